From an optimization exercise on the open Yosys and OpenROAD flow, aimed at a short achievable clock period and few clock cycles; shortcuts taken in it are not production practice.
Function was checked by simulation only, so behaviour that the tests miss may differ from the original.
The runs stand in the order in which they began. Some may have run side by side, so a run need not build on the results above it, and the first need not be the original design.
The series may have gaps, and a smaller design here may also do less where the tests do not look.
Power is estimated from default activity; no workload was simulated.

File: run.sh
#!/bin/bash
# synth_recipe.tcl (not shown) runs the flow's synth.tcl, then flattens the netlist and writes it again
# the make line also repeats each setting of config.mk as NAME=value (left out here)
make -C /OpenROAD-flow-scripts/flow DESIGN_CONFIG=/design/flow/config.mk WORK_HOME=/design/flow/orfs CLKGATE_MAP_FILE= SYNTH_SCRIPT=/design/flow/synth_recipe.tcl finish
File: constraint.sdc
create_clock -name core_clock -period 7.0 [get_ports {clk}]
set_input_delay 1.4000 -clock core_clock [delete_from_list [all_inputs] [get_ports {clk}]]
set_output_delay 1.4000 -clock core_clock [all_outputs]
set_load 0.01 [all_outputs]
File: design.v
`timescale 1ns / 1ns
`timescale 1ns / 1ns
module alu #(
    parameter DATA_WIDTH = 16
) (
    input [DATA_WIDTH-1:0] data_in1,
    data_in2,
    input [1:0] op,
    output reg [DATA_WIDTH-1:0] data_out,
    output [2:0] flag
);
  reg carry;
  wire zero, neg;
  wire [16:0] data_in1_add, data_in2_add;
  assign data_in1_add = data_in1;
  assign data_in2_add = data_in2;
  always @(*) begin
    case (op)
      2'b00: {carry, data_out} = {1'b0, ~(data_in1 | data_in2)};
      2'b01: {carry, data_out} = data_in1_add + data_in2_add;
      2'b10: {carry, data_out} = {1'b0, data_in1};
      2'b11: {carry, data_out} = {1'b0, (data_in2 >> 1)};
    endcase
  end
  assign zero = ~(|data_out);
  assign neg  = data_out[DATA_WIDTH-1];
  assign flag = {zero, neg, carry};
endmodule
`timescale 1ns / 1ns
module register #(
    parameter N = 16
) (
    input clk,
    rst,
    en,
    input [N-1:0] data_in,
    output reg [N-1:0] data_out
);
  always @(posedge clk, negedge rst) begin
    if (!rst) begin
      data_out <= 0;
    end else begin
      if (en) begin
        data_out <= data_in;
      end
    end
  end
endmodule
`timescale 1ns / 1ns
module registerfile #(
    parameter N = 16,
    M = 5
) (
    input clk,
    en,
    input [N-1:0] wr_data,
    input [M-1:0] addr,
    output [N-1:0] rd_data
);
  reg [N-1:0] mem[(2**M)-1:0];
  assign rd_data = (addr == 29) ? 0 : ( (addr == 30) ? 16'h1 : ( (addr == 31) ? 16'hffff : mem[addr]));
  always @(posedge clk) begin
    if (en) begin
      mem[addr] <= wr_data;
    end
  end
endmodule
`timescale 1ns / 1ns
 `timescale 1ns / 1ns
module state (
    input            clk,
    rst,
    input      [2:0] op,
    output reg [3:0] state,
    input      [2:0] flag
);
  reg [3:0] nextstate;
  reg       br;
  always @(*) begin
    case (state)
      4'b0000: begin
        if (op == 3'b000) begin
          nextstate = 4'b0001;
        end else if (op == 3'b001) begin
          nextstate = 4'b0010;
        end else if (op == 3'b010) begin
          nextstate = 4'b0011;
        end else if (op == 3'b011) begin
          nextstate = 4'b1010;
        end else if (op == 3'b100) begin
          nextstate = 4'b0100;
        end else if (op == 3'b101) begin
          nextstate = 4'b0101;
        end else if (op == 3'b110) begin
          nextstate = 4'b1000;
        end else nextstate = 4'b0111;
      end
      4'b0001: begin
        nextstate = 4'b1010;
      end
      4'b0010: nextstate = 4'b1010;
      4'b0011: nextstate = 4'b1010;
      4'b0100: nextstate = 4'b1010;
      4'b0101: nextstate = 4'b0110;
      4'b0110: nextstate = 4'b1010;
      4'b0111: nextstate = 4'b1010;
      4'b1000:
      if (br) nextstate = 4'b1001;
      else nextstate = 4'b1010;
      4'b1001: nextstate = 4'b0000;
      4'b1010: nextstate = 4'b0000;
      default: nextstate = 4'b0000;
    endcase   
  end
  always @(posedge clk, negedge rst) begin
    if (!rst) begin
      state <= 4'b0000;
    end else begin
      state <= nextstate;
    end
  end
  always @(*) begin
    case (op)
      3'h0: br = 0;
      3'h1: br = flag[0];
      3'h2: br = flag[1];
      3'h3: br = flag[1] | flag[0];
      3'h4: br = flag[2];
      3'h5: br = flag[2] | flag[0];
      3'h6: br = flag[2] | flag[1];
      3'h7: br = 1;
      default: br = 0;
    endcase   
  end   
endmodule   
`timescale 1ns / 1ns
 `timescale 1ns / 1ns
module decode (
    input [2:0] op,
    input [3:0] state,
    output reg [13:0] dec
);
  always @(*) begin
    case (state)
      4'b0000: begin
        if (op == 3'b110) begin
          dec = 14'b1_1_x_x_xx_xx_1_0_0_1_0_0;
        end else if (op == 3'b101) begin
          dec = 14'b1_1_x_x_xx_xx_1_0_0_0_0_0;
        end else if (op == 3'b011) begin
          dec = 14'bx_1_0_x_1x_xx_0_0_1_0_0_0;
        end else begin
          dec = 14'bx_1_x_x_xx_xx_0_0_0_1_0_0;
        end
      end
      4'b0001: dec = 14'bx_1_x_1_xx_00_0_1_0_0_1_0;
      4'b0010: dec = 14'bx_1_x_1_xx_01_0_1_0_0_1_0;
      4'b0011: dec = 14'bx_0_x_0_1x_xx_0_1_0_0_0_0;
      4'b0100: dec = 14'bx_0_x_x_xx_xx_0_0_0_0_0_1;
      4'b0101: dec = 14'b1_1_x_0_00_xx_1_1_0_0_0_0;
      4'b0110: dec = 14'b1_1_x_0_01_xx_0_1_0_0_0_0;
      4'b1000: dec = 14'bx_1_1_x_xx_xx_0_0_1_0_0_0;
      4'b1001: dec = 14'b0_1_x_x_xx_xx_1_0_0_0_0_0;
      4'b0111: dec = 14'bx_1_x_1_xx_11_0_1_0_0_1_0;
      4'b1011: dec = 14'bx_1_0_x_xx_xx_0_0_0_0_0_1;
      4'b1010: dec = 14'b1_1_x_x_xx_xx_1_0_0_0_0_0;
      default: dec = 14'b0;
    endcase
  end
endmodule
`timescale 1ns / 1ns
module Temple #(
    parameter ADDR_WIDTH = 16,
    parameter DATA_WIDTH = 16
) (
    input                   clk,
    rst,
    output [ADDR_WIDTH-1:0] addr,
    input  [          15:0] rd_data,
    output [          15:0] wr_data,
    output                  en
);
  wire [15:0] pc_sel_data, acc_sel_data, reg_sel_data, imm_sel_data;
  wire [15:0] pc_out, add_out, acc_out;
  wire [15:0] regfile_out, rf_out, alu_out;
  wire [2:0] flag_out, alu_flag;
  wire pc_sel, acc_sel, reg_sel, addr_sel;
  wire pc_en, acc_en, regfile_en, flag_en, rf_en;
  wire [1:0] imm_sel, alu_op;
  wire [ 2:0] op;
  wire [ 3:0] state;
  wire [13:0] dec;
  wire [ 4:0] regfile_addr;
  wire [ 7:0] half_imm_data;
  assign {pc_sel,addr_sel,reg_sel,acc_sel,imm_sel[1:0],alu_op[1:0],pc_en,acc_en,regfile_en,rf_en,flag_en,en} = dec;
  state statemachine (
      .clk(clk),
      .rst(rst),
      .op(op),
      .state(state),
      .flag(flag_out)
  );
  decode decode (
      .op(op),
      .state(state),
      .dec(dec)
  );
  register PC (
      .clk(clk),
      .rst(rst),
      .en(pc_en),
      .data_in(pc_sel_data),
      .data_out(pc_out)
  );
  register Acc (
      .clk(clk),
      .rst(rst),
      .en(acc_en),
      .data_in(acc_sel_data),
      .data_out(acc_out)
  );
  register #(
      .N(3)
  ) flag (
      .clk(clk),
      .rst(rst),
      .en(flag_en),
      .data_in(alu_flag),
      .data_out(flag_out)
  );
  register regi (
      .clk(clk),
      .rst(rst),
      .en(rf_en),
      .data_in(regfile_out),
      .data_out(rf_out)
  );
  alu alu (
      .data_in1(rf_out),
      .data_in2(acc_out),
      .op(alu_op),
      .data_out(alu_out),
      .flag(alu_flag)
  );
  registerfile regfile (
      .clk(clk),
      .en(regfile_en),
      .wr_data(reg_sel_data),
      .rd_data(regfile_out),
      .addr(regfile_addr)
  );
  assign pc_sel_data = (pc_sel) ? add_out : rf_out;
  assign add_out = pc_out + 16'h1;
  assign acc_sel_data = (acc_sel) ? alu_out : imm_sel_data;
  assign reg_sel_data = (reg_sel) ? add_out : acc_out;
  assign addr = addr_sel ? {pc_out[15:1], 1'b0} : {rf_out[15:1], 1'b0};
  assign wr_data = acc_out;
  assign op = (pc_out[0]) ? rd_data[15:13] : rd_data[7:5];
  assign regfile_addr = (pc_out[0]) ? rd_data[12:8] : rd_data[4:0];
  assign half_imm_data = (pc_out[0]) ? rd_data[15:8] : rd_data[7:0];
  assign imm_sel_data = (imm_sel[1]) ? rd_data[15:0] : ( (imm_sel[0]) ? {half_imm_data, acc_out[7:0]} : {acc_out[15:8], half_imm_data});
endmodule   
File: config.mk
export PLATFORM = sky130hd
export DESIGN_NAME = Temple
export DESIGN_NICKNAME = Temple
export VERILOG_FILES = /design/flow/design.v
export SDC_FILE = /design/flow/constraint.sdc
export NUM_CORES = 4
export LEC_CHECK = 0
export CAP_MARGIN = 20
export CORE_MARGIN = 2
export CORE_UTILIZATION = 40
export PLACE_DENSITY = 0.6
export SLEW_MARGIN = 20
==> flow_metrics.py, run 1 <==
metrics = {
    "power": {
        "clkPwrFrac_pct": 25.4,
        "seqPwrFrac_pct": 40.1,
        "pwr-share-comb_pct": 34.6,
        "powerDensity_nw_per_um2": 447,
        "vdd.ir_drop.worst_mv": 0.273,
        "p_leak_nw": 9.09,
        "internal_power_mw": 7.82,
        "p_switching_mw": 4.37,
        "switching_share_pct": 35.8,
    },
    "synthesis": {
        "synth.area.top_cells": "edfxtp_1 63%, mux4_2 11%, dfrtp_1 5.8%",
        "synth-async-reset-ratio_pct": 10.0,
        "syn_nets": 1544,
        "yosysWarnings": 6,
        "synth_common_cells": "495 x edfxtp_1, 125 x nand2_1, 112 x mux4_2",
        "synth_cell_types": 66,
        "syn-cell-area_um2": 23500,
        "synth_edf_count": 495,
        "yosysSeqAreaShare_pct": 69.0,
        "ys.flop_type": "edfxtp_1",
        "synthDominantCellAreaShare_pct": 63.1,
        "netlist_instances": 1492,
        "synth_top_cell_by_area": "edfxtp_1",
        "synth_seq_cells": 550,
        "synth_most_common_cell": "edfxtp_1",
        "synth_area_per_cell_um2": 15.8,
    },
    "clock_tree": {
        "post-cts-setup-buffers": 0,
        "cts.sinks": 550,
        "cts_resized": 0,
        "cts_tree": "yes",
        "ctsHoldBuffers": 0,
        "clkLatencyLatePin_ns": 0.64,
        "root_buffer": "clkbuf_16",
        "ctsLongestPathBuffers": 3,
        "numCtsBuffers": 56,
        "clkTransAtPathRegs_ns": 0.06,
        "cts_htree_levels": 2,
    },
    "global_routing": {
        "track_usage_pct": 21.4,
        "grt-ovfl-total": 0,
        "grt_pass1_vias": 13600,
        "grt_max_degree": 76,
        "antenna_found_initial": 3,
        "grt_pass1_wl_mm": 93.9,
    },
    "layout": {
        "nFillCells": 4944,
        "fin_cells": 2392,
        "area_growth_pct": 15.7,
        "final_nets": 1636,
        "drive_above_1_share_pct": 18.9,
        "antenna_cells": 0,
    },
    "sta": {
        "setup_tns_ns": 0,
        "maxSlewHeadroom_pct": 27.1,
        "layout_setup_ws_ns": 2.38,
        "max_freq_mhz": 216,
        "slew_viol_final": 0,
        "fin_worst_skew_ns": 0.0386,
        "setup_viol": 0,
        "whs_ns": 0.495,
        "period_minus_slack_ns": 4.62,
        "period_share_pct": 66.0,
        "hold_viol_final": 0,
        "rsz0062_at_grt": "no",
        "worstMarginPinSlew_ns": 1.09,
    },
    "min_path": {
        "hp-class": "reg2reg",
    },
    "setup_path": {
        "cpPeakStageDelay_ns": 0.78,
        "worstPathCellList": "nor2_1, o21ai_0, o31a_2, nand2_1, o21ai_0, clkdlybuf4s50_1",
        "cp-start-kind": "flop",
        "cp_num_buf_inv": 1,
        "crit_path_frequent_cell": "o21ai_0",
        "critical-path-top-delay-family": "compound AO/OA/AOI/OAI gates",
        "crit_path_end_kind": "output port",
        "crit_fanout": 30,
        "crit_arrival_ns": 3.22,
        "crit_type": "reg2out",
        "critPathSlowestCell": "dfrtp_1",
        "cp.required_ns": 5.60,
    },
    "floorplanning": {
        "dieArea_um2": 60800,
        "fp.coreArea_um2": 57900,
        "pin_count": 51,
        "initial_core_util_pct": 40.6,
        "fp-row-count": 88,
        "die_y_um": 247,
        "chipWidth_um": 247,
    },
    "job": {
        "max-cap-violations": 0,
    },
    "routing": {
        "drt-pass1-iter-count": 6,
        "drtIter0Drc": 1755,
        "totalWireLength_mm": 64.3,
        "drt-vias-per-instance": 5.85,
        "route.detailed.drc": 0,
        "vias": 14000,
        "wl_per_cell_um": 26.9,
        "ant_nets": 0,
    },
    "placed_design": {
        "portBuffers": 49,
        "placed_cells": 2290,
        "place.gp.congestion": 0.887,
        "post-place-ws_ns": 2.00,
        "hpwl_mm": 40.7,
    },
    "run_status": {
        "status": "finished clean",
    },
}
area by class of cell:
cell class / instances / area, um2 / area share, %
clock buffer: 73 / 1520 / 5.56
multi-input combinational: 821 / 7020 / 25.8
clock inverter: 28 / 393 / 1.44
inverter: 45 / 169 / 0.620
sequential: 550 / 16200 / 59.6
tap: 765 / 957 / 3.51
timing repair buffer: 110 / 943 / 3.46
kinds of logic (layout without fill, tap and decap cells):
logic type | Yosys count | in the layout | share of synthesized area (%)
flops | 550 | 550 | 69.0
compound gates | 322 | 322 | 8.60
simple gates | 311 | 311 | 6.10
mux | 131 | 131 | 11.6
buf+inv | 121 | 256 | 2.07
fa+ha+maj | 34 | 34 | 1.84
xor+xnor | 22 | 22 | 0.819
other cells | 1 | 1 | 0.0159
worst reg2reg max path: cells and delay by family, from the launching register on:
kind                   cells  cell delay, ns
AO/OA/AOI/OAI              2            0.58
buffers and inverters      2            1.04
flip-flops                 1            0.55
multiplexers               2            1.27
AND/OR/NAND/NOR            1            0.28
path summary, 6_finish.rpt:
path	depth (start not counted)	slack (ns)	start	end
max in group asynchronous	2	5.45	rst	PC.data_out[10]$_DFFE_PN0P_
hold reg to reg	2	0.50	flag.data_out[0]$_DFFE_PN0P_	flag.data_out[0]$_DFFE_PN0P_
setup / recovery	6	2.38	statemachine.state[0]$_DFF_PN0_	addr[4]
min in group asynchronous	2	0.95	rst	Acc.data_out[0]$_DFFE_PN0P_
hold / removal	2	0.50	flag.data_out[0]$_DFFE_PN0P_	flag.data_out[0]$_DFFE_PN0P_
setup reg to reg	7	3.13	PC.data_out[0]$_DFFE_PN0P_	regi.data_out[12]$_DFFE_PN0P_
through the flow:
step | power (mW) | area (um2) | util (%)
floorplan | 7.37 | 23500 | -
global placement | 9.05 | 25300 | 43.6
detailed placement | 9.16 | 25300 | 43.7
CTS | 12.2 | 27200 | 47.0
global route | 12.8 | 27200 | 47.0
finish | 12.2 | 27200 | 47.0
routing by layer:
metal	track usage (%)	share of wire, %
met3	5.35	8.6
met4	6.41	3.0
met1	29.4	42
met2	33.7	47
met5	0	0.020
registers in the layout (all words and copies together) (netlist names):
signal              cells
statemachine.state      4
Acc.data_out           16
regfile.mem           495
PC.data_out            16
regi.data_out          16
flag.data_out           3
layout by cell type (no fill, tap or decap), types with 9 or more instances in the layout:
cell type	count
nand3_1	11
o21ai_0	92
nor3_1	11
xor2_1	11
xnor2_1	11
and4_1	17
mux2i_1	9
edfxtp_1	495
a22oi_1	57
a21oi_1	59
mux4_2	112
o21ai_2	12
nand2_1	125
dfrtp_1	55
a31oi_1	21
nor2_1	90
inv_1	45
clkbuf_1	12
clkdlybuf4s50_1	48
ha_1	33
buf_4	61
nand2b_1	9
clkbuf_16	56
power groups by stage:
stage	combinational [mW]	clock [mW]	sequential (mW)
2_1_floorplan	2.53	0	4.84
3_5_place_dp	4.21	0	4.95
6_report	4.21	3.09	4.88
3_3_place_gp	4.11	0	4.94
4_1_cts	4.22	3.15	4.88
5_1_grt	4.59	3.29	4.92
Testbench counts, summed over its fixed seeds: cycles 396,368.
==> inputs of run 2 (changes only) <==
==> design.v (replaced) <==
`timescale 1ns / 1ns
module ksadd (
    input  [15:0] a,
    input  [15:0] b,
    input  [ 1:0] k,
    output [16:0] sum
);
  wire [15:0] kk = {14'd0, k};
  wire [15:0] s = a ^ b ^ kk;
  wire [16:0] c = {(a & b) | (a & kk) | (b & kk), 1'b0};
  wire [15:0] g0 = s & c[15:0];
  wire [15:0] p0 = s ^ c[15:0];
  wire [15:0] g1, p1, g2, p2, g3, p3, g4, p4;
  genvar i;
  generate
    for (i = 0; i < 16; i = i + 1) begin : l1
      if (i >= 1) begin : a
        assign g1[i] = g0[i] | (p0[i] & g0[i-1]);
        assign p1[i] = p0[i] & p0[i-1];
      end else begin : b
        assign g1[i] = g0[i];
        assign p1[i] = p0[i];
      end
    end
    for (i = 0; i < 16; i = i + 1) begin : l2
      if (i >= 2) begin : a
        assign g2[i] = g1[i] | (p1[i] & g1[i-2]);
        assign p2[i] = p1[i] & p1[i-2];
      end else begin : b
        assign g2[i] = g1[i];
        assign p2[i] = p1[i];
      end
    end
    for (i = 0; i < 16; i = i + 1) begin : l3
      if (i >= 4) begin : a
        assign g3[i] = g2[i] | (p2[i] & g2[i-4]);
        assign p3[i] = p2[i] & p2[i-4];
      end else begin : b
        assign g3[i] = g2[i];
        assign p3[i] = p2[i];
      end
    end
    for (i = 0; i < 16; i = i + 1) begin : l4
      if (i >= 8) begin : a
        assign g4[i] = g3[i] | (p3[i] & g3[i-8]);
        assign p4[i] = p3[i] & p3[i-8];
      end else begin : b
        assign g4[i] = g3[i];
        assign p4[i] = p3[i];
      end
    end
  endgenerate
  assign sum[15:0] = p0 ^ {g4[14:0], 1'b0};
  assign sum[16] = c[16] ^ g4[15];
endmodule
`timescale 1ns / 1ns
module Temple #(
    parameter ADDR_WIDTH = 16,
    parameter DATA_WIDTH = 16
) (
    input                   clk,
    rst,
    output [ADDR_WIDTH-1:0] addr,
    input  [          15:0] rd_data,
    output [          15:0] wr_data,
    output                  en
);
  localparam QN = 12;   
  localparam CB = 5;   
  localparam NC = 1 << CB;
  localparam OP_NOR = 3'b000, OP_ADD = 3'b001, OP_LD = 3'b010, OP_MOVE = 3'b011;
  localparam OP_SD = 3'b100, OP_SETI = 3'b101, OP_JL = 3'b110, OP_SRL = 3'b111;
  reg  [     7:0] q        [0:QN-1];
  reg  [  QN+3:1] vt;   
  reg  [    15:0] pcq;   
  reg  [    15:0] fa;   
  reg  [    14:0] cw1, cw2, cw3;   
  reg             cah, cbh;   
  reg  [    15:0] caw, cbw;
  reg  [  NC-1:0] c_v;
  reg  [14-CB:0] c_tag    [0:NC-1];
  reg  [    15:0] c_dat    [0:NC-1];
  reg             ev;   
  reg             e_mv;   
  reg  [     4:0] e_mvr;
  reg  [     7:0] e_op;   
  reg             e_za;   
  reg  [     1:0] e_k;   
  reg             e_sm;   
  reg  [     4:0] e_smr;
  reg  [     4:0] e_l;   
  reg  [    15:0] e_imm;   
  reg  [     2:0] e_cond;   
  reg  [    15:0] opr;   
  reg             msel;   
  reg             en_r;   
  reg             o_sel;   
  reg  [    14:0] o_opr;   
  reg  [    14:0] o_fa;   
  reg  [    15:0] o_wd;   
  reg  [    15:0] acc;
  reg             cf, nf, zf;
  reg  [29*16-1:0] rfv;   
  wire [    15:0] rv       [0:31];
  genvar gi;
  generate
    for (gi = 0; gi < 29; gi = gi + 1) begin : g_rv
      assign rv[gi] = rfv[16*gi+:16];
    end
  endgenerate
  assign rv[29] = 16'h0000;
  assign rv[30] = 16'h0001;
  assign rv[31] = 16'hffff;
  function [1:0] oplen(input [2:0] op);
    oplen = (op == OP_SETI) ? 2'd3 : ((op == OP_JL) ? 2'd2 : 2'd1);
  endfunction
  function opreads(input [2:0] op);
    opreads = (op == OP_NOR) | (op == OP_ADD) | (op == OP_LD) | (op == OP_SD) | (op == OP_JL);
  endfunction
  function brcond(input [2:0] c, input cc, input nn, input zz);
    case (c)
      3'd0: brcond = 1'b0;
      3'd1: brcond = cc;
      3'd2: brcond = nn;
      3'd3: brcond = nn | cc;
      3'd4: brcond = zz;
      3'd5: brcond = zz | cc;
      3'd6: brcond = zz | nn;
      default: brcond = 1'b1;
    endcase
  endfunction
  wire e_nor = e_op[OP_NOR], e_add = e_op[OP_ADD], e_ld = e_op[OP_LD], e_move = e_op[OP_MOVE];
  wire e_sd = e_op[OP_SD], e_seti = e_op[OP_SETI], e_jl = e_op[OP_JL], e_srl = e_op[OP_SRL];
  wire [15:0] aa = e_za ? 16'h0000 : acc;
  wire [16:0] sum;
  ksadd adder (
      .a  (opr),
      .b  (aa),
      .k  (e_k),
      .sum(sum)
  );
  wire [15:0] orv = opr | acc;
  wire [15:0] ax = opr ^ aa;
  wire [15:0] ao = opr | aa;
  wire [15:0] an = opr & aa;
  wire [15:0] k1c = 16'hffff, k2c = 16'hfffe;
  wire z0 = ~|(ax ^ {ao[14:0], 1'b0});
  wire z1 = ~|(ax ^ k1c ^ {an[14:0], 1'b0});
  wire [15:0] cc2 = an | (ao & ~k2c);
  wire z2 = ~|(ax ^ k2c ^ {cc2[14:0], 1'b0});
  wire zk = (e_k == 2'd0) ? z0 : ((e_k == 2'd1) ? z1 : z2);
  reg c_n, n_n, z_n;   
  always @(*) begin
    c_n = cf;
    n_n = nf;
    z_n = zf;
    if (ev & e_nor) begin
      c_n = 1'b0;
      n_n = ~orv[15];
      z_n = &orv;
    end
    if (ev & e_add) begin
      c_n = (e_k != 2'd0) ? zk : sum[16];
      n_n = sum[15];
      z_n = zk;
    end
    if (ev & e_srl) begin
      c_n = 1'b0;
      n_n = 1'b0;
      z_n = ~|acc[15:1];
    end
  end
  reg [15:0] acc_o;   
  always @(*) begin
    acc_o = acc;
    if (ev) begin
      if (e_nor) acc_o = ~orv;
      if (e_srl) acc_o = {1'b0, acc[15:1]};
      if (e_ld) acc_o = rd_data;
      if (e_seti) acc_o = e_imm;
    end
  end
  wire e_addv = ev & e_add;
  wire [15:0] acc_n = e_addv ? sum[15:0] : acc_o;
  wire e_setf = ev & (e_nor | e_add | e_srl);
  wire taken = ev & e_jl & brcond(e_cond, cf, nf, zf);
  wire sdflush = ev & e_sd & ((opr[15:4] == pcq[15:4]) | (opr[15:4] == fa[15:4]));
  wire kill = taken | sdflush;
  wire wa = ev & e_mv;
  wire wb = ev & e_jl;
  wire wc = ev & e_sm;
  assign addr = o_sel ? {o_opr, 1'b0} : {o_fa, 1'b0};
  assign wr_data = o_wd;
  assign en = en_r;
  wire [14:0] faw = fa[15:1];
  wire [14:0] tw = opr[15:1];
  wire sdcw = ev & e_sd;   
  wire [CB-1:0] sdi = tw[CB-1:0];
  wire hita = cah, hitb = cbh;
  wire [15:0] cda = caw, cdb = cbw;
  wire lh0 = c_v[faw[CB-1:0]] & (c_tag[faw[CB-1:0]] == faw[14:CB]);
  wire lh1 = c_v[cw1[CB-1:0]] & (c_tag[cw1[CB-1:0]] == cw1[14:CB]);
  wire lh2 = c_v[cw2[CB-1:0]] & (c_tag[cw2[CB-1:0]] == cw2[14:CB]);
  wire lh3 = c_v[cw3[CB-1:0]] & (c_tag[cw3[CB-1:0]] == cw3[14:CB]);
  wire [15:0] ld0 = c_dat[faw[CB-1:0]];
  wire [15:0] ld1 = c_dat[cw1[CB-1:0]];
  wire [15:0] ld2 = c_dat[cw2[CB-1:0]];
  wire [15:0] ld3 = c_dat[cw3[CB-1:0]];
  wire [14:0] tw1 = tw + 15'd1, tw2 = tw + 15'd2;
  wire lht1 = c_v[tw1[CB-1:0]] & (c_tag[tw1[CB-1:0]] == tw1[14:CB]);
  wire lht2 = c_v[tw2[CB-1:0]] & (c_tag[tw2[CB-1:0]] == tw2[14:CB]);
  wire [15:0] ldt1 = c_dat[tw1[CB-1:0]];
  wire [15:0] ldt2 = c_dat[tw2[CB-1:0]];
  wire room = ~vt[QN-3];
  wire pfetch = ~msel & room;
  wire cfetch = msel & ~taken & hita & room;
  wire useb = pfetch & hitb;
  wire [2:0] op0 = q[0][7:5], op1 = q[1][7:5], op2 = q[2][7:5], op3 = q[3][7:5];
  wire [4:0] r0 = q[0][4:0], r1 = q[1][4:0], r2 = q[2][4:0], r3 = q[3][4:0];
  wire [2:0] op[0:6];
  wire [4:0] rr[0:6];
  genvar gp;
  generate
    for (gp = 0; gp < 7; gp = gp + 1) begin : g_dec
      assign op[gp] = q[gp][7:5];
      assign rr[gp] = q[gp][4:0];
    end
  endgenerate
  wire [6:0] inc;   
  generate
    for (gp = 0; gp < 7; gp = gp + 1) begin : g_inc
      assign inc[gp] = (op[gp] == OP_ADD) & (rr[gp] == 5'd30) & vt[gp+1];
    end
  endgenerate
  wire g0_c = (op0 == OP_NOR) & (r0 == 5'd31) & (op1 == OP_ADD) & vt[2];
  wire g0_a = (op0 == OP_ADD);
  wire g0_k1 = g0_c ? inc[2] : (g0_a & inc[1]);
  wire g0_k2 = g0_c ? (inc[2] & inc[3]) : (g0_a & inc[1] & inc[2]);
  wire [4:1] g0_l;
  assign g0_l[4] = g0_c & g0_k2;
  assign g0_l[3] = (g0_c & g0_k1 & ~g0_k2) | (g0_a & g0_k2) | (~g0_c & ~g0_a & (op0 == OP_SETI));
  assign g0_l[2] = (g0_c & ~g0_k1) | (g0_a & g0_k1 & ~g0_k2) | (~g0_c & ~g0_a & (op0 == OP_JL));
  assign g0_l[1] = ~g0_l[4] & ~g0_l[3] & ~g0_l[2];
  wire g0_ok = (g0_l[1] & vt[1]) | (g0_l[2] & vt[2]) | (g0_l[3] & vt[3]) | (g0_l[4] & vt[4]);
  wire g0_w = (op0 != OP_MOVE) & (op0 != OP_SD) & (op0 != OP_JL);
  wire g0_s = g0_w & ((g0_l[1] & (op1 == OP_MOVE) & vt[2]) | (g0_l[2] & (op2 == OP_MOVE) & vt[3]) |
                      (g0_l[3] & (op3 == OP_MOVE) & vt[4]) | (g0_l[4] & (op[4] == OP_MOVE) & vt[5]));
  wire [4:0] g0_sr = g0_l[1] ? r1 : (g0_l[2] ? r2 : (g0_l[3] ? r3 : rr[4]));
  wire g1_c = (op1 == OP_NOR) & (r1 == 5'd31) & (op2 == OP_ADD) & vt[3];
  wire g1_a = (op1 == OP_ADD);
  wire g1_k1 = g1_c ? inc[3] : (g1_a & inc[2]);
  wire g1_k2 = g1_c ? (inc[3] & inc[4]) : (g1_a & inc[2] & inc[3]);
  wire [4:1] g1_l;
  assign g1_l[4] = g1_c & g1_k2;
  assign g1_l[3] = (g1_c & g1_k1 & ~g1_k2) | (g1_a & g1_k2) | (~g1_c & ~g1_a & (op1 == OP_SETI));
  assign g1_l[2] = (g1_c & ~g1_k1) | (g1_a & g1_k1 & ~g1_k2) | (~g1_c & ~g1_a & (op1 == OP_JL));
  assign g1_l[1] = ~g1_l[4] & ~g1_l[3] & ~g1_l[2];
  wire g1_ok = (g1_l[1] & vt[2]) | (g1_l[2] & vt[3]) | (g1_l[3] & vt[4]) | (g1_l[4] & vt[5]);
  wire g1_w = (op1 != OP_MOVE) & (op1 != OP_SD) & (op1 != OP_JL);
  wire g1_s = g1_w & ((g1_l[1] & (op2 == OP_MOVE) & vt[3]) | (g1_l[2] & (op3 == OP_MOVE) & vt[4]) |
                      (g1_l[3] & (op[4] == OP_MOVE) & vt[5]) | (g1_l[4] & (op[5] == OP_MOVE) & vt[6]));
  wire [4:0] g1_sr = g1_l[1] ? r2 : (g1_l[2] ? r3 : (g1_l[3] ? rr[4] : rr[5]));
  wire g1_conf = g1_c ? (r2 == r0) : (opreads(op1) & (r1 == r0));
  wire fuse = (op0 == OP_MOVE) & g1_ok & (op1 != OP_MOVE) & ~g1_conf;
  wire dv = g0_ok & ~kill;
  wire sfx = fuse ? g1_s : g0_s;
  wire [6:0] sh;
  assign sh[0] = ~dv;
  assign sh[1] = dv & (fuse ? 1'b0 : (g0_l[1] & ~g0_s));
  assign sh[2] = dv & (fuse ? (g1_l[1] & ~g1_s) : ((g0_l[2] & ~g0_s) | (g0_l[1] & g0_s)));
  assign sh[3] = dv & (fuse ? ((g1_l[2] & ~g1_s) | (g1_l[1] & g1_s)) : ((g0_l[3] & ~g0_s) | (g0_l[2] & g0_s)));
  assign sh[4] = dv & (fuse ? ((g1_l[3] & ~g1_s) | (g1_l[2] & g1_s)) : ((g0_l[4] & ~g0_s) | (g0_l[3] & g0_s)));
  assign sh[5] = dv & (fuse ? ((g1_l[4] & ~g1_s) | (g1_l[3] & g1_s)) : (g0_l[4] & g0_s));
  assign sh[6] = dv & fuse & g1_l[4] & g1_s;
  wire g0_g = g0_c | g0_a, g1_g = g1_c | g1_a;
  wire [2:0] mop = fuse ? (g1_g ? OP_ADD : op1) : (g0_g ? OP_ADD : op0);
  wire mza = fuse ? g1_c : g0_c;
  wire [1:0] mk = fuse ? {g1_k2, g1_k1 & ~g1_k2} : {g0_k2, g0_k1 & ~g0_k2};
  wire [7:0] bl = fuse ? q[2] : q[1];   
  wire [7:0] bh = fuse ? q[3] : q[2];   
  wire msm = sfx | (~fuse & (op0 == OP_MOVE));
  wire [4:0] msr = (~fuse & (op0 == OP_MOVE)) ? r0 : (fuse ? g1_sr : g0_sr);
  function [15:0] fwd(input [4:0] r, input [15:0] p);
    if (r[4:2] == 3'b111 && r[1:0] != 2'b00) fwd = p;
    else if (wb && e_l == r) fwd = pcq;
    else if (wa && e_mvr == r) fwd = acc;
    else fwd = p;
  endfunction
  function fwdc(input [4:0] r);
    fwdc = ~(r[4:2] == 3'b111 && r[1:0] != 2'b00) & wc & (e_smr == r);
  endfunction
  wire [15:0] opd0 = fwd(r0, rv[r0]);
  wire [15:0] opd1 = fwd(r1, rv[r1]);
  wire [15:0] opd2 = fwd(r2, rv[r2]);
  wire os0 = ~fuse & ~g0_c;
  wire os1 = fuse ? ~g1_c : g0_c;
  wire os2 = fuse & g1_c;
  wire [15:0] opd0c = fwdc(r0) ? acc_n : opd0;
  wire [15:0] opd1c = fwdc(r1) ? acc_n : opd1;
  wire [15:0] opd2c = fwdc(r2) ? acc_n : opd2;
  wire [15:0] opd = ({16{os0}} & opd0c) | ({16{os1}} & opd1c) | ({16{os2}} & opd2c);
  wire d_tk = e_setf | brcond(bl[7:5], cf, nf, zf);
  wire d_ld = mop == OP_LD, d_sd = mop == OP_SD, d_jl = mop == OP_JL;
  wire ins_odd = taken ? opr[0] : fa[0];
  wire [15:0] wa_d = (msel & ~taken) ? cda : rd_data;   
  reg  [7:0] insb[0:3];
  always @(*) begin
    if (ins_odd) begin
      insb[0] = wa_d[15:8];
      insb[1] = cdb[7:0];
      insb[2] = cdb[15:8];
      insb[3] = cdb[15:8];
    end else begin
      insb[0] = wa_d[7:0];
      insb[1] = wa_d[15:8];
      insb[2] = cdb[7:0];
      insb[3] = cdb[15:8];
    end
  end
  wire ins_en = (taken | pfetch | cfetch) & ~sdflush;
  wire [4:0] nh;
  assign nh[0] = ~ins_en;
  assign nh[1] = ins_en & ins_odd & ~useb;
  assign nh[2] = ins_en & ~ins_odd & ~useb;
  assign nh[3] = ins_en & ins_odd & useb;
  assign nh[4] = ins_en & ~ins_odd & useb;
  wire [QN:0] ceq;
  genvar gk;
  generate
    for (gk = 0; gk <= QN; gk = gk + 1) begin : g_ceq
      if (gk == 0) assign ceq[gk] = ~vt[1];
      else assign ceq[gk] = vt[gk] & ~vt[gk+1];
    end
  endgenerate
  reg [7:0] strm[0:QN+5];
  integer i, j;
  always @(*) begin
    for (i = 0; i < QN + 6; i = i + 1) begin
      strm[i] = (i < QN) ? q[i] : 8'h00;
      if (i >= QN || !vt[i+1])
        for (j = 0; j < 4; j = j + 1) if (i >= j && i - j <= QN && ceq[i-j]) strm[i] = insb[j];
    end
    if (taken) begin
      for (i = 0; i < QN + 6; i = i + 1) strm[i] = (i < 4) ? insb[i] : 8'h00;
    end
  end
  reg [7:0] qn[0:QN-1];
  always @(*) begin
    for (i = 0; i < QN; i = i + 1) begin
      qn[i] = ({8{sh[0]}} & strm[i]) | ({8{sh[1]}} & strm[i+1]) | ({8{sh[2]}} & strm[i+2]) |
              ({8{sh[3]}} & strm[i+3]) | ({8{sh[4]}} & strm[i+4]) | ({8{sh[5]}} & strm[i+5]) |
              ({8{sh[6]}} & strm[i+6]);
    end
  end
  wire [QN+3:1] vb = (taken | sdflush) ? {(QN + 3) {1'b0}} : vt;
  reg [10:0] kd;
  integer a, b;
  always @(*) begin
    kd = 11'd0;
    for (a = 0; a < 7; a = a + 1)
      for (b = 0; b < 5; b = b + 1) kd[b-a+6] = kd[b-a+6] | (sh[a] & nh[b]);
  end
  wire [QN+12:0] vx = {6'b000000, vb, 4'b1111};
  reg [QN+3:1] vn;
  integer d;
  always @(*) begin
    for (i = 1; i <= QN + 3; i = i + 1) begin
      vn[i] = 1'b0;
      for (d = 0; d < 11; d = d + 1)
        if (i - d + 6 >= -3) vn[i] = vn[i] | (kd[d] & vx[i-d+6+3]);
    end
  end
  wire [15:0] pcq_n = ({16{sh[0]}} & pcq) | ({16{sh[1]}} & (pcq + 16'd1)) | ({16{sh[2]}} & (pcq + 16'd2)) |
                      ({16{sh[3]}} & (pcq + 16'd3)) | ({16{sh[4]}} & (pcq + 16'd4)) |
                      ({16{sh[5]}} & (pcq + 16'd5)) | ({16{sh[6]}} & (pcq + 16'd6));
  always @(posedge clk, negedge rst) begin
    if (!rst) begin
      vt   <= {(QN + 3) {1'b0}};
      pcq  <= 16'd0;
      fa   <= 16'd0;
      cw1  <= 15'd1;
      cw2  <= 15'd2;
      cw3  <= 15'd3;
      cah   <= 1'b0;
      cbh   <= 1'b0;
      ev   <= 1'b0;
      msel <= 1'b0;
      o_sel <= 1'b0;
      o_fa <= 15'd0;
      o_wd <= 16'd0;
      en_r <= 1'b0;
      acc  <= 16'd0;
      cf   <= 1'b0;
      nf   <= 1'b0;
      zf   <= 1'b0;
      c_v  <= {NC{1'b0}};
    end else begin
      vt   <= vn;
      ev   <= dv;
      msel <= dv & (d_ld | d_sd | (d_jl & d_tk));
      o_sel <= dv & (d_ld | d_sd | (d_jl & d_tk));
      if (ev) o_wd <= acc_n;
      en_r <= dv & d_sd;
      cf   <= c_n;
      nf   <= n_n;
      zf   <= z_n;
      if (taken) begin
        pcq <= opr;
        fa  <= {tw + 15'd1, 1'b0};
        o_fa <= tw + 15'd1;
        cw1 <= tw + 15'd2;
        cw2 <= tw + 15'd3;
        cw3 <= tw + 15'd4;
        cah  <= lht1;
        cbh  <= lht2;
        caw  <= ldt1;
        cbw  <= ldt2;
      end else if (sdflush) begin
        fa  <= pcq;
        o_fa <= pcq[15:1];
        cw1 <= pcq[15:1] + 15'd1;
        cw2 <= pcq[15:1] + 15'd2;
        cw3 <= pcq[15:1] + 15'd3;
        cah  <= 1'b0;
        cbh  <= 1'b0;
      end else begin
        pcq <= pcq_n;
        if (pfetch | cfetch) begin
          fa  <= {useb ? cw2 : cw1, 1'b0};
          o_fa <= useb ? cw2 : cw1;
          cw1 <= useb ? cw3 : cw2;
          cw2 <= useb ? cw3 + 15'd1 : cw3;
          cw3 <= useb ? cw3 + 15'd2 : cw3 + 15'd1;
          cah  <= (useb ? lh2 : lh1) & ~(sdcw & (sdi == (useb ? cw2[CB-1:0] : cw1[CB-1:0])));
          cbh  <= (useb ? lh3 : lh2) & ~(sdcw & (sdi == (useb ? cw3[CB-1:0] : cw2[CB-1:0])));
          caw  <= useb ? ld2 : ld1;
          cbw  <= useb ? ld3 : ld2;
        end else begin
          cah  <= lh0 & ~(sdcw & (sdi == faw[CB-1:0]));
          cbh  <= lh1 & ~(sdcw & (sdi == cw1[CB-1:0]));
          caw  <= ld0;
          cbw  <= ld1;
        end
      end
      acc  <= acc_n;
      if (pfetch) c_v[faw[CB-1:0]] <= 1'b1;
      else if (taken) c_v[tw[CB-1:0]] <= 1'b1;
      else if (ev & e_sd) c_v[tw[CB-1:0]] <= 1'b1;
    end
  end
  always @(posedge clk) begin
    if (pfetch) begin
      c_tag[faw[CB-1:0]] <= faw[14:CB];
      c_dat[faw[CB-1:0]] <= rd_data;
    end else if (taken) begin
      c_tag[tw[CB-1:0]] <= tw[14:CB];
      c_dat[tw[CB-1:0]] <= rd_data;
    end else if (ev & e_sd) begin
      c_tag[tw[CB-1:0]] <= tw[14:CB];
      c_dat[tw[CB-1:0]] <= acc;
    end
  end
  always @(posedge clk) begin
    for (i = 0; i < QN; i = i + 1) q[i] <= qn[i];
    e_mv  <= fuse;
    e_mvr <= r0;
    e_op  <= 8'd1 << mop;
    e_za  <= mza;
    e_k   <= mk;
    e_sm  <= msm;
    e_smr <= msr;
    e_l   <= bl[4:0];
    e_imm <= {bh, bl};
    e_cond <= bl[7:5];
    opr   <= opd;
    if (dv) o_opr <= opd[15:1];
  end
  generate
    for (gi = 0; gi < 29; gi = gi + 1) begin : g_rf
      always @(posedge clk) begin
        if (wc && e_smr == gi) rfv[16*gi+:16] <= acc_n;
        else if (wb && e_l == gi) rfv[16*gi+:16] <= pcq;
        else if (wa && e_mvr == gi) rfv[16*gi+:16] <= acc;
      end
    end
  endgenerate
endmodule
--- a/config.mk
+++ b/config.mk
@@ -5,8 +5,10 @@
 export SDC_FILE = /design/flow/constraint.sdc
 export NUM_CORES = 4
 export LEC_CHECK = 0
+export ABC_CLOCK_PERIOD_IN_PS = 2500
 export CAP_MARGIN = 20
 export CORE_MARGIN = 2
-export CORE_UTILIZATION = 40
-export PLACE_DENSITY = 0.6
+export CORE_UTILIZATION = 20
+export PLACE_DENSITY = 0.4
+export SETUP_SLACK_MARGIN = 3.5
 export SLEW_MARGIN = 20
==> run 2 against run 1 <==
Compared with the run above: routed wire length rose to 13 times the previous value; worst setup slack improved by 0.52 ns; combinational power rose to 18 times the previous value; global-route usage rose by 1.8 points; flip-flop and latch count rose by 1107; register-to-register slack got worse by 0.23 ns; design area rose to 6.2 times the previous value; count of clock-buffer cells in the layout rose by 198; clock skew rose by 0.091 ns; critical path type is now reg2reg; largest power group is now combinational logic.
==> flow_metrics.py, run 2 <==
metrics = {
    "run_status": {
        "status": "finished clean",
    },
    "layout": {
        "drive_above_1_share_pct": 37.9,
        "layout_commonest_cell": "mux4_2",
        "area_growth_pct": 29.3,
        "fin_cells": 20900,
        "final_area_um2": 170000,
        "largest_reg_flops": 512,
        "layout_common_cells": "1581 x mux4_2, 1343 x edfxtp_1, 1066 x nand2_1, 745 x nor2_1, 741 x buf_4",
        "fin_util_pct": 25.9,
        "final_nets": 12100,
        "nFillCells": 68000,
    },
    "setup_path": {
        "critPathSlowestCell": "a221o_2",
        "cp_num_buf_inv": 5,
        "r2r_end": "rfv[317]$_DFFE_PP_",
        "cpPeakStageDelay_ns": 0.47,
        "crit_arrival_ns": 4.80,
        "critical-path-top-delay-family": "compound AO/OA/AOI/OAI gates",
        "cp.required_ns": 7.70,
        "crit_fanout": 7,
        "reg2regPathDepth": 19,
        "cp-start-kind": "flop",
        "crit_path_end_kind": "flop",
        "crit_type": "reg2reg",
        "reg2reg_setup_slack_ns": 2.90,
        "r2r_start": "acc[1]$_DFF_PN0_",
        "worstPathCellList": "nand2b_4, inv_4, fa_2, ha_4, fa_2, a21o_1, a21oi_2, o21bai_1, nand2_1, a211oi_2, o31a_1, buf_4, buf_6, o31a_1, xor2_2, a221o_2, buf_12, clkinv_8, a21oi_2",
    },
    "synthesis": {
        "synthAdderAreaFrac_pct": 0.711,
        "netlist_instances": 11700,
        "synth_seq_cells": 1657,
        "synth_cell_types": 102,
        "synth_compound_area_share_pct": 15.8,
        "synth_top_family_by_area": "multiplexers",
        "ys.flop_type": "edfxtp_1",
        "synth.area.top_cells": "edfxtp_1 31%, mux4_2 27%, mux2i_1 3.9%",
        "synth-async-reset-ratio_pct": 9.90,
        "synth_xor_area_share_pct": 2.02,
        "synth_edf_count": 1343,
        "synthDominantCellAreaShare_pct": 30.6,
        "yosysSeqAreaShare_pct": 36.0,
        "syn-cell-area_um2": 132000,
        "synth_common_cells": "1581 x mux4_2, 1343 x edfxtp_1, 1136 x nand2_1",
        "synth_most_common_cell": "mux4_2",
        "synth_top_cell_by_area": "edfxtp_1",
        "synth_area_per_cell_um2": 11.3,
        "synthMuxAreaShare_pct": 31.6,
        "yosysWarnings": 28,
        "syn_nets": 11800,
        "yosys.area_share.simple_pct": 9.70,
    },
    "global_routing": {
        "grt_pass1_vias": 117000,
        "grt-ovfl-total": 0,
        "grt_pass1_wl_mm": 1080,
        "grt_max_degree": 112,
        "track_usage_pct": 23.2,
        "antenna_found_initial": 72,
    },
    "sta": {
        "setup_viol": 0,
        "slew_viol_final": 0,
        "hold_viol_final": 0,
        "period_share_pct": 58.6,
        "whs_ns": 0.341,
        "rsz0062_at_grt": "yes",
        "period_minus_slack_ns": 4.10,
        "max_freq_mhz": 244,
        "maxSlewHeadroom_pct": 17.3,
        "setup_tns_ns": 0,
        "layout_setup_ws_ns": 2.90,
        "worstMarginPinSlew_ns": 1.24,
        "fin_worst_skew_ns": 0.129,
    },
    "routing": {
        "drt-pass1-iter-count": 16,
        "vias": 128000,
        "drtIter0Drc": 22800,
        "ant_nets": 0,
        "wl_per_cell_um": 39.5,
        "route.detailed.drc": 0,
        "drt-vias-per-instance": 6.09,
        "totalWireLength_mm": 827,
    },
    "clock_tree": {
        "cts_htree_levels": 4,
        "ctsLongestPathBuffers": 4,
        "cts_tree": "yes",
        "ctsHoldBuffers": 0,
        "numCtsBuffers": 214,
        "root_buffer": "clkbuf_16",
        "cts.sinks": 1657,
        "clkTransAtPathRegs_ns": 0.07,
        "clkLatencyLatePin_ns": 1.02,
    },
    "floorplanning": {
        "dieArea_um2": 665000,
        "fp.coreArea_um2": 657000,
        "fp-row-count": 298,
        "initial_core_util_pct": 20.0,
        "chipWidth_um": 815,
        "die_y_um": 815,
        "pin_count": 51,
    },
    "job": {
        "max-cap-violations": 0,
    },
    "power": {
        "vdd.ir_drop.worst_mv": 0.451,
        "power_mw": 103,
        "internal_power_mw": 51.1,
        "p_switching_mw": 52.2,
        "clkPwrFrac_pct": 11.6,
        "switching_share_pct": 50.5,
        "seqPwrFrac_pct": 16.3,
        "powerDensity_nw_per_um2": 607,
        "p_leak_nw": 55.6,
        "pwr-share-comb_pct": 72.1,
    },
    "placed_design": {
        "dpl_cell_area_um2": 144000,
        "portBuffers": 49,
        "hpwl_mm": 475,
        "placed_cells": 19700,
        "post-place-ws_ns": 1.56,
        "place.gp.congestion": 0.966,
    },
    "min_path": {
        "hp-class": "in2async",
    },
}
run 2: changes by cell type after synthesis, moves of 167 or more:
cell / change
a21oi_1: +610
a22oi_1: +499
clkbuf_1: +917
nand3_1: +192
xnor2_1: +196
buf_1: +239
nand2_1: +1011
nor2_1: +852
o21ai_0: +593
edfxtp_1: +848
a221oi_1: +167
mux2i_1: +507
mux4_2: +1469
run 2: final cells by class:
| type | instances | area (um2) | area share (%) |
|---|---|---|---|
| repair buffers | 1403 | 17400 | 10.2 |
| well taps | 8700 | 10900 | 6.39 |
| clock inverters | 116 | 1430 | 0.840 |
| repair inverters | 5 | 63.8 | 0.0375 |
| diodes | 45 | 113 | 0.0661 |
| clock buffers | 271 | 5750 | 3.38 |
| inverters | 115 | 576 | 0.338 |
| multi-input cells | 8621 | 86400 | 50.7 |
| flip-flops and latches | 1657 | 47700 | 28.0 |
run 2: how the worst max path moves through the flow:
stage	startpoint	endpoint	slack (ns)	cells after the start
after global placement	vt[3]$_DFF_PN0_	pcq[6]$_DFFE_PN0N_	1.33	13
after floorplan	opr[2]$_DFF_P_	rfv[29]$_DFFE_PP_	3.13	19
after global routing	acc[1]$_DFF_PN0_	rfv[317]$_DFFE_PP_	2.79	19
after CTS	acc[1]$_DFF_PN0_	rfv[127]$_DFFE_PP_	2.92	19
final	acc[1]$_DFF_PN0_	rfv[317]$_DFFE_PP_	2.90	19
after detailed placement	q[0][4]$_DFF_P_	vt[1]$_DFF_PN0_	1.56	11
run 2: power by group through the flow:
stage / Combinational, mW / Clock [mW] / Sequential, mW
2_1_floorplan: 36.4 / 0 / 14.7
3_3_place_gp: 55.5 / 0 / 17.5
3_5_place_dp: 55.3 / 0 / 17.4
4_1_cts: 65.9 / 12.1 / 16.7
5_1_grt: 75.9 / 12.4 / 16.9
6_report: 74.5 / 12.0 / 16.8
run 2: what timing repair did:
action | in CTS | in global routing
pin swaps | 229 | 326
endpoints found under the setup margin | 2174 | 637
resized for setup | 1321 | 871
gates cloned | 75 | 45
buffers inserted | 476 | 244
run 2: routing by layer:
layer / global-route usage [%] / vias up / wire [um]
li1: - / 47900 / -
met1: 29.0 / 65000 / 302000
met2: 34.0 / 11400 / 346000
met3: 8.85 / 3202 / 112000
met4: 13.8 / 62 / 66000
met5: 0.598 / - / 1040
run 2: kinds of logic (layout without fill, tap and decap cells):
kind of cell / Yosys count / count (layout)
adder cells (fa/ha/maj): 73 / 73
buffers and inverters: 1403 / 1910
other: 1 / 46
multiplexers: 2176 / 2181
AO/OA/AOI/OAI: 3133 / 3136
AND/OR/NAND/NOR: 2918 / 2927
XOR/XNOR: 303 / 303
flip-flops: 1657 / 1657
run 2: worst register-to-register path, stage by stage, from the launching register on:
cell and delay (ns):
dfrtp_2 0.44, nand2b_4 0.10, inv_4 0.04, fa_2 0.44, ha_4 0.19, fa_2 0.34
a21o_1 0.18, a21oi_2 0.16, o21bai_1 0.10, nand2_1 0.11, a211oi_2 0.08, o31a_1 0.26
buf_4 0.14, buf_6 0.10, o31a_1 0.26, xor2_2 0.16, a221o_2 0.47, buf_12 0.19
clkinv_8 0.10, a21oi_2 0.06
Testbench counts for the RTL of run 2, summed over its fixed seeds: cycles 101,086.
==> inputs of run 3 (changes only) <==
--- a/design.v
+++ b/design.v
@@ -70,9 +70,10 @@
   localparam NC = 1 << CB;
   localparam OP_NOR = 3'b000, OP_ADD = 3'b001, OP_LD = 3'b010, OP_MOVE = 3'b011;
   localparam OP_SD = 3'b100, OP_SETI = 3'b101, OP_JL = 3'b110, OP_SRL = 3'b111;
-  reg  [     7:0] q        [0:QN-1];
+  reg  [    15:0] q        [0:QN-1];   
   reg  [  QN+3:1] vt;   
-  reg  [    15:0] pcq;   
+  reg  [    15:0] pcb;   
+  reg  [     2:0] padv;
   reg  [    15:0] fa;   
   reg  [    14:0] cw1, cw2, cw3;   
   reg             cah, cbh;   
@@ -87,14 +88,17 @@
   reg             e_za;   
   reg  [     1:0] e_k;   
   reg             e_sm;   
+  reg             e_sx;   
   reg  [     4:0] e_smr;
+  reg             pw_v;
+  reg  [     4:0] pw_r;
   reg  [     4:0] e_l;   
   reg  [    15:0] e_imm;   
   reg  [     2:0] e_cond;   
   reg  [    15:0] opr;   
   reg             msel;   
   reg             en_r;   
-  reg             o_sel;   
+  reg             o_fsel;   
   reg  [    14:0] o_opr;   
   reg  [    14:0] o_fa;   
   reg  [    15:0] o_wd;   
@@ -111,6 +115,16 @@
   assign rv[29] = 16'h0000;
   assign rv[30] = 16'h0001;
   assign rv[31] = 16'hffff;
+  function [7:0] pdec(input [7:0] b);
+    pdec[0] = b[7:5] == OP_MOVE;
+    pdec[1] = b == {OP_NOR, 5'd31};
+    pdec[2] = b[7:5] == OP_ADD;
+    pdec[3] = b == {OP_ADD, 5'd30};
+    pdec[4] = b[7:5] == OP_SETI;
+    pdec[5] = b[7:5] == OP_JL;
+    pdec[6] = (b[7:5] == OP_NOR) | (b[7:5] == OP_ADD) | (b[7:5] == OP_LD) | (b[7:5] == OP_SD) | (b[7:5] == OP_JL);
+    pdec[7] = (b[7:5] != OP_MOVE) & (b[7:5] != OP_SD) & (b[7:5] != OP_JL);
+  endfunction
   function [1:0] oplen(input [2:0] op);
     oplen = (op == OP_SETI) ? 2'd3 : ((op == OP_JL) ? 2'd2 : 2'd1);
   endfunction
@@ -184,12 +198,15 @@
   wire [15:0] acc_n = e_addv ? sum[15:0] : acc_o;
   wire e_setf = ev & (e_nor | e_add | e_srl);
   wire taken = ev & e_jl & brcond(e_cond, cf, nf, zf);
-  wire sdflush = ev & e_sd & ((opr[15:4] == pcq[15:4]) | (opr[15:4] == fa[15:4]));
+  wire [15:0] pcq = pcb + {13'd0, padv};
+  wire [11:0] pcb1 = pcb[15:4] + 12'd1;
+  wire sdflush = ev & e_sd & ((opr[15:4] == pcb[15:4]) | (opr[15:4] == pcb1) | (opr[15:4] == fa[15:4]));
   wire kill = taken | sdflush;
   wire wa = ev & e_mv;
   wire wb = ev & e_jl;
-  wire wc = ev & e_sm;
-  assign addr = o_sel ? {o_opr, 1'b0} : {o_fa, 1'b0};
+  wire wc = ev & e_sm;   
+  wire wd = pw_v;   
+  assign addr = o_fsel ? {o_fa, 1'b0} : {o_opr, 1'b0};
   assign wr_data = o_wd;
   assign en = en_r;
   wire [14:0] faw = fa[15:1];
@@ -206,11 +223,6 @@
   wire [15:0] ld1 = c_dat[cw1[CB-1:0]];
   wire [15:0] ld2 = c_dat[cw2[CB-1:0]];
   wire [15:0] ld3 = c_dat[cw3[CB-1:0]];
-  wire [14:0] tw1 = tw + 15'd1, tw2 = tw + 15'd2;
-  wire lht1 = c_v[tw1[CB-1:0]] & (c_tag[tw1[CB-1:0]] == tw1[14:CB]);
-  wire lht2 = c_v[tw2[CB-1:0]] & (c_tag[tw2[CB-1:0]] == tw2[14:CB]);
-  wire [15:0] ldt1 = c_dat[tw1[CB-1:0]];
-  wire [15:0] ldt2 = c_dat[tw2[CB-1:0]];
   wire room = ~vt[QN-3];
   wire pfetch = ~msel & room;
   wire cfetch = msel & ~taken & hita & room;
@@ -219,50 +231,55 @@
   wire [4:0] r0 = q[0][4:0], r1 = q[1][4:0], r2 = q[2][4:0], r3 = q[3][4:0];
   wire [2:0] op[0:6];
   wire [4:0] rr[0:6];
+  wire [6:0] pm, pn, pa, pi, ps, pj, pr, pw;   
   genvar gp;
   generate
     for (gp = 0; gp < 7; gp = gp + 1) begin : g_dec
       assign op[gp] = q[gp][7:5];
       assign rr[gp] = q[gp][4:0];
+      assign pm[gp] = q[gp][8];
+      assign pn[gp] = q[gp][9];
+      assign pa[gp] = q[gp][10];
+      assign pi[gp] = q[gp][11];
+      assign ps[gp] = q[gp][12];
+      assign pj[gp] = q[gp][13];
+      assign pr[gp] = q[gp][14];
+      assign pw[gp] = q[gp][15];
     end
   endgenerate
-  wire [6:0] inc;   
-  generate
-    for (gp = 0; gp < 7; gp = gp + 1) begin : g_inc
-      assign inc[gp] = (op[gp] == OP_ADD) & (rr[gp] == 5'd30) & vt[gp+1];
-    end
-  endgenerate
-  wire g0_c = (op0 == OP_NOR) & (r0 == 5'd31) & (op1 == OP_ADD) & vt[2];
-  wire g0_a = (op0 == OP_ADD);
+  wire [6:0] inc = pi & vt[7:1];   
+  wire g0_c = pn[0] & pa[1] & vt[2];
+  wire g0_a = pa[0];
   wire g0_k1 = g0_c ? inc[2] : (g0_a & inc[1]);
   wire g0_k2 = g0_c ? (inc[2] & inc[3]) : (g0_a & inc[1] & inc[2]);
   wire [4:1] g0_l;
   assign g0_l[4] = g0_c & g0_k2;
-  assign g0_l[3] = (g0_c & g0_k1 & ~g0_k2) | (g0_a & g0_k2) | (~g0_c & ~g0_a & (op0 == OP_SETI));
-  assign g0_l[2] = (g0_c & ~g0_k1) | (g0_a & g0_k1 & ~g0_k2) | (~g0_c & ~g0_a & (op0 == OP_JL));
+  assign g0_l[3] = (g0_c & g0_k1 & ~g0_k2) | (g0_a & g0_k2) | (~g0_c & ps[0]);
+  assign g0_l[2] = (g0_c & ~g0_k1) | (g0_a & g0_k1 & ~g0_k2) | (~g0_c & pj[0]);
   assign g0_l[1] = ~g0_l[4] & ~g0_l[3] & ~g0_l[2];
   wire g0_ok = (g0_l[1] & vt[1]) | (g0_l[2] & vt[2]) | (g0_l[3] & vt[3]) | (g0_l[4] & vt[4]);
-  wire g0_w = (op0 != OP_MOVE) & (op0 != OP_SD) & (op0 != OP_JL);
-  wire g0_s = g0_w & ((g0_l[1] & (op1 == OP_MOVE) & vt[2]) | (g0_l[2] & (op2 == OP_MOVE) & vt[3]) |
-                      (g0_l[3] & (op3 == OP_MOVE) & vt[4]) | (g0_l[4] & (op[4] == OP_MOVE) & vt[5]));
+  wire g0_s = pw[0] & ((g0_l[1] & pm[1] & vt[2]) | (g0_l[2] & pm[2] & vt[3]) |
+                       (g0_l[3] & pm[3] & vt[4]) | (g0_l[4] & pm[4] & vt[5]));
   wire [4:0] g0_sr = g0_l[1] ? r1 : (g0_l[2] ? r2 : (g0_l[3] ? r3 : rr[4]));
-  wire g1_c = (op1 == OP_NOR) & (r1 == 5'd31) & (op2 == OP_ADD) & vt[3];
-  wire g1_a = (op1 == OP_ADD);
+  wire g1_c = pn[1] & pa[2] & vt[3];
+  wire g1_a = pa[1];
   wire g1_k1 = g1_c ? inc[3] : (g1_a & inc[2]);
   wire g1_k2 = g1_c ? (inc[3] & inc[4]) : (g1_a & inc[2] & inc[3]);
   wire [4:1] g1_l;
   assign g1_l[4] = g1_c & g1_k2;
-  assign g1_l[3] = (g1_c & g1_k1 & ~g1_k2) | (g1_a & g1_k2) | (~g1_c & ~g1_a & (op1 == OP_SETI));
-  assign g1_l[2] = (g1_c & ~g1_k1) | (g1_a & g1_k1 & ~g1_k2) | (~g1_c & ~g1_a & (op1 == OP_JL));
+  assign g1_l[3] = (g1_c & g1_k1 & ~g1_k2) | (g1_a & g1_k2) | (~g1_c & ps[1]);
+  assign g1_l[2] = (g1_c & ~g1_k1) | (g1_a & g1_k1 & ~g1_k2) | (~g1_c & pj[1]);
   assign g1_l[1] = ~g1_l[4] & ~g1_l[3] & ~g1_l[2];
   wire g1_ok = (g1_l[1] & vt[2]) | (g1_l[2] & vt[3]) | (g1_l[3] & vt[4]) | (g1_l[4] & vt[5]);
-  wire g1_w = (op1 != OP_MOVE) & (op1 != OP_SD) & (op1 != OP_JL);
-  wire g1_s = g1_w & ((g1_l[1] & (op2 == OP_MOVE) & vt[3]) | (g1_l[2] & (op3 == OP_MOVE) & vt[4]) |
-                      (g1_l[3] & (op[4] == OP_MOVE) & vt[5]) | (g1_l[4] & (op[5] == OP_MOVE) & vt[6]));
+  wire g1_s = pw[1] & ((g1_l[1] & pm[2] & vt[3]) | (g1_l[2] & pm[3] & vt[4]) |
+                       (g1_l[3] & pm[4] & vt[5]) | (g1_l[4] & pm[5] & vt[6]));
   wire [4:0] g1_sr = g1_l[1] ? r2 : (g1_l[2] ? r3 : (g1_l[3] ? rr[4] : rr[5]));
-  wire g1_conf = g1_c ? (r2 == r0) : (opreads(op1) & (r1 == r0));
-  wire fuse = (op0 == OP_MOVE) & g1_ok & (op1 != OP_MOVE) & ~g1_conf;
-  wire dv = g0_ok & ~kill;
+  wire g1_conf = g1_c ? (r2 == r0) : (pr[1] & (r1 == r0));
+  wire fuse = pm[0] & g1_ok & ~pm[1] & ~g1_conf;
+  wire hx = ev & e_sx & (((pr[0] & ~pm[0] & ~pn[0]) & (r0 == e_smr)) |
+                         (((pm[0] & pr[1] & ~pn[1]) | (pn[0] & pa[1])) & (r1 == e_smr)) |
+                         ((pm[0] & pn[1] & pa[2]) & (r2 == e_smr)));
+  wire dv = g0_ok & ~kill & ~hx;
   wire sfx = fuse ? g1_s : g0_s;
   wire [6:0] sh;
   assign sh[0] = ~dv;
@@ -276,34 +293,33 @@
   wire [2:0] mop = fuse ? (g1_g ? OP_ADD : op1) : (g0_g ? OP_ADD : op0);
   wire mza = fuse ? g1_c : g0_c;
   wire [1:0] mk = fuse ? {g1_k2, g1_k1 & ~g1_k2} : {g0_k2, g0_k1 & ~g0_k2};
-  wire [7:0] bl = fuse ? q[2] : q[1];   
-  wire [7:0] bh = fuse ? q[3] : q[2];   
-  wire msm = sfx | (~fuse & (op0 == OP_MOVE));
-  wire [4:0] msr = (~fuse & (op0 == OP_MOVE)) ? r0 : (fuse ? g1_sr : g0_sr);
+  wire [7:0] bl = fuse ? q[2][7:0] : q[1][7:0];   
+  wire [7:0] bh = fuse ? q[3][7:0] : q[2][7:0];   
+  wire msm = ~fuse & pm[0];
+  wire [4:0] msr = (~fuse & pm[0]) ? r0 : (fuse ? g1_sr : g0_sr);
   function [15:0] fwd(input [4:0] r, input [15:0] p);
     if (r[4:2] == 3'b111 && r[1:0] != 2'b00) fwd = p;
     else if (wb && e_l == r) fwd = pcq;
-    else if (wa && e_mvr == r) fwd = acc;
+    else if ((wa && e_mvr == r) || (wc && e_smr == r) || (wd && pw_r == r)) fwd = acc;
     else fwd = p;
   endfunction
-  function fwdc(input [4:0] r);
-    fwdc = ~(r[4:2] == 3'b111 && r[1:0] != 2'b00) & wc & (e_smr == r);
-  endfunction
   wire [15:0] opd0 = fwd(r0, rv[r0]);
   wire [15:0] opd1 = fwd(r1, rv[r1]);
   wire [15:0] opd2 = fwd(r2, rv[r2]);
   wire os0 = ~fuse & ~g0_c;
   wire os1 = fuse ? ~g1_c : g0_c;
   wire os2 = fuse & g1_c;
-  wire [15:0] opd0c = fwdc(r0) ? acc_n : opd0;
-  wire [15:0] opd1c = fwdc(r1) ? acc_n : opd1;
-  wire [15:0] opd2c = fwdc(r2) ? acc_n : opd2;
-  wire [15:0] opd = ({16{os0}} & opd0c) | ({16{os1}} & opd1c) | ({16{os2}} & opd2c);
+  wire [15:0] opd = ({16{os0}} & opd0) | ({16{os1}} & opd1) | ({16{os2}} & opd2);
   wire d_tk = e_setf | brcond(bl[7:5], cf, nf, zf);
   wire d_ld = mop == OP_LD, d_sd = mop == OP_SD, d_jl = mop == OP_JL;
   wire ins_odd = taken ? opr[0] : fa[0];
   wire [15:0] wa_d = (msel & ~taken) ? cda : rd_data;   
   reg  [7:0] insb[0:3];
+  wire [15:0] insp[0:3];
+  assign insp[0] = {pdec(insb[0]), insb[0]};
+  assign insp[1] = {pdec(insb[1]), insb[1]};
+  assign insp[2] = {pdec(insb[2]), insb[2]};
+  assign insp[3] = {pdec(insb[3]), insb[3]};
   always @(*) begin
     if (ins_odd) begin
       insb[0] = wa_d[15:8];
@@ -332,24 +348,24 @@
       else assign ceq[gk] = vt[gk] & ~vt[gk+1];
     end
   endgenerate
-  reg [7:0] strm[0:QN+5];
+  reg [15:0] strm[0:QN+5];
   integer i, j;
   always @(*) begin
     for (i = 0; i < QN + 6; i = i + 1) begin
-      strm[i] = (i < QN) ? q[i] : 8'h00;
+      strm[i] = (i < QN) ? q[i] : 16'h0000;
       if (i >= QN || !vt[i+1])
-        for (j = 0; j < 4; j = j + 1) if (i >= j && i - j <= QN && ceq[i-j]) strm[i] = insb[j];
+        for (j = 0; j < 4; j = j + 1) if (i >= j && i - j <= QN && ceq[i-j]) strm[i] = insp[j];
     end
     if (taken) begin
-      for (i = 0; i < QN + 6; i = i + 1) strm[i] = (i < 4) ? insb[i] : 8'h00;
+      for (i = 0; i < QN + 6; i = i + 1) strm[i] = (i < 4) ? insp[i] : 16'h0000;
     end
   end
-  reg [7:0] qn[0:QN-1];
+  reg [15:0] qn[0:QN-1];
   always @(*) begin
     for (i = 0; i < QN; i = i + 1) begin
-      qn[i] = ({8{sh[0]}} & strm[i]) | ({8{sh[1]}} & strm[i+1]) | ({8{sh[2]}} & strm[i+2]) |
-              ({8{sh[3]}} & strm[i+3]) | ({8{sh[4]}} & strm[i+4]) | ({8{sh[5]}} & strm[i+5]) |
-              ({8{sh[6]}} & strm[i+6]);
+      qn[i] = ({16{sh[0]}} & strm[i]) | ({16{sh[1]}} & strm[i+1]) | ({16{sh[2]}} & strm[i+2]) |
+              ({16{sh[3]}} & strm[i+3]) | ({16{sh[4]}} & strm[i+4]) | ({16{sh[5]}} & strm[i+5]) |
+              ({16{sh[6]}} & strm[i+6]);
     end
   end
   wire [QN+3:1] vb = (taken | sdflush) ? {(QN + 3) {1'b0}} : vt;
@@ -370,13 +386,12 @@
         if (i - d + 6 >= -3) vn[i] = vn[i] | (kd[d] & vx[i-d+6+3]);
     end
   end
-  wire [15:0] pcq_n = ({16{sh[0]}} & pcq) | ({16{sh[1]}} & (pcq + 16'd1)) | ({16{sh[2]}} & (pcq + 16'd2)) |
-                      ({16{sh[3]}} & (pcq + 16'd3)) | ({16{sh[4]}} & (pcq + 16'd4)) |
-                      ({16{sh[5]}} & (pcq + 16'd5)) | ({16{sh[6]}} & (pcq + 16'd6));
+  wire [2:0] s_n = {sh[4] | sh[5] | sh[6], sh[2] | sh[3] | sh[6], sh[1] | sh[3] | sh[5]};
   always @(posedge clk, negedge rst) begin
     if (!rst) begin
       vt   <= {(QN + 3) {1'b0}};
-      pcq  <= 16'd0;
+      pcb  <= 16'd0;
+      padv <= 3'd0;
       fa   <= 16'd0;
       cw1  <= 15'd1;
       cw2  <= 15'd2;
@@ -385,7 +400,8 @@
       cbh   <= 1'b0;
       ev   <= 1'b0;
       msel <= 1'b0;
-      o_sel <= 1'b0;
+      o_fsel <= 1'b1;
+      pw_v <= 1'b0;
       o_fa <= 15'd0;
       o_wd <= 16'd0;
       en_r <= 1'b0;
@@ -398,24 +414,26 @@
       vt   <= vn;
       ev   <= dv;
       msel <= dv & (d_ld | d_sd | (d_jl & d_tk));
-      o_sel <= dv & (d_ld | d_sd | (d_jl & d_tk));
+      o_fsel <= ~(dv & (d_ld | d_sd | (d_jl & d_tk)));
+      pw_v <= ev & e_sx;
       if (ev) o_wd <= acc_n;
       en_r <= dv & d_sd;
       cf   <= c_n;
       nf   <= n_n;
       zf   <= z_n;
       if (taken) begin
-        pcq <= opr;
+        pcb <= opr;
+        padv <= 3'd0;
         fa  <= {tw + 15'd1, 1'b0};
         o_fa <= tw + 15'd1;
         cw1 <= tw + 15'd2;
         cw2 <= tw + 15'd3;
         cw3 <= tw + 15'd4;
-        cah  <= lht1;
-        cbh  <= lht2;
-        caw  <= ldt1;
-        cbw  <= ldt2;
+        cah  <= 1'b0;
+        cbh  <= 1'b0;
       end else if (sdflush) begin
+        pcb <= pcq;
+        padv <= 3'd0;
         fa  <= pcq;
         o_fa <= pcq[15:1];
         cw1 <= pcq[15:1] + 15'd1;
@@ -424,10 +442,11 @@
         cah  <= 1'b0;
         cbh  <= 1'b0;
       end else begin
-        pcq <= pcq_n;
+        pcb <= pcq;
+        padv <= s_n;
         if (pfetch | cfetch) begin
           fa  <= {useb ? cw2 : cw1, 1'b0};
-          o_fa <= useb ? cw2 : cw1;
+          o_fa <= useb ? o_fa + 15'd2 : o_fa + 15'd1;
           cw1 <= useb ? cw3 : cw2;
           cw2 <= useb ? cw3 + 15'd1 : cw3;
           cw3 <= useb ? cw3 + 15'd2 : cw3 + 15'd1;
@@ -468,6 +487,8 @@
     e_za  <= mza;
     e_k   <= mk;
     e_sm  <= msm;
+    e_sx  <= sfx;
+    pw_r  <= e_smr;
     e_smr <= msr;
     e_l   <= bl[4:0];
     e_imm <= {bh, bl};
@@ -478,9 +499,8 @@
   generate
     for (gi = 0; gi < 29; gi = gi + 1) begin : g_rf
       always @(posedge clk) begin
-        if (wc && e_smr == gi) rfv[16*gi+:16] <= acc_n;
-        else if (wb && e_l == gi) rfv[16*gi+:16] <= pcq;
-        else if (wa && e_mvr == gi) rfv[16*gi+:16] <= acc;
+        if (wb && e_l == gi) rfv[16*gi+:16] <= pcq;
+        else if ((wa && e_mvr == gi) || (wc && e_smr == gi) || (wd && pw_r == gi)) rfv[16*gi+:16] <= acc;
       end
     end
   endgenerate
==> run 3 against run 2 <==
Compared with the run above: the layout now fails its checks (antenna violations); critical path depth down 6; routed wire length down 2.8%; worst hold slack worse by 0.022 ns; total power down 5.0%; sequential share of layout area up 2.8 points; worst setup slack better by 0.12 ns; critical path type unchanged; largest cell class unchanged.
==> flow_metrics.py, run 3 <==
metrics = {
    "synthesis": {
        "yosysSeqAreaShare_pct": 40.3,
        "syn-cell-area_um2": 124000,
        "syn_nets": 11600,
        "synth-async-reset-ratio_pct": 10.3,
        "synth.area.top_cells": "edfxtp_1 33%, mux4_2 19%, dfxtp_1 4.1%",
        "netlist_instances": 11500,
        "synth_cell_types": 113,
        "synth_area_per_cell_um2": 10.8,
        "synthDominantCellAreaShare_pct": 32.6,
        "yosysWarnings": 28,
        "synth_edf_count": 1343,
        "synth_seq_cells": 1778,
        "ys.flop_type": "edfxtp_1",
        "synth_common_cells": "1343 x edfxtp_1, 1074 x nor2_1, 1034 x mux4_2",
        "synth_top_cell_by_area": "edfxtp_1",
        "synth_most_common_cell": "edfxtp_1",
    },
    "sta": {
        "worstMarginPinSlew_ns": 1.21,
        "hold_viol_final": 0,
        "period_share_pct": 56.9,
        "slew_viol_final": 0,
        "max_freq_mhz": 251,
        "rsz0062_at_grt": "yes",
        "period_minus_slack_ns": 3.98,
        "setup_tns_ns": 0,
        "fin_worst_skew_ns": 0.0986,
        "maxSlewHeadroom_pct": 18.9,
        "setup_viol": 0,
    },
    "setup_path": {
        "reg2reg_setup_slack_ns": 3.02,
        "crit_arrival_ns": 4.78,
        "r2r_end": "q[2][10]$_DFF_P_",
        "r2r_start": "vt[2]$_DFF_PN0_",
        "crit_fanout": 25,
        "crit_path_end_kind": "flop",
        "cp.required_ns": 7.79,
        "crit_type": "reg2reg",
        "cp-start-kind": "flop",
        "reg2regPathDepth": 13,
    },
    "placed_design": {
        "hpwl_mm": 466,
        "place.gp.congestion": 0.986,
        "portBuffers": 49,
        "dpl_cell_area_um2": 136000,
    },
    "routing": {
        "drt-pass1-iter-count": 15,
        "vias": 126000,
        "ant_nets": 1,
        "wl_per_cell_um": 39.3,
        "drt-vias-per-instance": 6.18,
        "route.detailed.drc": 0,
        "drtIter0Drc": 23300,
        "totalWireLength_mm": 804,
    },
    "min_path": {
        "hp-class": "in2async",
    },
    "clock_tree": {
        "cts_htree_levels": 4,
        "cts_tree": "yes",
        "ctsLongestPathBuffers": 4,
        "cts.sinks": 1778,
        "root_buffer": "clkbuf_16",
        "clkLatencyLatePin_ns": 0.99,
        "clkTransAtPathRegs_ns": 0.06,
        "numCtsBuffers": 220,
    },
    "floorplanning": {
        "pin_count": 51,
        "dieArea_um2": 626000,
        "fp-row-count": 289,
        "die_y_um": 791,
        "initial_core_util_pct": 20.0,
        "fp.coreArea_um2": 618000,
        "chipWidth_um": 791,
    },
    "job": {
        "max-cap-violations": 0,
    },
    "global_routing": {
        "grt_pass1_wl_mm": 1050,
        "globalRouteMet3Util_pct": 9.92,
        "grt-ovfl-total": 0,
        "met2_usage_pct": 34.5,
        "grt_max_degree": 70,
        "track_usage_pct": 24.0,
        "grt.busiest_layer": "met2",
        "grt_pass1_vias": 115000,
        "antenna_found_initial": 78,
        "grtUsageMet1_pct": 30.4,
    },
    "layout": {
        "final_area_um2": 163000,
        "area_growth_pct": 31.3,
        "layout_common_cells": "1343 x edfxtp_1, 1034 x mux4_2, 953 x buf_4, 849 x nor2_1, 849 x nand2_1",
        "layout_commonest_cell": "edfxtp_1",
        "drive_above_1_share_pct": 35.3,
        "final_nets": 12100,
        "largest_reg_flops": 512,
    },
    "power": {
        "powerDensity_nw_per_um2": 603,
        "power_mw": 98.2,
        "p_leak_nw": 53.7,
        "vdd.ir_drop.worst_mv": 0.442,
    },
    "run_status": {
        "status": "failed layout checks",
        "so_faults": "antenna violations",
    },
}
[run 3: cell count changes after synthesis, moves of 159 or more]
cell,before,now
o22ai_1,166,325
nand2_1,1136,921
mux2i_1,518,196
a221oi_1,173,354
a22oi_1,556,304
mux4_2,1581,1034
[run 3: metrics by stage]
step / std cells / util [%] / hold slack, ns / setup WS, ns
2_1_floorplan: 11500 / - / 0.326 / 3.17
3_3_place_gp: 19000 / 22.0 / 0.451 / 1.51
3_5_place_dp: 19000 / 22.0 / 0.465 / 1.51
4_1_cts: 20100 / 25.2 / 0.226 / 3.16
5_1_grt: 20400 / 26.3 / 0.295 / 3.00
6_report: 20400 / 26.3 / 0.319 / 3.02
[run 3: worst max path at each step]
| stage | startpoint | end | slack [ns] | cells past startpoint |
|---|---|---|---|---|
| 2_1_floorplan | ev$_DFF_PN0_ | c_dat[0][0]$_DFFE_PP_ | 3.17 | 11 |
| 3_3_place_gp | rd_data[14] | q[4][11]$_DFF_P_ | 1.51 | 10 |
| 3_5_place_dp | rd_data[5] | q[4][11]$_DFF_P_ | 1.51 | 10 |
| 4_1_cts | cf$_DFFE_PN0P_ | q[6][15]$_DFF_P_ | 3.16 | 16 |
| 5_1_grt | cf$_DFFE_PN0P_ | q[5][15]$_DFF_P_ | 3.00 | 17 |
| 6_report | vt[2]$_DFF_PN0_ | q[2][10]$_DFF_P_ | 3.02 | 13 |
[run 3: worst max-delay path, stage by stage, from the launching register on]
cell	delay, ns
dfrtp_2	0.52
buf_12	0.22
clkinv_1	0.09
buf_6	0.37
nor2_2	0.10
buf_4	0.33
nor2_4	0.38
nor2_1	0.15
o221ai_1	0.20
a221oi_1	0.09
nor2_2	0.42
o22ai_1	0.19
a2111oi_2	0.41
o21ai_2	0.24
[run 3: metal layers]
| metal | part of all wire (%) | vias up |
|---|---|---|
| met5 | 0.14 | - |
| met4 | 7.6 | 54 |
| met3 | 14 | 3461 |
| met2 | 41 | 11300 |
| met1 | 38 | 64000 |
| li1 | - | 47400 |
[run 3: layout make-up]
class / count / area [um2]
Timing Repair inverter: 3 / 47.5
Sequential cell: 1778 / 50100
Tap cell: 8148 / 10200
Timing Repair Buffer: 1564 / 17400
Clock inverter: 136 / 1520
Multi-Input combinational cell: 8361 / 76800
Inverter: 110 / 498
Fill cell: 64600 / 456000
Antenna cell: 68 / 170
Clock buffer: 272 / 5900
[run 3: kinds of logic after synthesis]
logic type	count (synthesis)	synth area share [%]
AO/OA/AOI/OAI	3672	20.2
AND/OR/NAND/NOR	2900	10.4
flip-flops	1778	40.3
multiplexers	1366	21.6
buffers and inverters	1337	4.28
XOR/XNOR	328	2.32
adder cells (fa/ha/maj)	76	0.792
other	1	0.00303
[run 3: timing repair]
item / CTS / global route
pin swaps: 306 / 344
hold buffers: 0 / 0
buffers inserted: 566 / 278
gates cloned: 73 / 32
endpoints found under the setup margin: 1434 / 716
gates resized for setup: 1297 / 762
[run 3: power breakdown]
part | switching (mW) | internal, mW | leakage (nW)
Sequential | 3.53 | 14.6 | 16.3
Combinational | 41.7 | 25.9 | 33.8
Clock | 5.38 | 7.02 | 3.59
Total | 50.6 | 47.5 | 53.7
Testbench counts for the RTL of run 3, summed over its fixed seeds: cycles 103,500.
==> inputs of run 4 (changes only) <==
--- a/design.v
+++ b/design.v
@@ -97,6 +97,8 @@
   reg  [     2:0] e_cond;   
   reg  [    15:0] opr;   
   reg             msel;   
+  reg             sdf_r;
+  reg  [    15:0] sdf_pc;
   reg             en_r;   
   reg             o_fsel;   
   reg  [    14:0] o_opr;   
@@ -143,6 +145,7 @@
       default: brcond = 1'b1;
     endcase
   endfunction
+  wire evx = ev & ~sdf_r;
   wire e_nor = e_op[OP_NOR], e_add = e_op[OP_ADD], e_ld = e_op[OP_LD], e_move = e_op[OP_MOVE];
   wire e_sd = e_op[OP_SD], e_seti = e_op[OP_SETI], e_jl = e_op[OP_JL], e_srl = e_op[OP_SRL];
   wire [15:0] aa = e_za ? 16'h0000 : acc;
@@ -168,17 +171,17 @@
     c_n = cf;
     n_n = nf;
     z_n = zf;
-    if (ev & e_nor) begin
+    if (evx & e_nor) begin
       c_n = 1'b0;
       n_n = ~orv[15];
       z_n = &orv;
     end
-    if (ev & e_add) begin
+    if (evx & e_add) begin
       c_n = (e_k != 2'd0) ? zk : sum[16];
       n_n = sum[15];
       z_n = zk;
     end
-    if (ev & e_srl) begin
+    if (evx & e_srl) begin
       c_n = 1'b0;
       n_n = 1'b0;
       z_n = ~|acc[15:1];
@@ -187,31 +190,31 @@
   reg [15:0] acc_o;   
   always @(*) begin
     acc_o = acc;
-    if (ev) begin
+    if (evx) begin
       if (e_nor) acc_o = ~orv;
       if (e_srl) acc_o = {1'b0, acc[15:1]};
       if (e_ld) acc_o = rd_data;
       if (e_seti) acc_o = e_imm;
     end
   end
-  wire e_addv = ev & e_add;
+  wire e_addv = evx & e_add;
   wire [15:0] acc_n = e_addv ? sum[15:0] : acc_o;
-  wire e_setf = ev & (e_nor | e_add | e_srl);
-  wire taken = ev & e_jl & brcond(e_cond, cf, nf, zf);
+  wire e_setf = evx & (e_nor | e_add | e_srl);
+  wire taken = evx & e_jl & brcond(e_cond, cf, nf, zf);
   wire [15:0] pcq = pcb + {13'd0, padv};
   wire [11:0] pcb1 = pcb[15:4] + 12'd1;
-  wire sdflush = ev & e_sd & ((opr[15:4] == pcb[15:4]) | (opr[15:4] == pcb1) | (opr[15:4] == fa[15:4]));
-  wire kill = taken | sdflush;
-  wire wa = ev & e_mv;
-  wire wb = ev & e_jl;
-  wire wc = ev & e_sm;   
+  wire sdhit = evx & e_sd & ((opr[15:4] == pcb[15:4]) | (opr[15:4] == pcb1) | (opr[15:4] == fa[15:4]));
+  wire kill = taken | sdf_r;
+  wire wa = evx & e_mv;
+  wire wb = evx & e_jl;
+  wire wc = evx & e_sm;   
   wire wd = pw_v;   
   assign addr = o_fsel ? {o_fa, 1'b0} : {o_opr, 1'b0};
   assign wr_data = o_wd;
   assign en = en_r;
   wire [14:0] faw = fa[15:1];
   wire [14:0] tw = opr[15:1];
-  wire sdcw = ev & e_sd;   
+  wire sdcw = evx & e_sd;   
   wire [CB-1:0] sdi = tw[CB-1:0];
   wire hita = cah, hitb = cbh;
   wire [15:0] cda = caw, cdb = cbw;
@@ -225,7 +228,7 @@
   wire [15:0] ld3 = c_dat[cw3[CB-1:0]];
   wire room = ~vt[QN-3];
   wire pfetch = ~msel & room;
-  wire cfetch = msel & ~taken & hita & room;
+  wire cfetch = msel & ~e_jl & hita & room;
   wire useb = pfetch & hitb;
   wire [2:0] op0 = q[0][7:5], op1 = q[1][7:5], op2 = q[2][7:5], op3 = q[3][7:5];
   wire [4:0] r0 = q[0][4:0], r1 = q[1][4:0], r2 = q[2][4:0], r3 = q[3][4:0];
@@ -312,8 +315,8 @@
   wire [15:0] opd = ({16{os0}} & opd0) | ({16{os1}} & opd1) | ({16{os2}} & opd2);
   wire d_tk = e_setf | brcond(bl[7:5], cf, nf, zf);
   wire d_ld = mop == OP_LD, d_sd = mop == OP_SD, d_jl = mop == OP_JL;
-  wire ins_odd = taken ? opr[0] : fa[0];
-  wire [15:0] wa_d = (msel & ~taken) ? cda : rd_data;   
+  wire ins_odd = (msel & e_jl) ? opr[0] : fa[0];
+  wire [15:0] wa_d = (msel & ~e_jl) ? cda : rd_data;   
   reg  [7:0] insb[0:3];
   wire [15:0] insp[0:3];
   assign insp[0] = {pdec(insb[0]), insb[0]};
@@ -333,7 +336,7 @@
       insb[3] = cdb[15:8];
     end
   end
-  wire ins_en = (taken | pfetch | cfetch) & ~sdflush;
+  wire ins_en = (taken | pfetch | cfetch) & ~sdf_r;
   wire [4:0] nh;
   assign nh[0] = ~ins_en;
   assign nh[1] = ins_en & ins_odd & ~useb;
@@ -356,9 +359,6 @@
       if (i >= QN || !vt[i+1])
         for (j = 0; j < 4; j = j + 1) if (i >= j && i - j <= QN && ceq[i-j]) strm[i] = insp[j];
     end
-    if (taken) begin
-      for (i = 0; i < QN + 6; i = i + 1) strm[i] = (i < 4) ? insp[i] : 16'h0000;
-    end
   end
   reg [15:0] qn[0:QN-1];
   always @(*) begin
@@ -366,9 +366,10 @@
       qn[i] = ({16{sh[0]}} & strm[i]) | ({16{sh[1]}} & strm[i+1]) | ({16{sh[2]}} & strm[i+2]) |
               ({16{sh[3]}} & strm[i+3]) | ({16{sh[4]}} & strm[i+4]) | ({16{sh[5]}} & strm[i+5]) |
               ({16{sh[6]}} & strm[i+6]);
+      if (taken) qn[i] = (i < 4) ? insp[i] : 16'h0000;
     end
   end
-  wire [QN+3:1] vb = (taken | sdflush) ? {(QN + 3) {1'b0}} : vt;
+  wire [QN+3:1] vb = (taken | sdf_r) ? {(QN + 3) {1'b0}} : vt;
   reg [10:0] kd;
   integer a, b;
   always @(*) begin
@@ -402,6 +403,7 @@
       msel <= 1'b0;
       o_fsel <= 1'b1;
       pw_v <= 1'b0;
+      sdf_r <= 1'b0;
       o_fa <= 15'd0;
       o_wd <= 16'd0;
       en_r <= 1'b0;
@@ -415,9 +417,10 @@
       ev   <= dv;
       msel <= dv & (d_ld | d_sd | (d_jl & d_tk));
       o_fsel <= ~(dv & (d_ld | d_sd | (d_jl & d_tk)));
-      pw_v <= ev & e_sx;
-      if (ev) o_wd <= acc_n;
-      en_r <= dv & d_sd;
+      pw_v <= evx & e_sx;
+      if (evx) o_wd <= acc_n;
+      sdf_r <= sdhit;
+      en_r <= dv & d_sd & ~sdhit;
       cf   <= c_n;
       nf   <= n_n;
       zf   <= z_n;
@@ -431,14 +434,14 @@
         cw3 <= tw + 15'd4;
         cah  <= 1'b0;
         cbh  <= 1'b0;
-      end else if (sdflush) begin
-        pcb <= pcq;
+      end else if (sdf_r) begin
+        pcb <= sdf_pc;
         padv <= 3'd0;
-        fa  <= pcq;
-        o_fa <= pcq[15:1];
-        cw1 <= pcq[15:1] + 15'd1;
-        cw2 <= pcq[15:1] + 15'd2;
-        cw3 <= pcq[15:1] + 15'd3;
+        fa  <= sdf_pc;
+        o_fa <= sdf_pc[15:1];
+        cw1 <= sdf_pc[15:1] + 15'd1;
+        cw2 <= sdf_pc[15:1] + 15'd2;
+        cw3 <= sdf_pc[15:1] + 15'd3;
         cah  <= 1'b0;
         cbh  <= 1'b0;
       end else begin
@@ -464,7 +467,7 @@
       acc  <= acc_n;
       if (pfetch) c_v[faw[CB-1:0]] <= 1'b1;
       else if (taken) c_v[tw[CB-1:0]] <= 1'b1;
-      else if (ev & e_sd) c_v[tw[CB-1:0]] <= 1'b1;
+      else if (evx & e_sd) c_v[tw[CB-1:0]] <= 1'b1;
     end
   end
   always @(posedge clk) begin
@@ -474,7 +477,7 @@
     end else if (taken) begin
       c_tag[tw[CB-1:0]] <= tw[14:CB];
       c_dat[tw[CB-1:0]] <= rd_data;
-    end else if (ev & e_sd) begin
+    end else if (evx & e_sd) begin
       c_tag[tw[CB-1:0]] <= tw[14:CB];
       c_dat[tw[CB-1:0]] <= acc;
     end
@@ -489,6 +492,7 @@
     e_sm  <= msm;
     e_sx  <= sfx;
     pw_r  <= e_smr;
+    sdf_pc <= pcq;
     e_smr <= msr;
     e_l   <= bl[4:0];
     e_imm <= {bh, bl};
==> run 4 against run 3 <==
Compared with the run above: the run now finishes clean; non-clock buffer count decreased by 205; synthesized cell count decreased by 0.14%; via count decreased by 3.0%; first-iteration DRC count decreased by 6.3%; synthesized area decreased by 0.37%; critical path type unchanged; clock power about the same; design area decreased by 2.3%; combinational power decreased by 2%.
==> flow_metrics.py, run 4 <==
metrics = {
    "power": {
        "powerDensity_nw_per_um2": 610,
        "p_leak_nw": 52.2,
        "vdd.ir_drop.worst_mv": 0.380,
    },
    "sta": {
        "hold_viol_final": 0,
        "worstMarginPinSlew_ns": 1.39,
        "layout_setup_ws_ns": 3.01,
        "setup_tns_ns": 0,
        "whs_ns": 0.320,
        "period_minus_slack_ns": 3.99,
        "slew_viol_final": 0,
        "max_freq_mhz": 250,
        "maxSlewHeadroom_pct": 7.12,
        "period_share_pct": 57.0,
        "fin_worst_skew_ns": 0.135,
        "rsz0062_at_grt": "yes",
        "setup_viol": 0,
    },
    "synthesis": {
        "synth_seq_cells": 1795,
        "yosysWarnings": 28,
        "synth_xor_area_share_pct": 2.29,
        "synth_area_per_cell_um2": 10.8,
        "synth.area.top_cells": "edfxtp_1 33%, mux4_2 18%, dfxtp_1 4.3%",
        "synthMuxAreaShare_pct": 21.3,
        "synth_top_family_by_area": "multiplexers",
        "synth_cell_types": 104,
        "synth_common_cells": "1343 x edfxtp_1, 1104 x nand2_1, 994 x mux4_2",
        "syn_nets": 11500,
        "yosysSeqAreaShare_pct": 40.8,
        "synth_top_cell_by_area": "edfxtp_1",
        "synth_most_common_cell": "edfxtp_1",
        "netlist_instances": 11400,
        "yosys.area_share.simple_pct": 9.92,
        "synthDominantCellAreaShare_pct": 32.7,
        "synth_edf_count": 1343,
        "ys.flop_type": "edfxtp_1",
        "synth_compound_area_share_pct": 20.6,
        "synthAdderAreaFrac_pct": 0.795,
        "syn-cell-area_um2": 123000,
        "synth-async-reset-ratio_pct": 10.3,
    },
    "global_routing": {
        "antenna_found_initial": 80,
        "grt_pass1_wl_mm": 994,
        "grt-ovfl-total": 0,
        "grt_max_degree": 141,
        "track_usage_pct": 22.6,
        "grt_pass1_vias": 111000,
    },
    "routing": {
        "vias": 122000,
        "totalWireLength_mm": 765,
        "ant_nets": 0,
        "drt-pass1-iter-count": 13,
        "drt-vias-per-instance": 6.06,
        "wl_met1_mm": 291,
        "highest_layer": "met5",
        "wl_met2_mm": 315,
        "wl_per_cell_um": 37.9,
        "wl_met3_mm": 101,
        "drtIter0Drc": 21800,
        "route.detailed.drc": 0,
    },
    "floorplanning": {
        "fp-row-count": 288,
        "fp.coreArea_um2": 615000,
        "initial_core_util_pct": 20.1,
        "dieArea_um2": 623000,
        "chipWidth_um": 790,
        "pin_count": 51,
        "die_y_um": 790,
    },
    "setup_path": {
        "crit_type": "reg2reg",
        "reg2reg_setup_slack_ns": 3.01,
        "r2r_end": "q[1][9]$_DFF_P_",
        "crit_path_end_kind": "flop",
        "crit_arrival_ns": 4.69,
        "crit_path_start": "q[0][14]$_DFF_P_",
        "cp.required_ns": 7.70,
        "reg2regPathDepth": 11,
        "cp-start-kind": "flop",
        "crit_fanout": 21,
        "r2r_start": "q[0][14]$_DFF_P_",
        "crit_end": "q[1][9]$_DFF_P_",
    },
    "layout": {
        "largest_reg_flops": 512,
        "final_nets": 11900,
        "fin_util_pct": 25.8,
        "drive_above_1_share_pct": 32.6,
        "layout_common_cells": "1343 x edfxtp_1, 1034 x nand2_1, 995 x mux4_2, 833 x buf_4, 785 x nor2_1",
        "nFillCells": 64000,
        "final_area_um2": 159000,
        "layout_commonest_cell": "edfxtp_1",
        "area_growth_pct": 28.8,
    },
    "clock_tree": {
        "ctsHoldBuffers": 0,
        "root_buffer": "clkbuf_16",
        "ctsLongestPathBuffers": 4,
        "cts.sinks": 1795,
        "clkLatencyLatePin_ns": 1.02,
        "cts_tree": "yes",
        "clkTransAtPathRegs_ns": 0.07,
        "cts_htree_levels": 4,
        "numCtsBuffers": 224,
    },
    "placed_design": {
        "place.gp.congestion": 0.947,
        "dpl_cell_area_um2": 135000,
        "portBuffers": 49,
        "post-place-ws_ns": 1.23,
        "hpwl_mm": 439,
    },
    "run_status": {
        "status": "finished clean",
    },
    "min_path": {
        "hp-class": "in2async",
    },
    "job": {
        "max-cap-violations": 0,
    },
}
[run 4: cell count changes after synthesis, sizes merged, moves of 21 or more]
| cell | change |
|---|---|
| a31oi | +34 |
| a222oi | +35 |
| nor2 | -111 |
| mux2i | +64 |
| o221ai | +41 |
| nand3 | -54 |
| nand4 | -22 |
| nand2 | +183 |
| o211ai | -80 |
| a22oi | +71 |
| clkbuf | +40 |
| a21oi | -45 |
| mux4 | -40 |
| buf | -21 |
[run 4: critical path, cell delays in order, from the launching register on]
cell      delay (ns)
dfxtp_1         0.76
nand2_1         0.41
nor3_1          0.36
o311ai_2        0.19
nand3_4         0.27
buf_6           0.17
buf_12          0.17
nor2_4          0.07
buf_12          0.15
buf_12          0.17
a222oi_1        0.57
a31oi_4         0.33
[run 4: how the worst min path moves through the flow]
stage                   startpoint  cells after the start  slack, ns             endpoint
6_report                       rst                      1       0.32  o_fa[8]$_DFFE_PN0P_
5_1_grt                        rst                      1       0.34  o_fa[8]$_DFFE_PN0P_
4_1_cts                        rst                      1       0.31  o_fa[8]$_DFFE_PN0P_
3_5_place_dp   o_wd[3]$_DFFE_PN0P_                      1       0.48  o_wd[3]$_DFFE_PN0P_
3_3_place_gp   o_wd[3]$_DFFE_PN0P_                      1       0.48  o_wd[3]$_DFFE_PN0P_
2_1_floorplan      q[0][2]$_DFF_P_                      0       0.33     e_mvr[2]$_DFF_P_
[run 4: cell type report]
cell class,count,area [um2],area share (%)
Antenna cell,71,178,0.112
Clock buffer,281,6010,3.78
Clock inverter,140,1570,0.986
Inverter,106,473,0.298
Multi-Input combinational cell,8318,74900,47.1
Sequential cell,1795,50500,31.8
Tap cell,8120,10200,6.39
Timing Repair Buffer,1359,15100,9.53
Timing Repair inverter,1,8.76,0.00551
[run 4: stage by stage]
stage               total power, mW  std cells
floorplan                      47.7      11400
global placement               69.0      18900
detailed placement             68.8      18900
CTS                            87.3      19800
global route                   98.8      20100
finish                         96.9      20200
[run 4: cell families (layout without fill, tap and decap cells)]
logic type / after synthesis / count (layout)
AND/OR/NAND/NOR: 2820 / 2835
flip-flops: 1795 / 1795
XOR/XNOR: 322 / 322
AO/OA/AOI/OAI: 3705 / 3710
multiplexers: 1371 / 1374
buffers and inverters: 1352 / 1887
adder cells (fa/ha/maj): 76 / 76
other: 1 / 72
[run 4: repair_timing]
item	4_1_cts	5_1_grt
pin swaps	147	383
gates cloned	41	57
setup endpoints to repair	2453	1038
buffers inserted	379	308
resized for setup	904	922
[run 4: power breakdown]
| group | total (mW) | switching (mW) | internal [mW] |
|---|---|---|---|
| clock network | 12.6 | 5.38 | 7.18 |
| registers | 18.2 | 3.48 | 14.7 |
| logic | 66.1 | 41.0 | 25.1 |
| total | 96.9 | 49.9 | 47.0 |
[run 4: routing by layer]
metal  GRT usage (%)  up-vias
met4            12.4       68
met2            32.9    10300
met5           0.267        -
met3            7.47     2969
li1                -    47000
met1            29.3    62100
Testbench counts for the RTL of run 4, summed over its fixed seeds: cycles 103,580.
==> inputs of run 5 (changes only) <==
==> flow/run.sh (new file) <==
#!/bin/bash
# The standard layout (standard.sh), with two changes: the port buffers are
# buf_4 cells instead of the smallest buffer, and the resizer may change a
# cell to one with another footprint (a stronger flip-flop of the same type,
# a faster buffer). make's output goes to flow_make.log here; each ORFS step
# keeps its own log under orfs/logs.
set -o pipefail
bash standard.sh MATCH_CELL_FOOTPRINT=0 "BUFFER_PORTS_ARGS=-buffer_cell sky130_fd_sc_hd__buf_4" finish > flow_make.log 2>&1
==> standard.sh (new file) <==
#!/bin/bash
# synth_recipe.tcl (not shown) runs the flow's synth.tcl, then flattens the netlist and writes it again
# the make line also repeats each setting of config.mk as NAME=value (left out here)
make -C /OpenROAD-flow-scripts/flow DESIGN_CONFIG=/design/flow/config.mk WORK_HOME=/design/flow/orfs CLKGATE_MAP_FILE= SYNTH_SCRIPT=/design/flow/synth_recipe.tcl "${@:-finish}"
removed: run.sh
==> run 5 against run 4 <==
Compared with the run above: sequential share of layout area is 0.59 points higher; worst setup slack better by 0.27 ns; clock power is 3% lower; total power is 2.5% lower; first-iteration DRC count is 0.83% lower; sequential power hardly changed; clock skew is 0.021 ns lower; critical path depth is 2 higher; largest cell class unchanged; highest routed layer unchanged.
==> flow_metrics.py, run 5 <==
metrics = {
    "floorplanning": {
        "fp-row-count": 288,
        "initial_core_util_pct": 20.1,
        "die_y_um": 790,
        "fp.coreArea_um2": 615000,
        "dieArea_um2": 623000,
        "pin_count": 51,
        "chipWidth_um": 790,
    },
    "setup_path": {
        "reg2regPathDepth": 13,
        "crit_arrival_ns": 4.49,
        "cpPeakStageDelay_ns": 0.57,
        "critical-path-top-delay-family": "compound AO/OA/AOI/OAI gates",
        "r2r_end": "vt[8]$_DFF_PN0_",
        "crit_path_frequent_cell": "buf_12",
        "crit_fanout": 8,
        "crit_path_end_kind": "flop",
        "crit_path_start": "q[2][10]$_DFF_P_",
        "crit_type": "reg2reg",
        "path_depth": 13,
        "r2r_start": "q[2][10]$_DFF_P_",
        "worstPathCellList": "and3_4, mux2i_4, a31oi_4, a311o_2, buf_12, nand2_8, buf_12, o31ai_4, buf_4, nand3_2, or4b_4, a222oi_1, a31oi_1",
        "crit_end": "vt[8]$_DFF_PN0_",
        "cp.required_ns": 7.76,
        "cp_num_buf_inv": 3,
        "reg2reg_setup_slack_ns": 3.28,
        "critPathSlowestCell": "or4b_4",
        "cp-start-kind": "flop",
    },
    "min_path": {
        "hp-class": "in2async",
    },
    "sta": {
        "setup_tns_ns": 0,
        "rsz0062_at_grt": "yes",
        "period_minus_slack_ns": 3.72,
        "worstMarginPinSlew_ns": 1.25,
        "maxSlewHeadroom_pct": 16.1,
        "hold_viol_final": 0,
        "setup_viol": 0,
        "max_freq_mhz": 269,
        "fin_worst_skew_ns": 0.114,
        "period_share_pct": 53.2,
        "slew_viol_final": 0,
        "layout_setup_ws_ns": 3.28,
    },
    "synthesis": {
        "synth_cell_types": 104,
        "synth_top_cell_by_area": "edfxtp_1",
        "synth_area_per_cell_um2": 10.8,
        "synth-async-reset-ratio_pct": 10.3,
        "ys.flop_type": "edfxtp_1",
        "yosysSeqAreaShare_pct": 40.8,
        "netlist_instances": 11400,
        "synthDominantCellAreaShare_pct": 32.7,
        "synth_common_cells": "1343 x edfxtp_1, 1104 x nand2_1, 994 x mux4_2",
        "syn-cell-area_um2": 123000,
        "synth_edf_count": 1343,
        "synth_most_common_cell": "edfxtp_1",
        "yosysWarnings": 28,
        "synth_seq_cells": 1795,
        "syn_nets": 11500,
        "synth.area.top_cells": "edfxtp_1 33%, mux4_2 18%, dfxtp_1 4.3%",
    },
    "layout": {
        "seq_area_um2": 50500,
        "area_growth_pct": 26.4,
        "layout_commonest_cell": "edfxtp_1",
        "largest_reg_flops": 512,
        "layout_common_cells": "1343 x edfxtp_1, 1035 x nand2_1, 995 x mux4_2, 910 x buf_4, 792 x nor2_1",
        "final_area_um2": 156000,
        "drive_above_1_share_pct": 31.1,
        "final_nets": 11900,
        "nFillCells": 64300,
        "multiInputGateArea_um2": 73600,
    },
    "routing": {
        "totalWireLength_mm": 764,
        "drt-pass1-iter-count": 17,
        "vias": 122000,
        "ant_nets": 0,
        "wl_per_cell_um": 38.0,
        "drt-vias-per-instance": 6.07,
        "route.detailed.drc": 0,
        "drtIter0Drc": 21600,
    },
    "clock_tree": {
        "ctsHoldBuffers": 0,
        "ctsLongestPathBuffers": 4,
        "numCtsBuffers": 222,
        "clkTransAtPathRegs_ns": 0.07,
        "cts_htree_levels": 4,
        "cts.sinks": 1795,
        "clkLatencyLatePin_ns": 1.01,
        "cts_tree": "yes",
        "root_buffer": "clkbuf_16",
    },
    "power": {
        "switching_share_pct": 51.7,
        "p_switching_mw": 48.9,
        "p_leak_nw": 51.0,
        "powerDensity_nw_per_um2": 605,
        "seqPwrFrac_pct": 19.3,
        "clkPwrFrac_pct": 12.9,
        "internal_power_mw": 45.6,
        "vdd.ir_drop.worst_mv": 0.421,
        "pwr-share-comb_pct": 67.8,
    },
    "job": {
        "max-cap-violations": 0,
    },
    "placed_design": {
        "portBuffers": 49,
        "post-place-ws_ns": 1.25,
        "hpwl_mm": 439,
        "place.gp.congestion": 0.944,
        "dpl_cell_area_um2": 135000,
    },
    "global_routing": {
        "grt_max_degree": 135,
        "track_usage_pct": 22.8,
        "grt_pass1_vias": 111000,
        "grt-ovfl-total": 0,
        "grt_pass1_wl_mm": 1000,
        "antenna_found_initial": 72,
    },
    "run_status": {
        "status": "finished clean",
    },
}
## run 5: cell counts after synthesis
No cell type changed its count.
## run 5: cell type report
type                    instances  area share [%]
well taps                    8120            6.51
flip-flops and latches       1795            32.4
repair inverters                1         0.00722
clock inverters               115           0.780
repair buffers               1317            8.92
multi-input cells            8318            47.1
clock buffers                 295            3.87
inverters                     106           0.326
diodes                         46          0.0738
## run 5: logic make-up (layout without fill, tap and decap cells)
logic type	after synthesis	count (layout)	synth area share [%]
flops	1795	1795	40.8
mux	1371	1373	21.3
simple gates	2820	2834	9.92
fa+ha+maj	76	76	0.795
xor+xnor	322	322	2.29
compound gates	3705	3712	20.6
other cells	1	47	0.00304
buf+inv	1352	1834	4.28
## run 5: how the worst min path moves through the flow
stage	startpoint	end	slack, ns	depth (start not counted)
finish	rst	o_fa[14]$_DFFE_PN0P_	0.27	1
global route	rst	o_fa[13]$_DFFE_PN0P_	0.28	1
CTS	rst	o_fa[13]$_DFFE_PN0P_	0.23	1
floorplan	q[0][2]$_DFF_P_	e_mvr[2]$_DFF_P_	0.33	0
detailed placement	o_wd[4]$_DFFE_PN0P_	o_wd[4]$_DFFE_PN0P_	0.49	2
global placement	o_wd[3]$_DFFE_PN0P_	o_wd[3]$_DFFE_PN0P_	0.48	1
## run 5: per-stage QoR
step / instances / hold slack [ns] / power [mW] / util, %
final: 20100 / 0.275 / 94.5 / 25.4
after global routing: 20100 / 0.275 / 96.3 / 25.4
after CTS: 19700 / 0.235 / 86.6 / 24.3
after detailed placement: 18900 / 0.486 / 68.4 / 21.9
after global placement: 18900 / 0.481 / 68.6 / 21.9
after floorplan: 11400 / 0.329 / 47.7 / -
## run 5: timing repair
item                                     CTS  global route
buffers inserted                         338           319
gates resized for setup                  861           594
gates cloned                              52            37
pin swaps                                129           261
endpoints found under the setup margin  1651           486
## run 5: worst register-to-register path: cells and delay by family, from the launching register on
| kind | cells | cell delay (ns) |
|---|---|---|
| and+or+nand+nor | 4 | 1.14 |
| AOI/OAI and AO/OA | 5 | 1.16 |
| muxes | 1 | 0.32 |
| buffers and inverters | 3 | 0.47 |
| DFF | 1 | 0.44 |
## run 5: per-layer routing
| layer | track usage [%] | vias to the layer above | share of wire [%] |
|---|---|---|---|
| li1 | - | 46800 | - |
| met1 | 29.1 | 61900 | 38 |
| met2 | 33.0 | 10300 | 41 |
| met3 | 8.90 | 3160 | 14 |
| met4 | 12.3 | 64 | 7.5 |
| met5 | 0.107 | - | 0.088 |
## run 5: power by group through the flow
stage	Combinational (mW)	Clock [mW]	Sequential, mW
after CTS	56.3	12.3	18.0
after floorplan	31.9	0	15.8
after detailed placement	49.9	0	18.5
after global routing	65.4	12.6	18.3
final	64.0	12.2	18.2
after global placement	50.0	0	18.5
==> inputs of run 6 (changes only) <==
--- a/design.v
+++ b/design.v
@@ -100,7 +100,6 @@
   reg             sdf_r;
   reg  [    15:0] sdf_pc;
   reg             en_r;   
-  reg             o_fsel;   
   reg  [    14:0] o_opr;   
   reg  [    14:0] o_fa;   
   reg  [    15:0] o_wd;   
@@ -209,7 +208,7 @@
   wire wb = evx & e_jl;
   wire wc = evx & e_sm;   
   wire wd = pw_v;   
-  assign addr = o_fsel ? {o_fa, 1'b0} : {o_opr, 1'b0};
+  assign addr = msel ? {o_opr, 1'b0} : {o_fa, 1'b0};
   assign wr_data = o_wd;
   assign en = en_r;
   wire [14:0] faw = fa[15:1];
@@ -370,21 +369,17 @@
     end
   end
   wire [QN+3:1] vb = (taken | sdf_r) ? {(QN + 3) {1'b0}} : vt;
-  reg [10:0] kd;
-  integer a, b;
-  always @(*) begin
-    kd = 11'd0;
-    for (a = 0; a < 7; a = a + 1)
-      for (b = 0; b < 5; b = b + 1) kd[b-a+6] = kd[b-a+6] | (sh[a] & nh[b]);
-  end
-  wire [QN+12:0] vx = {6'b000000, vb, 4'b1111};
+  reg [QN+9:1] va;
   reg [QN+3:1] vn;
-  integer d;
   always @(*) begin
+    for (i = 1; i <= QN + 9; i = i + 1) begin
+      va[i] = nh[0] & ((i <= QN + 3) ? vb[i] : 1'b0);
+      for (j = 1; j < 5; j = j + 1)
+        va[i] = va[i] | (nh[j] & ((i <= j) ? 1'b1 : ((i - j <= QN + 3) ? vb[i-j] : 1'b0)));
+    end
     for (i = 1; i <= QN + 3; i = i + 1) begin
       vn[i] = 1'b0;
-      for (d = 0; d < 11; d = d + 1)
-        if (i - d + 6 >= -3) vn[i] = vn[i] | (kd[d] & vx[i-d+6+3]);
+      for (j = 0; j < 7; j = j + 1) vn[i] = vn[i] | (sh[j] & va[i+j]);
     end
   end
   wire [2:0] s_n = {sh[4] | sh[5] | sh[6], sh[2] | sh[3] | sh[6], sh[1] | sh[3] | sh[5]};
@@ -401,7 +396,6 @@
       cbh   <= 1'b0;
       ev   <= 1'b0;
       msel <= 1'b0;
-      o_fsel <= 1'b1;
       pw_v <= 1'b0;
       sdf_r <= 1'b0;
       o_fa <= 15'd0;
@@ -416,7 +410,6 @@
       vt   <= vn;
       ev   <= dv;
       msel <= dv & (d_ld | d_sd | (d_jl & d_tk));
-      o_fsel <= ~(dv & (d_ld | d_sd | (d_jl & d_tk)));
       pw_v <= evx & e_sx;
       if (evx) o_wd <= acc_n;
       sdf_r <= sdhit;
==> run.sh (new file) <==
#!/bin/bash
# synth_recipe.tcl (not shown) runs the flow's synth.tcl, then flattens the netlist and writes it again
# the make line also repeats each setting of config.mk as NAME=value (left out here)
make -C /OpenROAD-flow-scripts/flow DESIGN_CONFIG=/design/flow/config.mk WORK_HOME=/design/flow/orfs CLKGATE_MAP_FILE= SYNTH_SCRIPT=/design/flow/synth_recipe.tcl finish
--- a/config.mk
+++ b/config.mk
@@ -8,7 +8,8 @@
 export ABC_CLOCK_PERIOD_IN_PS = 2500
 export CAP_MARGIN = 20
 export CORE_MARGIN = 2
-export CORE_UTILIZATION = 20
-export PLACE_DENSITY = 0.4
+export CORE_UTILIZATION = 25
+export CTS_CLUSTER_SIZE = 30
+export PLACE_DENSITY = 0.45
 export SETUP_SLACK_MARGIN = 3.5
 export SLEW_MARGIN = 20
removed: flow/run.sh
removed: standard.sh
==> run 6 against run 5 <==
Compared with the run above: total power shrank 5.1%; maximum frequency is 0.47% lower; global-route usage grew 5.1 points; worst hold slack improved by 0.022 ns; die area decreased by 19%; design area fell by 1.3%; clock power about the same; count of clock-buffer cells in the layout fell by 19; largest power group unchanged; highest routed layer unchanged.
==> flow_metrics.py, run 6 <==
metrics = {
    "global_routing": {
        "grt_pass1_vias": 113000,
        "antenna_found_initial": 49,
        "grt-ovfl-total": 0,
        "grt_pass1_wl_mm": 988,
        "track_usage_pct": 28.0,
        "grt_max_degree": 103,
    },
    "routing": {
        "wl_per_cell_um": 40.4,
        "wl_met2_mm": 309,
        "wl_met1_mm": 273,
        "drt-pass1-iter-count": 22,
        "vias": 124000,
        "route.detailed.drc": 0,
        "highest_layer": "met5",
        "ant_nets": 0,
        "wl_met3_mm": 104,
        "totalWireLength_mm": 751,
        "drt-vias-per-instance": 6.68,
        "drtIter0Drc": 24200,
    },
    "clock_tree": {
        "numCtsBuffers": 221,
        "ctsHoldBuffers": 0,
        "ctsLongestPathBuffers": 4,
        "cts.sinks": 1794,
        "cts_htree_levels": 4,
        "clkTransAtPathRegs_ns": 0.06,
        "root_buffer": "clkbuf_16",
        "clkLatencyLatePin_ns": 1.05,
        "cts_tree": "yes",
    },
    "synthesis": {
        "yosysWarnings": 28,
        "synth_common_cells": "1343 x edfxtp_1, 990 x nand2_1, 989 x nor2_1",
        "netlist_instances": 11600,
        "ys.flop_type": "edfxtp_1",
        "synthMuxAreaShare_pct": 20.1,
        "synth_seq_cells": 1794,
        "synth.area.top_cells": "edfxtp_1 32%, mux4_2 17%, dfxtp_1 4.3%",
        "syn-cell-area_um2": 124000,
        "synth-async-reset-ratio_pct": 10.3,
        "synthDominantCellAreaShare_pct": 32.5,
        "synth_area_per_cell_um2": 10.7,
        "synth_cell_types": 107,
        "synth_compound_area_share_pct": 22.0,
        "synth_xor_area_share_pct": 2.20,
        "syn_nets": 11700,
        "yosys.area_share.simple_pct": 9.99,
        "synth_most_common_cell": "edfxtp_1",
        "synth_top_cell_by_area": "edfxtp_1",
        "yosysSeqAreaShare_pct": 40.5,
        "synth_top_family_by_area": "compound AO/OA/AOI/OAI gates",
        "synthAdderAreaFrac_pct": 0.790,
        "synth_edf_count": 1343,
    },
    "sta": {
        "fin_worst_skew_ns": 0.0983,
        "slew_viol_final": 0,
        "period_minus_slack_ns": 3.74,
        "rsz0062_at_grt": "yes",
        "worstMarginPinSlew_ns": 1.27,
        "period_share_pct": 53.5,
        "hold_viol_final": 0,
        "setup_tns_ns": 0,
        "max_freq_mhz": 267,
        "layout_setup_ws_ns": 3.26,
        "whs_ns": 0.296,
        "setup_viol": 0,
        "maxSlewHeadroom_pct": 14.9,
    },
    "setup_path": {
        "cp-start-kind": "flop",
        "reg2regPathDepth": 13,
        "worstPathCellList": "buf_12, buf_8, buf_12, buf_8, nor2b_4, nand2_1, a2111o_1, a211o_4, a221o_1, a2111oi_4, a21oi_4, o22ai_2, o32a_1",
        "crit_path_end_kind": "flop",
        "reg2reg_setup_slack_ns": 3.26,
        "crit_type": "reg2reg",
        "cpPeakStageDelay_ns": 0.56,
        "r2r_end": "q[3][9]$_DFF_P_",
        "critPathSlowestCell": "a2111o_1",
        "r2r_start": "msel$_DFF_PN0_",
        "cp.required_ns": 7.91,
        "crit_arrival_ns": 4.65,
        "crit_fanout": 7,
    },
    "layout": {
        "layout_common_cells": "1343 x edfxtp_1, 941 x nand2_1, 919 x mux4_2, 818 x nor2_1, 784 x buf_4",
        "fin_util_pct": 31.2,
        "layout_commonest_cell": "edfxtp_1",
        "drive_above_1_share_pct": 28.9,
        "largest_reg_flops": 512,
        "final_nets": 12000,
        "area_growth_pct": 24.1,
    },
    "floorplanning": {
        "initial_core_util_pct": 25.1,
        "dieArea_um2": 502000,
        "chipWidth_um": 709,
        "fp.coreArea_um2": 494000,
        "fp-row-count": 258,
        "die_y_um": 709,
        "pin_count": 51,
    },
    "placed_design": {
        "place.gp.congestion": 0.990,
        "post-place-ws_ns": 1.48,
        "hpwl_mm": 439,
        "portBuffers": 49,
    },
    "power": {
        "powerDensity_nw_per_um2": 582,
        "p_leak_nw": 50.8,
        "vdd.ir_drop.worst_mv": 0.342,
    },
    "run_status": {
        "status": "finished clean",
    },
    "job": {
        "max-cap-violations": 0,
    },
    "min_path": {
        "hp-class": "in2async",
    },
}
-- run 6: changes by cell type after synthesis, sizes merged, moves of 41 or more --
cell   previous run  this run
a22oi           375       545
mux4            994       919
xor2            108       149
xnor2           214       162
nand2          1107       991
o22ai           318       264
-- run 6: how the worst max path moves through the flow --
stage              startpoint  cells past startpoint                      to
3_3_place_gp       rd_data[5]                     12      q[8][8]$_SDFF_PP0_
4_1_cts        msel$_DFF_PN0_                      5                 addr[6]
5_1_grt        msel$_DFF_PN0_                     14         q[2][9]$_DFF_P_
6_report       msel$_DFF_PN0_                     13         q[3][9]$_DFF_P_
3_5_place_dp       rd_data[5]                     12      q[8][8]$_SDFF_PP0_
2_1_floorplan  msel$_DFF_PN0_                     13  c_dat[19][0]$_DFFE_PP_
-- run 6: kinds of logic (layout without fill, tap and decap cells) --
logic type	after synthesis	in the layout
AO/OA/AOI/OAI	3940	3949
AND/OR/NAND/NOR	2802	2825
flip-flops	1794	1794
buffers and inverters	1383	1775
multiplexers	1324	1324
XOR/XNOR	311	311
adder cells (fa/ha/maj)	76	76
other	1	42
-- run 6: layer usage --
metal | up-vias | global-route usage [%]
met5 | - | 0
met4 | 20 | 17.9
met3 | 3286 | 9.85
met2 | 11200 | 40.4
met1 | 62300 | 35.3
li1 | 47400 | -
-- run 6: power by group --
group / total [mW] / switching (mW) / internal [mW]
clock: 12.3 / 5.36 / 6.94
combinational: 59.4 / 37.3 / 22.1
sequential: 18.0 / 3.32 / 14.7
-- run 6: area by class of cell --
cell class	count	area (um2)
Clock inverter	132	1600
Multi-Input combinational cell	8486	73600
Sequential cell	1794	50400
Timing Repair inverter	3	26.3
Inverter	128	577
Clock buffer	276	5840
Tap cell	6500	8130
Timing Repair Buffer	1236	13600
Antenna cell	41	103
Fill cell	49900	340000
-- run 6: worst max-delay path: cells and delay by family (launching register included) --
family / cells / cell delay, ns
simple gates: 2 / 0.43
buf+inv: 4 / 0.49
flops: 1 / 0.41
compound gates: 7 / 2.32
-- run 6: stage by stage --
stage / total power, mW / cells / cell area (um2)
floorplan: 46.9 / 11600 / 124000
global placement: 66.4 / 17400 / 134000
detailed placement: 66.2 / 17400 / 134000
CTS: 83.1 / 18200 / 148000
global route: 91.4 / 18600 / 154000
finish: 89.7 / 18600 / 154000
-- run 6: timing repair --
item / 4_1_cts / 5_1_grt
buffers inserted: 345 / 269
setup endpoints to repair: 2327 / 1277
gates resized for setup: 768 / 594
gates cloned: 48 / 37
pin swaps: 130 / 192
Testbench counts for the RTL of run 6, summed over its fixed seeds: cycles 103,580.
==> inputs of run 7 (changes only) <==
--- a/design.v
+++ b/design.v
@@ -97,6 +97,8 @@
   reg  [     2:0] e_cond;   
   reg  [    15:0] opr;   
   reg             msel;   
+  reg             mls;   
+  reg             mjl;   
   reg             sdf_r;
   reg  [    15:0] sdf_pc;
   reg             en_r;   
@@ -227,7 +229,7 @@
   wire [15:0] ld3 = c_dat[cw3[CB-1:0]];
   wire room = ~vt[QN-3];
   wire pfetch = ~msel & room;
-  wire cfetch = msel & ~e_jl & hita & room;
+  wire cfetch = mls & hita & room;
   wire useb = pfetch & hitb;
   wire [2:0] op0 = q[0][7:5], op1 = q[1][7:5], op2 = q[2][7:5], op3 = q[3][7:5];
   wire [4:0] r0 = q[0][4:0], r1 = q[1][4:0], r2 = q[2][4:0], r3 = q[3][4:0];
@@ -314,8 +316,8 @@
   wire [15:0] opd = ({16{os0}} & opd0) | ({16{os1}} & opd1) | ({16{os2}} & opd2);
   wire d_tk = e_setf | brcond(bl[7:5], cf, nf, zf);
   wire d_ld = mop == OP_LD, d_sd = mop == OP_SD, d_jl = mop == OP_JL;
-  wire ins_odd = (msel & e_jl) ? opr[0] : fa[0];
-  wire [15:0] wa_d = (msel & ~e_jl) ? cda : rd_data;   
+  wire ins_odd = mjl ? opr[0] : fa[0];
+  wire [15:0] wa_d = mls ? cda : rd_data;   
   reg  [7:0] insb[0:3];
   wire [15:0] insp[0:3];
   assign insp[0] = {pdec(insb[0]), insb[0]};
@@ -396,6 +398,8 @@
       cbh   <= 1'b0;
       ev   <= 1'b0;
       msel <= 1'b0;
+      mls  <= 1'b0;
+      mjl  <= 1'b0;
       pw_v <= 1'b0;
       sdf_r <= 1'b0;
       o_fa <= 15'd0;
@@ -410,6 +414,8 @@
       vt   <= vn;
       ev   <= dv;
       msel <= dv & (d_ld | d_sd | (d_jl & d_tk));
+      mls  <= dv & (d_ld | d_sd);
+      mjl  <= dv & d_jl & d_tk;
       pw_v <= evx & e_sx;
       if (evx) o_wd <= acc_n;
       sdf_r <= sdhit;
==> flow/run.sh (new file) <==
#!/bin/bash
# The standard layout (standard.sh), with two changes: the port buffers are
# buf_4 cells instead of the smallest buffer, and the resizer may change a
# cell to one with another footprint (a stronger flip-flop of the same type,
# a faster buffer). make's output goes to flow_make.log here; each ORFS step
# keeps its own log under orfs/logs.
set -o pipefail
bash standard.sh MATCH_CELL_FOOTPRINT=0 "BUFFER_PORTS_ARGS=-buffer_cell sky130_fd_sc_hd__buf_4" finish > flow_make.log 2>&1
==> standard.sh (new file) <==
#!/bin/bash
# synth_recipe.tcl (not shown) runs the flow's synth.tcl, then flattens the netlist and writes it again
# the make line also repeats each setting of config.mk as NAME=value (left out here)
make -C /OpenROAD-flow-scripts/flow DESIGN_CONFIG=/design/flow/config.mk WORK_HOME=/design/flow/orfs CLKGATE_MAP_FILE= SYNTH_SCRIPT=/design/flow/synth_recipe.tcl "${@:-finish}"
--- a/config.mk
+++ b/config.mk
@@ -9,7 +9,6 @@
 export CAP_MARGIN = 20
 export CORE_MARGIN = 2
 export CORE_UTILIZATION = 25
-export CTS_CLUSTER_SIZE = 30
 export PLACE_DENSITY = 0.45
 export SETUP_SLACK_MARGIN = 3.5
 export SLEW_MARGIN = 20
removed: run.sh
==> run 7 against run 6 <==
Compared with the run above: still clean on timing, DRC and antenna; non-clock buffer count down 154; synthesized area hardly changed; flip-flop and latch count rose by 2; critical endpoint is now cbh$_DFF_PN0_.
==> flow_metrics.py, run 7 <==
metrics = {
    "synthesis": {
        "syn-cell-area_um2": 124000,
        "synthDominantCellAreaShare_pct": 32.5,
        "yosysWarnings": 28,
        "yosysSeqAreaShare_pct": 40.6,
        "synth.area.top_cells": "edfxtp_1 33%, mux4_2 17%, dfxtp_1 4.3%",
        "synth_area_per_cell_um2": 10.6,
        "netlist_instances": 11800,
        "ys.flop_type": "edfxtp_1",
        "syn_nets": 11800,
        "synth-async-reset-ratio_pct": 10.4,
        "synth_edf_count": 1343,
        "synth_common_cells": "1343 x edfxtp_1, 1111 x nor2_1, 966 x nand2_1",
        "synth_most_common_cell": "edfxtp_1",
        "synth_cell_types": 101,
        "synth_seq_cells": 1796,
        "synth_top_cell_by_area": "edfxtp_1",
    },
    "routing": {
        "drt-pass1-iter-count": 15,
        "ant_nets": 0,
        "drt-vias-per-instance": 6.63,
        "vias": 123000,
        "totalWireLength_mm": 742,
        "route.detailed.drc": 0,
        "drtIter0Drc": 23400,
        "wl_per_cell_um": 40.1,
    },
    "global_routing": {
        "grt-ovfl-total": 0,
        "track_usage_pct": 27.8,
        "grt_pass1_wl_mm": 983,
        "grt_max_degree": 133,
        "antenna_found_initial": 72,
        "grt_pass1_vias": 113000,
    },
    "clock_tree": {
        "cts_htree_levels": 4,
        "clkLatencyLatePin_ns": 1.00,
        "cts_tree": "yes",
        "cts.sinks": 1796,
        "root_buffer": "clkbuf_16",
        "ctsHoldBuffers": 0,
        "numCtsBuffers": 219,
        "ctsLongestPathBuffers": 4,
        "clkTransAtPathRegs_ns": 0.06,
    },
    "placed_design": {
        "portBuffers": 49,
        "hpwl_mm": 431,
        "place.gp.congestion": 0.983,
    },
    "setup_path": {
        "reg2reg_setup_slack_ns": 3.26,
        "cp.required_ns": 7.88,
        "r2r_start": "cw1[0]$_DFFE_PN1P_",
        "reg2regPathDepth": 11,
        "crit_arrival_ns": 4.62,
        "crit_type": "reg2reg",
        "crit_fanout": 8,
        "cp-start-kind": "flop",
        "r2r_end": "cbh$_DFF_PN0_",
        "crit_path_end_kind": "flop",
    },
    "sta": {
        "period_share_pct": 53.4,
        "fin_worst_skew_ns": 0.116,
        "worstMarginPinSlew_ns": 1.30,
        "maxSlewHeadroom_pct": 13.5,
        "rsz0062_at_grt": "yes",
        "setup_tns_ns": 0,
        "setup_viol": 0,
        "hold_viol_final": 0,
        "period_minus_slack_ns": 3.74,
        "max_freq_mhz": 267,
        "slew_viol_final": 0,
    },
    "power": {
        "powerDensity_nw_per_um2": 566,
        "seqPwrFrac_pct": 20.6,
        "pwr-share-comb_pct": 64.7,
        "vdd.ir_drop.worst_mv": 0.405,
        "clkPwrFrac_pct": 14.6,
        "power_mw": 85.3,
        "internal_power_mw": 41.8,
        "p_leak_nw": 49.5,
        "p_switching_mw": 43.4,
        "switching_share_pct": 51.0,
    },
    "layout": {
        "area_growth_pct": 21.3,
        "layout_commonest_cell": "edfxtp_1",
        "final_nets": 11900,
        "largest_reg_flops": 512,
        "nFillCells": 50400,
        "seq_area_um2": 50500,
        "layout_common_cells": "1343 x edfxtp_1, 945 x nor2_1, 925 x nand2_1, 917 x mux4_2, 871 x a21oi_1",
        "drive_above_1_share_pct": 26.4,
        "multiInputGateArea_um2": 72000,
    },
    "floorplanning": {
        "die_y_um": 708,
        "fp-row-count": 258,
        "chipWidth_um": 708,
        "fp.coreArea_um2": 494000,
        "initial_core_util_pct": 25.1,
        "pin_count": 51,
        "dieArea_um2": 502000,
    },
    "job": {
        "max-cap-violations": 0,
    },
    "run_status": {
        "status": "finished clean",
    },
    "min_path": {
        "hp-class": "in2async",
    },
}
## run 7: cell types whose count changed in the layout (fill, tap and decap cells not counted), moves of 28 or more
cell,delta
nor2_1,+127
a22oi_1,-57
o21ai_0,+38
buf_4,-62
o31a_1,-28
a221oi_1,-42
mux2i_1,+62
o22ai_1,+40
a21oi_1,+179
nor3_1,+35
## run 7: area by class of cell
type / instances / area share, %
Antenna cell: 29 / 0.0482
Clock buffer: 278 / 3.97
Clock inverter: 127 / 1.01
Inverter: 118 / 0.355
Multi-Input combinational cell: 8583 / 47.8
Sequential cell: 1796 / 33.5
Tap cell: 6500 / 5.40
Timing Repair Buffer: 1082 / 7.80
Timing Repair inverter: 4 / 0.0283
## run 7: timing repair
action / in CTS / in global routing
setup endpoints to repair: 1659 / 985
pin swaps: 105 / 71
buffers inserted: 350 / 121
cloned: 48 / 31
resized for setup: 492 / 349
## run 7: cell families (layout without fill, tap and decap cells)
family          count (synthesis)  count (layout)  share of synthesized area (%)
buf+inv                      1394            1609                           4.46
simple gates                 2892            2911                           10.2
compound gates               3887            3890                           21.2
other cells                     1              30                        0.00302
xor+xnor                      320             320                           2.26
mux                          1384            1384                           20.6
fa+ha+maj                      77              77                          0.801
flops                        1796            1796                           40.6
## run 7: power by group through the flow
stage | registers (mW) | clock network, mW | logic, mW
2_1_floorplan | 15.7 | 0 | 29.7
3_3_place_gp | 18.0 | 0 | 46.0
4_1_cts | 17.3 | 12.5 | 50.4
3_5_place_dp | 17.9 | 0 | 45.9
6_report | 17.6 | 12.5 | 55.2
5_1_grt | 17.6 | 12.9 | 56.5
## run 7: per-layer routing
layer  share of wire, %  GRT usage (%)  vias to the layer above
li1                   -              -                    47100
met1                 37           35.0                    61300
met2                 41           40.1                    11000
met3                 15           10.8                     3263
met4                8.0           16.1                       50
met5              0.087          0.500                        -
## run 7: metrics by stage
stage / hold slack [ns] / area, um2 / worst slack [ns] / cells / util [%]
after global routing: 0.258 / 150000 / 3.26 / 18500 / 30.5
after global placement: 0.446 / 133000 / 1.90 / 17500 / 27.0
after CTS: 0.217 / 147000 / 3.30 / 18300 / 29.8
final: 0.256 / 151000 / 3.26 / 18500 / 30.5
after detailed placement: 0.455 / 133000 / 1.88 / 17500 / 27.0
after floorplan: 0.326 / 124000 / 3.25 / 11800 / -
## run 7: worst max-delay path by stage
stage	endpoint	slack [ns]	start	cells past startpoint
final	cbh$_DFF_PN0_	3.26	cw1[0]$_DFFE_PN1P_	11
after global placement	q[4][9]$_SDFF_PP0_	1.90	vt[4]$_DFF_PN0_	12
after floorplan	c_dat[19][0]$_DFFE_PP_	3.25	fa[2]$_DFFE_PN0P_	8
after detailed placement	q[8][11]$_SDFF_PP0_	1.88	vt[4]$_DFF_PN0_	11
after global routing	cbh$_DFF_PN0_	3.26	cw3[0]$_DFFE_PN1P_	9
after CTS	addr[4]	3.30	msel$_DFF_PN0_	3
## run 7: worst max-delay path: stages (launching register included)
cell and delay [ns]:
dfstp_4 0.67, buf_12 0.16, clkbuf_16 0.19, buf_4 0.22, mux4_2 0.54, mux2i_1 0.26
o22a_1 0.17, o21ai_1 0.17, xnor2_1 0.42, nand4_1 0.15, or3_4 0.43, o221ai_4 0.24
Testbench counts for the RTL of run 7, summed over its fixed seeds: cycles 103,580.
==> inputs of run 8 (changes only) <==
--- a/config.mk
+++ b/config.mk
@@ -8,7 +8,7 @@
 export ABC_CLOCK_PERIOD_IN_PS = 2500
 export CAP_MARGIN = 20
 export CORE_MARGIN = 2
-export CORE_UTILIZATION = 25
-export PLACE_DENSITY = 0.45
+export CORE_UTILIZATION = 32
+export PLACE_DENSITY = 0.55
 export SETUP_SLACK_MARGIN = 3.5
 export SLEW_MARGIN = 20
==> run 8 against run 7 <==
Compared with the run above: still clean on timing, DRC and antenna; synthesized area stayed put; count of clock-buffer cells in the layout is 2 lower; worst hold slack better by 0.052 ns; critical path type unchanged; largest cell class unchanged.
==> flow_metrics.py, run 8 <==
metrics = {
    "sta": {
        "period_share_pct": 53.2,
        "setup_tns_ns": 0,
        "rsz0062_at_grt": "yes",
        "whs_ns": 0.307,
        "max_freq_mhz": 269,
        "layout_setup_ws_ns": 3.28,
        "maxSlewHeadroom_pct": 16.0,
        "worstMarginPinSlew_ns": 1.26,
        "period_minus_slack_ns": 3.72,
        "hold_viol_final": 0,
        "setup_viol": 0,
        "slew_viol_final": 0,
        "fin_worst_skew_ns": 0.133,
    },
    "clock_tree": {
        "clkTransAtPathRegs_ns": 0.06,
        "root_buffer": "clkbuf_16",
        "numCtsBuffers": 219,
        "cts_htree_levels": 4,
        "cts.sinks": 1796,
        "ctsHoldBuffers": 0,
        "clkLatencyLatePin_ns": 1.04,
        "ctsLongestPathBuffers": 4,
        "cts_tree": "yes",
    },
    "synthesis": {
        "synth-async-reset-ratio_pct": 10.4,
        "synth.area.top_cells": "edfxtp_1 33%, mux4_2 17%, dfxtp_1 4.3%",
        "yosysWarnings": 28,
        "synth_seq_cells": 1796,
        "syn_nets": 11800,
        "syn-cell-area_um2": 124000,
        "synth_most_common_cell": "edfxtp_1",
        "synth_cell_types": 101,
        "synthDominantCellAreaShare_pct": 32.5,
        "synth_common_cells": "1343 x edfxtp_1, 1111 x nor2_1, 966 x nand2_1",
        "synth_top_cell_by_area": "edfxtp_1",
        "netlist_instances": 11800,
        "synth_area_per_cell_um2": 10.6,
        "ys.flop_type": "edfxtp_1",
        "synth_edf_count": 1343,
        "yosysSeqAreaShare_pct": 40.6,
    },
    "floorplanning": {
        "chipWidth_um": 627,
        "fp.coreArea_um2": 386000,
        "initial_core_util_pct": 32.2,
        "fp-row-count": 228,
        "pin_count": 51,
        "die_y_um": 627,
        "dieArea_um2": 393000,
    },
    "layout": {
        "final_nets": 11700,
        "area_growth_pct": 17.2,
        "fin_cells": 17000,
        "drive_above_1_share_pct": 24.3,
        "nFillCells": 37700,
        "seq_area_um2": 50500,
        "largest_reg_flops": 512,
        "layout_commonest_cell": "edfxtp_1",
        "fin_util_pct": 37.7,
        "multiInputGateArea_um2": 71300,
        "final_area_um2": 145000,
        "layout_common_cells": "1343 x edfxtp_1, 990 x nor2_1, 924 x nand2_1, 917 x mux4_2, 874 x a21oi_1",
    },
    "setup_path": {
        "reg2reg_setup_slack_ns": 3.28,
        "crit_arrival_ns": 4.55,
        "cp-start-kind": "flop",
        "crit_path_end_kind": "flop",
        "crit_type": "reg2reg",
        "cp.required_ns": 7.82,
        "crit_fanout": 14,
        "reg2regPathDepth": 9,
    },
    "routing": {
        "route.detailed.drc": 0,
        "vias": 122000,
        "wl_per_cell_um": 40.1,
        "wl_met1_mm": 236,
        "wl_met2_mm": 279,
        "drtIter0Drc": 23900,
        "drt-pass1-iter-count": 17,
        "ant_nets": 0,
        "drt-vias-per-instance": 7.18,
        "highest_layer": "met5",
        "wl_met3_mm": 105,
        "totalWireLength_mm": 682,
    },
    "power": {
        "powerDensity_nw_per_um2": 559,
        "vdd.ir_drop.worst_mv": 0.312,
        "p_leak_nw": 48.0,
        "power_mw": 81.3,
    },
    "global_routing": {
        "grt_pass1_wl_mm": 926,
        "antenna_found_initial": 41,
        "grt_max_degree": 87,
        "grt_pass1_vias": 112000,
        "track_usage_pct": 33.3,
        "grt-ovfl-total": 0,
    },
    "placed_design": {
        "placed_cells": 16200,
        "hpwl_mm": 404,
        "portBuffers": 49,
        "dpl_cell_area_um2": 131000,
        "post-place-ws_ns": 1.50,
        "place.gp.congestion": 1.02,
    },
    "min_path": {
        "hp-class": "in2async",
    },
    "run_status": {
        "status": "finished clean",
    },
    "job": {
        "max-cap-violations": 0,
    },
}
-- run 8: cell counts after synthesis --
No cell type changed its count.
-- run 8: what timing repair did --
action | 4_1_cts | 5_1_grt
setup buffers | 208 | 89
pin swaps | 74 | 55
gates cloned | 41 | 15
gates resized for setup | 485 | 287
setup endpoints to repair | 1602 | 1375
-- run 8: worst paths after layout --
kind                                     start                  end
setup / recovery            cw2[4]$_DFFE_PN0P_        cah$_DFF_PN0_
hold reg to reg            o_wd[7]$_DFFE_PN0P_  o_wd[7]$_DFFE_PN0P_
setup reg to reg            cw2[4]$_DFFE_PN0P_        cah$_DFF_PN0_
min in group core_clock    o_wd[7]$_DFFE_PN0P_  o_wd[7]$_DFFE_PN0P_
max in group asynchronous                  rst   cw1[3]$_DFFE_PN0P_
hold / removal                             rst  o_wd[8]$_DFFE_PN0P_
-- run 8: per-layer routing --
layer  global-route usage, %  up-vias
met5                   0.815        -
met4                    22.6       26
met3                    13.4     3526
met2                    47.7    11900
met1                    40.7    60000
li1                        -    46700
-- run 8: area by class of cell --
cell class | instances | area share (%)
antenna | 41 | 0.0706
clock buffer | 276 | 4.05
clock inverter | 128 | 0.886
inverter | 118 | 0.368
multi-input combinational | 8582 | 49.0
sequential | 1796 | 34.7
tap | 5175 | 4.45
timing repair buffer | 899 | 6.37
timing repair inverter | 3 | 0.0215
-- run 8: worst max-delay path: stages (launching register included) --
cell and delay (ns):
dfrtp_2 0.82, nand2_1 0.63, nor2_2 0.63, a22oi_1 0.18, o221ai_1 0.34, xor2_1 0.26, nor3_1 0.08, and4b_1 0.19
and2_1 0.15, o32a_1 0.32
-- run 8: cells by family (layout without fill, tap and decap cells) --
family	Yosys count	after routing	synth area share [%]
fa+ha+maj	77	77	0.801
mux	1384	1385	20.6
flops	1796	1796	40.6
other cells	1	42	0.00302
compound gates	3887	3889	21.2
buf+inv	1394	1424	4.46
simple gates	2892	2910	10.2
xor+xnor	320	320	2.26
-- run 8: power breakdown --
part	switching, mW	total, mW	leakage [nW]	internal (mW)
clock network	5.19	11.9	3.49	6.72
logic	32.6	51.7	27.9	19.1
registers	3.10	17.7	16.6	14.6
==> inputs of run 9 (changes only) <==
--- a/design.v
+++ b/design.v
@@ -102,8 +102,7 @@
   reg             sdf_r;
   reg  [    15:0] sdf_pc;
   reg             en_r;   
-  reg  [    14:0] o_opr;   
-  reg  [    14:0] o_fa;   
+  reg  [    14:0] a_r;   
   reg  [    15:0] o_wd;   
   reg  [    15:0] acc;
   reg             cf, nf, zf;
@@ -210,7 +209,7 @@
   wire wb = evx & e_jl;
   wire wc = evx & e_sm;   
   wire wd = pw_v;   
-  assign addr = msel ? {o_opr, 1'b0} : {o_fa, 1'b0};
+  assign addr = {a_r, 1'b0};
   assign wr_data = o_wd;
   assign en = en_r;
   wire [14:0] faw = fa[15:1];
@@ -385,6 +384,9 @@
     end
   end
   wire [2:0] s_n = {sh[4] | sh[5] | sh[6], sh[2] | sh[3] | sh[6], sh[1] | sh[3] | sh[5]};
+  wire ms_n = dv & (d_ld | d_sd | (d_jl & d_tk));
+  wire [14:0] fw_n = taken ? tw + 15'd1 : (sdf_r ? sdf_pc[15:1] :
+                     ((pfetch | cfetch) ? (useb ? cw2 : cw1) : fa[15:1]));
   always @(posedge clk, negedge rst) begin
     if (!rst) begin
       vt   <= {(QN + 3) {1'b0}};
@@ -402,7 +404,7 @@
       mjl  <= 1'b0;
       pw_v <= 1'b0;
       sdf_r <= 1'b0;
-      o_fa <= 15'd0;
+      a_r  <= 15'd0;
       o_wd <= 16'd0;
       en_r <= 1'b0;
       acc  <= 16'd0;
@@ -413,7 +415,8 @@
     end else begin
       vt   <= vn;
       ev   <= dv;
-      msel <= dv & (d_ld | d_sd | (d_jl & d_tk));
+      msel <= ms_n;
+      a_r  <= ms_n ? opd[15:1] : fw_n;
       mls  <= dv & (d_ld | d_sd);
       mjl  <= dv & d_jl & d_tk;
       pw_v <= evx & e_sx;
@@ -427,7 +430,6 @@
         pcb <= opr;
         padv <= 3'd0;
         fa  <= {tw + 15'd1, 1'b0};
-        o_fa <= tw + 15'd1;
         cw1 <= tw + 15'd2;
         cw2 <= tw + 15'd3;
         cw3 <= tw + 15'd4;
@@ -437,7 +439,6 @@
         pcb <= sdf_pc;
         padv <= 3'd0;
         fa  <= sdf_pc;
-        o_fa <= sdf_pc[15:1];
         cw1 <= sdf_pc[15:1] + 15'd1;
         cw2 <= sdf_pc[15:1] + 15'd2;
         cw3 <= sdf_pc[15:1] + 15'd3;
@@ -448,7 +449,6 @@
         padv <= s_n;
         if (pfetch | cfetch) begin
           fa  <= {useb ? cw2 : cw1, 1'b0};
-          o_fa <= useb ? o_fa + 15'd2 : o_fa + 15'd1;
           cw1 <= useb ? cw3 : cw2;
           cw2 <= useb ? cw3 + 15'd1 : cw3;
           cw3 <= useb ? cw3 + 15'd2 : cw3 + 15'd1;
@@ -497,7 +497,6 @@
     e_imm <= {bh, bl};
     e_cond <= bl[7:5];
     opr   <= opd;
-    if (dv) o_opr <= opd[15:1];
   end
   generate
     for (gi = 0; gi < 29; gi = gi + 1) begin : g_rf
--- a/config.mk
+++ b/config.mk
@@ -8,7 +8,7 @@
 export ABC_CLOCK_PERIOD_IN_PS = 2500
 export CAP_MARGIN = 20
 export CORE_MARGIN = 2
-export CORE_UTILIZATION = 32
-export PLACE_DENSITY = 0.55
+export CORE_UTILIZATION = 25
+export PLACE_DENSITY = 0.45
 export SETUP_SLACK_MARGIN = 3.5
 export SLEW_MARGIN = 20
==> run 9 against run 8 <==
Compared with the run above: routed wire length up 11%; combinational power grew 14%; final cell count is 10% higher; non-clock buffer count up 229; register-to-register slack worse by 0.06 ns; clock skew about the same.
==> flow_metrics.py, run 9 <==
metrics = {
    "synthesis": {
        "synth_top_cell_by_area": "edfxtp_1",
        "synth_seq_cells": 1781,
        "synth_area_per_cell_um2": 10.6,
        "yosysWarnings": 28,
        "yosys.area_share.simple_pct": 11.2,
        "synth-async-reset-ratio_pct": 10.4,
        "syn_nets": 11900,
        "netlist_instances": 11800,
        "synthMuxAreaShare_pct": 20.8,
        "synth_most_common_cell": "edfxtp_1",
        "synth.area.top_cells": "edfxtp_1 32%, mux4_2 17%, a22oi_1 4.6%",
        "synth_common_cells": "1328 x edfxtp_1, 1001 x nand2_1, 995 x nor2_1",
        "synth_compound_area_share_pct": 20.4,
        "synth_xor_area_share_pct": 2.19,
        "synth_top_family_by_area": "multiplexers",
        "synthAdderAreaFrac_pct": 0.787,
        "synth_edf_count": 1328,
        "ys.flop_type": "edfxtp_1",
        "synth_cell_types": 106,
        "yosysSeqAreaShare_pct": 40.0,
        "syn-cell-area_um2": 125000,
        "synthDominantCellAreaShare_pct": 32.0,
    },
    "layout": {
        "area_growth_pct": 22.1,
        "final_nets": 11900,
        "nFillCells": 50700,
        "layout_commonest_cell": "edfxtp_1",
        "layout_common_cells": "1328 x edfxtp_1, 968 x nand2_1, 942 x mux4_2, 888 x nor2_1, 768 x buf_4",
        "largest_reg_flops": 512,
        "drive_above_1_share_pct": 27.2,
        "fin_cells": 18700,
    },
    "floorplanning": {
        "fp-row-count": 259,
        "pin_count": 51,
        "fp.coreArea_um2": 497000,
        "initial_core_util_pct": 25.1,
        "dieArea_um2": 504000,
        "chipWidth_um": 710,
        "die_y_um": 710,
    },
    "power": {
        "vdd.ir_drop.worst_mv": 0.604,
        "powerDensity_nw_per_um2": 592,
        "p_leak_nw": 50.5,
    },
    "clock_tree": {
        "clkTransAtPathRegs_ns": 0.07,
        "cts_htree_levels": 4,
        "ctsHoldBuffers": 0,
        "clkLatencyLatePin_ns": 1.00,
        "root_buffer": "clkbuf_16",
        "ctsLongestPathBuffers": 4,
        "cts_tree": "yes",
        "cts.sinks": 1781,
        "numCtsBuffers": 222,
    },
    "setup_path": {
        "crit_arrival_ns": 4.58,
        "crit_type": "reg2reg",
        "crit_path_end_kind": "flop",
        "cp-start-kind": "flop",
        "cp.required_ns": 7.81,
        "crit_fanout": 11,
    },
    "sta": {
        "fin_worst_skew_ns": 0.133,
        "worstMarginPinSlew_ns": 1.36,
        "max_freq_mhz": 265,
        "hold_viol_final": 0,
        "whs_ns": 0.337,
        "setup_viol": 0,
        "period_minus_slack_ns": 3.78,
        "maxSlewHeadroom_pct": 9.66,
        "rsz0062_at_grt": "yes",
        "setup_tns_ns": 0,
        "slew_viol_final": 0,
        "period_share_pct": 54.0,
    },
    "routing": {
        "drt-pass1-iter-count": 22,
        "drtIter0Drc": 23000,
        "ant_nets": 0,
        "totalWireLength_mm": 758,
        "route.detailed.drc": 0,
        "drt-vias-per-instance": 6.57,
        "wl_per_cell_um": 40.4,
        "vias": 123000,
    },
    "global_routing": {
        "antenna_found_initial": 59,
        "grt_pass1_wl_mm": 1010,
        "track_usage_pct": 28.5,
        "grt_max_degree": 128,
        "grt-ovfl-total": 0,
        "grt_pass1_vias": 113000,
    },
    "job": {
        "max-cap-violations": 0,
    },
    "placed_design": {
        "portBuffers": 49,
        "hpwl_mm": 454,
        "place.gp.congestion": 1.01,
        "placed_cells": 17700,
    },
    "min_path": {
        "hp-class": "in2async",
    },
    "run_status": {
        "status": "finished clean",
    },
}
## run 9: cell count changes after synthesis, moves of 37 or more
cell,delta
and3_1,+79
o22ai_1,-40
a22oi_1,+294
a21oi_1,-185
a221oi_1,-125
buf_2,+37
clkbuf_1,-44
nor2_1,-116
a222oi_1,+48
a22o_1,-142
## run 9: cell families after synthesis
family	after synthesis
AOI/OAI and AO/OA	3721
DFF	1781
muxes	1394
buffers and inverters	1427
other	1
xor gates and xnor gates	311
adders and majority gates	76
and+or+nand+nor	3055
## run 9: cell type report
class                      instances  area (um2)  area share [%]
antenna                           29        72.6          0.0477
clock buffer                     262        5860            3.85
clock inverter                   152        2000            1.31
inverter                         142         613           0.403
multi-input combinational       8578       72800            47.9
sequential                      1781       50100            32.9
tap                             6655        8330            5.47
timing repair buffer            1128       12400            8.12
timing repair inverter             1        7.51         0.00494
## run 9: timing repair
item | CTS | global route
resized for setup | 598 | 380
buffers inserted | 299 | 169
cloned | 45 | 32
pin swaps | 116 | 161
setup endpoints to repair | 1767 | 629
## run 9: final timing paths
kind	slack, ns	from	cells after the start	to
max in group asynchronous	5.34	rst	2	fa[3]$_DFFE_PN0P_
min in group core_clock	0.49	sdf_pc[0]$_DFF_P_	1	fa[0]$_DFFE_PN0P_
min	0.34	rst	1	vt[5]$_DFF_PN0_
max reg2reg	3.22	q[2][0]$_DFF_P_	11	a_r[14]$_DFF_PN0_
max	3.22	q[2][0]$_DFF_P_	11	a_r[14]$_DFF_PN0_
min reg2reg	0.49	sdf_pc[0]$_DFF_P_	1	fa[0]$_DFFE_PN0P_
## run 9: metal layers
| layer | vias up | track usage, % | routed length, um |
|---|---|---|---|
| met5 | - | 0.457 | 476 |
| met4 | 50 | 18.7 | 64600 |
| met3 | 2980 | 9.58 | 101000 |
| met2 | 10800 | 41.0 | 312000 |
| met1 | 61800 | 36.1 | 279000 |
| li1 | 47300 | - | - |
## run 9: report_power, final
group	switching (mW)	total (mW)	internal, mW
Clock	5.38	13.0	7.57
Combinational	37.5	59.1	21.6
Sequential	3.41	18.0	14.6
## run 9: through the flow
stage	util [%]	setup slack (ns)	cell area, um2	total power [mW]
5_1_grt	30.6	3.25	152000	92.0
4_1_cts	29.8	3.31	148000	85.0
3_5_place_dp	27.0	1.82	134000	67.9
6_report	30.6	3.22	152000	90.0
2_1_floorplan	-	3.24	125000	48.0
3_3_place_gp	26.9	1.83	134000	68.0
## run 9: worst max-delay path, stage by stage (launching register included)
cell and delay [ns]:
dfxtp_4 0.41, buf_8 0.18, buf_4 0.22, and2_1 0.24, and3_1 0.20, a2111oi_1 0.72
nand3_1 0.19, or4_1 0.68, o21ai_0 0.16, a22o_1 0.19, a211oi_2 0.13, mux2_2 0.32
Testbench counts for the RTL of run 9, summed over its fixed seeds: cycles 103,580.
==> inputs of run 10 (changes only) <==
--- a/config.mk
+++ b/config.mk
@@ -8,7 +8,7 @@
 export ABC_CLOCK_PERIOD_IN_PS = 2500
 export CAP_MARGIN = 20
 export CORE_MARGIN = 2
-export CORE_UTILIZATION = 25
-export PLACE_DENSITY = 0.45
+export CORE_UTILIZATION = 20
+export PLACE_DENSITY = 0.4
 export SETUP_SLACK_MARGIN = 3.5
 export SLEW_MARGIN = 20
==> run 10 against run 9 <==
Compared with the run above: final cell count up 8.8%; utilization down 5.7 points; largest power group unchanged; first-iteration DRC count is 0.57% lower.
==> flow_metrics.py, run 10 <==
metrics = {
    "placed_design": {
        "place.gp.congestion": 0.966,
        "hpwl_mm": 479,
        "portBuffers": 49,
    },
    "sta": {
        "rsz0062_at_grt": "yes",
        "period_share_pct": 54.1,
        "maxSlewHeadroom_pct": 17.3,
        "setup_tns_ns": 0,
        "whs_ns": 0.392,
        "max_freq_mhz": 264,
        "setup_viol": 0,
        "fin_worst_skew_ns": 0.136,
        "period_minus_slack_ns": 3.78,
        "slew_viol_final": 0,
        "hold_viol_final": 0,
        "worstMarginPinSlew_ns": 1.24,
    },
    "synthesis": {
        "synth_xor_area_share_pct": 2.19,
        "synthAdderAreaFrac_pct": 0.787,
        "yosys.area_share.simple_pct": 11.2,
        "synth_seq_cells": 1781,
        "synth_cell_types": 106,
        "syn_nets": 11900,
        "syn-cell-area_um2": 125000,
        "synth_top_cell_by_area": "edfxtp_1",
        "synth_most_common_cell": "edfxtp_1",
        "synth_top_family_by_area": "multiplexers",
        "synth_edf_count": 1328,
        "synthDominantCellAreaShare_pct": 32.0,
        "synth-async-reset-ratio_pct": 10.4,
        "netlist_instances": 11800,
        "yosysSeqAreaShare_pct": 40.0,
        "synth_common_cells": "1328 x edfxtp_1, 1001 x nand2_1, 995 x nor2_1",
        "ys.flop_type": "edfxtp_1",
        "yosysWarnings": 28,
        "synthMuxAreaShare_pct": 20.8,
        "synth.area.top_cells": "edfxtp_1 32%, mux4_2 17%, a22oi_1 4.6%",
        "synth_compound_area_share_pct": 20.4,
        "synth_area_per_cell_um2": 10.6,
    },
    "global_routing": {
        "globalRouteMet3Util_pct": 7.61,
        "grt_pass1_vias": 113000,
        "grt.busiest_layer": "met2",
        "grt-ovfl-total": 0,
        "track_usage_pct": 24.0,
        "grt_pass1_wl_mm": 1050,
        "met2_usage_pct": 34.7,
        "grt_max_degree": 148,
        "grtUsageMet1_pct": 30.7,
        "antenna_found_initial": 68,
    },
    "floorplanning": {
        "pin_count": 51,
        "dieArea_um2": 629000,
        "fp-row-count": 289,
        "initial_core_util_pct": 20.1,
        "die_y_um": 793,
        "fp.coreArea_um2": 620000,
        "chipWidth_um": 793,
    },
    "routing": {
        "totalWireLength_mm": 801,
        "vias": 123000,
        "drt-pass1-iter-count": 13,
        "route.detailed.drc": 0,
        "ant_nets": 0,
        "wl_per_cell_um": 39.3,
        "drt-vias-per-instance": 6.03,
        "drtIter0Drc": 22900,
    },
    "clock_tree": {
        "clkLatencyLatePin_ns": 1.05,
        "cts_htree_levels": 4,
        "ctsHoldBuffers": 0,
        "ctsLongestPathBuffers": 4,
        "clkTransAtPathRegs_ns": 0.07,
        "cts.sinks": 1781,
        "root_buffer": "clkbuf_16",
        "cts_tree": "yes",
        "numCtsBuffers": 222,
    },
    "power": {
        "powerDensity_nw_per_um2": 594,
        "p_leak_nw": 50.5,
        "vdd.ir_drop.worst_mv": 0.389,
    },
    "layout": {
        "area_growth_pct": 23.7,
        "multiInputGateArea_um2": 73000,
        "largest_reg_flops": 512,
        "drive_above_1_share_pct": 27.4,
        "layout_commonest_cell": "edfxtp_1",
        "nFillCells": 65500,
        "layout_common_cells": "1328 x edfxtp_1, 967 x nand2_1, 942 x mux4_2, 883 x nor2_1, 793 x buf_4",
        "seq_area_um2": 50100,
        "final_nets": 12000,
    },
    "run_status": {
        "status": "finished clean",
    },
    "job": {
        "max-cap-violations": 0,
    },
    "setup_path": {
        "r2r_start": "q[1][3]$_DFF_P_",
        "r2r_end": "a_r[9]$_DFF_PN0_",
        "crit_arrival_ns": 4.68,
        "cp-start-kind": "flop",
        "crit_path_end_kind": "flop",
        "cp.required_ns": 7.90,
        "crit_fanout": 8,
        "crit_type": "reg2reg",
        "reg2regPathDepth": 11,
        "reg2reg_setup_slack_ns": 3.22,
    },
    "min_path": {
        "hp-class": "in2async",
    },
}
==> run 10: cell count changes in the layout (fill, tap and decap cells not counted), sizes merged, moves of 3 or more <==
cell,before,now
clkinv,82,99
clkinvlp,35,19
nor2b,60,57
nand2b,66,69
buf,1071,1085
bufinv,43,34
diode,29,38
==> run 10: final cells by class <==
type	count	share of cell area (%)
sequential	1781	32.5
timing repair buffer	1136	8.00
tap	8293	6.73
multi-input combinational	8575	47.4
antenna	38	0.0617
clock inverter	141	1.13
inverter	142	0.398
timing repair inverter	3	0.0162
clock buffer	269	3.83
==> run 10: per-stage QoR <==
stage	cell area (um2)	setup WS, ns	total power [mW]	util [%]	instances
after floorplan	125000	3.24	48.0	-	11800
after global placement	136000	1.72	69.7	22.0	19400
after detailed placement	136000	1.80	69.5	22.0	19400
after CTS	151000	3.29	87.0	24.3	20200
after global routing	154000	3.22	93.6	24.8	20300
final	154000	3.22	91.7	24.9	20400
==> run 10: kinds of logic (layout without fill, tap and decap cells) <==
family                   after synthesis  in the layout
AND/OR/NAND/NOR                     3055           3065
flip-flops                          1781           1781
other                                  1             39
buffers and inverters               1427           1691
AO/OA/AOI/OAI                       3721           3726
multiplexers                        1394           1396
XOR/XNOR                             311            311
adder cells (fa/ha/maj)               76             76
==> run 10: worst max-delay path by stage <==
stage / cells past startpoint / from / endpoint / slack, ns
2_1_floorplan: 10 / fa[3]$_DFFE_PN0P_ / c_dat[20][0]$_DFFE_PP_ / 3.24
3_3_place_gp: 11 / vt[3]$_DFF_PN0_ / q[10][5]$_SDFF_PP0_ / 1.72
5_1_grt: 11 / cw2[0]$_DFFE_PN0P_ / cah$_DFF_PN0_ / 3.22
3_5_place_dp: 11 / vt[3]$_DFF_PN0_ / q[2][14]$_DFF_P_ / 1.80
4_1_cts: 11 / cw2[0]$_DFFE_PN0P_ / cah$_DFF_PN0_ / 3.29
6_report: 11 / q[1][3]$_DFF_P_ / a_r[9]$_DFF_PN0_ / 3.22
==> run 10: power breakdown <==
group / internal [mW] / switching [mW]
registers: 14.6 / 3.57
logic: 21.9 / 38.9
clock network: 7.27 / 5.40
==> run 10: layer usage <==
metal | up-vias | share of wire (%) | routed length (um)
met5 | - | 0.058 | 463
met4 | 46 | 8.4 | 67200
met3 | 2885 | 13 | 100000
met2 | 10300 | 41 | 331000
met1 | 62400 | 38 | 302000
li1 | 47300 | - | -
==> run 10: timing repair <==
item / 4_1_cts / 5_1_grt
resized for setup: 707 / 316
pin swaps: 108 / 89
endpoints found under the setup margin: 1777 / 703
setup buffers: 330 / 147
gates cloned: 43 / 31
==> run 10: critical path, stage by stage, from the launching register on <==
cell	delay (ns)
dfxtp_4	0.43
buf_12	0.18
nor3b_4	0.60
and2_2	0.57
buf_4	0.38
a22oi_1	0.14
nand4_1	0.11
nor2_1	0.07
a21oi_1	0.53
o221ai_1	0.25
o221ai_2	0.19
mux2_4	0.22

-- what the ideal ports hide --
The flow's constraints put no driver on any port. The routed layouts listed below were extracted and timed again, unchanged, in two steps. Step 1 assumes that a clkbuf_16 drives the clock port and a buf_2 every other input. Step 2 moves the port delays by t, midway between the first and last clock arrival at a register: inputs arrive t later, outputs are due t later. That takes back most of the time a late clock gives input paths. Slacks: ideal / step 1 / step 2; pairs: ideal / step 1.
run | t (ns) | slack for setup (ns) | worst register clock-pin slew, ns | worst data-port slew with drivers (ns)
run 1 | 0.676 | 2.377 / 2.319 / 2.028 | 0.07 / 0.07 | 0.04
run 2 | 1.078 | 2.898 / 2.898 / 2.286 | 0.07 / 0.07 | 0.24
run 3 | 1.067 | 3.016 / 3.016 / 1.983 | 0.07 / 0.07 | 0.32
run 4 | 1.074 | 3.007 / 3.007 / 1.940 | 0.07 / 0.07 | 0.32
run 5 | 1.087 | 3.276 / 3.200 / 2.308 | 0.07 / 0.07 | 0.35
run 6 | 1.099 | 3.258 / 3.147 / 2.308 | 0.07 / 0.07 | 0.30
run 7 | 1.077 | 3.261 / 3.261 / 2.492 | 0.07 / 0.07 | 0.34
run 8 | 1.071 | 3.277 / 3.277 / 2.679 | 0.07 / 0.07 | 0.22
run 9 | 1.061 | 3.222 / 3.222 / 2.395 | 0.07 / 0.07 | 0.36
run 10 | 1.121 | 3.216 / 3.216 / 2.356 | 0.07 / 0.07 | 0.29
For run 4, which loses most, drivers alone change the setup slack by 0.000 ns; drivers and shift together by -1.067 ns.
